Source: an optimization exercise on an open RTL-to-GDS flow (aim: small area and a short achievable clock period). Production flows keep margins and buffers that such runs may drop. Where RTL was checked, it was by simulation tests only, not by an equivalence proof against the original. Order is by start time. A run may have started before the one above it ended, and the first run may already hold edits. The series may have gaps, and a smaller design here may also do less where the tests do not look. Only the layout flow was run in runs 7, 8, 20 and 22; the RTL was not checked for function there. Power is estimated from default activity; no workload was simulated.

<file path="design/flow/config.mk">
export PLATFORM = sky130hd
export DESIGN_NAME = ENIGMA
export DESIGN_NICKNAME = ENIGMA
export VERILOG_FILES = /design/flow/design.v
export SDC_FILE = /design/flow/constraint.sdc
export NUM_CORES = 4
export LEC_CHECK = 0
export CAP_MARGIN = 20
export CORE_MARGIN = 2
export CORE_UTILIZATION = 25
export PLACE_DENSITY = 0.4
export SLEW_MARGIN = 20
</file>
<file path="design/flow/constraint.sdc">
create_clock -name core_clock -period 15.0 [get_ports {clk}]
set_input_delay 3.0000 -clock core_clock [delete_from_list [all_inputs] [get_ports {clk}]]
set_output_delay 3.0000 -clock core_clock [all_outputs]
set_load 0.01 [all_outputs]
</file>
<file path="design/flow/design.v">
module ENIGMA(
	clk,
	rst_n,
	in_valid,
	in_valid_2,
	crypt_mode,
	code_in,
	out_code,
	out_valid
);
input clk;
input rst_n;
input in_valid;
input in_valid_2;
input crypt_mode;
input [5:0] code_in;
output reg out_valid;
output reg [5:0] out_code;
integer i, g, k;
function [2:0] grp_src;
	input [2:0] ty;
	input [2:0] p;
	begin
		case (ty)
			3'd1: grp_src = p ^ 3'd1;
			3'd2: grp_src = p ^ 3'd2;
			3'd3: grp_src = (p == 3'd0 || p == 3'd7) ? p : (p <= 3'd3 ? p + 3'd3 : p - 3'd3);
			3'd4: grp_src = p ^ 3'd4;
			3'd5: grp_src = (p == 3'd3 || p == 3'd4) ? p : (p <= 3'd2 ? p + 3'd5 : p - 3'd5);
			3'd6: case (p)
					3'd0: grp_src = 3'd6; 3'd1: grp_src = 3'd7; 3'd2: grp_src = 3'd3; 3'd3: grp_src = 3'd2;
					3'd4: grp_src = 3'd5; 3'd5: grp_src = 3'd4; 3'd6: grp_src = 3'd0; default: grp_src = 3'd1;
				  endcase
			3'd7: grp_src = 3'd7 - p;
			default: grp_src = p;
		endcase
	end
endfunction
reg iv, iv2;
reg cm;
reg [5:0] code;
always @(posedge clk or negedge rst_n) begin
	if (!rst_n) begin
		iv  <= 1'b0;
		iv2 <= 1'b0;
	end else begin
		iv  <= in_valid;
		iv2 <= in_valid_2;
	end
end
always @(posedge clk) begin
	cm   <= crypt_mode;
	code <= code_in;
end
reg [6:0] cnt;
reg mode;
always @(posedge clk or negedge rst_n) begin
	if (!rst_n) cnt <= 7'd0;
	else if (iv) cnt <= cnt + 7'd1;
	else cnt <= 7'd0;
end
always @(posedge clk or negedge rst_n) begin
	if (!rst_n) mode <= 1'b0;
	else if (iv && cnt == 7'd0) mode <= cm;
end
reg [5:0] ra [0:63];         
reg [5:0] rb [0:63];         
wire loadA = iv & ~cnt[6];
always @(posedge clk) begin
	for (i = 0; i < 63; i = i + 1)
		ra[i] <= ra[i + 1];
	ra[63] <= loadA ? code : ra[0];
end
always @(posedge clk) begin
	for (g = 0; g < 8; g = g + 1) begin
		for (k = 0; k < 7; k = k + 1)
			rb[8 * g + k] <= rb[8 * g + k + 1];
		rb[8 * g + 7] <= (iv && cnt[6] && cnt[5:3] == g) ? code : rb[8 * g];
	end
end
reg [5:0] ro_off;            
reg [2:0] pt [0:7];          
reg [2:0] qt [0:7];          
wire [5:0] slotA = code - ro_off;
wire [5:0] s2 = ra[slotA];
wire [2:0] bslot = pt[s2[2:0]];
wire [5:0] s3 = rb[{s2[5:3], bslot}];
wire [5:0] s4 = ~s3;
reg [7:0] hit_slot;
reg [7:0] hit_grp;
reg [2:0] s5lo;
always @(*) begin
	hit_slot = 8'd0;
	hit_grp  = 8'd0;
	for (g = 0; g < 8; g = g + 1)
		for (k = 0; k < 8; k = k + 1)
			if (rb[8 * g + k] == s4) begin
				hit_slot[k] = 1'b1;
				hit_grp[g]  = 1'b1;
			end
	s5lo = 3'd0;
	for (k = 0; k < 8; k = k + 1)
		s5lo = s5lo | ({3{hit_slot[k]}} & qt[k]);
end
wire [2:0] s5hi = {hit_grp[4] | hit_grp[5] | hit_grp[6] | hit_grp[7],
                   hit_grp[2] | hit_grp[3] | hit_grp[6] | hit_grp[7],
                   hit_grp[1] | hit_grp[3] | hit_grp[5] | hit_grp[7]};
wire [5:0] s5 = {s5hi, s5lo};
wire [1:0] sh = mode ? s5[1:0] : s2[1:0];
wire [2:0] ty = mode ? s4[2:0] : s3[2:0];
always @(posedge clk) begin
	if (iv) begin
		ro_off <= 6'd0;
		for (k = 0; k < 8; k = k + 1) begin
			pt[k] <= k;
			qt[k] <= k;
		end
	end else begin
		ro_off <= ro_off + 6'd1 + (iv2 ? {4'd0, sh} : 6'd0);
		for (k = 0; k < 8; k = k + 1) begin
			pt[k] <= (iv2 ? pt[grp_src(ty, k)] : pt[k]) - 3'd1;
			qt[k] <= iv2 ? grp_src(ty, qt[(k + 1) % 8]) : qt[(k + 1) % 8];
		end
	end
end
reg v2;
reg [5:0] s5_r;
reg [5:0] off_r;
always @(posedge clk or negedge rst_n) begin
	if (!rst_n) v2 <= 1'b0;
	else v2 <= iv2;
end
always @(posedge clk) begin
	s5_r  <= s5;
	off_r <= ro_off + 6'd1;
end
reg [5:0] hitA;
always @(*) begin
	hitA = 6'd0;
	for (k = 0; k < 64; k = k + 1)
		if (ra[k] == s5_r) hitA = hitA | k;
end
wire [5:0] s6 = hitA + off_r;
always @(posedge clk or negedge rst_n) begin
	if (!rst_n) begin
		out_valid <= 1'b0;
		out_code  <= 6'd0;
	end else begin
		out_valid <= v2;
		out_code  <= v2 ? s6 : 6'd0;
	end
end
endmodule
</file>
<file path="design/flow/run.sh">
#!/bin/bash
# synth_recipe.tcl (not shown) runs the flow's synth.tcl, then flattens the netlist and writes it again
# the make line also repeats each setting of config.mk as NAME=value (left out here)
make -C /OpenROAD-flow-scripts/flow DESIGN_CONFIG=/design/flow/config.mk WORK_HOME=/design/flow/orfs CLKGATE_MAP_FILE= SYNTH_SCRIPT=/design/flow/synth_recipe.tcl finish
</file>
==> key figures, run 1 <==
Outcome
  • Outcome: finished clean

Logic synthesis
  • Netlist area before placement: 46600 sq um
  • Top cells by instance count after synthesis: 841 x dfxtp_1, 403 x xnor2_1, 304 x nand2_1
  • Mean cell area of the mapped netlist: 8.78 sq um
  • Number of synthesized flops with an enable pin: 0
  • Number of distinct standard cells referenced by the synthesized netlist: 112
  • Number of synthesized register bits: 859
  • Post-synth net total: 5399
  • Yosys synthesis warning count: 5
  • Dominant cells by area after synthesis: dfxtp_1 36%, xnor2_1 7.6%, xor2_1 3.7%
  • Leading area contributor after synthesis: dfxtp_1
  • Area share of the largest cell type after synthesis: 36.2%
  • Post-synth ARST share: 2.10%
  • Top FF cell, synth: dfxtp_1
  • Post-synthesis sequential area ratio: 37.1%
  • Cell with the most instances after synthesis: dfxtp_1
  • Post-synthesis cell count: 5306

Clock tree
  • CTS tree: yes
  • Clock Pin Slew Worst Setup and Hold Paths: 0.06 ns
  • CTS Root Buffer Type: clkbuf_16
  • Max H-tree Level: 3
  • CTS resizes: 0
  • Insertion delay of the later-clocked pin in the worst-skew pair: 0.80 ns
  • Maximum buffer depth of the clock tree: 3
  • Hold buffer count at cts: 0
  • Clock sinks: 859
  • Inserted Clock Buffers: 99
  • Post-CTS Setup Repair Bufs: 0

Drt
  • Routed wire per std cell: 40.0 um
  • Remaining number of nets flagged by the antenna check after routing: 0
  • Detailed-route DRC error count: 0
  • TritonRoute pass-1 iters: 8
  • Violation count after the first detailed-route iteration: 7135
  • Mean number of vias per cell: 6.23
  • Aggregate routed wire length: 313000 um
  • Vias post-DR: 48800

Place
  • DP HPWL: 232000 um
  • Total instance count after detailed placement: 7635
  • Number of buffers inserted by port buffering: 17
  • Final GP Congestion: 1.10

Floorplanning
  • DIE WIDTH: 436 um
  • Number of placement rows: 158
  • Y dimension of the die: 436 um
  • Die area: 190000 sq um
  • Ports placed on the boundary: 18
  • Starting density of the core: 25.1%
  • Core region area: 185000 sq um

GRT
  • Largest net degree at the start of global routing: 75
  • Global-route wire length before repair: 421000 um
  • Antenna violations before repair: 37
  • Vias in the first global route: 45800
  • Total global routing overflow: 0
  • Total global routing track utilization: 31.8%

Setup path
  • Delay of the slowest cell on the worst path: 1.01 ns
  • Max stage delay cell, worst path: fa_4
  • Category of the worst setup path capture point: register
  • Critical path buffers and inverters: 9
  • CP delay by family, top: compound AO/OA/AOI/OAI gates
  • Worst endpoint data arrival time: 13.83 ns
  • CP startpoint kind: register
  • Reg-to-reg critical path startpoint: code[0]
  • Setup Crit Path Kind: reg2reg
  • Most frequent cell on the critical path: buf_4
  • Critical-path maximum fanout: 28
  • Critical path launch point: code[0]
  • Crit path required time: 15.62 ns

Layout
  • Number of nets at the end of the flow: 5350
  • Area growth from synthesis to layout: 15.9%
  • Fill cells: 19700
  • Non-filler cells in the finished layout: 7829
  • Share of final-layout standard cells stronger than drive strength 1: 12.1%

Timing
  • Final setup TNS: 0 ns
  • Least-Margin Pin Slew: 1.28 ns
  • Tightest hold margin: 0.342 ns
  • Highest achievable clock rate: 75.7 MHz
  • Count of final max-slew check failures: 0
  • RSZ-0062 raised after global routing: false
  • Final worst path period need: 13.21 ns
  • Worst slew margin relative to its limit: 13.6%
  • Count of endpoints failing setup in the final report: 0
  • Layout Skew: 0.0904 ns
  • Final Cycle Share: 88.1%
  • Final Hold Violating Endpoints: 0

Worst hold path
  • Startpoint of the tightest hold check path: ra[50][0]
  • Worst hold path type: reg2reg

Job
  • Max capacitance violation total: 0
-- state kept, by name, summed over array words and instances (netlist names) --
register / flops
cm: 1
cnt: 7
code: 6
iv: 1
iv2: 1
mode: 1
off_r: 6
out_code: 6
out_valid: 1
pt: 24
qt: 24
ra: 384
rb: 384
ro_off: 6
s5_r: 6
v2: 1
-- placed cells by master (no fill, tap or decap), types with 145 or more instances in the layout --
| master | netlist | final |
|---|---|---|
| nand2_1 | 304 | 301 |
| nor3_1 | 148 | 145 |
| dfxtp_1 | 841 | 829 |
| a21oi_1 | 290 | 284 |
| nor2_1 | 256 | 249 |
| xnor2_1 | 403 | 401 |
| nand3_1 | 204 | 204 |
| buf_4 | 21 | 248 |
| o21ai_0 | 281 | 279 |
| xor2_1 | 196 | 196 |
-- cell families (layout without fill, tap and decap cells) --
family | count (synthesis) | count (layout) | share of synthesized area (%)
buffers and inverters | 519 | 547 | 4.77
adders and majority gates | 82 | 82 | 2.25
other | 0 | 15 | 0
AOI/OAI and AO/OA | 1583 | 1583 | 23.6
muxes | 181 | 181 | 4.30
and+or+nand+nor | 1481 | 1481 | 16.6
DFF | 859 | 859 | 37.1
xor gates and xnor gates | 601 | 601 | 11.3
-- worst register-to-register path: cells and delay by family (launching register included) --
kind / cells / cell delay (ns)
AOI/OAI and AO/OA: 12 / 5.41
and+or+nand+nor: 12 / 2.94
buffers and inverters: 9 / 2.02
adders and majority gates: 4 / 1.90
DFF: 1 / 0.37
muxes: 1 / 0.28
xor gates and xnor gates: 1 / 0.17
-- final cells by class --
type | instances | area [sq um] | share of cell area [%]
Antenna cell | 15 | 37.5 | 0.0696
Multi-Input combinational cell | 3928 | 27500 | 50.9
Clock buffer | 141 | 2810 | 5.20
Timing Repair Buffer | 275 | 2220 | 4.11
Sequential cell | 859 | 17300 | 32.1
Clock inverter | 37 | 643 | 1.19
Tap cell | 2480 | 3100 | 5.75
Inverter | 94 | 353 | 0.654
-- path summary, 6_finish.rpt --
path	end	slack, ns	cells past startpoint
min in group asynchronous	out_valid	2.20	1
min reg2reg	ra[49][0]	0.34	0
max	ro_off[4]	1.79	39
max in group asynchronous	iv	12.40	1
max reg2reg	ro_off[4]	1.79	39
min	ra[49][0]	0.34	0
-- per-layer routing --
layer | part of all wire (%) | wire length, um | vias to the layer above | global-route usage, %
met1 | 40 | 127000 | 24500 | 40.7
met3 | 9.6 | 30200 | 941 | 8.02
met4 | 8.1 | 25300 | 16 | 21.2
met2 | 42 | 131000 | 3373 | 46.9
met5 | 0.038 | 118 | - | 0
li1 | - | - | 19900 | -
-- per-stage QoR --
stage          util, %  cell area, sq um  setup WS [ns]
4_1_cts           29.1             53900           1.95
5_1_grt           29.1             53900           1.60
2_1_floorplan        -             46600           6.49
3_3_place_gp      27.2             50400           1.45
6_report          29.1             54000           1.79
3_5_place_dp      27.2             50400           1.94
Power of run 1 is not shown: default switching activity piles up to over one toggle a cycle in this logic, so the estimate is an artifact.
==> run 2: changes to the inputs <==
--- a/design/flow/config.mk
+++ b/design/flow/config.mk
@@ -5,8 +5,10 @@
 export SDC_FILE = /design/flow/constraint.sdc
 export NUM_CORES = 4
 export LEC_CHECK = 0
+export ABC_AREA = 1
 export CAP_MARGIN = 20
 export CORE_MARGIN = 2
 export CORE_UTILIZATION = 25
 export PLACE_DENSITY = 0.4
+export SETUP_SLACK_MARGIN = 5
 export SLEW_MARGIN = 20
==> run 2 against run 1 <==
Against the previous run:
- critical path depth rose by 15
- register-to-register slack improved by 3.6 ns
- core utilization fell by 0.052 points
- largest cell class unchanged
- maximum frequency rose by 37%
- synthesized area fell by 5.8%
- synthesized cell count rose by 21%
- clock-buffer cell count rose by 18
- global-route usage fell by 8.3 points
- hold slack improved by 0.019 ns
- still clean on timing, DRC and antenna
- flip-flop and latch count did not move
- final area fell by 6.1%
- sequential share of layout area rose by 2.1 points
==> key figures, run 2 <==
Setup path
  • Critical-path maximum fanout: 37
  • Max stage delay cell, worst path: fa_1
  • CP delay by family, top: simple AND/OR/NAND/NOR gates
  • Most frequent cell on the critical path: nand2_1
  • Critical path buffers and inverters: 9
  • CP startpoint kind: register
  • Category of the worst setup path capture point: register
  • Delay of the slowest cell on the worst path: 0.50 ns
  • Setup Crit Path Kind: reg2reg
  • Worst endpoint data arrival time: 10.32 ns
  • Crit path required time: 15.67 ns

Logic synthesis
  • Post-synth net total: 6498
  • Mean cell area of the mapped netlist: 6.85 sq um
  • Netlist area before placement: 43900 sq um
  • Dominant cells by area after synthesis: dfxtp_1 38%, nand2_1 16%, nand3_1 8.6%
  • Top FF cell, synth: dfxtp_1
  • Yosys synthesis warning count: 5
  • Number of distinct standard cells referenced by the synthesized netlist: 62
  • Cell with the most instances after synthesis: nand2_1
  • Area fraction in compound gates after synthesis: 8.99%
  • Number of synthesized flops with an enable pin: 0
  • Leading area contributor after synthesis: dfxtp_1
  • Top cells by instance count after synthesis: 1913 x nand2_1, 841 x dfxtp_1, 754 x nand3_1
  • Combinational family with the most area after synthesis: simple AND/OR/NAND/NOR gates
  • Post-synth ARST share: 2.10%
  • Simple-Gate Fraction of Synth Area: 36.5%
  • Area share of the largest cell type after synthesis: 38.4%
  • Share of synthesized area spent on multiplexers: 0.0228%
  • Adder-Cell Fraction of Synth Area: 2.39%
  • Post-synthesis share of cell area spent on xor and xnor gates: 4.63%
  • Post-synthesis cell count: 6405
  • Number of synthesized register bits: 859
  • Post-synthesis sequential area ratio: 39.4%

Drt
  • Routed wl met2: 98800 um
  • TritonRoute pass-1 iters: 6
  • Routed wire per std cell: 24.8 um
  • Aggregate routed wire length: 217000 um
  • Met1 wire length: 95300 um
  • Top sig layer: met5
  • Vias post-DR: 43900
  • Detailed-route DRC error count: 0
  • Violation count after the first detailed-route iteration: 4257
  • Remaining number of nets flagged by the antenna check after routing: 0
  • Detailed route wirelength on metal3: 13800 um
  • Mean number of vias per cell: 5.01

Layout
  • Most frequent cells in the layout: 1898 x nand2_1, 834 x dfxtp_1, 754 x nand3_1
  • Final std cell area, no fill: 50700 sq um
  • Most common cell after layout, fill and taps aside: nand2_1
  • Number of nets at the end of the flow: 6451
  • Largest regs: ra: 384 flops, rb: 384 flops
  • Share of final-layout standard cells stronger than drive strength 1: 7.06%
  • Area growth from synthesis to layout: 15.5%

Timing
  • Count of final max-slew check failures: 0
  • Highest achievable clock rate: 104 MHz
  • Tightest hold margin: 0.362 ns
  • Count of endpoints failing setup in the final report: 0
  • Layout Skew: 0.0315 ns
  • Least-Margin Pin Slew: 1.04 ns
  • RSZ-0062 raised after global routing: true
  • Final setup TNS: 0 ns
  • Final worst path period need: 9.65 ns
  • Worst slew margin relative to its limit: 30.7%
  • Post-route setup slack: 5.35 ns
  • Final Cycle Share: 64.3%
  • Final Hold Violating Endpoints: 0

GRT
  • Total global routing overflow: 0
  • Antenna violations before repair: 8
  • Total global routing track utilization: 23.5%
  • Largest net degree at the start of global routing: 86
  • Vias in the first global route: 41400
  • Global-route wire length before repair: 309000 um

Floorplanning
  • DIE WIDTH: 423 um
  • Ports placed on the boundary: 18
  • Core region area: 174000 sq um
  • Starting density of the core: 25.2%
  • Y dimension of the die: 423 um
  • Die area: 179000 sq um
  • Number of placement rows: 153

Clock tree
  • Insertion delay of the later-clocked pin in the worst-skew pair: 0.75 ns
  • CTS tree: yes
  • Hold buffer count at cts: 0
  • Maximum buffer depth of the clock tree: 3
  • Clock Pin Slew Worst Setup and Hold Paths: 0.06 ns
  • CTS Root Buffer Type: clkbuf_16
  • Max H-tree Level: 3
  • Clock sinks: 859
  • Inserted Clock Buffers: 106

Place
  • Number of buffers inserted by port buffering: 17
  • Pre-CTS setup slack: 3.55 ns
  • Final GP Congestion: 0.972
  • DP HPWL: 158000 um
  • Placement Cell Area: 46500 sq um

Outcome
  • Outcome: finished clean

Job
  • Max capacitance violation total: 0

Worst hold path
  • Worst hold path type: reg2reg
run 2: cell types whose count changed in the layout (fill, tap and decap cells not counted), moves of 162 or more:
cell / change
nor2_1: +344
buf_4: -162
inv_1: +488
nand2_1: +1597
xnor2_1: -310
nand3_1: +550
run 2: path summary, 6_finish.rpt:
check	startpoint	end	slack (ns)	depth (start not counted)
worst max register to register	code[0]	ro_off[5]	5.35	54
max in group asynchronous	rst_n	iv	12.40	1
worst min register to register	ra[30][4]	ra[29][4]	0.36	0
worst max-delay path	code[0]	ro_off[5]	5.35	54
min in group asynchronous	rst_n	out_code[1]	2.23	1
worst min-delay path	ra[30][4]	ra[29][4]	0.36	0
run 2: cell type report:
cell class / count / area (sq um)
fillers: 19000 / 124000
multi-input cells: 4657 / 23500
flip-flops and latches: 859 / 17300
clock buffers: 159 / 3230
well taps: 2325 / 2910
inverters: 613 / 2310
repair buffers: 121 / 1070
clock inverters: 33 / 349
diodes: 2 / 5.00
run 2: logic make-up (layout without fill, tap and decap cells):
logic type	count (synthesis)	count (layout)
xor+xnor	227	227
other cells	0	2
simple gates	3703	3704
fa+ha+maj	82	82
compound gates	642	643
buf+inv	891	926
mux	1	1
flops	859	859
run 2: per-stage QoR:
step | instances | utilization (%)
after floorplan | 6405 | -
after global placement | 8552 | 26.7
after detailed placement | 8554 | 26.7
after CTS | 8750 | 28.9
after global routing | 8767 | 29.1
final | 8769 | 29.1
run 2: what timing repair did:
item                                    CTS  global route
buffers inserted                          3            16
gates cloned                              1             1
endpoints found under the setup margin   60            26
gates resized for setup                  38            63
pin swaps                                 2            11
run 2: per-layer routing:
| metal | vias to the layer above | GRT usage, % |
|---|---|---|
| met2 | 1612 | 38.2 |
| li1 | 20800 | - |
| met4 | 10 | 9.03 |
| met5 | - | 0 |
| met3 | 403 | 3.42 |
| met1 | 21100 | 31.4 |
Power of run 2 is left out for the same reason.
==> run 3: changes to the inputs <==
==> design/flow/flow/run.sh (new file) <==
#!/bin/bash
set -euo pipefail
bash standard.sh finish SETUP_SLACK_MARGIN=9 > make_finish.log 2>&1
==> design/flow/standard.sh (new file) <==
#!/bin/bash
# synth_recipe.tcl (not shown) runs the flow's synth.tcl, then flattens the netlist and writes it again
# the make line also repeats each setting of config.mk as NAME=value (left out here)
make -C /OpenROAD-flow-scripts/flow DESIGN_CONFIG=/design/flow/config.mk WORK_HOME=/design/flow/orfs CLKGATE_MAP_FILE= SYNTH_SCRIPT=/design/flow/synth_recipe.tcl "${@:-finish}"
--- a/design/flow/config.mk
+++ b/design/flow/config.mk
@@ -10,5 +10,4 @@
 export CORE_MARGIN = 2
 export CORE_UTILIZATION = 25
 export PLACE_DENSITY = 0.4
-export SETUP_SLACK_MARGIN = 5
 export SLEW_MARGIN = 20
removed: design/flow/run.sh
==> run 3 against run 2 <==
Against the previous run:
- largest cell class unchanged
- synthesized cell count unchanged
- non-clock buffer count is 402 higher
- global-route usage rose by 2.6 points
- clock skew up 0.0033 ns
- maximum frequency is 22% higher
- clock-buffer cell count fell by 27
- first-iteration DRC count rose by 40%
==> key figures, run 3 <==
Outcome
  • Outcome: finished clean

Drt
  • Detailed-route DRC error count: 0
  • Violation count after the first detailed-route iteration: 5976
  • Mean number of vias per cell: 5.22
  • Aggregate routed wire length: 247000 um
  • Routed wire per std cell: 26.9 um
  • Remaining number of nets flagged by the antenna check after routing: 0
  • Vias post-DR: 48000
  • TritonRoute pass-1 iters: 8

Floorplanning
  • Number of placement rows: 153
  • Die area: 179000 sq um
  • Ports placed on the boundary: 18
  • Y dimension of the die: 423 um
  • DIE WIDTH: 423 um
  • Starting density of the core: 25.2%
  • Core region area: 174000 sq um

Setup path
  • Register-to-register setup slack: 7.09 ns
  • Critical-path maximum fanout: 10
  • FF-to-FF End: ro_off[4]
  • Max stage delay cell, worst path: fa_2
  • Category of the worst setup path capture point: register
  • Delay of the slowest cell on the worst path: 0.38 ns
  • Worst endpoint data arrival time: 8.60 ns
  • Reg-to-reg critical path startpoint: code[0]
  • Setup Crit Path Kind: reg2reg
  • Crit path required time: 15.68 ns
  • CP startpoint kind: register
  • Cells on worst reg2reg path: 59
  • Most frequent cell on the critical path: nor2_4

Logic synthesis
  • Top cells by instance count after synthesis: 1913 x nand2_1, 841 x dfxtp_1, 754 x nand3_1
  • Post-synth net total: 6498
  • Post-synthesis sequential area ratio: 39.4%
  • Cell with the most instances after synthesis: nand2_1
  • Number of distinct standard cells referenced by the synthesized netlist: 62
  • Yosys synthesis warning count: 5
  • Leading area contributor after synthesis: dfxtp_1
  • Number of synthesized register bits: 859
  • Number of synthesized flops with an enable pin: 0
  • Area share of the largest cell type after synthesis: 38.4%
  • Post-synthesis cell count: 6405
  • Top FF cell, synth: dfxtp_1
  • Mean cell area of the mapped netlist: 6.85 sq um
  • Dominant cells by area after synthesis: dfxtp_1 38%, nand2_1 16%, nand3_1 8.6%
  • Post-synth ARST share: 2.10%
  • Netlist area before placement: 43900 sq um

GRT
  • Met2 capacity usage during global routing: 38.2%
  • Total global routing track utilization: 26.1%
  • Met1 usage in global routing: 36.3%
  • Met3 Track Usage GR: 6.01%
  • Total global routing overflow: 0
  • Largest net degree at the start of global routing: 70
  • Global-route wire length before repair: 339000 um
  • Antenna violations before repair: 11
  • Busiest layer in global routing: met2
  • Vias in the first global route: 44500

Clock tree
  • Max H-tree Level: 3
  • Clock sinks: 859
  • Hold buffer count at cts: 0
  • CTS tree: yes
  • Maximum buffer depth of the clock tree: 3
  • Clock Pin Slew Worst Setup and Hold Paths: 0.06 ns
  • Inserted Clock Buffers: 103
  • Insertion delay of the later-clocked pin in the worst-skew pair: 0.76 ns
  • CTS Root Buffer Type: clkbuf_16

Timing
  • Final setup TNS: 0 ns
  • Layout Skew: 0.0348 ns
  • RSZ-0062 raised after global routing: true
  • Final worst path period need: 7.91 ns
  • Count of final max-slew check failures: 0
  • Highest achievable clock rate: 126 MHz
  • Least-Margin Pin Slew: 1.13 ns
  • Worst slew margin relative to its limit: 24.8%
  • Count of endpoints failing setup in the final report: 0
  • Final Hold Violating Endpoints: 0
  • Final Cycle Share: 52.8%

Layout
  • Share of final-layout standard cells stronger than drive strength 1: 21.0%
  • Largest regs: ra: 384 flops, rb: 384 flops
  • Most frequent cells in the layout: 1728 x nand2_1, 830 x dfxtp_1, 674 x nand3_1
  • Most common cell after layout, fill and taps aside: nand2_1
  • Number of nets at the end of the flow: 6870
  • Fill cells: 18300
  • Area growth from synthesis to layout: 37.4%
  • Area used by multi-input combinational logic: 27200 sq um
  • Final Core Density: 34.6%
  • Area taken by flip-flops and latches: 17300 sq um

Worst hold path
  • Startpoint of the tightest hold check path: ra[35][3]
  • Worst hold path type: reg2reg
  • Worst min-delay path endpoint: ra[34][3]
  • Cell depth of the worst hold path: 0

Job
  • Max capacitance violation total: 0

Place
  • Final GP Congestion: 0.988
  • Number of buffers inserted by port buffering: 17
  • DP HPWL: 160000 um
run 3: cell types whose count changed in the layout (fill, tap and decap cells not counted), sizes merged:
cell	change
clkdlybuf4s50	+1
bufinv	+13
buf	+374
diode	+20
clkinvlp	+10
clkinv	+3
nor2	+1
bufbuf	+11
clkbuf	-11
nand2	+17
run 3: worst max path at each step:
stage,start,endpoint,slack (ns),depth (start not counted)
3_5_place_dp,code[0],ro_off[5],3.78,57
5_1_grt,code[0],ro_off[4],6.82,58
6_report,code[0],ro_off[4],7.09,59
2_1_floorplan,code[0],ro_off[4],8.88,52
3_3_place_gp,code[0],ro_off[4],3.76,53
4_1_cts,code[0],ro_off[4],7.42,58
run 3: cells by family (layout without fill, tap and decap cells):
group / count (synthesis) / after routing / synth area share [%]
other: 0 / 22 / 0
flip-flops: 859 / 859 / 39.4
AND/OR/NAND/NOR: 3703 / 3722 / 36.5
multiplexers: 1 / 1 / 0.0228
XOR/XNOR: 227 / 227 / 4.63
adder cells (fa/ha/maj): 82 / 82 / 2.39
AO/OA/AOI/OAI: 642 / 643 / 8.99
buffers and inverters: 891 / 1327 / 8.05
run 3: layout make-up:
type | count | share of cell area, %
sequential | 859 | 28.7
multi-input combinational | 4675 | 45.2
tap | 2325 | 4.83
inverter | 613 | 4.05
clock inverter | 57 | 1.39
timing repair buffer | 523 | 11.0
antenna | 22 | 0.0914
clock buffer | 132 | 4.67
timing repair inverter | 2 | 0.0332
run 3: layer usage:
metal / part of all wire [%] / up-vias
met5: 0.033 / -
met4: 5.0 / 6
met3: 10 / 557
met2: 41 / 2483
met1: 44 / 23300
li1: - / 21700
run 3: stage by stage:
stage | hold WS [ns] | setup slack (ns) | cells | cell area [sq um]
detailed placement | 0.355 | 3.78 | 8547 | 46500
global route | 0.367 | 6.82 | 9205 | 60200
global placement | 0.356 | 3.76 | 8547 | 46500
finish | 0.358 | 7.09 | 9208 | 60300
floorplan | 0.346 | 8.88 | 6405 | 44000
CTS | 0.364 | 7.42 | 9061 | 57900
run 3: worst max-delay path: cells and delay by family, from the launching register on:
family / cells / cell delay, ns
buffers and inverters: 15 / 1.68
AO/OA/AOI/OAI: 3 / 0.43
flip-flops: 1 / 0.33
XOR/XNOR: 1 / 0.37
adder cells (fa/ha/maj): 4 / 0.99
AND/OR/NAND/NOR: 36 / 4.01
run 3: timing repair:
action                     CTS  global route
cloned                      59            20
setup endpoints to repair   60            60
setup buffers              266           104
resized for setup          967           261
pin swaps                  246           149
Power of run 3 is left out for the same reason.
==> run 4: changes to the inputs <==
==> design/flow/flow/run.sh (replaced) <==
#!/bin/bash
set -euo pipefail
bash standard.sh finish SETUP_SLACK_MARGIN=11 > make_finish.log 2>&1
==> run 4 against run 3 <==
Against the previous run:
- register-to-register slack improved by 0.03 ns
- global-route usage rose by 1.0 points
- routed wire length up 6.0%
- critical path type unchanged
- largest cell class unchanged
- flip-flop and latch count stayed put
- die area unchanged
- non-clock buffer count rose by 25
==> key figures, run 4 <==
Floorplanning
  • Die area: 179000 sq um
  • Starting density of the core: 25.2%
  • Number of placement rows: 153
  • Core region area: 174000 sq um
  • Y dimension of the die: 423 um
  • DIE WIDTH: 423 um
  • Ports placed on the boundary: 18

Logic synthesis
  • Mean cell area of the mapped netlist: 6.85 sq um
  • Number of synthesized flops with an enable pin: 0
  • Netlist area before placement: 43900 sq um
  • Post-synthesis cell count: 6405
  • Yosys synthesis warning count: 5
  • Cell with the most instances after synthesis: nand2_1
  • Number of synthesized register bits: 859
  • Number of distinct standard cells referenced by the synthesized netlist: 62
  • Area share of the largest cell type after synthesis: 38.4%
  • Post-synthesis sequential area ratio: 39.4%
  • Post-synth ARST share: 2.10%
  • Leading area contributor after synthesis: dfxtp_1
  • Post-synth net total: 6498
  • Top cells by instance count after synthesis: 1913 x nand2_1, 841 x dfxtp_1, 754 x nand3_1
  • Dominant cells by area after synthesis: dfxtp_1 38%, nand2_1 16%, nand3_1 8.6%
  • Top FF cell, synth: dfxtp_1

GRT
  • Largest net degree at the start of global routing: 63
  • Total global routing overflow: 0
  • Global-route wire length before repair: 348000 um
  • Antenna violations before repair: 13
  • Total global routing track utilization: 27.1%
  • Vias in the first global route: 44400

Timing
  • RSZ-0062 raised after global routing: true
  • Layout Skew: 0.0357 ns
  • Highest achievable clock rate: 127 MHz
  • Least-Margin Pin Slew: 1.11 ns
  • Tightest hold margin: 0.361 ns
  • Count of final max-slew check failures: 0
  • Worst slew margin relative to its limit: 26.0%
  • Count of endpoints failing setup in the final report: 0
  • Final setup TNS: 0 ns
  • Final Hold Violating Endpoints: 0
  • Final worst path period need: 7.89 ns
  • Final Cycle Share: 52.6%

Layout
  • Number of nets at the end of the flow: 6907
  • Area growth from synthesis to layout: 40.4%
  • Largest regs: ra: 384 flops, rb: 384 flops
  • Most frequent cells in the layout: 1694 x nand2_1, 830 x dfxtp_1, 649 x nand3_1
  • Area taken by flip-flops and latches: 17300 sq um
  • Most common cell after layout, fill and taps aside: nand2_1
  • Final Core Density: 35.4%
  • Area used by multi-input combinational logic: 27900 sq um
  • Fill cells: 18100
  • Share of final-layout standard cells stronger than drive strength 1: 22.8%

Drt
  • Vias post-DR: 49000
  • Aggregate routed wire length: 262000 um
  • Violation count after the first detailed-route iteration: 6221
  • Detailed-route DRC error count: 0
  • Remaining number of nets flagged by the antenna check after routing: 0
  • TritonRoute pass-1 iters: 6
  • Routed wire per std cell: 28.4 um
  • Mean number of vias per cell: 5.31

Clock tree
  • Clock sinks: 859
  • Max H-tree Level: 3
  • Inserted Clock Buffers: 106
  • CTS tree: yes
  • Hold buffer count at cts: 0
  • Insertion delay of the later-clocked pin in the worst-skew pair: 0.76 ns
  • Maximum buffer depth of the clock tree: 3
  • Clock Pin Slew Worst Setup and Hold Paths: 0.06 ns
  • CTS Root Buffer Type: clkbuf_16

Setup path
  • Critical-path maximum fanout: 8
  • Crit path required time: 15.66 ns
  • Category of the worst setup path capture point: register
  • Max stage delay cell, worst path: fa_2
  • Delay of the slowest cell on the worst path: 0.39 ns
  • Setup Crit Path Kind: reg2reg
  • Worst endpoint data arrival time: 8.55 ns
  • CP startpoint kind: register
  • Most frequent cell on the critical path: nand2_1

Worst hold path
  • Worst hold path type: reg2reg

Place
  • Final GP Congestion: 0.985
  • Number of buffers inserted by port buffering: 17
  • DP HPWL: 162000 um

Job
  • Max capacitance violation total: 0

Outcome
  • Outcome: finished clean
run 4: changes by cell type in the layout (fill, tap and decap cells not counted), sizes merged:
| cell | previous run | this run |
|---|---|---|
| clkinvlp | 14 | 12 |
| clkdlybuf4s50 | 17 | 10 |
| nor2 | 668 | 671 |
| diode | 22 | 11 |
| bufbuf | 11 | 7 |
| nand2 | 1954 | 1958 |
| bufinv | 19 | 8 |
| inv | 609 | 606 |
| buf | 479 | 505 |
| clkinv | 30 | 25 |
| clkbuf | 148 | 183 |
run 4: cell type report:
class                   instances  area share (%)
diodes                         11          0.0447
well taps                    2325            4.72
inverters                     613            4.02
flip-flops and latches        859            28.1
multi-input cells            4682            45.3
clock buffers                 157            5.09
repair inverters                4          0.0427
repair buffers                548            11.9
clock inverters                34           0.758
run 4: critical path, delay by kind of cell, from the launching register on:
kind / cells / cell delay [ns]
flip-flops: 1 / 0.36
adder cells (fa/ha/maj): 4 / 1.00
AND/OR/NAND/NOR: 34 / 4.56
buffers and inverters: 10 / 1.19
AO/OA/AOI/OAI: 3 / 0.42
XOR/XNOR: 1 / 0.19
run 4: metal layers:
metal,global-route usage (%),share of wire (%),up-vias
li1,-,-,21800
met1,37.2,43,23700
met2,39.3,41,2813
met3,6.85,11,682
met4,13.0,5.8,12
met5,0,0.081,-
run 4: timing repair:
item                       4_1_cts  5_1_grt
cloned                          60       35
setup buffers                  269      119
pin swaps                      181      302
setup endpoints to repair       73       71
resized for setup              962      427
run 4: per-stage QoR:
stage	instance area [sq um]	worst slack, ns	instances
finish	61600	7.11	9233
global route	61600	6.98	9230
CTS	58000	7.24	9068
detailed placement	46900	3.56	8548
global placement	46800	3.12	8546
floorplan	44600	8.93	6405
run 4: logic make-up after synthesis:
group	synth area share, %
flip-flops	39.4
adder cells (fa/ha/maj)	2.39
XOR/XNOR	4.63
multiplexers	0.0228
AND/OR/NAND/NOR	36.5
buffers and inverters	8.05
AO/OA/AOI/OAI	8.99
run 4: final timing paths:
kind                       startpoint           to  slack [ns]  depth (start not counted)
min                         rb[60][4]    rb[59][4]        0.36                          0
max reg2reg                   code[0]    ro_off[4]        7.11                         52
max in group asynchronous       rst_n  out_code[5]       12.02                          2
max                           code[0]    ro_off[4]        7.11                         52
min reg2reg                 rb[60][4]    rb[59][4]        0.36                          0
min in group asynchronous       rst_n  out_code[0]        2.64                          2
Power of run 4 is left out for the same reason.
==> run 5: changes to the inputs <==
--- a/design/flow/design.v
+++ b/design/flow/design.v
@@ -78,26 +78,59 @@
 		rb[8 * g + 7] <= (iv && cnt[6] && cnt[5:3] == g) ? code : rb[8 * g];
 	end
 end
-reg [5:0] ro_off;            
+reg [5:0] ro_lag;
+reg [1:0] sh_r;
 reg [2:0] pt [0:7];          
 reg [2:0] qt [0:7];          
-wire [5:0] slotA = code - ro_off;
-wire [5:0] s2 = ra[slotA];
-wire [2:0] bslot = pt[s2[2:0]];
-wire [5:0] s3 = rb[{s2[5:3], bslot}];
+wire [5:0] ro_off = ro_lag + 6'd1 + {4'd0, sh_r};
+reg v1;
+always @(posedge clk or negedge rst_n) begin
+	if (!rst_n) v1 <= 1'b0;
+	else v1 <= iv2;
+end
+wire [5:0] w = code - ro_off;
+wire [3:0] wb = w[5:2];
+wire [3:0] wb1 = w[5:2] - 4'd1;
+reg [5:0] win [0:7];         
+reg [5:0] cand [0:3];        
+always @(*) begin
+	for (k = 0; k < 4; k = k + 1) begin
+		win[4 + k] = ra[{wb, k[1:0]}];
+		win[k]     = ra[{wb1, k[1:0]}];
+	end
+end
+always @(posedge clk) begin
+	for (k = 0; k < 4; k = k + 1)
+		cand[k] <= win[{1'b1, w[1:0]} - k];
+end
+wire [5:0] s2 = cand[sh_r];
+reg [5:0] bg [0:7];
+always @(*) begin
+	for (k = 0; k < 8; k = k + 1)
+		bg[k] = rb[{s2[5:3], k[2:0]}];
+end
+reg [2:0] bs [0:3];
+always @(*) begin
+	for (k = 0; k < 4; k = k + 1)
+		bs[k] = pt[cand[k][2:0]];
+end
+wire [2:0] bslot = bs[sh_r];
+wire [5:0] s3 = bg[bslot];
 wire [5:0] s4 = ~s3;
+wire [63:0] hit;
+genvar gi;
+generate for (gi = 0; gi < 64; gi = gi + 1) begin : cam_b
+	assign hit[gi] = (rb[gi] == s4);
+end endgenerate
 reg [7:0] hit_slot;
 reg [7:0] hit_grp;
 reg [2:0] s5lo;
 always @(*) begin
-	hit_slot = 8'd0;
-	hit_grp  = 8'd0;
-	for (g = 0; g < 8; g = g + 1)
-		for (k = 0; k < 8; k = k + 1)
-			if (rb[8 * g + k] == s4) begin
-				hit_slot[k] = 1'b1;
-				hit_grp[g]  = 1'b1;
-			end
+	for (k = 0; k < 8; k = k + 1) begin
+		hit_slot[k] = hit[k] | hit[8 + k] | hit[16 + k] | hit[24 + k] |
+		              hit[32 + k] | hit[40 + k] | hit[48 + k] | hit[56 + k];
+		hit_grp[k]  = |hit[8 * k +: 8];
+	end
 	s5lo = 3'd0;
 	for (k = 0; k < 8; k = k + 1)
 		s5lo = s5lo | ({3{hit_slot[k]}} & qt[k]);
@@ -110,16 +143,18 @@
 wire [2:0] ty = mode ? s4[2:0] : s3[2:0];
 always @(posedge clk) begin
 	if (iv) begin
-		ro_off <= 6'd0;
+		ro_lag <= 6'd63;
+		sh_r   <= 2'd0;
 		for (k = 0; k < 8; k = k + 1) begin
 			pt[k] <= k;
 			qt[k] <= k;
 		end
 	end else begin
-		ro_off <= ro_off + 6'd1 + (iv2 ? {4'd0, sh} : 6'd0);
+		ro_lag <= ro_off;
+		sh_r   <= v1 ? sh : 2'd0;
 		for (k = 0; k < 8; k = k + 1) begin
-			pt[k] <= (iv2 ? pt[grp_src(ty, k)] : pt[k]) - 3'd1;
-			qt[k] <= iv2 ? grp_src(ty, qt[(k + 1) % 8]) : qt[(k + 1) % 8];
+			pt[k] <= (v1 ? pt[grp_src(ty, k)] : pt[k]) - 3'd1;
+			qt[k] <= v1 ? grp_src(ty, qt[(k + 1) % 8]) : qt[(k + 1) % 8];
 		end
 	end
 end
@@ -128,7 +163,7 @@
 reg [5:0] off_r;
 always @(posedge clk or negedge rst_n) begin
 	if (!rst_n) v2 <= 1'b0;
-	else v2 <= iv2;
+	else v2 <= v1;
 end
 always @(posedge clk) begin
 	s5_r  <= s5;
==> design/flow/run.sh (new file) <==
#!/bin/bash
# synth_recipe.tcl (not shown) runs the flow's synth.tcl, then flattens the netlist and writes it again
# the make line also repeats each setting of config.mk as NAME=value (left out here)
make -C /OpenROAD-flow-scripts/flow DESIGN_CONFIG=/design/flow/config.mk WORK_HOME=/design/flow/orfs CLKGATE_MAP_FILE= SYNTH_SCRIPT=/design/flow/synth_recipe.tcl finish
--- a/design/flow/config.mk
+++ b/design/flow/config.mk
@@ -5,9 +5,9 @@
 export SDC_FILE = /design/flow/constraint.sdc
 export NUM_CORES = 4
 export LEC_CHECK = 0
-export ABC_AREA = 1
 export CAP_MARGIN = 20
 export CORE_MARGIN = 2
 export CORE_UTILIZATION = 25
 export PLACE_DENSITY = 0.4
+export SETUP_SLACK_MARGIN = 5
 export SLEW_MARGIN = 20
removed: design/flow/flow/run.sh
removed: design/flow/standard.sh
==> run 5 against run 4 <==
Against the previous run:
- still clean
- die area decreased by 2.8%
- synthesized cell count decreased by 32%
- sequential share of layout area increased by 8.5 points
- non-clock buffer count decreased by 453
- final area decreased by 21%
- maximum frequency decreased by 1.3%
- global-route usage decreased by 4.4 points
- hold slack got worse by 0.0096 ns
- core utilization decreased by 6.6 points
- critical path depth decreased by 33
- via count decreased by 27%
- synthesized area decreased by 2.8%
- highest routed layer unchanged
==> key figures, run 5 <==
Drt
  • Routed wire per std cell: 31.1 um
  • Aggregate routed wire length: 204000 um
  • Violation count after the first detailed-route iteration: 4714
  • TritonRoute pass-1 iters: 9
  • Vias post-DR: 35800
  • Remaining number of nets flagged by the antenna check after routing: 0
  • Detailed-route DRC error count: 0
  • Mean number of vias per cell: 5.47

Logic synthesis
  • Post-synthesis sequential area ratio: 41.8%
  • Yosys synthesis warning count: 9
  • Dominant cells by area after synthesis: dfxtp_1 41%, xor2_1 9.2%, xnor2_1 7.5%
  • Top cells by instance count after synthesis: 867 x dfxtp_1, 447 x xor2_1, 365 x xnor2_1
  • Netlist area before placement: 42600 sq um
  • Number of synthesized register bits: 886
  • Number of distinct standard cells referenced by the synthesized netlist: 89
  • Mean cell area of the mapped netlist: 9.80 sq um
  • Top FF cell, synth: dfxtp_1
  • Area share of the largest cell type after synthesis: 40.7%
  • Post-synth ARST share: 2.14%
  • Leading area contributor after synthesis: dfxtp_1
  • Number of synthesized flops with an enable pin: 0
  • Cell with the most instances after synthesis: dfxtp_1
  • Post-synth net total: 4445
  • Post-synthesis cell count: 4352

Clock tree
  • Clock Pin Slew Worst Setup and Hold Paths: 0.07 ns
  • CTS tree: yes
  • Post-CTS Setup Repair Bufs: 0
  • Insertion delay of the later-clocked pin in the worst-skew pair: 0.75 ns
  • Clock sinks: 886
  • Maximum buffer depth of the clock tree: 3
  • Max H-tree Level: 3
  • CTS resizes: 0
  • Inserted Clock Buffers: 100
  • CTS Root Buffer Type: clkbuf_16
  • Hold buffer count at cts: 0

Floorplanning
  • Y dimension of the die: 417 um
  • DIE WIDTH: 417 um
  • Ports placed on the boundary: 18
  • Core region area: 169000 sq um
  • Number of placement rows: 151
  • Die area: 174000 sq um
  • Starting density of the core: 25.2%

Setup path
  • Most frequent cell on the critical path: buf_4
  • Delay of the slowest cell on the worst path: 0.97 ns
  • Worst endpoint data arrival time: 8.60 ns
  • Critical path launch point: sh_r[0]
  • Crit path to: pt[4][2]
  • Reg-to-reg critical path startpoint: sh_r[0]
  • Cells on worst reg2reg path: 19
  • Worst-path cell chain: mux4_4 -> buf_4 -> nor2b_1 -> nand2_1 -> o21ai_0 -> a221oi_1 -> a2111o_1 -> a31oi_4 -> buf_4 -> xnor2_2 -> buf_4 -> nand3_1 -> nand2_1 -> a32oi_1 -> o21ai_0 -> a22oi_1 -> ha_1 -> xor2_1 -> nand2b_1
  • Max stage delay cell, worst path: nor2b_1
  • CP startpoint kind: register
  • Critical-path maximum fanout: 52
  • Crit path required time: 15.61 ns
  • Category of the worst setup path capture point: register
  • Setup Crit Path Kind: reg2reg
  • Register-to-register setup slack: 7.01 ns
  • FF-to-FF End: pt[4][2]

Layout
  • Area growth from synthesis to layout: 14.4%
  • Fill cells: 17700
  • Most frequent cells in the layout: 861 x dfxtp_1, 444 x xor2_1, 362 x xnor2_1
  • Most common cell after layout, fill and taps aside: dfxtp_1
  • Share of final-layout standard cells stronger than drive strength 1: 10.2%
  • Number of nets at the end of the flow: 4330
  • Largest regs: ra: 384 flops, rb: 384 flops

Timing
  • Count of endpoints failing setup in the final report: 0
  • Highest achievable clock rate: 125 MHz
  • Final setup TNS: 0 ns
  • Count of final max-slew check failures: 0
  • Final Hold Violating Endpoints: 0
  • Least-Margin Pin Slew: 1.22 ns
  • RSZ-0062 raised after global routing: false
  • Final Cycle Share: 53.3%
  • Worst slew margin relative to its limit: 17.6%
  • Final worst path period need: 7.99 ns
  • Layout Skew: 0.0584 ns

Worst hold path
  • Worst hold path type: reg2reg

GRT
  • Global-route wire length before repair: 283000 um
  • Vias in the first global route: 35200
  • Total global routing track utilization: 22.7%
  • Largest net degree at the start of global routing: 53
  • Total global routing overflow: 0
  • Antenna violations before repair: 15

Place
  • DP HPWL: 151000 um
  • Number of buffers inserted by port buffering: 17
  • Final GP Congestion: 1.01

Job
  • Max capacitance violation total: 0

Outcome
  • Outcome: finished clean
-- run 5: cell count changes after synthesis, sizes merged, moves of 69 or more --
cell / delta
a22o: +69
a22oi: +167
inv: -545
mux2: +82
mux2i: +99
nand2: -1723
nand3: -646
nand3b: -117
nor2: -460
o21ai: -90
xnor2: +273
xor2: +312
-- run 5: metal layers --
metal,up-vias,wire [um],global-route usage [%]
met5,-,34,0
met4,6,10200,9.84
met3,405,15100,3.93
met2,1825,91100,35.8
met1,17900,87100,30.4
li1,15700,-,-
-- run 5: worst min-delay path by stage --
| stage | start | end | cells past startpoint |
|---|---|---|---|
| 2_1_floorplan | rb[18][5] | rb[17][5] | 0 |
| 3_3_place_gp | iv2 | v1 | 0 |
| 3_5_place_dp | rb[34][3] | rb[33][3] | 0 |
| 4_1_cts | rb[34][3] | rb[33][3] | 0 |
| 5_1_grt | rb[22][5] | rb[21][5] | 0 |
| 6_report | rb[34][3] | rb[33][3] | 0 |
-- run 5: stage by stage --
stage          instances  hold slack [ns]  cell area, sq um  setup WS (ns)  util, %
3_3_place_gp        6353            0.335             45000           7.19     26.6
5_1_grt             6542            0.361             48800           6.61     28.8
3_5_place_dp        6353            0.337             45100           7.11     26.6
4_1_cts             6542            0.355             48800           7.07     28.8
6_report            6548            0.351             48800           7.01     28.8
2_1_floorplan       4352            0.331             42600          10.29        -
-- run 5: cell families after synthesis --
logic type	Yosys count	synth area share, %
and+or+nand+nor	987	11.7
adders and majority gates	82	2.46
DFF	886	41.8
muxes	222	6.63
buffers and inverters	372	3.93
xor gates and xnor gates	812	16.7
AOI/OAI and AO/OA	991	16.8
-- run 5: cell type report --
cell class              instances  area, sq um  area share [%]
multi-input cells            3094        23400            48.1
flip-flops and latches        886        17900            36.6
clock inverters                53          843            1.73
well taps                    2218         2780            5.69
inverters                      60          225           0.462
repair buffers                 95          756            1.55
clock buffers                 136         2870            5.88
diodes                          6         15.0          0.0308
-- run 5: critical path: cells and delay by family, from the launching register on --
family / cells / cell delay [ns]
compound gates: 7 / 1.75
xor+xnor: 2 / 0.32
fa+ha+maj: 1 / 0.26
buf+inv: 3 / 1.74
flops: 1 / 0.79
mux: 1 / 0.72
simple gates: 5 / 2.16
Power of run 5 is left out for the same reason.
==> run 6: changes to the inputs <==
==> design/flow/flow/run.sh (new file) <==
#!/bin/bash
set -euo pipefail
bash standard.sh finish SETUP_SLACK_MARGIN=11.5 > make_finish.log 2>&1
==> design/flow/standard.sh (new file) <==
#!/bin/bash
# synth_recipe.tcl (not shown) runs the flow's synth.tcl, then flattens the netlist and writes it again
# the make line also repeats each setting of config.mk as NAME=value (left out here)
make -C /OpenROAD-flow-scripts/flow DESIGN_CONFIG=/design/flow/config.mk WORK_HOME=/design/flow/orfs CLKGATE_MAP_FILE= SYNTH_SCRIPT=/design/flow/synth_recipe.tcl "${@:-finish}"
--- a/design/flow/config.mk
+++ b/design/flow/config.mk
@@ -9,5 +9,4 @@
 export CORE_MARGIN = 2
 export CORE_UTILIZATION = 25
 export PLACE_DENSITY = 0.4
-export SETUP_SLACK_MARGIN = 5
 export SLEW_MARGIN = 20
removed: design/flow/run.sh
==> run 6 against run 5 <==
Against the previous run:
- via count increased by 8.9%
- clock-buffer cell count increased by 6
- synthesized cell count unchanged
- clock skew decreased by 0.0053 ns
==> key figures, run 6 <==
Logic synthesis
  • Yosys synthesis warning count: 9
  • Post-synth net total: 4445
  • Post-synth ARST share: 2.14%
  • Mean cell area of the mapped netlist: 9.80 sq um
  • Number of synthesized flops with an enable pin: 0
  • Post-synthesis cell count: 4352
  • Area share of the largest cell type after synthesis: 40.7%
  • Leading area contributor after synthesis: dfxtp_1
  • Post-synthesis sequential area ratio: 41.8%
  • Dominant cells by area after synthesis: dfxtp_1 41%, xor2_1 9.2%, xnor2_1 7.5%
  • Top FF cell, synth: dfxtp_1
  • Netlist area before placement: 42600 sq um
  • Top cells by instance count after synthesis: 867 x dfxtp_1, 447 x xor2_1, 365 x xnor2_1
  • Cell with the most instances after synthesis: dfxtp_1
  • Number of distinct standard cells referenced by the synthesized netlist: 89
  • Number of synthesized register bits: 886

Floorplanning
  • Ports placed on the boundary: 18
  • Core region area: 169000 sq um
  • Number of placement rows: 151
  • Die area: 174000 sq um
  • Y dimension of the die: 417 um
  • Starting density of the core: 25.2%
  • DIE WIDTH: 417 um

Drt
  • Remaining number of nets flagged by the antenna check after routing: 0
  • Routed wire per std cell: 34.1 um
  • Violation count after the first detailed-route iteration: 4784
  • Detailed route wirelength on metal3: 20200 um
  • Detailed-route DRC error count: 0
  • Mean number of vias per cell: 5.63
  • Routed wl met2: 105000 um
  • Aggregate routed wire length: 236000 um
  • Vias post-DR: 39000
  • Top sig layer: met5
  • Met1 wire length: 96200 um
  • TritonRoute pass-1 iters: 9

Layout
  • Share of final-layout standard cells stronger than drive strength 1: 28.2%
  • Final Core Density: 34.5%
  • Most frequent cells in the layout: 841 x dfxtp_1, 395 x xor2_1, 326 x xnor2_1
  • Area growth from synthesis to layout: 37.0%
  • Fill cells: 16800
  • Non-filler cells in the finished layout: 6925
  • Number of nets at the end of the flow: 4706
  • Largest regs: ra: 384 flops, rb: 384 flops
  • Final std cell area, no fill: 58400 sq um
  • Most common cell after layout, fill and taps aside: dfxtp_1

Setup path
  • Setup Crit Path Kind: reg2reg
  • Category of the worst setup path capture point: register
  • Crit path to: s5_r[1]
  • Crit path required time: 15.61 ns
  • Critical-path maximum fanout: 9
  • Cells on worst reg2reg path: 19
  • Critical path launch point: sh_r[0]
  • Worst endpoint data arrival time: 6.01 ns
  • FF-to-FF End: s5_r[1]
  • Register-to-register setup slack: 9.60 ns
  • Reg-to-reg critical path startpoint: sh_r[0]
  • CP startpoint kind: register

Place
  • Placement Cell Area: 45800 sq um
  • DP HPWL: 157000 um
  • Total instance count after detailed placement: 6356
  • Number of buffers inserted by port buffering: 17
  • Final GP Congestion: 1.03

Timing
  • Final Hold Violating Endpoints: 0
  • Count of final max-slew check failures: 0
  • Least-Margin Pin Slew: 1.05 ns
  • Final setup TNS: 0 ns
  • RSZ-0062 raised after global routing: true
  • Final Cycle Share: 36.0%
  • Worst slew margin relative to its limit: 29.3%
  • Layout Skew: 0.0531 ns
  • Count of endpoints failing setup in the final report: 0
  • Final worst path period need: 5.40 ns
  • Highest achievable clock rate: 185 MHz

Clock tree
  • Maximum buffer depth of the clock tree: 3
  • Clock Pin Slew Worst Setup and Hold Paths: 0.06 ns
  • Hold buffer count at cts: 0
  • Clock sinks: 886
  • Max H-tree Level: 3
  • Insertion delay of the later-clocked pin in the worst-skew pair: 0.76 ns
  • CTS Root Buffer Type: clkbuf_16
  • CTS tree: yes
  • Inserted Clock Buffers: 103

GRT
  • Total global routing track utilization: 25.8%
  • Largest net degree at the start of global routing: 56
  • Vias in the first global route: 37500
  • Global-route wire length before repair: 317000 um
  • Antenna violations before repair: 16
  • Total global routing overflow: 0

Worst hold path
  • Worst hold path type: reg2reg
  • Startpoint of the tightest hold check path: iv2

Job
  • Max capacitance violation total: 0

Outcome
  • Outcome: finished clean
[run 6: cell types whose count changed in the layout (fill, tap and decap cells not counted), moves of 40 or more]
| cell | delta |
|---|---|
| a221oi_1 | -59 |
| a221oi_2 | +54 |
| buf_6 | +57 |
| xor2_1 | -49 |
| nor4_1 | -48 |
| o21ai_0 | -40 |
| buf_16 | +44 |
| buf_4 | +147 |
| buf_12 | +59 |
[run 6: worst min path at each step]
stage	slack, ns	endpoint	depth (start not counted)
finish	0.35	v1	0
global placement	0.34	rb[33][3]	0
global route	0.36	rb[33][3]	0
floorplan	0.33	rb[17][5]	0
CTS	0.35	rb[33][3]	0
detailed placement	0.34	v1	0
[run 6: layer usage]
metal	track usage, %	vias to the layer above
met3	5.06	651
met4	11.8	20
met5	0	-
met2	41.1	2250
met1	33.6	19600
li1	-	16500
[run 6: final cells by class]
cell class,instances,area (sq um),share of cell area (%)
multi-input cells,3100,27400,47.0
flip-flops and latches,886,17900,30.6
repair buffers,462,6360,10.9
clock buffers,142,2950,5.04
well taps,2218,2780,4.75
clock inverters,53,795,1.36
inverters,60,231,0.396
diodes,4,10.0,0.0171
[run 6: logic make-up (layout without fill, tap and decap cells)]
group,count (synthesis),in the layout,share of synthesized area [%]
adder cells (fa/ha/maj),82,82,2.46
AND/OR/NAND/NOR,987,990,11.7
buffers and inverters,372,717,3.93
XOR/XNOR,812,812,16.7
other,0,4,0
flip-flops,886,886,41.8
multiplexers,222,224,6.63
AO/OA/AOI/OAI,991,992,16.8
[run 6: critical path, stage by stage (launching register included)]
cell,delay (ns)
dfxtp_4,0.39
mux4_4,0.74
buf_16,0.20
buf_12,0.15
nor2b_4,0.17
buf_4,0.17
a222oi_1,0.35
o22ai_1,0.18
o221ai_1,0.34
a31o_2,0.25
a21oi_4,0.09
buf_12,0.19
buf_12,0.14
xor2_1,0.14
nand4_1,0.18
nand4_1,0.12
or4_1,0.66
a22o_1,0.31
nor4_4,0.37
inv_1,0.10
[run 6: stage by stage]
stage,hold slack (ns),worst slack (ns)
finish,0.349,9.60
global route,0.358,9.48
CTS,0.351,9.66
detailed placement,0.340,7.18
global placement,0.338,7.26
floorplan,0.331,10.69
[run 6: what timing repair did]
action | 4_1_cts | 5_1_grt
cloned | 57 | 21
setup buffers | 170 | 122
setup endpoints to repair | 93 | 92
gates resized for setup | 584 | 279
pin swaps | 116 | 159
Power of run 6 is left out for the same reason.
==> run 7: changes to the inputs <==
--- a/design/flow/design.v
+++ b/design/flow/design.v
@@ -79,9 +79,10 @@
 	end
 end
 reg [5:0] ro_lag;
-reg [1:0] sh_r;
+reg [3:0] shh;
 reg [2:0] pt [0:7];          
 reg [2:0] qt [0:7];          
+wire [1:0] sh_r = {shh[2] | shh[3], shh[1] | shh[3]};
 wire [5:0] ro_off = ro_lag + 6'd1 + {4'd0, sh_r};
 reg v1;
 always @(posedge clk or negedge rst_n) begin
@@ -103,19 +104,38 @@
 	for (k = 0; k < 4; k = k + 1)
 		cand[k] <= win[{1'b1, w[1:0]} - k];
 end
-wire [5:0] s2 = cand[sh_r];
-reg [5:0] bg [0:7];
-always @(*) begin
+reg [5:0] s2;
+reg [7:0] gsel;              
+reg [7:0] bsel;              
+reg [3:0] s2lo;              
+integer c;
+always @(*) begin
+	s2 = 6'd0;
+	gsel = 8'd0;
+	bsel = 8'd0;
+	s2lo = 4'd0;
+	for (c = 0; c < 4; c = c + 1) begin
+		s2 = s2 | ({6{shh[c]}} & cand[c]);
+		for (k = 0; k < 8; k = k + 1) begin
+			gsel[k] = gsel[k] | (shh[c] & (cand[c][5:3] == k));
+			bsel[k] = bsel[k] | (shh[c] & (pt[cand[c][2:0]] == k));
+		end
+		for (k = 0; k < 4; k = k + 1)
+			s2lo[k] = s2lo[k] | (shh[c] & (cand[c][1:0] == k));
+	end
+end
+reg [5:0] bgs [0:7];         
+reg [5:0] s3;
+always @(*) begin
+	for (k = 0; k < 8; k = k + 1) begin
+		bgs[k] = 6'd0;
+		for (g = 0; g < 8; g = g + 1)
+			bgs[k] = bgs[k] | ({6{gsel[g]}} & rb[8 * g + k]);
+	end
+	s3 = 6'd0;
 	for (k = 0; k < 8; k = k + 1)
-		bg[k] = rb[{s2[5:3], k[2:0]}];
-end
-reg [2:0] bs [0:3];
-always @(*) begin
-	for (k = 0; k < 4; k = k + 1)
-		bs[k] = pt[cand[k][2:0]];
-end
-wire [2:0] bslot = bs[sh_r];
-wire [5:0] s3 = bg[bslot];
+		s3 = s3 | ({6{bsel[k]}} & bgs[k]);
+end
 wire [5:0] s4 = ~s3;
 wire [63:0] hit;
 genvar gi;
@@ -125,6 +145,7 @@
 reg [7:0] hit_slot;
 reg [7:0] hit_grp;
 reg [2:0] s5lo;
+reg [3:0] s5q;               
 always @(*) begin
 	for (k = 0; k < 8; k = k + 1) begin
 		hit_slot[k] = hit[k] | hit[8 + k] | hit[16 + k] | hit[24 + k] |
@@ -132,28 +153,37 @@
 		hit_grp[k]  = |hit[8 * k +: 8];
 	end
 	s5lo = 3'd0;
-	for (k = 0; k < 8; k = k + 1)
+	s5q = 4'd0;
+	for (k = 0; k < 8; k = k + 1) begin
 		s5lo = s5lo | ({3{hit_slot[k]}} & qt[k]);
+		for (c = 0; c < 4; c = c + 1)
+			s5q[c] = s5q[c] | (hit_slot[k] & (qt[k][1:0] == c));
+	end
 end
 wire [2:0] s5hi = {hit_grp[4] | hit_grp[5] | hit_grp[6] | hit_grp[7],
                    hit_grp[2] | hit_grp[3] | hit_grp[6] | hit_grp[7],
                    hit_grp[1] | hit_grp[3] | hit_grp[5] | hit_grp[7]};
 wire [5:0] s5 = {s5hi, s5lo};
-wire [1:0] sh = mode ? s5[1:0] : s2[1:0];
-wire [2:0] ty = mode ? s4[2:0] : s3[2:0];
+wire [3:0] shn = mode ? s5q : s2lo;
+wire [2:0] ty = s3[2:0] ^ {3{mode}};
+reg [2:0] ptd [0:7];
+always @(*) begin
+	for (k = 0; k < 8; k = k + 1)
+		ptd[k] = pt[k] - 3'd1;
+end
 always @(posedge clk) begin
 	if (iv) begin
 		ro_lag <= 6'd63;
-		sh_r   <= 2'd0;
+		shh    <= 4'b0001;
 		for (k = 0; k < 8; k = k + 1) begin
 			pt[k] <= k;
 			qt[k] <= k;
 		end
 	end else begin
 		ro_lag <= ro_off;
-		sh_r   <= v1 ? sh : 2'd0;
+		shh    <= v1 ? shn : 4'b0001;
 		for (k = 0; k < 8; k = k + 1) begin
-			pt[k] <= (v1 ? pt[grp_src(ty, k)] : pt[k]) - 3'd1;
+			pt[k] <= v1 ? ptd[grp_src(ty, k)] : ptd[k];
 			qt[k] <= v1 ? grp_src(ty, qt[(k + 1) % 8]) : qt[(k + 1) % 8];
 		end
 	end
==> run 7 against run 6 <==
Against the previous run:
- still clean on timing, DRC and antenna
- hold slack improved by 0.0089 ns
- clock skew rose by 0.031 ns
- final cell count is 8.0% higher
- die area up 4.2%
- synthesized cell count up 8.6%
- final area is 5.5% higher
- first-iteration DRC count is 47% higher
- core utilization up 0.44 points
- critical path depth down 4
==> key figures, run 7 <==
Outcome
  • Outcome: finished clean

Drt
  • Routed wire per std cell: 38.6 um
  • Aggregate routed wire length: 289000 um
  • Detailed-route DRC error count: 0
  • Vias post-DR: 46000
  • Violation count after the first detailed-route iteration: 7030
  • TritonRoute pass-1 iters: 10
  • Mean number of vias per cell: 6.15
  • Remaining number of nets flagged by the antenna check after routing: 0

Clock tree
  • CTS tree: yes
  • Maximum buffer depth of the clock tree: 3
  • Insertion delay of the later-clocked pin in the worst-skew pair: 0.81 ns
  • Inserted Clock Buffers: 107
  • Clock sinks: 888
  • Max H-tree Level: 3
  • CTS Root Buffer Type: clkbuf_16
  • Clock Pin Slew Worst Setup and Hold Paths: 0.07 ns

Timing
  • Worst slew margin relative to its limit: 26.7%
  • Count of endpoints failing setup in the final report: 0
  • Highest achievable clock rate: 192 MHz
  • Layout Skew: 0.0843 ns
  • Final Hold Violating Endpoints: 0
  • Tightest hold margin: 0.358 ns
  • Final worst path period need: 5.21 ns
  • Least-Margin Pin Slew: 1.09 ns
  • RSZ-0062 raised after global routing: true
  • Count of final max-slew check failures: 0
  • Final setup TNS: 0 ns
  • Final Cycle Share: 34.7%

Power and ir drop
  • Sequential power share: 20.3%
  • Max rail drop VDD: 0.000353 V
  • Share of total power consumed by net switching: 47.5%
  • Static power due to leakage: 0.0227 uW
  • Share of total power in combinational logic: 59.6%
  • Pint: 7200 uW
  • Clock power share: 20.0%
  • Total power divided by cell area: 222 nW/um^2
  • Reported net switching power: 6500 uW

Logic synthesis
  • Number of synthesized register bits: 888
  • Post-synth net total: 4820
  • Combinational family with the most area after synthesis: compound AO/OA/AOI/OAI gates
  • Cell with the most instances after synthesis: dfxtp_1
  • Netlist area before placement: 44500 sq um
  • Leading area contributor after synthesis: dfxtp_1
  • Area fraction in compound gates after synthesis: 22.9%
  • Dominant cells by area after synthesis: dfxtp_1 39%, xnor2_1 6.8%, xor2_1 5.2%
  • Mean cell area of the mapped netlist: 9.40 sq um
  • Share of synthesized area spent on multiplexers: 3.24%
  • Yosys synthesis warning count: 9
  • Number of distinct standard cells referenced by the synthesized netlist: 110
  • Adder-Cell Fraction of Synth Area: 2.36%
  • Post-synth ARST share: 2.14%
  • Top FF cell, synth: dfxtp_1
  • Number of synthesized flops with an enable pin: 0
  • Post-synthesis cell count: 4727
  • Post-synthesis share of cell area spent on xor and xnor gates: 12.1%
  • Top cells by instance count after synthesis: 869 x dfxtp_1, 346 x xnor2_1, 263 x xor2_1
  • Simple-Gate Fraction of Synth Area: 14.9%
  • Area share of the largest cell type after synthesis: 39.1%
  • Post-synthesis sequential area ratio: 40.2%

Setup path
  • CP delay by family, top: simple AND/OR/NAND/NOR gates
  • Category of the worst setup path capture point: register
  • Setup Crit Path Kind: reg2reg
  • Critical-path maximum fanout: 6
  • Worst-path cell chain: nand2b_4 -> o22ai_4 -> nor2_1 -> o2111ai_1 -> nor3_4 -> a21oi_1 -> or4_4 -> bufbuf_16 -> nor3_1 -> nor4b_2 -> nand4_1 -> o2111ai_4 -> or2_4 -> a222oi_1 -> a41oi_1
  • CP startpoint kind: register
  • Worst endpoint data arrival time: 5.83 ns
  • Critical path buffers and inverters: 1
  • Max stage delay cell, worst path: nor2_1
  • Crit path required time: 15.62 ns
  • Delay of the slowest cell on the worst path: 0.79 ns

Layout
  • Area growth from synthesis to layout: 38.7%
  • Largest regs: ra: 384 flops, rb: 384 flops
  • Fill cells: 17800
  • Share of final-layout standard cells stronger than drive strength 1: 30.0%
  • Most frequent cells in the layout: 821 x dfxtp_1, 325 x buf_4, 319 x xnor2_1
  • Number of nets at the end of the flow: 5130
  • Most common cell after layout, fill and taps aside: dfxtp_1

GRT
  • Largest net degree at the start of global routing: 64
  • Met2 capacity usage during global routing: 43.5%
  • Total global routing overflow: 0
  • Met1 usage in global routing: 38.2%
  • Vias in the first global route: 43100
  • Met3 Track Usage GR: 6.72%
  • Antenna violations before repair: 14
  • Busiest layer in global routing: met2
  • Total global routing track utilization: 29.5%
  • Global-route wire length before repair: 373000 um

Floorplanning
  • Number of placement rows: 154
  • Core region area: 176000 sq um
  • Ports placed on the boundary: 18
  • DIE WIDTH: 426 um
  • Die area: 181000 sq um
  • Starting density of the core: 25.2%
  • Y dimension of the die: 426 um

Worst hold path
  • Worst hold path type: reg2reg

Place
  • Final GP Congestion: 1.00
  • Number of buffers inserted by port buffering: 17
  • DP HPWL: 183000 um

Job
  • Max capacitance violation total: 0
[run 7: changes by cell type after synthesis, moves of 35 or more]
cell	previous run	this run
a221oi_1	83	120
xor2_1	447	263
a22o_1	71	149
nor4b_1	3	87
nor3_1	82	231
nand2_1	212	168
nand3_1	114	70
a21boi_0	5	48
nand4_1	99	140
mux4_2	40	5
o31a_1	10	54
mux2i_1	100	65
clkbuf_1	173	237
o21ai_0	114	250
[run 7: kinds of logic (layout without fill, tap and decap cells)]
family / Yosys count / count (layout)
compound gates: 1372 / 1385
xor+xnor: 611 / 611
fa+ha+maj: 82 / 82
buf+inv: 453 / 837
flops: 888 / 888
mux: 129 / 129
other cells: 0 / 7
simple gates: 1192 / 1198
[run 7: final cells by class]
type	instances	area [sq um]	area share, %
Multi-Input combinational cell	3405	29900	48.4
Sequential cell	888	18000	29.2
Timing Repair Buffer	548	6860	11.1
Clock buffer	148	3010	4.89
Tap cell	2340	2930	4.75
Clock inverter	54	627	1.02
Inverter	87	333	0.540
Antenna cell	7	17.5	0.0284
[run 7: what timing repair did]
action | 4_1_cts | 5_1_grt
resized for setup | 779 | 247
gates cloned | 55 | 32
endpoints found under the hold margin | 0 | 0
pin swaps | 158 | 146
setup buffers | 279 | 101
endpoints found under the setup margin | 95 | 94
hold buffers | 0 | 0
[run 7: metrics by stage]
| stage | total power [uW] | instances | cell area (sq um) | utilization [%] | setup slack, ns |
|---|---|---|---|---|---|
| 3_3_place_gp | 7710 | 6801 | 47500 | 26.9 | 7.84 |
| 2_1_floorplan | 5790 | 4727 | 45600 | - | 11.09 |
| 6_report | 13700 | 7477 | 61600 | 34.9 | 9.79 |
| 3_5_place_dp | 7670 | 6801 | 47500 | 26.9 | 7.76 |
| 5_1_grt | 13900 | 7470 | 61600 | 34.9 | 9.93 |
| 4_1_cts | 12000 | 7337 | 58500 | 33.2 | 10.12 |
[run 7: per-layer routing]
layer / vias up / wire length (um)
met1: 23000 / 112000
li1: 18700 / -
met4: 12 / 26400
met3: 942 / 31200
met5: - / 172
met2: 3434 / 119000
[run 7: final timing paths]
| check | startpoint | end | slack, ns | cells after the start |
|---|---|---|---|---|
| hold reg to reg | rb[46][0] | rb[45][0] | 0.36 | 0 |
| min in group asynchronous | rst_n | v2 | 2.20 | 1 |
| setup reg to reg | cand[0][3] | shh[3] | 9.79 | 15 |
| max in group asynchronous | rst_n | iv | 12.43 | 1 |
| hold / removal | rb[46][0] | rb[45][0] | 0.36 | 0 |
| setup / recovery | cand[0][3] | shh[3] | 9.79 | 15 |
[run 7: power by group through the flow]
stage	clock network (uW)	registers, uW	logic, uW
2_1_floorplan	0	2650	3140
3_3_place_gp	0	2800	4900
3_5_place_dp	0	2800	4870
4_1_cts	2770	2770	6470
5_1_grt	2850	2800	8270
6_report	2750	2790	8170
==> run 8: changes to the inputs <==
==> design/flow/flow/run.sh (replaced) <==
#!/bin/bash
set -euo pipefail
bash standard.sh finish SETUP_SLACK_MARGIN=10 > make_finish.log 2>&1
--- a/design/flow/config.mk
+++ b/design/flow/config.mk
@@ -10,3 +10,4 @@
 export CORE_UTILIZATION = 25
 export PLACE_DENSITY = 0.4
 export SLEW_MARGIN = 20
+export TNS_END_PERCENT = 5
==> run 8 against run 7 <==
Against the previous run:
- still clean on timing, DRC and antenna
- critical path depth rose by 4
- power down 20%
- sequential power about the same
- flip-flop and latch count did not move
- final cell count down 3.6%
- synthesized cell count did not move
- core utilization is 3.8 points lower
- register-to-register slack worse by 0.24 ns
- synthesized area is the same
- clock-buffer cell count decreased by 19
- non-clock buffer count shrank 254
- maximum frequency decreased by 4.5%
- critical endpoint is now shh[2]
- largest power group unchanged
- highest routed layer unchanged
==> key figures, run 8 <==
Logic synthesis
  • Mean cell area of the mapped netlist: 9.40 sq um
  • Share of synthesized area spent on multiplexers: 3.24%
  • Number of synthesized register bits: 888
  • Number of synthesized flops with an enable pin: 0
  • Leading area contributor after synthesis: dfxtp_1
  • Post-synthesis share of cell area spent on xor and xnor gates: 12.1%
  • Top cells by instance count after synthesis: 869 x dfxtp_1, 346 x xnor2_1, 263 x xor2_1
  • Adder-Cell Fraction of Synth Area: 2.36%
  • Post-synthesis sequential area ratio: 40.2%
  • Post-synthesis cell count: 4727
  • Post-synth net total: 4820
  • Cell with the most instances after synthesis: dfxtp_1
  • Dominant cells by area after synthesis: dfxtp_1 39%, xnor2_1 6.8%, xor2_1 5.2%
  • Post-synth ARST share: 2.14%
  • Netlist area before placement: 44500 sq um
  • Area share of the largest cell type after synthesis: 39.1%
  • Combinational family with the most area after synthesis: compound AO/OA/AOI/OAI gates
  • Top FF cell, synth: dfxtp_1
  • Simple-Gate Fraction of Synth Area: 14.9%
  • Yosys synthesis warning count: 9
  • Area fraction in compound gates after synthesis: 22.9%
  • Number of distinct standard cells referenced by the synthesized netlist: 110

Setup path
  • FF-to-FF End: shh[2]
  • Crit path required time: 15.61 ns
  • Reg-to-reg critical path startpoint: shh[0]
  • Register-to-register setup slack: 9.55 ns
  • Category of the worst setup path capture point: register
  • CP startpoint kind: register
  • Crit path to: shh[2]
  • Critical-path maximum fanout: 11
  • Cells on worst reg2reg path: 19
  • Critical path launch point: shh[0]
  • Setup Crit Path Kind: reg2reg
  • Worst endpoint data arrival time: 6.06 ns

Timing
  • Final worst path period need: 5.45 ns
  • Least-Margin Pin Slew: 1.20 ns
  • Highest achievable clock rate: 183 MHz
  • Count of endpoints failing setup in the final report: 0
  • Final setup TNS: 0 ns
  • Count of final max-slew check failures: 0
  • RSZ-0062 raised after global routing: true
  • Layout Skew: 0.0661 ns
  • Worst slew margin relative to its limit: 19.5%
  • Final Cycle Share: 36.4%
  • Final Hold Violating Endpoints: 0

Floorplanning
  • Y dimension of the die: 426 um
  • Starting density of the core: 25.2%
  • Die area: 181000 sq um
  • Core region area: 176000 sq um
  • Ports placed on the boundary: 18
  • Number of placement rows: 154
  • DIE WIDTH: 426 um

GRT
  • Vias in the first global route: 41400
  • Global-route wire length before repair: 358000 um
  • Largest net degree at the start of global routing: 62
  • Antenna violations before repair: 19
  • Total global routing overflow: 0
  • Total global routing track utilization: 28.1%

Drt
  • Violation count after the first detailed-route iteration: 6140
  • Remaining number of nets flagged by the antenna check after routing: 0
  • TritonRoute pass-1 iters: 7
  • Mean number of vias per cell: 6.05
  • Aggregate routed wire length: 263000 um
  • Detailed-route DRC error count: 0
  • Routed wire per std cell: 36.4 um
  • Vias post-DR: 43600

Clock tree
  • Insertion delay of the later-clocked pin in the worst-skew pair: 0.79 ns
  • Maximum buffer depth of the clock tree: 3
  • Max H-tree Level: 3
  • Inserted Clock Buffers: 105
  • Clock Pin Slew Worst Setup and Hold Paths: 0.06 ns
  • CTS Root Buffer Type: clkbuf_16
  • CTS tree: yes
  • Clock sinks: 888

Place
  • Final GP Congestion: 1.01
  • Placement Cell Area: 47000 sq um
  • DP HPWL: 182000 um
  • Number of buffers inserted by port buffering: 17

Worst hold path
  • Startpoint of the tightest hold check path: iv2
  • Worst hold path type: reg2reg

Power and ir drop
  • Max rail drop VDD: 0.000342 V
  • Total power divided by cell area: 200 nW/um^2
  • Pwr Total: 11000 uW
  • Static power due to leakage: 0.0202 uW

Layout
  • Largest regs: ra: 384 flops, rb: 384 flops
  • Number of nets at the end of the flow: 4869
  • Share of final-layout standard cells stronger than drive strength 1: 18.9%
  • Final std cell area, no fill: 55000 sq um
  • Area growth from synthesis to layout: 23.6%
  • Most common cell after layout, fill and taps aside: dfxtp_1
  • Most frequent cells in the layout: 828 x dfxtp_1, 339 x xnor2_1, 258 x xor2_1

Outcome
  • Outcome: finished clean

Job
  • Max capacitance violation total: 0
==> run 8: worst min path at each step <==
stage	endpoint	slack, ns	cells after the start
detailed placement	v1	0.34	0
global route	v1	0.36	0
finish	v1	0.35	0
floorplan	rb[32][4]	0.33	0
CTS	v1	0.35	0
global placement	v1	0.34	0
==> run 8: what timing repair did <==
item                       4_1_cts  5_1_grt
setup endpoints to repair       84       85
setup buffers                  135       26
cloned                          30        0
resized for setup              399       89
pin swaps                       70       30
hold buffers                     0        0
==> run 8: area by class of cell <==
class | count | area (sq um)
sequential | 888 | 18000
fill | 18500 | 122000
timing repair buffer | 294 | 3260
inverter | 87 | 327
antenna | 3 | 7.51
tap | 2340 | 2930
clock inverter | 64 | 785
multi-input combinational | 3400 | 26800
clock buffer | 129 | 2870
==> run 8: logic make-up after synthesis <==
logic type,Yosys count
buf+inv,453
fa+ha+maj,82
xor+xnor,611
mux,129
flops,888
simple gates,1192
compound gates,1372
==> run 8: where the power goes <==
part	total [uW]	switching (uW)	internal (uW)	leakage, uW
Combinational	5470	3710	1750	0.0110
Sequential	2770	254	2520	0.00737
Clock	2740	1190	1550	0.00176
Total	11000	5150	5820	0.0202
==> run 8: per-layer routing <==
layer,global-route usage (%),part of all wire (%)
met5,0,0.024
met3,6.53,9.6
met1,36.8,41
met4,16.1,7.0
met2,42.2,43
==> run 8: worst max-delay path: stages (launching register included) <==
cell       delay [ns]
dfxtp_4          0.38
nand2b_4         0.14
o22ai_2          0.11
buf_6            0.14
or2_4            0.27
buf_16           0.16
buf_4            0.15
buf_4            0.14
a22o_1           0.18
nor3_2           0.29
a21oi_2          0.18
or4_4            0.70
nor2_8           0.26
xnor2_1          0.15
and4_4           0.24
nor4_4           0.40
o2111ai_4        0.29
buf_6            0.21
a222oi_1         0.59
a31oi_1          0.24
==> run 8: metrics by stage <==
step / hold slack (ns) / cells / utilization [%] / setup slack [ns]
global route: 0.362 / 7202 / 31.1 / 9.57
global placement: 0.340 / 6818 / 26.6 / 7.50
finish: 0.349 / 7205 / 31.1 / 9.55
detailed placement: 0.342 / 6818 / 26.6 / 7.69
floorplan: 0.331 / 4727 / - / 10.68
CTS: 0.351 / 7176 / 30.7 / 9.74
==> run 9: changes to the inputs <==
==> design/flow/design.v: back to that of run 5 <==
==> run 9 against run 8 <==
Against the previous run:
- synthesized cell count down 7.9%
- routed wire length down 19%
- non-clock buffer count down 94
- sequential share of layout area up 2.1 points
- core utilization down 0.84 points
- clock-buffer cell count up 7
- global-route usage down 4.6 points
- register-to-register slack better by 0.04 ns
- final area down 6.6%
- die area down 4.0%
- maximum frequency up 0.65%
==> key figures, run 9 <==
Logic synthesis
  • Area fraction in compound gates after synthesis: 16.8%
  • Leading area contributor after synthesis: dfxtp_1
  • Post-synthesis sequential area ratio: 41.8%
  • Adder-Cell Fraction of Synth Area: 2.46%
  • Area share of the largest cell type after synthesis: 40.7%
  • Number of synthesized flops with an enable pin: 0
  • Simple-Gate Fraction of Synth Area: 11.7%
  • Mean cell area of the mapped netlist: 9.80 sq um
  • Top cells by instance count after synthesis: 867 x dfxtp_1, 447 x xor2_1, 365 x xnor2_1
  • Top FF cell, synth: dfxtp_1
  • Yosys synthesis warning count: 9
  • Post-synthesis share of cell area spent on xor and xnor gates: 16.7%
  • Number of synthesized register bits: 886
  • Dominant cells by area after synthesis: dfxtp_1 41%, xor2_1 9.2%, xnor2_1 7.5%
  • Post-synth net total: 4445
  • Post-synth ARST share: 2.14%
  • Number of distinct standard cells referenced by the synthesized netlist: 89
  • Combinational family with the most area after synthesis: compound AO/OA/AOI/OAI gates
  • Netlist area before placement: 42600 sq um
  • Cell with the most instances after synthesis: dfxtp_1
  • Share of synthesized area spent on multiplexers: 6.63%
  • Post-synthesis cell count: 4352

Place
  • Final GP Congestion: 1.01
  • Number of buffers inserted by port buffering: 17
  • DP HPWL: 151000 um

Timing
  • Count of final max-slew check failures: 0
  • Final Cycle Share: 36.1%
  • Final worst path period need: 5.42 ns
  • Count of endpoints failing setup in the final report: 0
  • Layout Skew: 0.0594 ns
  • Final Hold Violating Endpoints: 0
  • Final setup TNS: 0 ns
  • RSZ-0062 raised after global routing: true
  • Least-Margin Pin Slew: 1.15 ns
  • Worst slew margin relative to its limit: 22.4%
  • Highest achievable clock rate: 185 MHz

Setup path
  • Worst endpoint data arrival time: 6.03 ns
  • Setup Crit Path Kind: reg2reg
  • Delay of the slowest cell on the worst path: 0.76 ns
  • Category of the worst setup path capture point: register
  • Crit path required time: 15.61 ns
  • Critical path buffers and inverters: 2
  • CP delay by family, top: simple AND/OR/NAND/NOR gates
  • Worst-path cell chain: mux4_4 -> bufbuf_16 -> mux4_2 -> mux2i_1 -> a32oi_1 -> nor2_1 -> a2111oi_4 -> o21ai_4 -> buf_12 -> xor2_2 -> nor4_2 -> or4_1 -> or4b_4 -> a22o_1 -> nor4_4 -> o21ai_1
  • Critical-path maximum fanout: 13
  • Max stage delay cell, worst path: mux4_4
  • CP startpoint kind: register

Drt
  • Remaining number of nets flagged by the antenna check after routing: 0
  • Detailed-route DRC error count: 0
  • TritonRoute pass-1 iters: 8
  • Violation count after the first detailed-route iteration: 4838
  • Vias post-DR: 36800
  • Routed wire per std cell: 31.9 um
  • Mean number of vias per cell: 5.53
  • Aggregate routed wire length: 212000 um

Job
  • Max capacitance violation total: 0

Floorplanning
  • Number of placement rows: 151
  • DIE WIDTH: 417 um
  • Starting density of the core: 25.2%
  • Core region area: 169000 sq um
  • Y dimension of the die: 417 um
  • Die area: 174000 sq um
  • Ports placed on the boundary: 18

GRT
  • Total global routing track utilization: 23.5%
  • Total global routing overflow: 0
  • Global-route wire length before repair: 292000 um
  • Antenna violations before repair: 16
  • Largest net degree at the start of global routing: 53
  • Vias in the first global route: 35900

Layout
  • Area taken by flip-flops and latches: 17900 sq um
  • Number of nets at the end of the flow: 4439
  • Fill cells: 17500
  • Largest regs: ra: 384 flops, rb: 384 flops
  • Area growth from synthesis to layout: 20.4%
  • Most common cell after layout, fill and taps aside: dfxtp_1
  • Most frequent cells in the layout: 841 x dfxtp_1, 435 x xor2_1, 357 x xnor2_1
  • Area used by multi-input combinational logic: 24300 sq um
  • Share of final-layout standard cells stronger than drive strength 1: 15.3%

Clock tree
  • Maximum buffer depth of the clock tree: 3
  • CTS Root Buffer Type: clkbuf_16
  • Max H-tree Level: 3
  • Hold buffer count at cts: 0
  • Insertion delay of the later-clocked pin in the worst-skew pair: 0.75 ns
  • Inserted Clock Buffers: 100
  • Clock sinks: 886
  • CTS tree: yes
  • Clock Pin Slew Worst Setup and Hold Paths: 0.07 ns

Worst hold path
  • Worst hold path type: reg2reg

Outcome
  • Outcome: finished clean
[run 9: final cells by class]
cell class	count	area share [%]
Timing Repair Buffer	200	4.78
Antenna cell	3	0.0146
Inverter	60	0.439
Multi-Input combinational cell	3098	47.3
Clock buffer	136	5.59
Clock inverter	53	1.64
Tap cell	2218	5.41
Sequential cell	886	34.8
[run 9: kinds of logic after synthesis]
kind of cell    count (synthesis)
compound gates                991
fa+ha+maj                      82
mux                           222
xor+xnor                      812
buf+inv                       372
flops                         886
simple gates                  987
[run 9: metal layers]
| metal | track usage, % | wire length (um) | vias up |
|---|---|---|---|
| li1 | - | - | 15900 |
| met1 | 31.6 | 90600 | 18400 |
| met2 | 37.0 | 94100 | 2008 |
| met3 | 4.11 | 16700 | 442 |
| met4 | 10.1 | 10700 | 8 |
| met5 | 0 | 51 | - |
[run 9: repair_timing]
item | CTS | global route
pin swaps | 36 | 24
gates cloned | 22 | 1
setup buffers | 63 | 23
setup endpoints to repair | 80 | 81
gates resized for setup | 180 | 86
[run 9: metrics by stage]
stage          area, sq um  hold slack, ns  utilization [%]  worst slack, ns  std cells
2_1_floorplan        42600           0.331                -            10.29       4352
3_3_place_gp         45000           0.335             26.6             7.19       6353
3_5_place_dp         45100           0.337             26.6             7.11       6353
4_1_cts              50700           0.355             29.9             9.61       6627
5_1_grt              51300           0.361             30.3             9.51       6651
6_report             51300           0.353             30.3             9.58       6654
[run 9: final timing paths]
path                              start          end  slack, ns  cells after the start
worst max register to register  sh_r[0]      sh_r[1]       9.58                     16
worst max-delay path            sh_r[0]      sh_r[1]       9.58                     16
worst min register to register      iv2           v1       0.35                      0
max in group asynchronous         rst_n       cnt[6]      12.00                      2
worst min-delay path                iv2           v1       0.35                      0
min in group asynchronous         rst_n  out_code[3]       2.65                      2
Power of run 9 is not shown: default switching activity piles up to over one toggle a cycle in this logic, so the estimate is an artifact.
==> run 10: changes to the inputs <==
==> design/flow/flow/run.sh (replaced) <==
#!/bin/bash
set -euo pipefail
bash standard.sh finish SETUP_SLACK_MARGIN=10.5 > make_finish.log 2>&1
--- a/design/flow/config.mk
+++ b/design/flow/config.mk
@@ -10,4 +10,4 @@
 export CORE_UTILIZATION = 25
 export PLACE_DENSITY = 0.4
 export SLEW_MARGIN = 20
-export TNS_END_PERCENT = 5
+export TNS_END_PERCENT = 1
==> run 10 against run 9 <==
Against the previous run:
- synthesized cell count unchanged
- hold slack got worse by 0.0091 ns
- final area increased by 0.71%
- die area did not move
- clock skew grew 0.021 ns
- sequential share of layout area down 0.24 points
- register-to-register slack is essentially flat
- first-iteration DRC count is 3.0% lower
- critical endpoint unchanged
==> key figures, run 10 <==
Setup path
  • Max stage delay cell, worst path: mux4_4
  • Critical path buffers and inverters: 4
  • Worst-path cell chain: mux4_4 -> buf_12 -> buf_16 -> mux4_2 -> mux2i_1 -> o211ai_1 -> nand4_1 -> a31oi_4 -> buf_12 -> buf_16 -> xor2_1 -> nand3_2 -> nor4_4 -> or4_1 -> or4b_4 -> a22o_1 -> nor4_4 -> o21ai_1
  • Setup Crit Path Kind: reg2reg
  • Delay of the slowest cell on the worst path: 0.71 ns
  • CP delay by family, top: simple AND/OR/NAND/NOR gates
  • CP startpoint kind: register
  • Critical-path maximum fanout: 26
  • Category of the worst setup path capture point: register
  • Crit path required time: 15.61 ns
  • Worst endpoint data arrival time: 6.04 ns

Timing
  • Worst slew margin relative to its limit: 18.1%
  • Count of endpoints failing setup in the final report: 0
  • Highest achievable clock rate: 184 MHz
  • Layout Skew: 0.0800 ns
  • Final worst path period need: 5.42 ns
  • Final Hold Violating Endpoints: 0
  • RSZ-0062 raised after global routing: true
  • Least-Margin Pin Slew: 1.22 ns
  • Count of final max-slew check failures: 0
  • Final setup TNS: 0 ns
  • Final Cycle Share: 36.1%

Floorplanning
  • Number of placement rows: 151
  • Die area: 174000 sq um
  • DIE WIDTH: 417 um
  • Starting density of the core: 25.2%
  • Ports placed on the boundary: 18
  • Core region area: 169000 sq um
  • Y dimension of the die: 417 um

Drt
  • Vias post-DR: 37000
  • Violation count after the first detailed-route iteration: 4694
  • Detailed-route DRC error count: 0
  • Aggregate routed wire length: 218000 um
  • Remaining number of nets flagged by the antenna check after routing: 0
  • Mean number of vias per cell: 5.54
  • Routed wire per std cell: 32.7 um
  • TritonRoute pass-1 iters: 7

Layout
  • Most frequent cells in the layout: 840 x dfxtp_1, 426 x xor2_1, 353 x xnor2_1
  • Most common cell after layout, fill and taps aside: dfxtp_1
  • Share of final-layout standard cells stronger than drive strength 1: 16.0%
  • Area growth from synthesis to layout: 21.2%
  • Largest regs: ra: 384 flops, rb: 384 flops
  • Number of nets at the end of the flow: 4465

Worst hold path
  • Worst hold path type: reg2reg

Logic synthesis
  • Post-synth ARST share: 2.14%
  • Area share of the largest cell type after synthesis: 40.7%
  • Post-synth net total: 4445
  • Top FF cell, synth: dfxtp_1
  • Top cells by instance count after synthesis: 867 x dfxtp_1, 447 x xor2_1, 365 x xnor2_1
  • Post-synthesis sequential area ratio: 41.8%
  • Yosys synthesis warning count: 9
  • Cell with the most instances after synthesis: dfxtp_1
  • Number of distinct standard cells referenced by the synthesized netlist: 89
  • Number of synthesized flops with an enable pin: 0
  • Mean cell area of the mapped netlist: 9.80 sq um
  • Netlist area before placement: 42600 sq um
  • Leading area contributor after synthesis: dfxtp_1
  • Number of synthesized register bits: 886
  • Post-synthesis cell count: 4352
  • Dominant cells by area after synthesis: dfxtp_1 41%, xor2_1 9.2%, xnor2_1 7.5%

Clock tree
  • Clock sinks: 886
  • Maximum buffer depth of the clock tree: 3
  • Clock Pin Slew Worst Setup and Hold Paths: 0.06 ns
  • CTS tree: yes
  • Inserted Clock Buffers: 104
  • Insertion delay of the later-clocked pin in the worst-skew pair: 0.77 ns
  • Max H-tree Level: 3
  • CTS Root Buffer Type: clkbuf_16

GRT
  • Largest net degree at the start of global routing: 63
  • Antenna violations before repair: 22
  • Global-route wire length before repair: 300000 um
  • Total global routing track utilization: 24.4%
  • Vias in the first global route: 36200
  • Total global routing overflow: 0

Outcome
  • Outcome: finished clean

Place
  • DP HPWL: 158000 um
  • Final GP Congestion: 1.02
  • Number of buffers inserted by port buffering: 17

Job
  • Max capacitance violation total: 0
-- run 10: worst paths after layout --
check,end,slack [ns],depth (start not counted),start
max in group asynchronous,cnt[6],12.37,1,rst_n
min in group asynchronous,out_valid,2.21,1,rst_n
hold reg to reg,ra[1][1],0.34,0,ra[2][1]
hold / removal,ra[1][1],0.34,0,ra[2][1]
setup reg to reg,sh_r[1],9.58,18,sh_r[1]
setup / recovery,sh_r[1],9.58,18,sh_r[1]
-- run 10: logic make-up (layout without fill, tap and decap cells) --
group	Yosys count	count (layout)	synth area share, %
DFF	886	886	41.8
AOI/OAI and AO/OA	991	992	16.8
other	0	2	0
muxes	222	225	6.63
adders and majority gates	82	82	2.46
and+or+nand+nor	987	987	11.7
xor gates and xnor gates	812	812	16.7
buffers and inverters	372	477	3.93
-- run 10: routing by layer --
| metal | GRT usage, % | wire length, um | vias to the layer above |
|---|---|---|---|
| met2 | 39.8 | 101000 | 1890 |
| li1 | - | - | 16000 |
| met5 | 0 | 64 | - |
| met4 | 9.78 | 10600 | 10 |
| met3 | 4.01 | 15400 | 424 |
| met1 | 31.8 | 91700 | 18700 |
-- run 10: final cells by class --
class / count / area [sq um]
timing repair buffer: 222 / 2590
clock inverter: 57 / 821
tap: 2218 / 2780
fill: 17500 / 118000
inverter: 60 / 225
multi-input combinational: 3098 / 24400
antenna: 2 / 5.00
sequential: 886 / 17900
clock buffer: 138 / 2960
-- run 10: per-stage QoR --
stage	util, %	instance area (sq um)	setup WS (ns)	hold WS [ns]	cells
2_1_floorplan	-	42700	10.46	0.331	4352
3_3_place_gp	26.6	45100	7.11	0.333	6355
3_5_place_dp	26.6	45100	7.11	0.336	6357
4_1_cts	30.2	51200	9.68	0.327	6645
5_1_grt	30.5	51700	9.45	0.347	6679
6_report	30.5	51700	9.58	0.344	6681
-- run 10: worst reg2reg max path, cell delays in order, from the launching register on --
cell and delay, ns:
dfxtp_4 0.39, mux4_4 0.71, buf_12 0.23, buf_16 0.20, mux4_2 0.46, mux2i_1 0.35, o211ai_1 0.17, nand4_1 0.19
a31oi_4 0.13, buf_12 0.16, buf_16 0.14, xor2_1 0.15, nand3_2 0.10, nor4_4 0.05, or4_1 0.53, or4b_4 0.60
a22o_1 0.24, nor4_4 0.37, o21ai_1 0.12
-- run 10: repair_timing --
item,4_1_cts,5_1_grt
endpoints found under the hold margin,0,0
setup endpoints to repair,92,92
gates resized for setup,231,45
hold buffers,0,0
gates cloned,21,1
buffers inserted,72,33
pin swaps,49,28
Power of run 10 is left out for the same reason.
==> run 11: changes to the inputs <==
==> design/flow/flow/run.sh (replaced) <==
#!/bin/bash
set -euo pipefail
bash standard.sh finish SETUP_SLACK_MARGIN=10 > make_finish.log 2>&1
--- a/design/flow/config.mk
+++ b/design/flow/config.mk
@@ -7,7 +7,7 @@
 export LEC_CHECK = 0
 export CAP_MARGIN = 20
 export CORE_MARGIN = 2
-export CORE_UTILIZATION = 25
-export PLACE_DENSITY = 0.4
+export CORE_UTILIZATION = 45
+export PLACE_DENSITY = 0.6
 export SLEW_MARGIN = 20
-export TNS_END_PERCENT = 1
+export TNS_END_PERCENT = 5
==> run 11 against run 10 <==
Against the previous run:
- still clean
- final area shrank 5.2%
- largest cell class unchanged
- maximum frequency is 1.2% higher
- worst setup slack improved by 0.065 ns
- sequential share of layout area rose by 1.9 points
==> key figures, run 11 <==
Drt
  • Vias post-DR: 37500
  • Violation count after the first detailed-route iteration: 5679
  • Routed wire per std cell: 34.6 um
  • Mean number of vias per cell: 6.65
  • Detailed-route DRC error count: 0
  • TritonRoute pass-1 iters: 8
  • Aggregate routed wire length: 195000 um
  • Remaining number of nets flagged by the antenna check after routing: 0

Setup path
  • Critical-path maximum fanout: 43
  • FF-to-FF End: out_code[5]
  • Crit path required time: 15.58 ns
  • Setup Crit Path Kind: reg2reg
  • Register-to-register setup slack: 9.64 ns
  • Cells on worst reg2reg path: 16
  • Worst endpoint data arrival time: 5.94 ns
  • Category of the worst setup path capture point: register
  • Reg-to-reg critical path startpoint: s5_r[4]
  • CP startpoint kind: register

Clock tree
  • Insertion delay of the later-clocked pin in the worst-skew pair: 0.71 ns
  • Clock sinks: 886
  • Max H-tree Level: 3
  • CTS Root Buffer Type: clkbuf_16
  • Inserted Clock Buffers: 95
  • Maximum buffer depth of the clock tree: 3
  • Clock Pin Slew Worst Setup and Hold Paths: 0.06 ns
  • CTS tree: yes

Place
  • DP HPWL: 137000 um
  • Final GP Congestion: 1.05
  • Number of buffers inserted by port buffering: 17
  • Total instance count after detailed placement: 5378
  • Placement Cell Area: 43800 sq um

Timing
  • Final setup TNS: 0 ns
  • Count of final max-slew check failures: 0
  • Layout Skew: 0.0307 ns
  • Count of endpoints failing setup in the final report: 0
  • Final Cycle Share: 35.7%
  • RSZ-0062 raised after global routing: true
  • Final Hold Violating Endpoints: 0
  • Least-Margin Pin Slew: 1.32 ns
  • Worst slew margin relative to its limit: 11.2%
  • Final worst path period need: 5.36 ns
  • Highest achievable clock rate: 187 MHz

Logic synthesis
  • Post-synthesis sequential area ratio: 41.8%
  • Post-synth net total: 4445
  • Number of synthesized register bits: 886
  • Post-synth ARST share: 2.14%
  • Cell with the most instances after synthesis: dfxtp_1
  • Netlist area before placement: 42600 sq um
  • Post-synthesis cell count: 4352
  • Top cells by instance count after synthesis: 867 x dfxtp_1, 447 x xor2_1, 365 x xnor2_1
  • Yosys synthesis warning count: 9
  • Number of synthesized flops with an enable pin: 0
  • Area share of the largest cell type after synthesis: 40.7%
  • Number of distinct standard cells referenced by the synthesized netlist: 89
  • Mean cell area of the mapped netlist: 9.80 sq um
  • Top FF cell, synth: dfxtp_1
  • Leading area contributor after synthesis: dfxtp_1
  • Dominant cells by area after synthesis: dfxtp_1 41%, xor2_1 9.2%, xnor2_1 7.5%

Worst hold path
  • Startpoint of the tightest hold check path: iv2
  • Worst hold path type: reg2reg
  • Cell depth of the worst hold path: 0
  • Worst min-delay path endpoint: v1

Floorplanning
  • Number of placement rows: 112
  • Y dimension of the die: 312 um
  • Ports placed on the boundary: 18
  • Starting density of the core: 45.6%
  • DIE WIDTH: 312 um
  • Core region area: 93600 sq um
  • Die area: 97300 sq um

Layout
  • Non-filler cells in the finished layout: 5640
  • Final Core Density: 52.4%
  • Most common cell after layout, fill and taps aside: dfxtp_1
  • Area growth from synthesis to layout: 15.0%
  • Share of final-layout standard cells stronger than drive strength 1: 13.5%
  • Final std cell area, no fill: 49000 sq um
  • Number of nets at the end of the flow: 4395
  • Most frequent cells in the layout: 844 x dfxtp_1, 438 x xor2_1, 359 x xnor2_1
  • Largest regs: ra: 384 flops, rb: 384 flops

GRT
  • Vias in the first global route: 35700
  • Antenna violations before repair: 12
  • Global-route wire length before repair: 272000 um
  • Largest net degree at the start of global routing: 68
  • Total global routing track utilization: 38.8%
  • Total global routing overflow: 0

Job
  • Max capacitance violation total: 0

Outcome
  • Outcome: finished clean
==> run 11: cell counts after synthesis <==
Identical to the previous run, type by type.
==> run 11: area by class of cell <==
cell class | count | area, sq um
antenna | 8 | 20.0
clock buffer | 117 | 2600
clock inverter | 56 | 678
fill | 8519 | 44600
inverter | 60 | 225
multi-input combinational | 3100 | 24100
sequential | 886 | 17900
tap | 1254 | 1570
timing repair buffer | 159 | 1950
==> run 11: how the worst max path moves through the flow <==
stage | to | from | cells after the start | slack, ns
2_1_floorplan | pt[2][2] | sh_r[1] | 23 | 10.29
3_3_place_gp | sh_r[1] | sh_r[0] | 19 | 7.19
3_5_place_dp | sh_r[1] | sh_r[0] | 19 | 7.10
4_1_cts | sh_r[0] | sh_r[0] | 19 | 9.86
5_1_grt | sh_r[0] | sh_r[0] | 17 | 9.62
6_report | out_code[5] | s5_r[4] | 16 | 9.64
==> run 11: repair_timing <==
| item | CTS | global route |
|---|---|---|
| gates cloned | 20 | 0 |
| resized for setup | 169 | 44 |
| pin swaps | 35 | 3 |
| endpoints found under the setup margin | 81 | 78 |
| setup buffers | 59 | 1 |
| hold buffers | 0 | 0 |
==> run 11: metal layers <==
metal  part of all wire, %  routed length (um)  global-route usage [%]
met5                0.0067                  13                       0
met4                   9.6               18800                    30.8
met3                    10               19900                    8.71
met2                    44               84900                    59.2
met1                    37               71400                    47.3
==> run 11: cells by family after synthesis <==
family	synth area share, %
AOI/OAI and AO/OA	16.8
xor gates and xnor gates	16.7
adders and majority gates	2.46
buffers and inverters	3.93
DFF	41.8
muxes	6.63
and+or+nand+nor	11.7
==> run 11: per-stage QoR <==
step,hold WS [ns],setup slack [ns]
global placement,0.335,7.19
CTS,0.356,9.86
finish,0.350,9.64
floorplan,0.331,10.29
detailed placement,0.339,7.10
global route,0.365,9.62
==> run 11: worst max-delay path: stages, from the launching register on <==
cell and delay, ns:
dfxtp_4 0.59, buf_4 0.61, xor2_1 0.31, nor4_1 1.04
nand3_1 0.36, o31ai_1 0.17, nor3_1 0.12, nand3_1 0.22
or3_1 0.22, ha_1 0.25, a21o_1 0.17, a21oi_1 0.24
o21bai_1 0.11, a21oi_1 0.18, xnor2_1 0.21, xnor2_1 0.19
and2_1 0.19
Power of run 11 is left out for the same reason.
==> run 12: changes to the inputs <==
--- a/design/flow/design.v
+++ b/design/flow/design.v
@@ -79,9 +79,10 @@
 	end
 end
 reg [5:0] ro_lag;
-reg [1:0] sh_r;
+reg [3:0] shh;
 reg [2:0] pt [0:7];          
 reg [2:0] qt [0:7];          
+wire [1:0] sh_r = {shh[2] | shh[3], shh[1] | shh[3]};
 wire [5:0] ro_off = ro_lag + 6'd1 + {4'd0, sh_r};
 reg v1;
 always @(posedge clk or negedge rst_n) begin
@@ -103,18 +104,26 @@
 	for (k = 0; k < 4; k = k + 1)
 		cand[k] <= win[{1'b1, w[1:0]} - k];
 end
-wire [5:0] s2 = cand[sh_r];
+reg [5:0] s2;
+reg [2:0] bslot;
+reg [3:0] s2lo;              
+integer c;
+always @(*) begin
+	s2 = 6'd0;
+	bslot = 3'd0;
+	s2lo = 4'd0;
+	for (c = 0; c < 4; c = c + 1) begin
+		s2 = s2 | ({6{shh[c]}} & cand[c]);
+		bslot = bslot | ({3{shh[c]}} & pt[cand[c][2:0]]);
+		for (k = 0; k < 4; k = k + 1)
+			s2lo[k] = s2lo[k] | (shh[c] & (cand[c][1:0] == k));
+	end
+end
 reg [5:0] bg [0:7];
 always @(*) begin
 	for (k = 0; k < 8; k = k + 1)
 		bg[k] = rb[{s2[5:3], k[2:0]}];
 end
-reg [2:0] bs [0:3];
-always @(*) begin
-	for (k = 0; k < 4; k = k + 1)
-		bs[k] = pt[cand[k][2:0]];
-end
-wire [2:0] bslot = bs[sh_r];
 wire [5:0] s3 = bg[bslot];
 wire [5:0] s4 = ~s3;
 wire [63:0] hit;
@@ -125,6 +134,7 @@
 reg [7:0] hit_slot;
 reg [7:0] hit_grp;
 reg [2:0] s5lo;
+reg [3:0] s5q;               
 always @(*) begin
 	for (k = 0; k < 8; k = k + 1) begin
 		hit_slot[k] = hit[k] | hit[8 + k] | hit[16 + k] | hit[24 + k] |
@@ -132,28 +142,37 @@
 		hit_grp[k]  = |hit[8 * k +: 8];
 	end
 	s5lo = 3'd0;
-	for (k = 0; k < 8; k = k + 1)
+	s5q = 4'd0;
+	for (k = 0; k < 8; k = k + 1) begin
 		s5lo = s5lo | ({3{hit_slot[k]}} & qt[k]);
+		for (c = 0; c < 4; c = c + 1)
+			s5q[c] = s5q[c] | (hit_slot[k] & (qt[k][1:0] == c));
+	end
 end
 wire [2:0] s5hi = {hit_grp[4] | hit_grp[5] | hit_grp[6] | hit_grp[7],
                    hit_grp[2] | hit_grp[3] | hit_grp[6] | hit_grp[7],
                    hit_grp[1] | hit_grp[3] | hit_grp[5] | hit_grp[7]};
 wire [5:0] s5 = {s5hi, s5lo};
-wire [1:0] sh = mode ? s5[1:0] : s2[1:0];
-wire [2:0] ty = mode ? s4[2:0] : s3[2:0];
+wire [3:0] shn = mode ? s5q : s2lo;
+wire [2:0] ty = s3[2:0] ^ {3{mode}};
+reg [2:0] ptd [0:7];
+always @(*) begin
+	for (k = 0; k < 8; k = k + 1)
+		ptd[k] = pt[k] - 3'd1;
+end
 always @(posedge clk) begin
 	if (iv) begin
 		ro_lag <= 6'd63;
-		sh_r   <= 2'd0;
+		shh    <= 4'b0001;
 		for (k = 0; k < 8; k = k + 1) begin
 			pt[k] <= k;
 			qt[k] <= k;
 		end
 	end else begin
 		ro_lag <= ro_off;
-		sh_r   <= v1 ? sh : 2'd0;
+		shh    <= v1 ? shn : 4'b0001;
 		for (k = 0; k < 8; k = k + 1) begin
-			pt[k] <= (v1 ? pt[grp_src(ty, k)] : pt[k]) - 3'd1;
+			pt[k] <= v1 ? ptd[grp_src(ty, k)] : ptd[k];
 			qt[k] <= v1 ? grp_src(ty, qt[(k + 1) % 8]) : qt[(k + 1) % 8];
 		end
 	end
--- a/design/flow/config.mk
+++ b/design/flow/config.mk
@@ -7,7 +7,7 @@
 export LEC_CHECK = 0
 export CAP_MARGIN = 20
 export CORE_MARGIN = 2
-export CORE_UTILIZATION = 45
-export PLACE_DENSITY = 0.6
+export CORE_UTILIZATION = 25
+export PLACE_DENSITY = 0.4
 export SLEW_MARGIN = 20
 export TNS_END_PERCENT = 5
==> run 12 against run 11 <==
Against the previous run:
- still clean
- register-to-register slack improved by 0.26 ns
- global-route usage down 14 points
- die area up 82%
- clock skew is 0.033 ns higher
- final area is 8.8% higher
- worst setup slack gained 0.26 ns
- critical path type unchanged
- critical endpoint is now shh[1]
==> key figures, run 12 <==
Logic synthesis
  • Post-synthesis sequential area ratio: 41.2%
  • Top cells by instance count after synthesis: 869 x dfxtp_1, 520 x xor2_1, 284 x xnor2_1
  • Leading area contributor after synthesis: dfxtp_1
  • Post-synth ARST share: 2.14%
  • Combinational family with the most area after synthesis: compound AO/OA/AOI/OAI gates
  • Area share of the largest cell type after synthesis: 40.1%
  • Cell with the most instances after synthesis: dfxtp_1
  • Share of synthesized area spent on multiplexers: 5.14%
  • Number of distinct standard cells referenced by the synthesized netlist: 106
  • Post-synthesis share of cell area spent on xor and xnor gates: 16.4%
  • Number of synthesized register bits: 888
  • Post-synthesis cell count: 4467
  • Number of synthesized flops with an enable pin: 0
  • Yosys synthesis warning count: 9
  • Post-synth net total: 4560
  • Top FF cell, synth: dfxtp_1
  • Area fraction in compound gates after synthesis: 18.5%
  • Dominant cells by area after synthesis: dfxtp_1 40%, xor2_1 11%, xnor2_1 5.7%
  • Adder-Cell Fraction of Synth Area: 2.42%
  • Simple-Gate Fraction of Synth Area: 12.3%
  • Netlist area before placement: 43400 sq um
  • Mean cell area of the mapped netlist: 9.71 sq um

Timing
  • Count of final max-slew check failures: 0
  • Least-Margin Pin Slew: 1.24 ns
  • Final Hold Violating Endpoints: 0
  • Layout Skew: 0.0639 ns
  • Count of endpoints failing setup in the final report: 0
  • Worst slew margin relative to its limit: 16.5%
  • RSZ-0062 raised after global routing: true
  • Final setup TNS: 0 ns
  • Final worst path period need: 5.10 ns
  • Final Cycle Share: 34.0%
  • Highest achievable clock rate: 196 MHz

Setup path
  • Setup Crit Path Kind: reg2reg
  • FF-to-FF End: shh[1]
  • Most frequent cell on the critical path: nor4_2
  • Register-to-register setup slack: 9.90 ns
  • CP startpoint kind: register
  • CP delay by family, top: compound AO/OA/AOI/OAI gates
  • Critical-path maximum fanout: 15
  • Crit path required time: 15.56 ns
  • Category of the worst setup path capture point: register
  • Delay of the slowest cell on the worst path: 0.74 ns
  • Worst endpoint data arrival time: 5.66 ns
  • Reg-to-reg critical path startpoint: shh[3]
  • Critical path buffers and inverters: 2
  • Max stage delay cell, worst path: o21ai_0
  • Cells on worst reg2reg path: 16
  • Worst-path cell chain: buf_6 -> a22o_4 -> o21ai_0 -> a21o_1 -> a21oi_1 -> o32a_1 -> a22oi_2 -> o2111ai_4 -> bufbuf_16 -> xor2_1 -> nand3_1 -> nor4_2 -> nor4_2 -> nand2_2 -> a222oi_1 -> a41oi_2

Clock tree
  • Clock Pin Slew Worst Setup and Hold Paths: 0.06 ns
  • Inserted Clock Buffers: 100
  • Maximum buffer depth of the clock tree: 3
  • Insertion delay of the later-clocked pin in the worst-skew pair: 0.78 ns
  • CTS Root Buffer Type: clkbuf_16
  • CTS tree: yes
  • Hold buffer count at cts: 0
  • Clock sinks: 888
  • Max H-tree Level: 3

Floorplanning
  • Core region area: 172000 sq um
  • Y dimension of the die: 421 um
  • Number of placement rows: 152
  • DIE WIDTH: 421 um
  • Die area: 177000 sq um
  • Ports placed on the boundary: 18
  • Starting density of the core: 25.2%

Layout
  • Number of nets at the end of the flow: 4600
  • Area growth from synthesis to layout: 23.0%
  • Area taken by flip-flops and latches: 17900 sq um
  • Fill cells: 18000
  • Largest regs: ra: 384 flops, rb: 384 flops
  • Most frequent cells in the layout: 851 x dfxtp_1, 501 x xor2_1, 279 x xnor2_1
  • Share of final-layout standard cells stronger than drive strength 1: 17.9%
  • Most common cell after layout, fill and taps aside: dfxtp_1
  • Area used by multi-input combinational logic: 25500 sq um

Worst hold path
  • Startpoint of the tightest hold check path: iv2
  • Worst min-delay path endpoint: v1
  • Cell depth of the worst hold path: 0
  • Worst hold path type: reg2reg

Drt
  • TritonRoute pass-1 iters: 9
  • Violation count after the first detailed-route iteration: 5166
  • Routed wire per std cell: 33.5 um
  • Detailed-route DRC error count: 0
  • Remaining number of nets flagged by the antenna check after routing: 0
  • Mean number of vias per cell: 5.63
  • Aggregate routed wire length: 232000 um
  • Vias post-DR: 38900

GRT
  • Total global routing track utilization: 25.3%
  • Antenna violations before repair: 13
  • Total global routing overflow: 0
  • Vias in the first global route: 37400
  • Largest net degree at the start of global routing: 58
  • Global-route wire length before repair: 316000 um

Outcome
  • Outcome: finished clean

Place
  • DP HPWL: 165000 um
  • Number of buffers inserted by port buffering: 17
  • Final GP Congestion: 1.01

Job
  • Max capacitance violation total: 0
-- run 12: cell count changes after synthesis, moves of 21 or more --
cell      before  now
a221oi_1      83  104
a22oi_1      200  230
nor2_1       206  184
mux4_2        40   15
nand3_1      114  154
xor2_1       447  520
nor2b_1       33    9
xnor2_1      365  284
a21oi_1      157  133
nor4_2         3   24
-- run 12: timing repair --
item | CTS | global route
endpoints found under the setup margin | 83 | 78
setup buffers | 62 | 36
gates cloned | 19 | 6
pin swaps | 46 | 31
resized for setup | 307 | 113
-- run 12: cells by family (layout without fill, tap and decap cells) --
family	count (synthesis)	after routing
buf+inv	381	503
other cells	0	5
simple gates	1025	1028
compound gates	1090	1090
mux	192	192
fa+ha+maj	82	82
xor+xnor	809	809
flops	888	888
-- run 12: layout make-up --
| type | count | share of cell area (%) |
|---|---|---|
| inverter | 73 | 0.518 |
| timing repair buffer | 243 | 5.65 |
| clock buffer | 130 | 5.36 |
| antenna | 5 | 0.0235 |
| tap | 2310 | 5.42 |
| sequential | 888 | 33.6 |
| multi-input combinational | 3201 | 47.8 |
| clock inverter | 57 | 1.60 |
-- run 12: metrics by stage --
stage / instance area [sq um] / hold slack [ns] / std cells / utilization [%] / setup slack, ns
floorplan: 43400 / 0.331 / 4467 / - / 10.50
finish: 53300 / 0.352 / 6907 / 31.0 / 9.90
detailed placement: 46000 / 0.340 / 6592 / 26.8 / 7.62
global placement: 46000 / 0.337 / 6590 / 26.8 / 7.40
CTS: 52300 / 0.355 / 6860 / 30.4 / 10.0
global route: 53300 / 0.360 / 6905 / 31.0 / 9.82
-- run 12: worst max-delay path by stage --
stage / from / to / slack, ns / cells past startpoint
2_1_floorplan: shh[3] / cand[3][4] / 10.50 / 20
5_1_grt: shh[3] / cand[1][4] / 9.82 / 20
3_3_place_gp: cand[1][0] / shh[1] / 7.40 / 15
4_1_cts: cand[1][1] / shh[1] / 10.0 / 17
6_report: shh[3] / shh[1] / 9.90 / 16
3_5_place_dp: cand[1][0] / shh[1] / 7.62 / 15
-- run 12: per-layer routing --
layer  share of wire [%]  track usage, %  up-vias
met5              0.0099               0        -
met4                 6.2            12.7        4
met3                 7.4            3.83      512
met2                  44            39.7     2288
met1                  42            33.5    19500
li1                    -               -    16600
Power of run 12 is left out for the same reason.
==> run 13: changes to the inputs <==
==> design/flow/design.v: back to that of run 5 <==
--- a/design/flow/config.mk
+++ b/design/flow/config.mk
@@ -7,7 +7,8 @@
 export LEC_CHECK = 0
 export CAP_MARGIN = 20
 export CORE_MARGIN = 2
-export CORE_UTILIZATION = 25
-export PLACE_DENSITY = 0.4
+export CORE_UTILIZATION = 45
+export CTS_BUF_LIST = sky130_fd_sc_hd__clkbuf_8 sky130_fd_sc_hd__clkbuf_4
+export PLACE_DENSITY = 0.6
 export SLEW_MARGIN = 20
 export TNS_END_PERCENT = 5
==> run 13 against run 12 <==
Against the previous run:
- via count decreased by 1.7%
- global-route usage increased by 14 points
- die area decreased by 45%
- synthesized cell count decreased by 2.6%
- flip-flop and latch count decreased by 2
- sequential share of layout area increased by 1.9 points
- critical path type unchanged
- critical endpoint is now out_code[5]
==> key figures, run 13 <==
Logic synthesis
  • Top FF cell, synth: dfxtp_1
  • Post-synthesis sequential area ratio: 41.8%
  • Netlist area before placement: 42600 sq um
  • Mean cell area of the mapped netlist: 9.80 sq um
  • Number of synthesized register bits: 886
  • Post-synth net total: 4445
  • Dominant cells by area after synthesis: dfxtp_1 41%, xor2_1 9.2%, xnor2_1 7.5%
  • Cell with the most instances after synthesis: dfxtp_1
  • Number of distinct standard cells referenced by the synthesized netlist: 89
  • Leading area contributor after synthesis: dfxtp_1
  • Yosys synthesis warning count: 9
  • Number of synthesized flops with an enable pin: 0
  • Area share of the largest cell type after synthesis: 40.7%
  • Post-synth ARST share: 2.14%
  • Top cells by instance count after synthesis: 867 x dfxtp_1, 447 x xor2_1, 365 x xnor2_1
  • Post-synthesis cell count: 4352

Worst hold path
  • Worst hold path type: reg2reg
  • Worst min-delay path endpoint: rb[33][3]
  • Cell depth of the worst hold path: 0
  • Startpoint of the tightest hold check path: rb[34][3]

GRT
  • Antenna violations before repair: 11
  • Total global routing track utilization: 39.3%
  • Total global routing overflow: 0
  • Vias in the first global route: 36500
  • Largest net degree at the start of global routing: 68
  • Global-route wire length before repair: 275000 um

Setup path
  • Critical-path maximum fanout: 43
  • Reg-to-reg critical path startpoint: s5_r[4]
  • Worst endpoint data arrival time: 6.14 ns
  • Worst-path cell chain: buf_4 -> xor2_1 -> nor4_1 -> nand3_1 -> o31ai_1 -> nor3_1 -> nand3_1 -> or3_1 -> ha_1 -> a21o_1 -> a21oi_1 -> o21bai_1 -> a21oi_1 -> xnor2_1 -> xnor2_1 -> and2_1
  • FF-to-FF End: out_code[5]
  • Crit path required time: 15.76 ns
  • Delay of the slowest cell on the worst path: 1.06 ns
  • Max stage delay cell, worst path: nor4_1
  • CP startpoint kind: register
  • Setup Crit Path Kind: reg2reg
  • Category of the worst setup path capture point: register
  • Cells on worst reg2reg path: 16
  • Register-to-register setup slack: 9.61 ns

Layout
  • Most frequent cells in the layout: 840 x dfxtp_1, 431 x xor2_1, 357 x xnor2_1
  • Area growth from synthesis to layout: 18.1%
  • Area used by multi-input combinational logic: 24600 sq um
  • Area taken by flip-flops and latches: 17900 sq um
  • Most common cell after layout, fill and taps aside: dfxtp_1
  • Share of final-layout standard cells stronger than drive strength 1: 17.8%
  • Fill cells: 8394
  • Largest regs: ra: 384 flops, rb: 384 flops
  • Number of nets at the end of the flow: 4505

Floorplanning
  • Y dimension of the die: 312 um
  • Starting density of the core: 45.6%
  • Number of placement rows: 112
  • Core region area: 93600 sq um
  • DIE WIDTH: 312 um
  • Die area: 97300 sq um
  • Ports placed on the boundary: 18

Clock tree
  • Max H-tree Level: 4
  • Clock Pin Slew Worst Setup and Hold Paths: 0.06 ns
  • CTS tree: yes
  • CTS Root Buffer Type: clkbuf_8
  • Insertion delay of the later-clocked pin in the worst-skew pair: 0.88 ns
  • Maximum buffer depth of the clock tree: 3
  • Clock sinks: 886
  • Inserted Clock Buffers: 152

Drt
  • Aggregate routed wire length: 198000 um
  • Remaining number of nets flagged by the antenna check after routing: 0
  • Mean number of vias per cell: 6.60
  • Violation count after the first detailed-route iteration: 5856
  • Detailed-route DRC error count: 0
  • Vias post-DR: 38300
  • Routed wire per std cell: 34.1 um
  • TritonRoute pass-1 iters: 9

Timing
  • Final Cycle Share: 35.9%
  • Least-Margin Pin Slew: 1.32 ns
  • Final setup TNS: 0 ns
  • Highest achievable clock rate: 186 MHz
  • Worst slew margin relative to its limit: 11.4%
  • RSZ-0062 raised after global routing: true
  • Count of endpoints failing setup in the final report: 0
  • Count of final max-slew check failures: 0
  • Layout Skew: 0.0458 ns
  • Final Hold Violating Endpoints: 0
  • Final worst path period need: 5.39 ns

Job
  • Max capacitance violation total: 0

Outcome
  • Outcome: finished clean

Place
  • DP HPWL: 137000 um
  • Final GP Congestion: 1.05
  • Number of buffers inserted by port buffering: 17
run 13: worst max-delay path by stage:
stage	startpoint	slack, ns	endpoint
after floorplan	sh_r[1]	10.29	pt[2][2]
after global placement	sh_r[0]	7.19	sh_r[1]
after detailed placement	sh_r[0]	7.10	sh_r[1]
final	s5_r[4]	9.61	out_code[5]
after global routing	s5_r[4]	9.63	out_code[5]
after CTS	sh_r[0]	9.87	cand[2][4]
run 13: per-layer routing:
| layer | global-route usage, % | share of wire, % |
|---|---|---|
| met3 | 9.98 | 11 |
| met4 | 32.2 | 10 |
| met1 | 46.9 | 36 |
| met5 | 0 | 0.0051 |
| met2 | 59.5 | 43 |
run 13: critical path: cells and delay by family, from the launching register on:
kind / cells / cell delay [ns]
buffers and inverters: 1 / 0.60
adder cells (fa/ha/maj): 1 / 0.25
XOR/XNOR: 3 / 0.73
AND/OR/NAND/NOR: 6 / 2.21
flip-flops: 1 / 0.59
AO/OA/AOI/OAI: 5 / 0.87
run 13: area by class of cell:
cell class / instances / area share [%]
multi-input cells: 3101 / 48.8
flip-flops and latches: 886 / 35.5
clock buffers: 236 / 5.98
repair buffers: 211 / 5.13
well taps: 1254 / 3.12
clock inverters: 42 / 1.01
inverters: 60 / 0.447
diodes: 8 / 0.0397
run 13: logic make-up (layout without fill, tap and decap cells):
group | count (synthesis) | count (layout) | synth area share [%]
xor gates and xnor gates | 812 | 812 | 16.7
AOI/OAI and AO/OA | 991 | 994 | 16.8
muxes | 222 | 226 | 6.63
DFF | 886 | 886 | 41.8
other | 0 | 8 | 0
buffers and inverters | 372 | 549 | 3.93
adders and majority gates | 82 | 82 | 2.46
and+or+nand+nor | 987 | 987 | 11.7
run 13: through the flow:
step                setup slack (ns)  util [%]  std cells  instance area (sq um)  hold slack [ns]
detailed placement              7.10      46.7       5378                  43800            0.339
global placement                7.19      46.7       5378                  43800            0.335
finish                          9.61      53.8       5798                  50400            0.352
floorplan                      10.29         -       4352                  42600            0.331
CTS                             9.87      52.8       5755                  49400            0.353
global route                    9.63      53.8       5791                  50300            0.362
run 13: timing repair:
item | CTS | global route
pin swaps | 41 | 27
setup endpoints to repair | 81 | 79
resized for setup | 197 | 124
cloned | 23 | 5
hold buffers | 0 | 0
buffers inserted | 76 | 29
Power of run 13 is left out for the same reason.
==> run 14: changes to the inputs <==
==> design/flow/design.v: back to that of run 12 <==
==> design/flow/flow/run.sh (replaced) <==
#!/bin/bash
set -euo pipefail
bash standard.sh finish SETUP_SLACK_MARGIN=11 > make_finish.log 2>&1
--- a/design/flow/config.mk
+++ b/design/flow/config.mk
@@ -8,7 +8,6 @@
 export CAP_MARGIN = 20
 export CORE_MARGIN = 2
 export CORE_UTILIZATION = 45
-export CTS_BUF_LIST = sky130_fd_sc_hd__clkbuf_8 sky130_fd_sc_hd__clkbuf_4
 export PLACE_DENSITY = 0.6
 export SLEW_MARGIN = 20
 export TNS_END_PERCENT = 5
==> run 14 against run 13 <==
Against the previous run:
- core utilization up 1.8 points
- sequential share of layout area down 1.7 points
- final area increased by 5.2%
- critical endpoint is now cand[0][0]
- critical path depth up 4
- via count increased by 6.6%
- routed wire length rose by 6.7%
- register-to-register slack improved by 0.50 ns
- worst setup slack better by 0.50 ns
- synthesized cell count grew 2.6%
- global-route usage is 1.5 points higher
- maximum frequency grew 10%
- synthesized area grew 1.7%
==> key figures, run 14 <==
Logic synthesis
  • Post-synth net total: 4560
  • Netlist area before placement: 43400 sq um
  • Post-synth ARST share: 2.14%
  • Leading area contributor after synthesis: dfxtp_1
  • Number of distinct standard cells referenced by the synthesized netlist: 106
  • Number of synthesized flops with an enable pin: 0
  • Adder-Cell Fraction of Synth Area: 2.42%
  • Number of synthesized register bits: 888
  • Share of synthesized area spent on multiplexers: 5.14%
  • Yosys synthesis warning count: 9
  • Area share of the largest cell type after synthesis: 40.1%
  • Post-synthesis share of cell area spent on xor and xnor gates: 16.4%
  • Area fraction in compound gates after synthesis: 18.5%
  • Simple-Gate Fraction of Synth Area: 12.3%
  • Mean cell area of the mapped netlist: 9.71 sq um
  • Top cells by instance count after synthesis: 869 x dfxtp_1, 520 x xor2_1, 284 x xnor2_1
  • Post-synthesis sequential area ratio: 41.2%
  • Post-synthesis cell count: 4467
  • Dominant cells by area after synthesis: dfxtp_1 40%, xor2_1 11%, xnor2_1 5.7%
  • Combinational family with the most area after synthesis: compound AO/OA/AOI/OAI gates
  • Top FF cell, synth: dfxtp_1
  • Cell with the most instances after synthesis: dfxtp_1

Clock tree
  • Clock Pin Slew Worst Setup and Hold Paths: 0.06 ns
  • Hold buffer count at cts: 0
  • Inserted Clock Buffers: 96
  • CTS tree: yes
  • CTS Root Buffer Type: clkbuf_16
  • Maximum buffer depth of the clock tree: 3
  • Insertion delay of the later-clocked pin in the worst-skew pair: 0.72 ns
  • Clock sinks: 888
  • Max H-tree Level: 3

Layout
  • Most frequent cells in the layout: 845 x dfxtp_1, 491 x xor2_1, 272 x xnor2_1
  • Share of final-layout standard cells stronger than drive strength 1: 19.5%
  • Fill cells: 8298
  • Non-filler cells in the finished layout: 5897
  • Most common cell after layout, fill and taps aside: dfxtp_1
  • Area growth from synthesis to layout: 22.2%
  • Number of nets at the end of the flow: 4645
  • Largest regs: ra: 384 flops, rb: 384 flops

Setup path
  • Category of the worst setup path capture point: register
  • Delay of the slowest cell on the worst path: 0.56 ns
  • Max stage delay cell, worst path: fa_2
  • Setup Crit Path Kind: reg2reg
  • Worst-path cell chain: nor2_4 -> ha_4 -> inv_1 -> fa_2 -> inv_2 -> ha_1 -> a21o_1 -> a21o_1 -> a21o_1 -> a21o_4 -> xnor2_4 -> buf_8 -> nor3_4 -> buf_12 -> a22o_1 -> a221oi_1 -> nand3_1 -> or3_1 -> o21ai_0 -> mux2i_1
  • Most frequent cell on the critical path: a21o_1
  • Crit path required time: 15.53 ns
  • Worst endpoint data arrival time: 5.42 ns
  • CP startpoint kind: register
  • Critical-path maximum fanout: 42

Drt
  • Routed wire per std cell: 35.8 um
  • Remaining number of nets flagged by the antenna check after routing: 0
  • Detailed-route DRC error count: 0
  • Violation count after the first detailed-route iteration: 7393
  • Mean number of vias per cell: 6.92
  • TritonRoute pass-1 iters: 9
  • Aggregate routed wire length: 211000 um
  • Vias post-DR: 40800

Timing
  • Count of endpoints failing setup in the final report: 0
  • Count of final max-slew check failures: 0
  • Highest achievable clock rate: 205 MHz
  • Final Hold Violating Endpoints: 0
  • RSZ-0062 raised after global routing: true
  • Layout Skew: 0.0323 ns
  • Final Cycle Share: 32.6%
  • Final setup TNS: 0 ns
  • Final worst path period need: 4.88 ns
  • Worst slew margin relative to its limit: 24.3%
  • Least-Margin Pin Slew: 1.13 ns
  • Post-route setup slack: 10.12 ns

Job
  • Max capacitance violation total: 0

GRT
  • Busiest layer in global routing: met2
  • Total global routing overflow: 0
  • Antenna violations before repair: 4
  • Met1 usage in global routing: 50.9%
  • Largest net degree at the start of global routing: 64
  • Global-route wire length before repair: 290000 um
  • Met3 Track Usage GR: 10.8%
  • Total global routing track utilization: 40.8%
  • Met2 capacity usage during global routing: 60.4%
  • Vias in the first global route: 38100

Floorplanning
  • Y dimension of the die: 314 um
  • Number of placement rows: 113
  • DIE WIDTH: 314 um
  • Core region area: 95300 sq um
  • Die area: 98900 sq um
  • Ports placed on the boundary: 18
  • Starting density of the core: 45.5%

Worst hold path
  • Worst hold path type: reg2reg

Place
  • Final GP Congestion: 1.07
  • Total instance count after detailed placement: 5522
  • DP HPWL: 141000 um
  • Pre-CTS setup slack: 7.75 ns
  • Number of buffers inserted by port buffering: 17

Outcome
  • Outcome: finished clean
==> run 14: changes by cell type in the layout (fill, tap and decap cells not counted), sizes merged, moves of 20 or more <==
cell,previous run,this run
a211oi,32,53
a21oi,158,133
a22oi,201,232
buf,178,246
clkbuf,242,155
mux4,44,15
nand2b,39,19
nand3,114,155
nor2b,33,9
nor4,102,140
xnor2,365,287
xor2,447,522
==> run 14: per-layer routing <==
| metal | share of wire [%] | vias to the layer above |
|---|---|---|
| li1 | - | 16700 |
| met1 | 36 | 19500 |
| met2 | 42 | 3578 |
| met3 | 13 | 995 |
| met4 | 9.9 | 2 |
| met5 | 0.0052 | - |
==> run 14: kinds of logic after synthesis <==
| family | after synthesis |
|---|---|
| compound gates | 1090 |
| xor+xnor | 809 |
| fa+ha+maj | 82 |
| buf+inv | 381 |
| flops | 888 |
| mux | 192 |
| simple gates | 1025 |
==> run 14: worst paths after layout <==
kind                        start         end  slack [ns]  cells past startpoint
setup / recovery           shh[3]  cand[0][0]       10.12                     20
hold / removal                iv2          v1        0.36                      0
setup reg to reg           shh[3]  cand[0][0]       10.12                     20
hold reg to reg               iv2          v1        0.36                      0
max in group asynchronous   rst_n          iv       12.05                      2
min in group asynchronous   rst_n   out_valid        2.67                      2
==> run 14: layout make-up <==
class / count / area (sq um) / share of cell area, %
repair buffers: 293 / 3860 / 7.28
clock buffers: 135 / 2810 / 5.31
clock inverters: 42 / 544 / 1.03
well taps: 1265 / 1580 / 2.99
inverters: 73 / 274 / 0.517
diodes: 1 / 2.50 / 0.00472
flip-flops and latches: 888 / 17900 / 33.9
multi-input cells: 3200 / 26000 / 49.0
==> run 14: critical path, delay by kind of cell, from the launching register on <==
kind | cells | cell delay, ns
AO/OA/AOI/OAI | 7 | 1.48
adder cells (fa/ha/maj) | 3 | 0.97
AND/OR/NAND/NOR | 4 | 0.72
buffers and inverters | 4 | 0.50
flip-flops | 1 | 0.41
XOR/XNOR | 1 | 0.28
multiplexers | 1 | 0.23
==> run 14: through the flow <==
step / cell area (sq um) / hold slack [ns] / util [%]
floorplan: 43700 / 0.331 / -
global placement: 44700 / 0.337 / 46.9
detailed placement: 44700 / 0.348 / 46.9
CTS: 51300 / 0.362 / 53.8
global route: 53000 / 0.367 / 55.6
finish: 53000 / 0.362 / 55.6
==> run 14: repair_timing <==
action	CTS	global route
pin swaps	60	42
setup endpoints to repair	94	94
resized for setup	380	119
buffers inserted	86	70
cloned	21	16
Power of run 14 is left out for the same reason.
==> run 15: changes to the inputs <==
==> design/flow/flow/run.sh (replaced) <==
#!/bin/bash
set -euo pipefail
bash standard.sh finish SETUP_SLACK_MARGIN=10 > make_finish.log 2>&1
==> run 15 against run 14 <==
Against the previous run:
- via count decreased by 1.2%
- maximum frequency decreased by 4.3%
- critical path depth decreased by 1
- die area unchanged
- hold slack got worse by 0.0095 ns
- first-iteration DRC count decreased by 4.2%
- clock skew increased by 0.0072 ns
- largest cell class unchanged
==> key figures, run 15 <==
Logic synthesis
  • Post-synth net total: 4560
  • Top cells by instance count after synthesis: 869 x dfxtp_1, 520 x xor2_1, 284 x xnor2_1
  • Yosys synthesis warning count: 9
  • Mean cell area of the mapped netlist: 9.71 sq um
  • Top FF cell, synth: dfxtp_1
  • Number of synthesized flops with an enable pin: 0
  • Leading area contributor after synthesis: dfxtp_1
  • Dominant cells by area after synthesis: dfxtp_1 40%, xor2_1 11%, xnor2_1 5.7%
  • Number of distinct standard cells referenced by the synthesized netlist: 106
  • Netlist area before placement: 43400 sq um
  • Number of synthesized register bits: 888
  • Post-synthesis sequential area ratio: 41.2%
  • Post-synth ARST share: 2.14%
  • Cell with the most instances after synthesis: dfxtp_1
  • Post-synthesis cell count: 4467
  • Area share of the largest cell type after synthesis: 40.1%

Floorplanning
  • Number of placement rows: 113
  • Starting density of the core: 45.5%
  • Die area: 98900 sq um
  • Y dimension of the die: 314 um
  • DIE WIDTH: 314 um
  • Ports placed on the boundary: 18
  • Core region area: 95300 sq um

Place
  • Total instance count after detailed placement: 5529
  • Final GP Congestion: 1.11
  • Pre-CTS setup slack: 7.84 ns
  • DP HPWL: 154000 um
  • Number of buffers inserted by port buffering: 17

Drt
  • Top sig layer: met5
  • Mean number of vias per cell: 6.96
  • Met1 wire length: 85500 um
  • TritonRoute pass-1 iters: 7
  • Routed wl met2: 84200 um
  • Vias post-DR: 40300
  • Detailed-route DRC error count: 0
  • Aggregate routed wire length: 214000 um
  • Remaining number of nets flagged by the antenna check after routing: 0
  • Routed wire per std cell: 36.9 um
  • Detailed route wirelength on metal3: 32000 um
  • Violation count after the first detailed-route iteration: 7083

Job
  • Max capacitance violation total: 0

Layout
  • Largest regs: ra: 384 flops, rb: 384 flops
  • Most common cell after layout, fill and taps aside: dfxtp_1
  • Share of final-layout standard cells stronger than drive strength 1: 16.2%
  • Number of nets at the end of the flow: 4542
  • Area growth from synthesis to layout: 17.1%
  • Final Core Density: 53.3%
  • Non-filler cells in the finished layout: 5793
  • Most frequent cells in the layout: 852 x dfxtp_1, 493 x xor2_1, 279 x xnor2_1
  • Fill cells: 8604

Setup path
  • Setup Crit Path Kind: reg2reg
  • Max stage delay cell, worst path: o211ai_1
  • Delay of the slowest cell on the worst path: 0.42 ns
  • Critical-path maximum fanout: 21
  • Reg-to-reg critical path startpoint: shh[2]
  • Cells on worst reg2reg path: 19
  • Register-to-register setup slack: 9.90 ns
  • Category of the worst setup path capture point: register
  • CP startpoint kind: register
  • Critical path buffers and inverters: 5
  • FF-to-FF End: shh[3]
  • Worst endpoint data arrival time: 5.63 ns
  • Crit path required time: 15.53 ns
  • Worst-path cell chain: buf_4 -> a22o_2 -> nor2_4 -> buf_12 -> buf_16 -> mux2_2 -> a22oi_1 -> o22ai_1 -> o211ai_1 -> a31oi_4 -> nor2_8 -> buf_12 -> buf_16 -> xor2_1 -> nor4_4 -> nor4_4 -> nand2_2 -> a222oi_1 -> a41oi_1
  • CP delay by family, top: compound AO/OA/AOI/OAI gates

Clock tree
  • Max H-tree Level: 3
  • Inserted Clock Buffers: 95
  • Clock sinks: 888
  • CTS Root Buffer Type: clkbuf_16
  • Insertion delay of the later-clocked pin in the worst-skew pair: 0.70 ns
  • CTS tree: yes
  • Maximum buffer depth of the clock tree: 3
  • Clock Pin Slew Worst Setup and Hold Paths: 0.06 ns

GRT
  • Antenna violations before repair: 10
  • Vias in the first global route: 36400
  • Global-route wire length before repair: 290000 um
  • Total global routing overflow: 0
  • Total global routing track utilization: 41.3%
  • Largest net degree at the start of global routing: 61

Worst hold path
  • Startpoint of the tightest hold check path: rb[37][3]
  • Cell depth of the worst hold path: 0
  • Worst min-delay path endpoint: rb[36][3]
  • Worst hold path type: reg2reg

Timing
  • Highest achievable clock rate: 196 MHz
  • Final worst path period need: 5.10 ns
  • Least-Margin Pin Slew: 1.30 ns
  • RSZ-0062 raised after global routing: true
  • Final setup TNS: 0 ns
  • Final Cycle Share: 34.0%
  • Worst slew margin relative to its limit: 13.1%
  • Post-route setup slack: 9.90 ns
  • Count of final max-slew check failures: 0
  • Final Hold Violating Endpoints: 0
  • Layout Skew: 0.0395 ns
  • Count of endpoints failing setup in the final report: 0

Outcome
  • Outcome: finished clean
run 15: cell types whose count changed in the layout (fill, tap and decap cells not counted), sizes merged, moves of 2 or more:
cell / delta
buf: -88
bufbuf: -4
clkbuf: -24
clkinv: +6
diode: +2
inv: +4
nand2: +2
run 15: per-stage QoR:
stage                     instance area [sq um]  hold WS [ns]
after global placement                    44600         0.337
after global routing                      50800         0.357
final                                     50800         0.352
after floorplan                           43400         0.331
after detailed placement                  44600         0.342
after CTS                                 49400         0.354
run 15: layout make-up:
cell class | count | area (sq um) | share of cell area (%)
repair buffers | 188 | 2300 | 4.53
inverters | 73 | 274 | 0.540
clock buffers | 123 | 2680 | 5.27
multi-input cells | 3203 | 25500 | 50.1
flip-flops and latches | 888 | 17900 | 35.3
clock inverters | 50 | 574 | 1.13
well taps | 1265 | 1580 | 3.12
diodes | 3 | 7.51 | 0.0148
run 15: kinds of logic after synthesis:
family / synth area share (%)
xor+xnor: 16.4
simple gates: 12.3
compound gates: 18.5
buf+inv: 3.99
flops: 41.2
fa+ha+maj: 2.42
mux: 5.14
run 15: worst max-delay path by stage:
stage	from	to	slack [ns]	cells past startpoint
5_1_grt	shh[3]	cand[1][0]	9.87	21
3_3_place_gp	shh[0]	shh[1]	7.69	16
4_1_cts	shh[3]	cand[3][0]	9.96	18
2_1_floorplan	shh[3]	cand[3][4]	10.50	20
6_report	shh[2]	shh[3]	9.90	19
3_5_place_dp	shh[0]	shh[2]	7.84	16
run 15: worst register-to-register path: cells and delay by family (launching register included):
kind	cells	cell delay, ns
flip-flops	1	0.30
XOR/XNOR	1	0.35
buffers and inverters	5	0.96
multiplexers	1	0.38
AND/OR/NAND/NOR	5	1.09
AO/OA/AOI/OAI	7	1.86
run 15: repair_timing:
action,in CTS,in global routing
gates resized for setup,185,177
gates cloned,12,9
hold buffers,0,0
setup buffers,43,24
pin swaps,28,31
endpoints found under the setup margin,84,78
run 15: per-layer routing:
layer | vias up | track usage (%)
li1 | 16400 | -
met1 | 19600 | 57.0
met2 | 3529 | 57.2
met3 | 716 | 15.6
met4 | 14 | 16.8
met5 | - | 1.74
Power of run 15 is left out for the same reason.
==> run 16: changes to the inputs <==
--- a/design/flow/config.mk
+++ b/design/flow/config.mk
@@ -7,7 +7,7 @@
 export LEC_CHECK = 0
 export CAP_MARGIN = 20
 export CORE_MARGIN = 2
-export CORE_UTILIZATION = 45
-export PLACE_DENSITY = 0.6
+export CORE_UTILIZATION = 60
+export PLACE_DENSITY = 0.75
 export SLEW_MARGIN = 20
 export TNS_END_PERCENT = 5
==> run 16 against run 15 <==
Against the previous run:
- non-clock buffer count decreased by 12
- maximum frequency decreased by 2.1%
- critical path depth decreased by 1
- core utilization increased by 17 points
- critical path type unchanged
- clock-buffer cell count decreased by 1
- global-route usage increased by 10 points
- still clean
==> key figures, run 16 <==
Logic synthesis
  • Netlist area before placement: 43400 sq um
  • Number of synthesized flops with an enable pin: 0
  • Post-synthesis sequential area ratio: 41.2%
  • Number of distinct standard cells referenced by the synthesized netlist: 106
  • Mean cell area of the mapped netlist: 9.71 sq um
  • Cell with the most instances after synthesis: dfxtp_1
  • Yosys synthesis warning count: 9
  • Post-synth ARST share: 2.14%
  • Dominant cells by area after synthesis: dfxtp_1 40%, xor2_1 11%, xnor2_1 5.7%
  • Post-synthesis cell count: 4467
  • Post-synth net total: 4560
  • Top FF cell, synth: dfxtp_1
  • Top cells by instance count after synthesis: 869 x dfxtp_1, 520 x xor2_1, 284 x xnor2_1
  • Area share of the largest cell type after synthesis: 40.1%
  • Leading area contributor after synthesis: dfxtp_1
  • Number of synthesized register bits: 888

Setup path
  • Setup Crit Path Kind: reg2reg
  • CP startpoint kind: register
  • Max stage delay cell, worst path: or4_4
  • Most frequent cell on the critical path: buf_4
  • Category of the worst setup path capture point: register
  • Delay of the slowest cell on the worst path: 0.69 ns
  • Crit path required time: 15.56 ns
  • Critical-path maximum fanout: 13
  • Worst-path cell chain: nor2_1 -> a32oi_1 -> a41oi_4 -> or4_4 -> a211oi_4 -> buf_4 -> o21ai_2 -> a41oi_4 -> buf_4 -> buf_6 -> xor2_1 -> nand4_1 -> nor3_2 -> nor4_2 -> buf_4 -> a21boi_1 -> a2111oi_4 -> a41oi_2
  • Worst endpoint data arrival time: 5.77 ns

Drt
  • TritonRoute pass-1 iters: 10
  • Mean number of vias per cell: 7.48
  • Remaining number of nets flagged by the antenna check after routing: 0
  • Aggregate routed wire length: 201000 um
  • Detailed-route DRC error count: 0
  • Violation count after the first detailed-route iteration: 8092
  • Vias post-DR: 40800
  • Routed wire per std cell: 36.8 um

Place
  • Pre-CTS setup slack: 8.04 ns
  • DP HPWL: 137000 um
  • Placement Cell Area: 44100 sq um
  • Final GP Congestion: 1.21
  • Number of buffers inserted by port buffering: 17

Layout
  • Largest regs: ra: 384 flops, rb: 384 flops
  • Most frequent cells in the layout: 848 x dfxtp_1, 492 x xor2_1, 278 x xnor2_1
  • Share of final-layout standard cells stronger than drive strength 1: 15.8%
  • Final std cell area, no fill: 50100 sq um
  • Most common cell after layout, fill and taps aside: dfxtp_1
  • Number of nets at the end of the flow: 4526
  • Fill cells: 5358
  • Area growth from synthesis to layout: 15.5%

Outcome
  • Outcome: finished clean

GRT
  • Vias in the first global route: 37600
  • Total global routing track utilization: 51.3%
  • Global-route wire length before repair: 277000 um
  • Total global routing overflow: 0
  • Largest net degree at the start of global routing: 64
  • Antenna violations before repair: 10

Clock tree
  • CTS tree: yes
  • Clock Pin Slew Worst Setup and Hold Paths: 0.06 ns
  • Maximum buffer depth of the clock tree: 3
  • Insertion delay of the later-clocked pin in the worst-skew pair: 0.68 ns
  • Inserted Clock Buffers: 91
  • Hold buffer count at cts: 0
  • Max H-tree Level: 3
  • CTS Root Buffer Type: clkbuf_16
  • Clock sinks: 888

Timing
  • Final setup TNS: 0 ns
  • Post-route setup slack: 9.79 ns
  • Least-Margin Pin Slew: 1.18 ns
  • Final Hold Violating Endpoints: 0
  • Count of final max-slew check failures: 0
  • Highest achievable clock rate: 192 MHz
  • Final worst path period need: 5.21 ns
  • Worst slew margin relative to its limit: 21.1%
  • Layout Skew: 0.0262 ns
  • Tightest hold margin: 0.354 ns
  • Final Cycle Share: 34.7%
  • RSZ-0062 raised after global routing: true
  • Count of endpoints failing setup in the final report: 0

Worst hold path
  • Worst hold path type: reg2reg

Floorplanning
  • Core region area: 71500 sq um
  • DIE WIDTH: 273 um
  • Die area: 74400 sq um
  • Starting density of the core: 60.7%
  • Number of placement rows: 98
  • Y dimension of the die: 273 um
  • Ports placed on the boundary: 18

Job
  • Max capacitance violation total: 0
run 16: kinds of logic after synthesis:
kind of cell / after synthesis / synth area share (%)
compound gates: 1090 / 18.5
xor+xnor: 809 / 16.4
fa+ha+maj: 82 / 2.42
buf+inv: 381 / 3.99
flops: 888 / 41.2
mux: 192 / 5.14
simple gates: 1025 / 12.3
run 16: critical path, delay by kind of cell (launching register included):
family,cells,cell delay (ns)
AO/OA/AOI/OAI,8,1.91
XOR/XNOR,1,0.22
buffers and inverters,4,0.73
flip-flops,1,0.50
AND/OR/NAND/NOR,5,1.71
run 16: per-layer routing:
layer,up-vias,GRT usage (%),wire [um]
met5,-,0.257,101
met4,12,43.7,23900
met3,1253,15.2,27300
met2,3940,76.1,83000
met1,19200,61.0,66500
li1,16400,-,-
run 16: repair_timing:
| action | CTS | global route |
|---|---|---|
| pin swaps | 13 | 51 |
| setup endpoints to repair | 83 | 83 |
| gates cloned | 7 | 13 |
| setup buffers | 17 | 44 |
| resized for setup | 115 | 241 |
run 16: path summary, 6_finish.rpt:
path	from	endpoint	slack (ns)	cells past startpoint
max in group asynchronous	rst_n	iv	11.46	1
min in group asynchronous	rst_n	out_code[5]	2.88	1
max reg2reg	cand[2][1]	shh[2]	9.79	18
min reg2reg	iv2	v1	0.35	0
min	iv2	v1	0.35	0
max	cand[2][1]	shh[2]	9.79	18
run 16: area by class of cell:
cell class / count / area [sq um] / area share (%)
clock buffers: 122 / 2590 / 5.17
clock inverters: 44 / 693 / 1.38
multi-input cells: 3203 / 25400 / 50.8
well taps: 950 / 1190 / 2.37
diodes: 3 / 7.51 / 0.0150
inverters: 73 / 274 / 0.547
flip-flops and latches: 888 / 17900 / 35.8
repair buffers: 176 / 1950 / 3.89
run 16: stage by stage:
| step | utilization (%) | std cells |
|---|---|---|
| final | 70.0 | 5459 |
| after global routing | 70.0 | 5456 |
| after CTS | 67.5 | 5397 |
| after detailed placement | 61.7 | 5207 |
| after global placement | 61.7 | 5207 |
| after floorplan | - | 4467 |
Power of run 16 is left out for the same reason.
==> run 17: changes to the inputs <==
--- a/design/flow/config.mk
+++ b/design/flow/config.mk
@@ -7,7 +7,9 @@
 export LEC_CHECK = 0
 export CAP_MARGIN = 20
 export CORE_MARGIN = 2
-export CORE_UTILIZATION = 60
-export PLACE_DENSITY = 0.75
+export CORE_UTILIZATION = 45
+export CTS_CLUSTER_DIAMETER = 100
+export CTS_CLUSTER_SIZE = 24
+export PLACE_DENSITY = 0.6
 export SLEW_MARGIN = 20
 export TNS_END_PERCENT = 5
==> run 17 against run 16 <==
Against the previous run:
- synthesized area unchanged
- sequential share of layout area up 0.68 points
- critical path type unchanged
- clock-buffer cell count fell by 69
- final area decreased by 1.9%
- via count shrank 2.3%
==> key figures, run 17 <==
Logic synthesis
  • Post-synth net total: 4560
  • Number of synthesized register bits: 888
  • Post-synthesis cell count: 4467
  • Leading area contributor after synthesis: dfxtp_1
  • Top cells by instance count after synthesis: 869 x dfxtp_1, 520 x xor2_1, 284 x xnor2_1
  • Number of synthesized flops with an enable pin: 0
  • Mean cell area of the mapped netlist: 9.71 sq um
  • Yosys synthesis warning count: 9
  • Top FF cell, synth: dfxtp_1
  • Cell with the most instances after synthesis: dfxtp_1
  • Dominant cells by area after synthesis: dfxtp_1 40%, xor2_1 11%, xnor2_1 5.7%
  • Post-synth ARST share: 2.14%
  • Post-synthesis sequential area ratio: 41.2%
  • Number of distinct standard cells referenced by the synthesized netlist: 106
  • Netlist area before placement: 43400 sq um
  • Area share of the largest cell type after synthesis: 40.1%

Worst hold path
  • Worst hold path type: reg2reg
  • Cell depth of the worst hold path: 0

Clock tree
  • CTS Root Buffer Type: clkbuf_16
  • Hold buffer count at cts: 0
  • Clock sinks: 888
  • Clock Pin Slew Worst Setup and Hold Paths: 0.10 ns
  • Max H-tree Level: 2
  • Insertion delay of the later-clocked pin in the worst-skew pair: 0.69 ns
  • Maximum buffer depth of the clock tree: 3
  • Inserted Clock Buffers: 45
  • CTS tree: yes

Place
  • Total instance count after detailed placement: 5529
  • Final GP Congestion: 1.11
  • DP HPWL: 154000 um
  • Number of buffers inserted by port buffering: 17

Layout
  • Area used by multi-input combinational logic: 25600 sq um
  • Area growth from synthesis to layout: 13.3%
  • Most frequent cells in the layout: 851 x dfxtp_1, 486 x xor2_1, 277 x xnor2_1
  • Share of final-layout standard cells stronger than drive strength 1: 15.0%
  • Number of nets at the end of the flow: 4499
  • Area taken by flip-flops and latches: 17900 sq um
  • Largest regs: ra: 384 flops, rb: 384 flops
  • Fill cells: 8764
  • Non-filler cells in the finished layout: 5691
  • Most common cell after layout, fill and taps aside: dfxtp_1

Setup path
  • Register-to-register setup slack: 9.96 ns
  • Worst-path cell chain: or3_1 -> o21ai_0 -> o22a_2 -> buf_4 -> a21oi_4 -> a221oi_1 -> o211ai_1 -> buf_4 -> clkbuf_16 -> xor2_1 -> nand3_1 -> nor4_1 -> nor4_2 -> nand2_2 -> buf_4 -> a21oi_1 -> a31oi_1
  • Worst endpoint data arrival time: 5.64 ns
  • CP startpoint kind: register
  • Cell depth of the worst setup path: 17
  • Crit path required time: 15.60 ns
  • Critical-path maximum fanout: 17
  • Most frequent cell on the critical path: buf_4
  • Critical path buffers and inverters: 4
  • CP delay by family, top: compound AO/OA/AOI/OAI gates
  • Delay of the slowest cell on the worst path: 0.50 ns
  • Cells on worst reg2reg path: 17
  • Setup Crit Path Kind: reg2reg
  • Max stage delay cell, worst path: xor2_1
  • Category of the worst setup path capture point: register

Timing
  • RSZ-0062 raised after global routing: true
  • Count of final max-slew check failures: 0
  • Highest achievable clock rate: 198 MHz
  • Tightest hold margin: 0.359 ns
  • Final Hold Violating Endpoints: 0
  • Worst slew margin relative to its limit: 18.2%
  • Final worst path period need: 5.04 ns
  • Final setup TNS: 0 ns
  • Count of endpoints failing setup in the final report: 0
  • Least-Margin Pin Slew: 1.22 ns
  • Final Cycle Share: 33.6%
  • Layout Skew: 0.0410 ns

Drt
  • Vias post-DR: 39900
  • Aggregate routed wire length: 213000 um
  • Violation count after the first detailed-route iteration: 7351
  • Detailed-route DRC error count: 0
  • TritonRoute pass-1 iters: 10
  • Mean number of vias per cell: 7.01
  • Remaining number of nets flagged by the antenna check after routing: 0
  • Routed wire per std cell: 37.4 um

GRT
  • Antenna violations before repair: 10
  • Largest net degree at the start of global routing: 61
  • Vias in the first global route: 36100
  • Met1 usage in global routing: 56.6%
  • Busiest layer in global routing: met2
  • Met3 Track Usage GR: 15.5%
  • Met2 capacity usage during global routing: 57.1%
  • Total global routing overflow: 0
  • Total global routing track utilization: 41.0%
  • Global-route wire length before repair: 289000 um

Floorplanning
  • DIE WIDTH: 314 um
  • Y dimension of the die: 314 um
  • Core region area: 95300 sq um
  • Starting density of the core: 45.5%
  • Ports placed on the boundary: 18
  • Die area: 98900 sq um
  • Number of placement rows: 113

Outcome
  • Outcome: finished clean

Job
  • Max capacitance violation total: 0
-- run 17: cell count changes in the layout (fill, tap and decap cells not counted), sizes merged, moves of 2 or more --
cell and delta:
buf +17, bufinv -14, bufbuf +6, clkinv -14
clkbuf -71, clkinvlp -3, inv -3, nand2 +2
nor2 -2
-- run 17: kinds of logic (layout without fill, tap and decap cells) --
| kind of cell | after synthesis | count (layout) | share of synthesized area [%] |
|---|---|---|---|
| compound gates | 1090 | 1090 | 18.5 |
| xor+xnor | 809 | 810 | 16.4 |
| fa+ha+maj | 82 | 82 | 2.42 |
| buf+inv | 381 | 332 | 3.99 |
| flops | 888 | 888 | 41.2 |
| mux | 192 | 192 | 5.14 |
| other cells | 0 | 4 | 0 |
| simple gates | 1025 | 1028 | 12.3 |
-- run 17: final timing paths --
path | start | endpoint
worst max-delay path | cand[1][2] | shh[0]
worst min-delay path | rb[37][3] | rb[36][3]
worst max register to register | cand[1][2] | shh[0]
worst min register to register | rb[37][3] | rb[36][3]
max in group asynchronous | rst_n | v1
min in group asynchronous | rst_n | iv
-- run 17: cell type report --
cell class,instances,area share [%]
multi-input combinational,3202,52.1
sequential,888,36.5
timing repair buffer,196,4.87
tap,1265,3.22
clock buffer,53,2.44
inverter,73,0.558
clock inverter,10,0.252
antenna,4,0.0204
-- run 17: layer usage --
metal	routed length [um]	up-vias
met4	11900	16
met5	437	-
met2	83300	3450
met3	32700	732
li1	-	16300
met1	84200	19400
-- run 17: timing repair --
item,4_1_cts,5_1_grt
endpoints found under the hold margin,0,0
gates resized for setup,193,203
gates cloned,12,10
pin swaps,25,33
endpoints found under the setup margin,84,80
buffers inserted,34,39
-- run 17: per-stage QoR --
step           setup WS (ns)  utilization (%)  area [sq um]
4_1_cts                 9.93             49.9         47500
2_1_floorplan          10.50                -         43400
3_5_place_dp            7.84             46.8         44600
3_3_place_gp            7.69             46.8         44600
5_1_grt                 9.88             51.5         49100
6_report                9.96             51.5         49100
Power of run 17 is left out for the same reason.
==> run 18: changes to the inputs <==
==> design/flow/flow/run.sh (replaced) <==
#!/bin/bash
set -euo pipefail
bash standard.sh finish SETUP_SLACK_MARGIN=11 > make_finish.log 2>&1
==> run 18 against run 17 <==
Against the previous run:
- still clean on timing, DRC and antenna
- final cell count increased by 1.8%
- synthesized area unchanged
- sequential share of layout area decreased by 1.5 points
- non-clock buffer count increased by 96
- critical path depth increased by 2
- worst setup slack improved by 0.10 ns
==> key figures, run 18 <==
Floorplanning
  • Core region area: 95300 sq um
  • Number of placement rows: 113
  • DIE WIDTH: 314 um
  • Ports placed on the boundary: 18
  • Die area: 98900 sq um
  • Starting density of the core: 45.5%
  • Y dimension of the die: 314 um

Clock tree
  • CTS tree: yes
  • Clock Pin Slew Worst Setup and Hold Paths: 0.11 ns
  • CTS Root Buffer Type: clkbuf_16
  • Hold buffer count at cts: 0
  • Clock sinks: 888
  • Maximum buffer depth of the clock tree: 3
  • Max H-tree Level: 2
  • Inserted Clock Buffers: 45
  • Insertion delay of the later-clocked pin in the worst-skew pair: 0.68 ns

Drt
  • Violation count after the first detailed-route iteration: 6951
  • TritonRoute pass-1 iters: 7
  • Detailed route wirelength on metal3: 26100 um
  • Top sig layer: met5
  • Vias post-DR: 40400
  • Routed wl met2: 86800 um
  • Aggregate routed wire length: 209000 um
  • Remaining number of nets flagged by the antenna check after routing: 0
  • Mean number of vias per cell: 6.98
  • Routed wire per std cell: 36.1 um
  • Met1 wire length: 75500 um
  • Detailed-route DRC error count: 0

Logic synthesis
  • Mean cell area of the mapped netlist: 9.71 sq um
  • Yosys synthesis warning count: 9
  • Area share of the largest cell type after synthesis: 40.1%
  • Number of synthesized flops with an enable pin: 0
  • Post-synthesis cell count: 4467
  • Number of synthesized register bits: 888
  • Leading area contributor after synthesis: dfxtp_1
  • Post-synthesis sequential area ratio: 41.2%
  • Dominant cells by area after synthesis: dfxtp_1 40%, xor2_1 11%, xnor2_1 5.7%
  • Post-synth net total: 4560
  • Cell with the most instances after synthesis: dfxtp_1
  • Netlist area before placement: 43400 sq um
  • Top cells by instance count after synthesis: 869 x dfxtp_1, 520 x xor2_1, 284 x xnor2_1
  • Number of distinct standard cells referenced by the synthesized netlist: 106
  • Top FF cell, synth: dfxtp_1
  • Post-synth ARST share: 2.14%

GRT
  • Total global routing track utilization: 40.1%
  • Vias in the first global route: 37400
  • Global-route wire length before repair: 286000 um
  • Total global routing overflow: 0
  • Largest net degree at the start of global routing: 64
  • Antenna violations before repair: 9

Timing
  • RSZ-0062 raised after global routing: true
  • Final setup TNS: 0 ns
  • Count of endpoints failing setup in the final report: 0
  • Final Cycle Share: 33.0%
  • Layout Skew: 0.0545 ns
  • Final Hold Violating Endpoints: 0
  • Highest achievable clock rate: 202 MHz
  • Worst slew margin relative to its limit: 8.91%
  • Tightest hold margin: 0.359 ns
  • Count of final max-slew check failures: 0
  • Final worst path period need: 4.94 ns
  • Least-Margin Pin Slew: 1.35 ns

Layout
  • Fill cells: 8425
  • Most common cell after layout, fill and taps aside: dfxtp_1
  • Number of nets at the end of the flow: 4595
  • Largest regs: ra: 384 flops, rb: 384 flops
  • Non-filler cells in the finished layout: 5791
  • Final Core Density: 53.8%
  • Area growth from synthesis to layout: 18.2%
  • Most frequent cells in the layout: 844 x dfxtp_1, 459 x xor2_1, 274 x xnor2_1
  • Share of final-layout standard cells stronger than drive strength 1: 18.5%

Place
  • DP HPWL: 141000 um
  • Number of buffers inserted by port buffering: 17
  • Final GP Congestion: 1.07
  • Total instance count after detailed placement: 5522

Worst hold path
  • Worst hold path type: reg2reg
  • Worst min-delay path endpoint: rb[28][3]
  • Cell depth of the worst hold path: 0
  • Startpoint of the tightest hold check path: rb[29][3]

Setup path
  • Worst-path cell chain: or3_1 -> o21ai_1 -> a41oi_2 -> or4_4 -> buf_12 -> buf_4 -> a2111oi_2 -> a22oi_1 -> nand4_1 -> buf_4 -> buf_16 -> xor2_1 -> nand3_1 -> nor4_1 -> nor4_2 -> buf_4 -> a21boi_2 -> a2111oi_4 -> a31oi_2
  • Setup Crit Path Kind: reg2reg
  • Reg-to-reg critical path startpoint: cand[1][2]
  • Critical-path maximum fanout: 15
  • Register-to-register setup slack: 10.06 ns
  • Crit path required time: 15.53 ns
  • Cells on worst reg2reg path: 19
  • CP startpoint kind: register
  • Most frequent cell on the critical path: buf_4
  • Worst endpoint data arrival time: 5.48 ns
  • Delay of the slowest cell on the worst path: 0.58 ns
  • Critical path launch point: cand[1][2]
  • FF-to-FF End: shh[0]
  • Category of the worst setup path capture point: register
  • Max stage delay cell, worst path: or4_4

Job
  • Max capacitance violation total: 0

Outcome
  • Outcome: finished clean
==> run 18: cell types whose count changed in the layout (fill, tap and decap cells not counted), moves of 8 or more <==
| cell | delta |
|---|---|
| buf_16 | +14 |
| o21ai_1 | +8 |
| xor2_1 | -27 |
| nor3_4 | +15 |
| clkbuf_16 | +11 |
| xor2_2 | +21 |
| buf_12 | +10 |
| buf_4 | +47 |
| nor3_2 | -9 |
==> run 18: through the flow <==
step                worst slack [ns]  area, sq um
global placement                7.78        44700
global route                   10.02        51300
CTS                            10.27        49000
floorplan                      10.98        43700
finish                         10.06        51300
detailed placement              7.75        44700
==> run 18: logic make-up after synthesis <==
family	Yosys count	synth area share, %
AOI/OAI and AO/OA	1090	18.5
xor gates and xnor gates	809	16.4
adders and majority gates	82	2.42
buffers and inverters	381	3.99
DFF	888	41.2
muxes	192	5.14
and+or+nand+nor	1025	12.3
==> run 18: worst max path at each step <==
stage / end / depth (start not counted)
floorplan: cand[0][5] / 22
global placement: shh[2] / 15
detailed placement: shh[2] / 15
CTS: cand[1][5] / 22
global route: shh[3] / 19
finish: shh[0] / 19
==> run 18: cell type report <==
type | count | area, sq um | area share, %
Timing Repair Buffer | 292 | 3790 | 7.39
Antenna cell | 7 | 17.5 | 0.0342
Sequential cell | 888 | 17900 | 35.0
Multi-Input combinational cell | 3202 | 26400 | 51.4
Tap cell | 1265 | 1580 | 3.09
Clock inverter | 7 | 95.1 | 0.185
Clock buffer | 57 | 1210 | 2.36
Inverter | 73 | 274 | 0.534
==> run 18: routing by layer <==
layer / up-vias / track usage [%]
li1: 16500 / -
met1: 19400 / 50.2
met4: 4 / 28.6
met3: 995 / 10.1
met5: - / 0
met2: 3586 / 60.1
==> run 18: repair_timing <==
item / in CTS / in global routing
gates cloned: 18 / 20
setup buffers: 81 / 75
pin swaps: 53 / 59
setup endpoints to repair: 94 / 94
gates resized for setup: 349 / 198
==> run 18: worst max-delay path: cells and delay by family, from the launching register on <==
family          cells  cell delay [ns]
buf+inv             5             0.87
simple gates        6             1.91
xor+xnor            1             0.41
flops               1             0.42
compound gates      7             1.21
Power of run 18 is left out for the same reason.
==> run 19: changes to the inputs <==
--- a/design/flow/design.v
+++ b/design/flow/design.v
@@ -100,9 +100,17 @@
 		win[k]     = ra[{wb1, k[1:0]}];
 	end
 end
-always @(posedge clk) begin
+reg [7:0] cgrp [0:3];        
+reg [5:0] nc [0:3];
+always @(*) begin
 	for (k = 0; k < 4; k = k + 1)
-		cand[k] <= win[{1'b1, w[1:0]} - k];
+		nc[k] = win[{1'b1, w[1:0]} - k];
+end
+always @(posedge clk) begin
+	for (k = 0; k < 4; k = k + 1) begin
+		cand[k] <= nc[k];
+		cgrp[k] <= 8'd1 << nc[k][5:3];
+	end
 end
 reg [5:0] s2;
 reg [2:0] bslot;
@@ -119,10 +127,17 @@
 			s2lo[k] = s2lo[k] | (shh[c] & (cand[c][1:0] == k));
 	end
 end
+reg [7:0] gsel;
 reg [5:0] bg [0:7];
 always @(*) begin
-	for (k = 0; k < 8; k = k + 1)
-		bg[k] = rb[{s2[5:3], k[2:0]}];
+	gsel = 8'd0;
+	for (c = 0; c < 4; c = c + 1)
+		gsel = gsel | ({8{shh[c]}} & cgrp[c]);
+	for (k = 0; k < 8; k = k + 1) begin
+		bg[k] = 6'd0;
+		for (g = 0; g < 8; g = g + 1)
+			bg[k] = bg[k] | ({6{gsel[g]}} & rb[8 * g + k]);
+	end
 end
 wire [5:0] s3 = bg[bslot];
 wire [5:0] s4 = ~s3;
==> design/flow/flow/run.sh (replaced) <==
#!/bin/bash
set -euo pipefail
bash standard.sh finish SETUP_SLACK_MARGIN=10 > make_finish.log 2>&1
==> run 19 against run 18 <==
Against the previous run:
- still clean on timing, DRC and antenna
- routed wire length is 6.9% lower
- global-route usage is 2.0 points lower
- synthesized cell count decreased by 1.5%
- via count down 6.4%
- worst setup slack lost 0.19 ns
- hold slack got worse by 0.023 ns
- synthesized area down 0.36%
- critical path depth decreased by 1
- die area is 0.35% lower
- sequential share of layout area rose by 3.6 points
- clock skew up 0.0036 ns
- flip-flop and latch count is 20 higher
==> key figures, run 19 <==
Outcome
  • Outcome: finished clean

Drt
  • Detailed-route DRC error count: 0
  • Remaining number of nets flagged by the antenna check after routing: 0
  • Routed wire per std cell: 35.0 um
  • Vias post-DR: 37900
  • Violation count after the first detailed-route iteration: 5769
  • TritonRoute pass-1 iters: 7
  • Mean number of vias per cell: 6.81
  • Aggregate routed wire length: 195000 um

Layout
  • Most common cell after layout, fill and taps aside: dfxtp_1
  • Number of nets at the end of the flow: 4369
  • Largest regs: ra: 384 flops, rb: 384 flops, cgrp: 32 flops
  • Most frequent cells in the layout: 866 x dfxtp_1, 427 x xor2_1, 365 x xnor2_1
  • Fill cells: 8694
  • Area growth from synthesis to layout: 10.0%
  • Share of final-layout standard cells stronger than drive strength 1: 11.2%

GRT
  • Total global routing track utilization: 38.1%
  • Total global routing overflow: 0
  • Antenna violations before repair: 4
  • Global-route wire length before repair: 272000 um
  • Vias in the first global route: 35400
  • Largest net degree at the start of global routing: 64

Place
  • Final GP Congestion: 1.05
  • DP HPWL: 139000 um
  • Pre-CTS setup slack: 8.47 ns
  • Number of buffers inserted by port buffering: 17

Logic synthesis
  • Post-synthesis cell count: 4401
  • Number of synthesized flops with an enable pin: 0
  • Number of synthesized register bits: 908
  • Leading area contributor after synthesis: dfxtp_1
  • Number of distinct standard cells referenced by the synthesized netlist: 95
  • Yosys synthesis warning count: 11
  • Dominant cells by area after synthesis: dfxtp_1 41%, xor2_1 8.8%, xnor2_1 7.5%
  • Area share of the largest cell type after synthesis: 41.2%
  • Post-synthesis sequential area ratio: 42.3%
  • Netlist area before placement: 43200 sq um
  • Top FF cell, synth: dfxtp_1
  • Post-synth ARST share: 2.09%
  • Mean cell area of the mapped netlist: 9.82 sq um
  • Post-synth net total: 4494
  • Cell with the most instances after synthesis: dfxtp_1
  • Top cells by instance count after synthesis: 889 x dfxtp_1, 432 x xor2_1, 371 x xnor2_1

Worst hold path
  • Startpoint of the tightest hold check path: rb[43][3]
  • Worst hold path type: reg2reg

Setup path
  • CP startpoint kind: register
  • Register-to-register setup slack: 9.87 ns
  • Most frequent cell on the critical path: mux2i_4
  • Delay of the slowest cell on the worst path: 0.64 ns
  • Max stage delay cell, worst path: nor4_1
  • Setup Crit Path Kind: reg2reg
  • Crit path required time: 15.62 ns
  • Critical-path maximum fanout: 20
  • Category of the worst setup path capture point: register
  • Worst endpoint data arrival time: 5.75 ns
  • Critical path launch point: pt[1][0]
  • Reg-to-reg critical path startpoint: pt[1][0]
  • Worst-path cell chain: inv_1 -> a221o_1 -> a31oi_1 -> or4_1 -> buf_6 -> mux2i_4 -> mux2i_4 -> mux2_8 -> buf_16 -> xor2_1 -> nand3_1 -> nor4_1 -> nor4bb_2 -> nand4b_1 -> buf_4 -> a22oi_1 -> a41oi_2 -> or3_1

Clock tree
  • CTS tree: yes
  • Max H-tree Level: 2
  • Clock Pin Slew Worst Setup and Hold Paths: 0.10 ns
  • Insertion delay of the later-clocked pin in the worst-skew pair: 0.72 ns
  • Maximum buffer depth of the clock tree: 3
  • Inserted Clock Buffers: 47
  • Clock sinks: 908
  • CTS Root Buffer Type: clkbuf_16

Timing
  • Worst slew margin relative to its limit: 19.1%
  • Layout Skew: 0.0581 ns
  • Least-Margin Pin Slew: 1.20 ns
  • Final Cycle Share: 34.2%
  • RSZ-0062 raised after global routing: true
  • Highest achievable clock rate: 195 MHz
  • Count of endpoints failing setup in the final report: 0
  • Final Hold Violating Endpoints: 0
  • Final worst path period need: 5.13 ns
  • Final setup TNS: 0 ns
  • Count of final max-slew check failures: 0
  • Tightest hold margin: 0.337 ns
  • Post-route setup slack: 9.87 ns

Floorplanning
  • Starting density of the core: 45.4%
  • Core region area: 95200 sq um
  • Number of placement rows: 113
  • DIE WIDTH: 314 um
  • Y dimension of the die: 314 um
  • Ports placed on the boundary: 18
  • Die area: 98500 sq um

Job
  • Max capacitance violation total: 0
[run 19: area by class of cell]
| cell class | instances | area, sq um | area share [%] |
|---|---|---|---|
| Inverter | 65 | 244 | 0.513 |
| Antenna cell | 3 | 7.51 | 0.0158 |
| Multi-Input combinational cell | 3120 | 24300 | 51.1 |
| Sequential cell | 908 | 18300 | 38.6 |
| Clock inverter | 11 | 195 | 0.411 |
| Clock buffer | 53 | 1200 | 2.52 |
| Tap cell | 1265 | 1580 | 3.33 |
| Timing Repair Buffer | 134 | 1700 | 3.58 |
[run 19: metrics by stage]
stage          util (%)  cell area, sq um  instances
2_1_floorplan         -             43200       4401
3_3_place_gp       46.4             44200       5431
3_5_place_dp       46.4             44200       5431
4_1_cts            49.4             47000       5544
5_1_grt            50.0             47500       5556
6_report           50.0             47500       5559
[run 19: layer usage]
layer | track usage (%) | share of wire, %
met5 | 0 | 0.0067
met4 | 25.1 | 8.5
met3 | 7.53 | 10
met2 | 59.2 | 44
met1 | 48.1 | 37
[run 19: worst max-delay path, delay by kind of cell (launching register included)]
| family | cells | cell delay [ns] |
|---|---|---|
| flops | 1 | 0.51 |
| simple gates | 6 | 1.48 |
| buf+inv | 4 | 0.84 |
| compound gates | 4 | 1.08 |
| xor+xnor | 1 | 0.26 |
| mux | 3 | 0.84 |
[run 19: logic make-up (layout without fill, tap and decap cells)]
logic type | count (synthesis) | in the layout | synth area share, %
adders and majority gates | 83 | 83 | 2.45
DFF | 908 | 908 | 42.3
and+or+nand+nor | 949 | 949 | 11.6
muxes | 142 | 143 | 4.09
other | 0 | 3 | 0
AOI/OAI and AO/OA | 1135 | 1137 | 19.0
buffers and inverters | 376 | 263 | 4.14
xor gates and xnor gates | 808 | 808 | 16.5
[run 19: final timing paths]
check                            end  cells after the start
min in group asynchronous         v1                      1
max in group asynchronous         v1                      1
min reg2reg                rb[42][3]                      0
min                        rb[42][3]                      0
max                           shh[0]                     18
max reg2reg                   shh[0]                     18
[run 19: what timing repair did]
action | CTS | global route
hold buffers | 0 | 0
gates resized for setup | 186 | 72
gates cloned | 10 | 3
pin swaps | 24 | 20
setup buffers | 39 | 9
endpoints found under the setup margin | 102 | 90
Power of run 19 is not shown: the default activity estimate is doubtful for this run.
==> run 20: changes to the inputs <==
--- a/design/flow/design.v
+++ b/design/flow/design.v
@@ -112,6 +112,7 @@
 		cgrp[k] <= 8'd1 << nc[k][5:3];
 	end
 end
+reg [2:0] bsc [0:3];
 reg [5:0] s2;
 reg [2:0] bslot;
 reg [3:0] s2lo;              
@@ -122,7 +123,7 @@
 	s2lo = 4'd0;
 	for (c = 0; c < 4; c = c + 1) begin
 		s2 = s2 | ({6{shh[c]}} & cand[c]);
-		bslot = bslot | ({3{shh[c]}} & pt[cand[c][2:0]]);
+		bslot = bslot | ({3{shh[c]}} & bsc[c]);
 		for (k = 0; k < 4; k = k + 1)
 			s2lo[k] = s2lo[k] | (shh[c] & (cand[c][1:0] == k));
 	end
@@ -174,6 +175,12 @@
 always @(*) begin
 	for (k = 0; k < 8; k = k + 1)
 		ptd[k] = pt[k] - 3'd1;
+end
+always @(posedge clk) begin
+	for (k = 0; k < 4; k = k + 1) begin
+		if (iv) bsc[k] <= nc[k][2:0];
+		else bsc[k] <= v1 ? ptd[grp_src(ty, nc[k][2:0])] : ptd[nc[k][2:0]];
+	end
 end
 always @(posedge clk) begin
 	if (iv) begin
==> run 20 against run 19 <==
Against the previous run:
- clock skew rose by 0.010 ns
- final area rose by 12%
- worst setup slack got worse by 2.2 ns
- synthesized area is 8.8% higher
- global-route usage rose by 5.6 points
- critical path type unchanged
- hold slack gained 0.018 ns
- still clean
- critical endpoint is now bsc[2][0]
- synthesized cell count is 17% higher
- clock-buffer cell count up 2
- core utilization grew 1.6 points
==> key figures, run 20 <==
Outcome
  • Outcome: finished clean

Logic synthesis
  • Mean cell area of the mapped netlist: 9.13 sq um
  • Post-synthesis cell count: 5154
  • Number of distinct standard cells referenced by the synthesized netlist: 99
  • Post-synth ARST share: 2.07%
  • Netlist area before placement: 47000 sq um
  • Cell with the most instances after synthesis: dfxtp_1
  • Top cells by instance count after synthesis: 897 x dfxtp_1, 412 x xnor2_1, 395 x xor2_1
  • Top FF cell, synth: dfxtp_1
  • Dominant cells by area after synthesis: dfxtp_1 38%, xnor2_1 7.7%, xor2_1 7.4%
  • Post-synth net total: 5274
  • Post-synthesis sequential area ratio: 39.2%
  • Area share of the largest cell type after synthesis: 38.2%
  • Number of synthesized flops with an enable pin: 0
  • Yosys synthesis warning count: 12
  • Number of synthesized register bits: 916
  • Leading area contributor after synthesis: dfxtp_1

Setup path
  • Crit path required time: 15.58 ns
  • CP startpoint kind: register
  • Cells on worst reg2reg path: 27
  • Category of the worst setup path capture point: register
  • Critical path launch point: shh[1]
  • Max stage delay cell, worst path: fa_2
  • Register-to-register setup slack: 7.63 ns
  • Setup Crit Path Kind: reg2reg
  • Worst endpoint data arrival time: 7.95 ns
  • Crit path to: bsc[2][0]
  • Critical-path maximum fanout: 8
  • FF-to-FF End: bsc[2][0]
  • Delay of the slowest cell on the worst path: 0.53 ns
  • Reg-to-reg critical path startpoint: shh[1]

GRT
  • Largest net degree at the start of global routing: 51
  • Global-route wire length before repair: 335000 um
  • Antenna violations before repair: 22
  • Vias in the first global route: 42500
  • Total global routing track utilization: 43.7%
  • Total global routing overflow: 0

Timing
  • Least-Margin Pin Slew: 1.28 ns
  • Final Cycle Share: 49.1%
  • Layout Skew: 0.0681 ns
  • Worst slew margin relative to its limit: 14.5%
  • Count of endpoints failing setup in the final report: 0
  • RSZ-0062 raised after global routing: true
  • Final Hold Violating Endpoints: 0
  • Highest achievable clock rate: 136 MHz
  • Count of final max-slew check failures: 0
  • Final setup TNS: 0 ns
  • Final worst path period need: 7.37 ns

Layout
  • Number of nets at the end of the flow: 5278
  • Most common cell after layout, fill and taps aside: dfxtp_1
  • Share of final-layout standard cells stronger than drive strength 1: 13.3%
  • Largest regs: ra: 384 flops, rb: 384 flops, cgrp: 32 flops
  • Most frequent cells in the layout: 888 x dfxtp_1, 407 x xnor2_1, 392 x xor2_1
  • Area growth from synthesis to layout: 13.6%

Clock tree
  • Max H-tree Level: 2
  • Maximum buffer depth of the clock tree: 3
  • CTS Root Buffer Type: clkbuf_16
  • Clock Pin Slew Worst Setup and Hold Paths: 0.12 ns
  • Hold buffer count at cts: 0
  • Insertion delay of the later-clocked pin in the worst-skew pair: 0.74 ns
  • Clock sinks: 916
  • CTS tree: yes
  • Inserted Clock Buffers: 47

Drt
  • Aggregate routed wire length: 244000 um
  • Mean number of vias per cell: 7.04
  • Routed wire per std cell: 37.1 um
  • Vias post-DR: 46200
  • Remaining number of nets flagged by the antenna check after routing: 0
  • Violation count after the first detailed-route iteration: 7942
  • TritonRoute pass-1 iters: 11
  • Detailed-route DRC error count: 0

Worst hold path
  • Worst hold path type: reg2reg

Floorplanning
  • Number of placement rows: 118
  • Die area: 107000 sq um
  • Starting density of the core: 45.4%
  • Core region area: 104000 sq um
  • DIE WIDTH: 327 um
  • Y dimension of the die: 327 um
  • Ports placed on the boundary: 18

Place
  • Final GP Congestion: 1.06
  • DP HPWL: 176000 um
  • Number of buffers inserted by port buffering: 17

Job
  • Max capacitance violation total: 0
-- run 20: cell type report --
cell class | instances | area (sq um)
Fill cell | 9814 | 50200
Multi-Input combinational cell | 3743 | 28300
Sequential cell | 916 | 18500
Timing Repair Buffer | 314 | 3020
Tap cell | 1380 | 1730
Clock buffer | 55 | 1210
Inverter | 135 | 533
Clock inverter | 13 | 208
Antenna cell | 8 | 20.0
Timing Repair inverter | 1 | 5.00
-- run 20: stage by stage --
| stage | instance area (sq um) | std cells | util (%) | hold WS (ns) | worst slack, ns |
|---|---|---|---|---|---|
| floorplan | 47500 | 5154 | - | 0.331 | 8.15 |
| global placement | 48900 | 6302 | 47.1 | 0.367 | 5.88 |
| detailed placement | 48900 | 6303 | 47.2 | 0.370 | 5.76 |
| CTS | 52900 | 6519 | 51.0 | 0.370 | 7.88 |
| global route | 53400 | 6558 | 51.5 | 0.374 | 7.53 |
| finish | 53400 | 6565 | 51.6 | 0.355 | 7.63 |
-- run 20: cell families after synthesis --
kind of cell | count (synthesis) | share of synthesized area [%]
buffers and inverters | 497 | 4.22
xor gates and xnor gates | 811 | 15.2
and+or+nand+nor | 1227 | 12.7
muxes | 178 | 4.13
AOI/OAI and AO/OA | 1415 | 21.6
adders and majority gates | 110 | 2.97
DFF | 916 | 39.2
-- run 20: per-layer routing --
metal | routed length (um) | vias up | global-route usage, %
met3 | 36000 | 943 | 19.0
met1 | 94000 | 22500 | 56.3
met4 | 16700 | 33 | 22.8
met5 | 345 | - | 0.887
met2 | 96800 | 3710 | 61.4
li1 | - | 19000 | -
-- run 20: how the worst min path moves through the flow --
stage / from / to / slack (ns) / depth (start not counted)
after floorplan: iv2 / v1 / 0.33 / 0
after global placement: rb[45][3] / rb[44][3] / 0.37 / 0
after CTS: ra[24][2] / ra[23][2] / 0.37 / 0
after detailed placement: ra[8][2] / ra[7][2] / 0.37 / 0
after global routing: ra[24][2] / ra[23][2] / 0.37 / 0
final: ra[24][2] / ra[23][2] / 0.36 / 0
-- run 20: timing repair --
action                                 4_1_cts  5_1_grt
endpoints found under the hold margin        0        0
pin swaps                                   92       47
cloned                                      15        1
setup buffers                              133       37
setup endpoints to repair                  113      111
gates resized for setup                    232       37
-- run 20: critical path: cells and delay by family (launching register included) --
family          cells  cell delay, ns
buf+inv             6            0.67
compound gates      9            2.61
mux                 2            0.52
simple gates        5            1.15
fa+ha+maj           5            1.88
flops               1            0.38
Power of run 20 is left out: the tool's default activity adds up to more than one toggle a clock period on the data nets, which glitch-free logic cannot reach.
==> run 21: changes to the inputs <==
--- a/design/flow/design.v
+++ b/design/flow/design.v
@@ -112,7 +112,6 @@
 		cgrp[k] <= 8'd1 << nc[k][5:3];
 	end
 end
-reg [2:0] bsc [0:3];
 reg [5:0] s2;
 reg [2:0] bslot;
 reg [3:0] s2lo;              
@@ -123,7 +122,7 @@
 	s2lo = 4'd0;
 	for (c = 0; c < 4; c = c + 1) begin
 		s2 = s2 | ({6{shh[c]}} & cand[c]);
-		bslot = bslot | ({3{shh[c]}} & bsc[c]);
+		bslot = bslot | ({3{shh[c]}} & pt[cand[c][2:0]]);
 		for (k = 0; k < 4; k = k + 1)
 			s2lo[k] = s2lo[k] | (shh[c] & (cand[c][1:0] == k));
 	end
@@ -175,12 +174,6 @@
 always @(*) begin
 	for (k = 0; k < 8; k = k + 1)
 		ptd[k] = pt[k] - 3'd1;
-end
-always @(posedge clk) begin
-	for (k = 0; k < 4; k = k + 1) begin
-		if (iv) bsc[k] <= nc[k][2:0];
-		else bsc[k] <= v1 ? ptd[grp_src(ty, nc[k][2:0])] : ptd[nc[k][2:0]];
-	end
 end
 always @(posedge clk) begin
 	if (iv) begin
==> design/flow/flow/run.sh (replaced) <==
#!/bin/bash
set -euo pipefail
bash standard.sh finish SETUP_SLACK_MARGIN=9.5 > make_finish.log 2>&1
==> run 21 against run 20 <==
Against the previous run:
- global-route usage shrank 6.2 points
- routed wire length shrank 22%
- hold slack gained 0.0048 ns
- synthesized cell count shrank 15%
- clock skew shrank 0.020 ns
- maximum frequency grew 35%
- die area shrank 8.0%
- register-to-register slack gained 1.9 ns
- highest routed layer unchanged
==> key figures, run 21 <==
Outcome
  • Outcome: finished clean

Place
  • Final GP Congestion: 1.06
  • Number of buffers inserted by port buffering: 17
  • Placement Cell Area: 44200 sq um
  • DP HPWL: 140000 um

Setup path
  • Max stage delay cell, worst path: dfxtp_2
  • Delay of the slowest cell on the worst path: 0.46 ns
  • CP delay by family, top: compound AO/OA/AOI/OAI gates
  • Critical-path maximum fanout: 47
  • Category of the worst setup path capture point: register
  • Critical path buffers and inverters: 2
  • Worst-path cell chain: a22o_1 -> or2_2 -> buf_4 -> a22o_1 -> a221oi_1 -> a2111oi_0 -> a31oi_1 -> o21a_4 -> buf_12 -> xor2_1 -> nor4_2 -> a31oi_1 -> nand4_4 -> a22oi_2 -> a41oi_1 -> or3_1
  • Setup Crit Path Kind: reg2reg
  • Register-to-register setup slack: 9.53 ns
  • CP startpoint kind: register
  • FF-to-FF End: shh[0]
  • Reg-to-reg critical path startpoint: shh[0]
  • Worst endpoint data arrival time: 6.02 ns
  • Cells on worst reg2reg path: 16
  • Crit path required time: 15.55 ns

Floorplanning
  • Ports placed on the boundary: 18
  • Die area: 98500 sq um
  • Starting density of the core: 45.4%
  • Y dimension of the die: 314 um
  • Core region area: 95200 sq um
  • DIE WIDTH: 314 um
  • Number of placement rows: 113

Layout
  • Area taken by flip-flops and latches: 18300 sq um
  • Area growth from synthesis to layout: 7.07%
  • Number of nets at the end of the flow: 4344
  • Area used by multi-input combinational logic: 23700 sq um
  • Fill cells: 8912
  • Share of final-layout standard cells stronger than drive strength 1: 9.00%
  • Final std cell area, no fill: 46300 sq um
  • Most frequent cells in the layout: 870 x dfxtp_1, 429 x xor2_1, 365 x xnor2_1
  • Most common cell after layout, fill and taps aside: dfxtp_1
  • Largest regs: ra: 384 flops, rb: 384 flops, cgrp: 32 flops

Logic synthesis
  • Cell with the most instances after synthesis: dfxtp_1
  • Dominant cells by area after synthesis: dfxtp_1 41%, xor2_1 8.8%, xnor2_1 7.5%
  • Mean cell area of the mapped netlist: 9.82 sq um
  • Post-synthesis cell count: 4401
  • Post-synth ARST share: 2.09%
  • Number of synthesized flops with an enable pin: 0
  • Yosys synthesis warning count: 11
  • Number of synthesized register bits: 908
  • Top cells by instance count after synthesis: 889 x dfxtp_1, 432 x xor2_1, 371 x xnor2_1
  • Number of distinct standard cells referenced by the synthesized netlist: 95
  • Post-synth net total: 4494
  • Post-synthesis sequential area ratio: 42.3%
  • Netlist area before placement: 43200 sq um
  • Leading area contributor after synthesis: dfxtp_1
  • Top FF cell, synth: dfxtp_1
  • Area share of the largest cell type after synthesis: 41.2%

Worst hold path
  • Worst hold path type: reg2reg
  • Worst min-delay path endpoint: v1
  • Cell depth of the worst hold path: 0
  • Startpoint of the tightest hold check path: iv2

Drt
  • Mean number of vias per cell: 6.76
  • TritonRoute pass-1 iters: 9
  • Remaining number of nets flagged by the antenna check after routing: 0
  • Routed wire per std cell: 34.5 um
  • Violation count after the first detailed-route iteration: 6006
  • Aggregate routed wire length: 191000 um
  • Vias post-DR: 37400
  • Detailed-route DRC error count: 0

Timing
  • Count of endpoints failing setup in the final report: 0
  • Final worst path period need: 5.47 ns
  • Final setup TNS: 0 ns
  • Worst slew margin relative to its limit: 9.55%
  • Final Hold Violating Endpoints: 0
  • Final Cycle Share: 36.5%
  • RSZ-0062 raised after global routing: true
  • Layout Skew: 0.0482 ns
  • Least-Margin Pin Slew: 1.34 ns
  • Highest achievable clock rate: 183 MHz
  • Count of final max-slew check failures: 0

GRT
  • Total global routing track utilization: 37.6%
  • Global-route wire length before repair: 269000 um
  • Vias in the first global route: 35000
  • Antenna violations before repair: 8
  • Largest net degree at the start of global routing: 62
  • Total global routing overflow: 0

Job
  • Max capacitance violation total: 0

Clock tree
  • Max H-tree Level: 2
  • Hold buffer count at cts: 0
  • Maximum buffer depth of the clock tree: 3
  • Inserted Clock Buffers: 46
  • Clock Pin Slew Worst Setup and Hold Paths: 0.09 ns
  • Clock sinks: 908
  • CTS Root Buffer Type: clkbuf_16
  • CTS tree: yes
  • Insertion delay of the later-clocked pin in the worst-skew pair: 0.70 ns
==> run 21: changes by cell type after synthesis, sizes merged, moves of 42 or more <==
cell    delta
o22ai     -51
nand4     -42
inv       -63
nor2      -77
nand2    -148
clkbuf    -68
a22oi     +44
a21oi     -94
nor3      -81
a22o      +42
mux2i     -51
nor4      +48
==> run 21: cell families (layout without fill, tap and decap cells) <==
group,count (synthesis),in the layout,share of synthesized area [%]
compound gates,1135,1137,19.0
simple gates,949,950,11.6
flops,908,908,42.3
xor+xnor,808,808,16.5
buf+inv,376,240,4.14
mux,142,142,4.09
fa+ha+maj,83,83,2.45
other cells,0,4,0
==> run 21: layer usage <==
metal  vias to the layer above  routed length, um  part of all wire [%]  track usage (%)
met5                         -                 34                 0.018                0
met4                         6              16300                   8.5             24.4
met3                       714              19500                    10             7.65
met2                      2785              82500                    43             58.0
met1                     18000              72700                    38             47.8
li1                      15900                  -                     -                -
==> run 21: final cells by class <==
class                   count  area share [%]
diodes                      4          0.0216
clock buffers              54            2.60
clock inverters            11           0.316
inverters                  65           0.527
multi-input cells        3120            51.2
flip-flops and latches    908            39.6
well taps                1265            3.42
repair buffers            110            2.31
==> run 21: how the worst max path moves through the flow <==
stage	startpoint	to	slack, ns	cells after the start
final	shh[0]	shh[0]	9.53	16
after global routing	shh[0]	shh[0]	9.43	17
after CTS	shh[3]	cgrp[0][1]	9.39	19
after detailed placement	cand[1][2]	shh[0]	8.29	16
after global placement	cand[1][2]	shh[0]	8.23	16
after floorplan	shh[2]	cand[3][0]	9.87	20
==> run 21: worst reg2reg max path, cell delays in order, from the launching register on <==
cell	delay (ns)
dfxtp_2	0.46
a22o_1	0.29
or2_2	0.29
buf_4	0.34
a22o_1	0.38
a221oi_1	0.44
a2111oi_0	0.23
a31oi_1	0.40
o21a_4	0.30
buf_12	0.30
xor2_1	0.27
nor4_2	0.11
a31oi_1	0.39
nand4_4	0.31
a22oi_2	0.26
a41oi_1	0.21
or3_1	0.39
==> run 21: repair_timing <==
| item | CTS | global route |
|---|---|---|
| pin swaps | 7 | 2 |
| resized for setup | 43 | 62 |
| buffers inserted | 15 | 10 |
| endpoints found under the setup margin | 100 | 84 |
| cloned | 3 | 0 |
==> run 21: through the flow <==
step	setup WS [ns]	hold slack (ns)	utilization [%]	std cells
detailed placement	8.29	0.340	46.5	5440
floorplan	9.87	0.331	-	4401
finish	9.53	0.360	48.6	5537
global route	9.43	0.376	48.6	5534
CTS	9.39	0.361	48.2	5523
global placement	8.23	0.335	46.5	5440
Power of run 21 is not shown: the default activity estimate is doubtful for this run.
==> run 22: changes to the inputs <==
--- a/design/flow/design.v
+++ b/design/flow/design.v
@@ -112,6 +112,7 @@
 		cgrp[k] <= 8'd1 << nc[k][5:3];
 	end
 end
+reg [2:0] bsc [0:3];
 reg [5:0] s2;
 reg [2:0] bslot;
 reg [3:0] s2lo;              
@@ -122,7 +123,7 @@
 	s2lo = 4'd0;
 	for (c = 0; c < 4; c = c + 1) begin
 		s2 = s2 | ({6{shh[c]}} & cand[c]);
-		bslot = bslot | ({3{shh[c]}} & pt[cand[c][2:0]]);
+		bslot = bslot | ({3{shh[c]}} & bsc[c]);
 		for (k = 0; k < 4; k = k + 1)
 			s2lo[k] = s2lo[k] | (shh[c] & (cand[c][1:0] == k));
 	end
@@ -175,6 +176,15 @@
 	for (k = 0; k < 8; k = k + 1)
 		ptd[k] = pt[k] - 3'd1;
 end
+reg [2:0] ptn [0:7];         
+always @(*) begin
+	for (k = 0; k < 8; k = k + 1)
+		ptn[k] = iv ? k : (v1 ? ptd[grp_src(ty, k)] : ptd[k]);
+end
+always @(posedge clk) begin
+	for (k = 0; k < 4; k = k + 1)
+		bsc[k] <= ptn[nc[k][2:0]];
+end
 always @(posedge clk) begin
 	if (iv) begin
 		ro_lag <= 6'd63;
@@ -187,7 +197,7 @@
 		ro_lag <= ro_off;
 		shh    <= v1 ? shn : 4'b0001;
 		for (k = 0; k < 8; k = k + 1) begin
-			pt[k] <= v1 ? ptd[grp_src(ty, k)] : ptd[k];
+			pt[k] <= ptn[k];
 			qt[k] <= v1 ? grp_src(ty, qt[(k + 1) % 8]) : qt[(k + 1) % 8];
 		end
 	end
==> design/flow/flow/run.sh (replaced) <==
#!/bin/bash
set -euo pipefail
bash standard.sh finish SETUP_SLACK_MARGIN=10 > make_finish.log 2>&1
==> run 22 against run 21 <==
Against the previous run:
- sequential share of layout area is 4.9 points lower
- via count is 25% higher
- final area is 15% higher
- still clean
- global-route usage is 9.7 points higher
- highest routed layer unchanged
- final cell count is 16% higher
==> key figures, run 22 <==
Outcome
  • Outcome: finished clean

Logic synthesis
  • Mean cell area of the mapped netlist: 9.25 sq um
  • Top FF cell, synth: dfxtp_1
  • Post-synth net total: 5054
  • Dominant cells by area after synthesis: dfxtp_1 39%, xnor2_1 7.6%, xor2_1 5.6%
  • Number of distinct standard cells referenced by the synthesized netlist: 111
  • Number of synthesized flops with an enable pin: 0
  • Area share of the largest cell type after synthesis: 39.1%
  • Yosys synthesis warning count: 13
  • Post-synthesis sequential area ratio: 40.2%
  • Top cells by instance count after synthesis: 897 x dfxtp_1, 397 x xnor2_1, 294 x xor2_1
  • Netlist area before placement: 45900 sq um
  • Cell with the most instances after synthesis: dfxtp_1
  • Post-synth ARST share: 2.07%
  • Number of synthesized register bits: 916
  • Leading area contributor after synthesis: dfxtp_1
  • Post-synthesis cell count: 4961

Drt
  • Detailed-route DRC error count: 0
  • Remaining number of nets flagged by the antenna check after routing: 0
  • Routed wire per std cell: 40.1 um
  • Aggregate routed wire length: 257000 um
  • Vias post-DR: 46700
  • Mean number of vias per cell: 7.30
  • Violation count after the first detailed-route iteration: 9092
  • TritonRoute pass-1 iters: 10

Floorplanning
  • Core region area: 101000 sq um
  • Y dimension of the die: 323 um
  • Die area: 105000 sq um
  • Ports placed on the boundary: 18
  • Number of placement rows: 117
  • DIE WIDTH: 323 um
  • Starting density of the core: 45.3%

Layout
  • Area growth from synthesis to layout: 15.9%
  • Final std cell area, no fill: 53200 sq um
  • Fill cells: 9312
  • Largest regs: ra: 384 flops, rb: 384 flops, cgrp: 32 flops
  • Share of final-layout standard cells stronger than drive strength 1: 15.6%
  • Most common cell after layout, fill and taps aside: dfxtp_1
  • Most frequent cells in the layout: 887 x dfxtp_1, 393 x xnor2_1, 286 x xor2_1
  • Number of nets at the end of the flow: 5091

Setup path
  • Crit path to: out_code[5]
  • CP startpoint kind: register
  • Worst endpoint data arrival time: 6.25 ns
  • Reg-to-reg critical path startpoint: s5_r[0]
  • Critical path launch point: s5_r[0]
  • Setup Crit Path Kind: reg2reg
  • Category of the worst setup path capture point: register
  • Cells on worst reg2reg path: 15
  • FF-to-FF End: out_code[5]
  • Register-to-register setup slack: 9.41 ns
  • Crit path required time: 15.66 ns
  • Critical-path maximum fanout: 38

Clock tree
  • CTS tree: yes
  • Insertion delay of the later-clocked pin in the worst-skew pair: 0.75 ns
  • CTS Root Buffer Type: clkbuf_16
  • Clock Pin Slew Worst Setup and Hold Paths: 0.10 ns
  • Inserted Clock Buffers: 47
  • Clock sinks: 916
  • Maximum buffer depth of the clock tree: 3
  • Max H-tree Level: 2

Timing
  • Final worst path period need: 5.59 ns
  • Least-Margin Pin Slew: 1.38 ns
  • Final Hold Violating Endpoints: 0
  • Final setup TNS: 0 ns
  • Count of endpoints failing setup in the final report: 0
  • Count of final max-slew check failures: 0
  • Final Cycle Share: 37.3%
  • Highest achievable clock rate: 179 MHz
  • RSZ-0062 raised after global routing: true
  • Worst slew margin relative to its limit: 7.44%
  • Layout Skew: 0.0584 ns

GRT
  • Global-route wire length before repair: 347000 um
  • Total global routing overflow: 0
  • Largest net degree at the start of global routing: 50
  • Vias in the first global route: 42600
  • Total global routing track utilization: 47.3%
  • Antenna violations before repair: 18

Place
  • Placement Cell Area: 47500 sq um
  • Number of buffers inserted by port buffering: 17
  • DP HPWL: 176000 um
  • Final GP Congestion: 1.13

Worst hold path
  • Worst hold path type: reg2reg

Job
  • Max capacitance violation total: 0
## run 22: changes by cell type in the layout (fill, tap and decap cells not counted), sizes merged, moves of 29 or more
cell and change:
and3 +29, nand2 +89, buf +208, o21ai +113, xor2 -140, nor2 +66, a22oi -123, a222oi +34
nor3 +61, mux2i +33, a21oi +89, o22ai +44, nand3 -41, a221oi -29
## run 22: critical path, stage by stage (launching register included)
cell and delay [ns]:
dfxtp_4 0.79, buf_6 0.51, xnor2_1 0.17, nand4_1 0.62
nor3_1 0.97, a31oi_1 0.23, nand2_1 0.15, nor4_1 0.07
nand3_1 0.26, ha_1 0.34, a21oi_1 0.24, o21bai_1 0.10
a21oi_1 0.17, xnor2_1 0.15, xnor2_1 0.42, and2_1 0.19
## run 22: layout make-up
class | instances | area (sq um) | area share [%]
antenna | 13 | 32.5 | 0.0612
inverter | 87 | 332 | 0.623
sequential | 916 | 18500 | 34.7
clock inverter | 16 | 198 | 0.372
clock buffer | 52 | 1200 | 2.27
timing repair buffer | 333 | 3580 | 6.72
multi-input combinational | 3613 | 27700 | 52.0
tap | 1368 | 1710 | 3.22
## run 22: cell families after synthesis
kind of cell | synth area share, %
AO/OA/AOI/OAI | 22.5
multiplexers | 3.88
AND/OR/NAND/NOR | 13.7
XOR/XNOR | 13.2
flip-flops | 40.2
adder cells (fa/ha/maj) | 2.31
buffers and inverters | 4.23
## run 22: worst min-delay path by stage
stage,from,endpoint,slack [ns],cells past startpoint
2_1_floorplan,iv2,v1,0.33,0
3_3_place_gp,iv2,v1,0.34,0
3_5_place_dp,iv2,v1,0.35,0
4_1_cts,iv2,v1,0.37,0
5_1_grt,iv2,v1,0.37,0
6_report,iv2,v1,0.37,0
## run 22: what timing repair did
item / 4_1_cts / 5_1_grt
gates resized for setup: 330 / 126
setup endpoints to repair: 111 / 87
pin swaps: 68 / 59
cloned: 17 / 8
buffers inserted: 111 / 64
hold buffers: 0 / 0
## run 22: stage by stage
| step | hold slack, ns | setup slack [ns] | cells | util (%) |
|---|---|---|---|---|
| 3_3_place_gp | 0.339 | 7.45 | 6116 | 46.8 |
| 5_1_grt | 0.373 | 9.58 | 6386 | 52.4 |
| 6_report | 0.368 | 9.41 | 6398 | 52.4 |
| 2_1_floorplan | 0.331 | 10.00 | 4961 | - |
| 4_1_cts | 0.368 | 9.72 | 6312 | 51.0 |
| 3_5_place_dp | 0.346 | 7.51 | 6116 | 46.8 |
## run 22: per-layer routing
layer | track usage [%] | up-vias | share of wire (%)
li1 | - | 18600 | -
met1 | 55.0 | 22300 | 34
met2 | 68.5 | 4439 | 41
met3 | 16.4 | 1431 | 13
met4 | 42.4 | 16 | 12
met5 | 0 | - | 0.044
Power of run 22 is left out: the tool's default activity adds up to more than one toggle a clock period on the data nets, which glitch-free logic cannot reach.

-- static timing again, ports no longer ideal --
In the flow no input, the clock included, has a driving cell. The finished layouts below were timed again as built, in two steps. Step 1 (the two cells are an assumption about what drives the block):
set clk [get_ports {clk}]
set_driving_cell -lib_cell sky130_fd_sc_hd__clkbuf_16 $clk
set_driving_cell -lib_cell sky130_fd_sc_hd__buf_2 [delete_from_list [all_inputs] $clk]
Step 2 also shifts input and output timing later by t, the mid clock arrival at the registers, as if the neighbouring blocks saw the same clock. a / b / c = ideal ports / drivers / drivers and shift; a / b = the first two.
run	shift t [ns]	setup slack, ns	latest minus earliest clock arrival (ns)
run 1	0.839	1.789 / 1.789 / 1.789	0.107 / 0.107
run 2	0.816	5.350 / 5.350 / 5.350	0.032 / 0.031
run 3	0.822	7.087 / 7.087 / 7.087	0.039 / 0.039
run 4	0.838	7.115 / 7.115 / 7.115	0.037 / 0.038
run 5	0.802	7.011 / 7.011 / 7.011	0.068 / 0.067
run 6	0.809	9.599 / 9.599 / 9.599	0.070 / 0.071
run 7	0.851	9.789 / 9.789 / 9.789	0.089 / 0.090
run 8	0.839	9.546 / 9.546 / 9.546	0.066 / 0.066
run 9	0.803	9.581 / 9.581 / 9.581	0.072 / 0.073
run 10	0.809	9.578 / 9.578 / 9.578	0.086 / 0.087
run 11	0.770	9.643 / 9.643 / 9.643	0.033 / 0.034
run 12	0.824	9.900 / 9.900 / 9.900	0.079 / 0.079
run 13	0.931	9.613 / 9.613 / 9.613	0.046 / 0.046
run 14	0.773	10.116 / 10.116 / 10.116	0.037 / 0.038
run 15	0.764	9.896 / 9.896 / 9.896	0.040 / 0.040
run 16	0.738	9.789 / 9.789 / 9.789	0.032 / 0.033
run 17	0.740	9.956 / 9.956 / 9.956	0.041 / 0.041
run 18	0.726	10.056 / 10.056 / 10.056	0.055 / 0.054
run 19	0.768	9.865 / 9.865 / 9.865	0.061 / 0.061
run 20	0.783	7.628 / 7.628 / 7.628	0.068 / 0.069
run 21	0.752	9.531 / 9.531 / 9.531	0.051 / 0.051
run 22	0.795	9.408 / 9.408 / 9.408	0.059 / 0.059
After both steps setup and hold are still met in every run listed.
